What follows belongs to an exercise in optimizing a design on an open flow for small area and a short achievable clock period; a production flow would make more cautious choices. At most, simulation tests tie the RTL to the original design; equivalence was not proved. The runs stand in the order in which they began. Some may have run side by side, so a run need not build on the results above it, and the first need not be the original design. The series may have gaps, and a smaller design here may also do less where the tests do not look. The RTL of run 14 was laid out without a check of its function. Power is estimated from default activity; no workload was simulated.

[flow/design.v]
module processor_arm #(
    parameter N = 64
) (
    input logic CLOCK_50,
    reset,
    output logic [N-1:0] DM_writeData,
    DM_addr,
    output logic DM_writeEnable,
    output logic DM_readEnable,
    input logic [N-1:0] DM_readData,
    output logic [N-1:0] IM_addr,
    input logic [31:0] IM_readData
);
  logic clk;
  assign clk = CLOCK_50;
  logic [63:2] pc;
  logic [31:21] opD;
  logic [20:0] fldD;
  logic [63:2] pcD;
  logic regWriteE, memReadE, memWriteE, branchE;
  logic fwdAE, fwdBE, useImmE, andE, orrE, subE;
  logic [4:0] rdE;
  logic [63:0] opAE, opBE;
  logic [15:0] immPE;
  logic [4:0] immQE;
  logic immSE, immE0E, immM1E, immM2E, immM3E;
  logic regWriteM, memReadM, memWriteM, takenM;
  logic [4:0] rdM;
  logic [63:0] aluM, wdM;
  logic [30:0][63:0] R;
  logic [30:0] valid;
  logic stall;
  always_ff @(posedge clk or posedge reset)
    if (reset) pc <= '0;
    else if (!stall) pc <= takenM ? aluM[63:2] : pc + 62'd1;
  assign IM_addr = {pc, 2'b00};
  always_ff @(posedge clk or posedge reset)
    if (reset) opD <= '0;
    else if (!stall) opD <= IM_readData[31:21];
  always_ff @(posedge clk)
    if (!stall) begin
      fldD <= IM_readData[20:0];
      pcD  <= pc;
    end
  logic isLDUR, isSTUR, isCBZ, isMOVZ, isADD, isSUB, isAND, isORR, isR, reg2loc;
  assign isLDUR = opD == 11'b11111000010;
  assign isSTUR = opD == 11'b11111000000;
  assign isCBZ = opD[31:24] == 8'b10110100;
  assign isMOVZ = opD[31:23] == 9'b110100101;
  assign isADD = opD == 11'b10001011000;
  assign isSUB = opD == 11'b11001011000;
  assign isAND = opD == 11'b10001010000;
  assign isORR = opD == 11'b10101010000;
  assign isR = isADD | isSUB | isAND | isORR;
  assign reg2loc = isSTUR | isCBZ | isMOVZ;
  logic [4:0] rnD, rmD, rdD;
  assign rnD = fldD[9:5];
  assign rmD = reg2loc ? fldD[4:0] : fldD[20:16];
  assign rdD = fldD[4:0];
  assign stall = memReadE && (rnD == rdE || rmD == rdE);
  logic [63:0] wbM;
  logic weRF;
  assign wbM  = memReadM ? DM_readData : aluM;
  assign weRF = regWriteM && rdM != 5'd31;
  logic noRegA, bypA, bypB;
  logic [31:0] ohA, ohB;
  logic [30:0] selA, selB, invA, invB;
  logic [63:0] rdA, rdB;
  logic [4:0] lowA, lowB;
  assign noRegA = isCBZ | isMOVZ;
  assign bypA = weRF && rdM == rnD && !noRegA;
  assign bypB = weRF && rdM == rmD;
  assign ohA = 32'd1 << rnD;
  assign ohB = 32'd1 << rmD;
  assign selA = ohA[30:0] & valid & {31{!bypA && !noRegA}};
  assign invA = ohA[30:0] & ~valid & {31{!bypA && !noRegA}};
  assign selB = ohB[30:0] & valid & {31{!bypB}};
  assign invB = ohB[30:0] & ~valid & {31{!bypB}};
  always_comb begin
    rdA  = ({64{bypA}} & wbM) | ({64{isCBZ}} & {pcD, 2'b00});
    rdB  = {64{bypB}} & wbM;
    lowA = '0;
    lowB = '0;
    for (int k = 0; k < 31; k++) begin
      rdA  = rdA | ({64{selA[k]}} & R[k]);
      rdB  = rdB | ({64{selB[k]}} & R[k]);
      lowA = lowA | ({5{invA[k]}} & 5'(k));
      lowB = lowB | ({5{invB[k]}} & 5'(k));
    end
    rdA[4:0] = rdA[4:0] | lowA;
    rdB[4:0] = rdB[4:0] | lowB;
  end
  logic [15:0] immP;
  logic [4:0] immQ;
  logic immS;
  always_comb begin
    if (isMOVZ) begin
      immP = fldD[20:5];
      immQ = '0;
      immS = 1'b0;
    end else if (isCBZ) begin
      immP = {fldD[18:5], 2'b00};
      immQ = {opD[23:21], fldD[20:19]};
      immS = opD[23];
    end else begin   
      immP = {{7{fldD[20]}}, fldD[20:12]};
      immQ = {5{fldD[20]}};
      immS = fldD[20];
    end
  end
  always_ff @(posedge clk or posedge reset)
    if (reset) begin
      regWriteE <= 1'b0;
      memReadE  <= 1'b0;
      memWriteE <= 1'b0;
      branchE   <= 1'b0;
    end else begin
      regWriteE <= !stall && (isLDUR || isR || isMOVZ);
      memReadE  <= !stall && isLDUR;
      memWriteE <= !stall && isSTUR;
      branchE   <= !stall && isCBZ;
    end
  always_ff @(posedge clk) begin
    fwdAE   <= regWriteE && rdE != 5'd31 && rdE == rnD && !noRegA;
    fwdBE   <= regWriteE && rdE != 5'd31 && rdE == rmD;
    useImmE <= !isR;
    andE    <= isAND;
    orrE    <= isORR;
    subE    <= isSUB;
    rdE     <= rdD;
    opAE    <= rdA;
    opBE    <= rdB;
    immPE   <= immP;
    immQE   <= immQ;
    immSE   <= immS;
    immE0E  <= !isMOVZ || opD[22:21] == 2'd0;
    immM1E  <= isMOVZ && opD[22:21] == 2'd1;
    immM2E  <= isMOVZ && opD[22:21] == 2'd2;
    immM3E  <= isMOVZ && opD[22:21] == 2'd3;
  end
  logic [63:0] aE, bfE, bE, immE, resE;
  assign immE[15:0]  = immE0E ? immPE : 16'd0;
  assign immE[20:16] = immM1E ? immPE[4:0] : immQE;
  assign immE[31:21] = immM1E ? immPE[15:5] : {11{immSE}};
  assign immE[47:32] = immM2E ? immPE : {16{immSE}};
  assign immE[63:48] = immM3E ? immPE : {16{immSE}};
  assign aE  = fwdAE ? aluM : opAE;
  assign bfE = fwdBE ? aluM : opBE;
  assign bE  = useImmE ? immE : bfE;
  always_comb
    if (andE) resE = aE & bE;
    else if (orrE) resE = aE | bE;
    else resE = aE + (subE ? ~bE : bE) + {63'd0, subE};
  always_ff @(posedge clk or posedge reset)
    if (reset) begin
      regWriteM <= 1'b0;
      memReadM  <= 1'b0;
      memWriteM <= 1'b0;
      takenM    <= 1'b0;
    end else begin
      regWriteM <= regWriteE;
      memReadM  <= memReadE;
      memWriteM <= memWriteE;
      takenM    <= branchE && bfE == 64'd0;
    end
  always_ff @(posedge clk) begin
    rdM  <= rdE;
    aluM <= resE;
    wdM  <= bfE;
  end
  assign DM_addr = aluM;
  assign DM_writeData = wdM;
  assign DM_writeEnable = memWriteM;
  assign DM_readEnable = memReadM;
  for (genvar k = 0; k < 31; k++) begin : g_rf
    always_ff @(posedge clk) if (weRF && rdM == 5'(k)) R[k] <= wbM;
    always_ff @(posedge clk or posedge reset)
      if (reset) valid[k] <= 1'b0;
      else if (weRF && rdM == 5'(k)) valid[k] <= 1'b1;
  end
endmodule
[flow/run.sh]
#!/bin/bash
# synth_recipe.tcl (not shown) runs the flow's synth.tcl, then flattens the netlist and writes it again
# the make line also repeats each setting of config.mk as NAME=value (left out here)
make -C /OpenROAD-flow-scripts/flow DESIGN_CONFIG=/design/flow/config.mk WORK_HOME=/design/flow/orfs CLKGATE_MAP_FILE= SYNTH_SCRIPT=/design/flow/synth_recipe.tcl finish
[flow/config.mk]
export PLATFORM = sky130hd
export DESIGN_NAME = processor_arm
export DESIGN_NICKNAME = processor_arm
export VERILOG_FILES = /design/flow/design.v
export SDC_FILE = /design/flow/constraint.sdc
export NUM_CORES = 8
export LEC_CHECK = 0
export CAP_MARGIN = 30
export CORE_MARGIN = 2
export CORE_UTILIZATION = 35
export PLACE_DENSITY = 0.55
export SLEW_MARGIN = 40
[flow/constraint.sdc]
create_clock -name core_clock -period 8.5 [get_ports {CLOCK_50}]
set_input_delay 1.7000 -clock core_clock [delete_from_list [all_inputs] [get_ports {CLOCK_50}]]
set_output_delay 1.7000 -clock core_clock [all_outputs]
set_load 0.01 [all_outputs]
==> key figures, run 1 <==
STA
  • FMAX: ~0.15 GHz
  • RSZ-0062 raised after global routing: false
  • Worst Max-Slew Pin Slew: between 1 and 1.5 ns
  • Worst setup margin: approximately 1.9 ns
  • Final min period: around 6.6 ns
  • Crit share post-route: 78.0%
  • Final setup viols: 0
  • Fin. Hold Viols: 0
  • Worst Skew: 0.0566 ns
  • Slew HR: about 15%
  • Setup tns final: 0 ns
  • Worst hold margin: 0.354 ns
  • Max Slew Vio Count: 0

Critical path
  • Crit path max-delay cell type: and3_4
  • Crit Reg-Reg Startpoint: opD[29]
  • Reg2Reg Setup Slack: about 1.9 ns
  • CP Launch Type: register
  • CP max FO: 33
  • Critical-path cell list: nor4bb_1 -> nand4_1 -> o22ai_4 -> mux2i_1 -> xor2_1 -> nand4_1 -> buf_4 -> and3_4 -> buf_4 -> buf_4 -> a221oi_1 -> nand4_1 -> or3_1
  • CP peak stage delay: between 0.9 and 1 ns
  • Crit end category: register
  • Req. time, crit path: 9.34 ns
  • R2R cell count: 13
  • WP data arrival: approximately 7.5 ns
  • CP bufs+invs: 3
  • Class of the most critical setup path: reg -> reg
  • RR Endpoint: opBE[56]
  • CP top delay family: simple AND/OR/NAND/NOR gates

Layout
  • Fin nets: approximately 8600
  • Final Util: between 40% and 50%
  • Share of layout cells above drive strength 1: about an eighth
  • Area growth syn-to-layout: 17.6%
  • Post-route cell area: between 100000 and 150000 um2

Flow run
  • Max Cap Viol: 0

Die
  • Boundary Pins: approximately 300
  • Chip height: 560 um
  • FP Rows: between 200 and 250
  • Core area: 308000 um2
  • Initial core utilization: 35.1%
  • Die width: 560 um
  • Die footprint: 314000 um2

Global routing
  • Initial antenna violation count: 95
  • First-pass GRT wire length: around 840 mm
  • Vias in the first global route: about 88000
  • Largest net degree at the start of global routing: about 120
  • Grt total ovfl: 0
  • Total GRT Usage: approximately 40%

Route
  • WL final: ~650 mm
  • Remaining DRCs: 0
  • First DRT Iteration DRCs: around 23000
  • Vias: approximately 98000
  • WL per Instance: 50.5 um
  • Antenna viol nets, final: 0
  • Via density: ~7.6
  • DRT Pass-1 Iters: 15

Power
  • Worst VDD drop: around 0.14 mV
  • Pwr/cell area: 214 nW/um2
  • Lkg Pwr: 42.2 nW

Yosys
  • EDFF count, synth: between 2000 and 2500
  • Warnings, synthesis: 1
  • Number of synthesized register bits: about 2500
  • Post-synth top area share: between 50% and 60%
  • Synth cell types: 94
  • Synth Cell Area: between 100000 and 150000 um2
  • Most used flip-flop cell after synthesis: edfxtp_1
  • Post-synthesis xor/xnor area fraction: under 10%
  • Post-Synth Simple-Gate Area: under 10%
  • Top post-synthesis cells by area: edfxtp_1 57%, a22oi_1 6.4%, dfxtp_1 5.5%
  • Commonest cells post-synth: 2067 x edfxtp_1, 917 x a22oi_1, 454 x a221oi_1, 428 x clkbuf_1, 399 x nand2_1
  • Complex-gate fraction of the synthesized area: about a fifth
  • Adder-Cell Fraction of Synth Area: less than 1%
  • Syn Inst Count: ~8000
  • Top-count cell post-synth: edfxtp_1
  • Seq/Total Area, Yosys: between 60% and 70%
  • Post-synthesis mux area share: 2.08%
  • Yosys top cell by area: edfxtp_1
  • Ys async rst share: under 10%
  • Mean Syn Cell Area: between 10 and 15 um2
  • Largest family of logic cells by synthesized area: compound AO/OA/AOI/OAI gates

Place
  • IO Port Bufs: 289
  • GPL Wtd Cong: 1.06
  • Post-DP HPWL: between 300 and 400 mm
  • Pre-CTS setup slack: between 2 and 2.5 ns
  • Area after DPL: about 120000 um2

Clocking
  • Htree depth: 5
  • Hold buffers post-CTS: 0
  • Worst skew pair latency: 0.94 ns
  • Clk slew on worst S/H paths: 0.07 ns
  • Deepest clock path buffer count: 4
  • Root Driver: clkbuf_16
  • CTS buffer count: 273
  • Post-CTS Setup Bufs: 0
  • Post_cts resized: 0
  • TritonCTS clock tree: yes
  • Clk sinks: roughly 2500

Hold path
  • Worst hold endpoint: memWriteM
  • Min-Delay Path Class: reg -> reg
  • Hold depth: 0
  • Worst Hold Launch: memWriteE

Status
  • Outcome: complete, no violations
[routing by layer]
metal / up-vias / global-route usage (%) / share of wire [%]
li1: 34400 / - / -
met1: 48100 / 47.0 / 33
met2: 11900 / 54.9 / 40
met3: 3281 / 21.1 / 18
met4: 71 / 28.9 / 9.2
met5: - / 0.181 / 0.21
[layout make-up]
cell class	count	area [um2]
diodes	137	343
clock buffers	352	7390
clock inverters	138	1510
fillers	28400	181000
inverters	162	618
multi-input cells	4912	35100
flip-flops and latches	2476	70800
well taps	4120	5150
repair buffers	615	6440
[where the power goes]
part	internal (mW)	total [mW]	switching [mW]
Combinational	0.345	1.22	0.879
Sequential	13.4	13.7	0.306
Clock	6.99	12.3	5.31
Total	20.7	27.2	6.49
[worst max path at each step]
| stage | startpoint | to | cells past startpoint |
|---|---|---|---|
| after detailed placement | opD[31] | opBE[30] | 13 |
| after global routing | opD[29] | opBE[42] | 14 |
| after floorplan | opD[31] | fldD[0] | 12 |
| final | opD[29] | opBE[56] | 13 |
| after global placement | opD[31] | opBE[46] | 13 |
| after CTS | opD[31] | opBE[42] | 14 |
[worst register-to-register path: stages (launching register included)]
cell and delay, ns:
dfrtp_1 0.51, nor4bb_1 0.55, nand4_1 0.34, o22ai_4 0.58
mux2i_1 0.38, xor2_1 0.16, nand4_1 0.63, buf_4 0.72
and3_4 0.95, buf_4 0.74, buf_4 0.53, a221oi_1 0.18
nand4_1 0.18, or3_1 0.12
[per-stage QoR]
step / cells / power (mW)
5_1_grt: 12800 / 27.5
3_3_place_gp: 12200 / 15.0
2_1_floorplan: 8196 / 14.2
4_1_cts: 12800 / 27.0
6_report: 12900 / 27.2
3_5_place_dp: 12300 / 15.0
[cell usage in the layout, fill, tap and decap left out, types with 150 or more instances in the layout]
cell             instances
nand3_1                229
nor2_1                 250
a22o_1                 370
nand2_1                396
clkdlybuf4s50_1        289
nand4_1                321
a221oi_1               454
dfxtp_1                292
buf_4                  229
o21ai_0                284
edfxtp_1              2067
clkbuf_16              282
a222oi_1               150
a22oi_1                917
a21oi_1                280
[kinds of logic after synthesis]
| kind of cell | Yosys count |
|---|---|
| DFF | 2476 |
| and+or+nand+nor | 1649 |
| xor gates and xnor gates | 137 |
| adders and majority gates | 64 |
| AOI/OAI and AO/OA | 2849 |
| other | 1 |
| muxes | 211 |
| buffers and inverters | 808 |
[flip-flops by register name (all words and copies together), names as in the netlist, 21 cells and up]
register  cells
aluM         64
fldD         21
opAE         64
pcD          62
wdM          64
R          1984
valid        31
opBE         64
pc           62
==> run 2, diff against run 1 <==
==> flow/design.v (replaced) <==
module alu (
    input  logic [63:0] fwd,
    input  logic [63:0] opA,
    input  logic [63:0] opX,
    input  logic        fwdA,
    input  logic        selFp,
    input  logic        selFn,
    input  logic        selX,
    input  logic        arith,
    input  logic        andOp,
    input  logic        orrOp,
    input  logic        sub,
    output logic [63:0] result
);
  logic [63:0] a, b;
  logic [64:0] sum;
  assign a = fwdA ? fwd : opA;
  assign b = ({64{selFp}} & fwd) | ({64{selFn}} & ~fwd) | ({64{selX}} & opX);
  assign sum = {a, sub} + {b, sub};
  assign result = ({64{arith}} & sum[64:1]) | ({64{andOp}} & a & b) | ({64{orrOp}} & (a | b));
endmodule
module processor_arm #(
    parameter N = 64
) (
    input logic CLOCK_50,
    reset,
    output logic [N-1:0] DM_writeData,
    DM_addr,
    output logic DM_writeEnable,
    output logic DM_readEnable,
    input logic [N-1:0] DM_readData,
    output logic [N-1:0] IM_addr,
    input logic [31:0] IM_readData
);
  logic clk;
  assign clk = CLOCK_50;
  logic [63:2] pc;
  logic isLDUR, isSTUR, isCBZ, isMOVZ, isADD, isSUB, isAND, isORR;
  logic [23:21] opD;
  logic [20:0] fldD;
  logic [4:0] rmD;
  logic bypRawA, bypRawB;   
  logic [63:2] pcD;
  logic regWriteE, memReadE, memWriteE, branchE;
  logic fwdAE, fwdBE, selBFpE, selBFnE, selBXE, andE, orrE, subE, arithE;
  logic [4:0] rdE;
  logic [63:0] opAE, opBE, opXE;
  logic regWriteM, memReadM, memWriteM, takenM, loadWbM;
  logic [4:0] rdM;
  logic [63:0] aluM, wdM;
  logic [30:0][63:0] R;
  logic [30:0] valid;
  logic stall;
  always_ff @(posedge clk or posedge reset)
    if (reset) pc <= '0;
    else if (!stall) pc <= takenM ? aluM[63:2] : pc + 62'd1;
  assign IM_addr = {pc, 2'b00};
  logic [10:0] opF;
  logic isSTURF, isCBZF, isMOVZF;
  assign opF = IM_readData[31:21];
  assign isSTURF = opF == 11'b11111000000;
  assign isCBZF = opF[10:3] == 8'b10110100;
  assign isMOVZF = opF[10:2] == 9'b110100101;
  always_ff @(posedge clk or posedge reset)
    if (reset) begin
      isLDUR <= 1'b0;
      isSTUR <= 1'b0;
      isCBZ  <= 1'b0;
      isMOVZ <= 1'b0;
      isADD  <= 1'b0;
      isSUB  <= 1'b0;
      isAND  <= 1'b0;
      isORR  <= 1'b0;
    end else if (!stall) begin
      isLDUR <= opF == 11'b11111000010;
      isSTUR <= isSTURF;
      isCBZ  <= isCBZF;
      isMOVZ <= isMOVZF;
      isADD  <= opF == 11'b10001011000;
      isSUB  <= opF == 11'b11001011000;
      isAND  <= opF == 11'b10001010000;
      isORR  <= opF == 11'b10101010000;
    end
  logic [4:0] rnNext, rmNext;
  assign rnNext = stall ? fldD[9:5] : IM_readData[9:5];
  assign rmNext = stall ? rmD :
      (isSTURF || isCBZF || isMOVZF) ? IM_readData[4:0] : IM_readData[20:16];
  always_ff @(posedge clk)
    if (!stall) begin
      opD  <= IM_readData[23:21];
      fldD <= IM_readData[20:0];
      pcD  <= pc;
    end
  always_ff @(posedge clk) rmD <= rmNext;
  always_ff @(posedge clk or posedge reset)
    if (reset) begin
      bypRawA <= 1'b0;
      bypRawB <= 1'b0;
    end else begin
      bypRawA <= regWriteE && rdE != 5'd31 && rdE == rnNext;
      bypRawB <= regWriteE && rdE != 5'd31 && rdE == rmNext;
    end
  logic isR;
  assign isR = isADD | isSUB | isAND | isORR;
  logic [4:0] rnD, rdD;
  assign rnD = fldD[9:5];
  assign rdD = fldD[4:0];
  assign stall = memReadE && (rnD == rdE || rmD == rdE);
  logic [63:0] wbM;
  logic weRF;
  assign wbM  = loadWbM ? DM_readData : aluM;
  assign weRF = regWriteM && rdM != 5'd31;
  logic noRegA, bypA, bypB;
  logic [30:0] selA, selB;
  logic [63:0] rdA, rdB;
  logic [4:0] lowA, lowB;
  assign noRegA = isCBZ | isMOVZ;
  assign bypA = bypRawA && !noRegA;
  assign bypB = bypRawB;
  logic noRegNext;
  logic [30:0] validNext, selANext, selBNext;
  logic [4:0] lowANext, lowBNext;
  assign noRegNext = stall ? noRegA : (isCBZF || isMOVZF);
  for (genvar k = 0; k < 31; k++) begin : g_sel
    assign validNext[k] = valid[k] || (weRF && rdM == 5'(k));
    assign selANext[k]  = rnNext == 5'(k) && validNext[k] && !noRegNext;
    assign selBNext[k]  = rmNext == 5'(k) && validNext[k];
  end
  logic [31:0] validNext32;
  assign validNext32 = {1'b1, validNext};   
  assign lowANext = (!validNext32[rnNext] && !noRegNext) ? rnNext : 5'd0;
  assign lowBNext = !validNext32[rmNext] ? rmNext : 5'd0;
  always_ff @(posedge clk) begin
    selA <= selANext;
    selB <= selBNext;
    lowA <= lowANext;
    lowB <= lowBNext;
  end
  logic [63:0] treeA, treeB;
  always_comb begin
    treeA = {64{isCBZ}} & {pcD, 2'b00};
    treeB = '0;
    for (int k = 0; k < 31; k++) begin
      treeA = treeA | ({64{selA[k]}} & R[k]);
      treeB = treeB | ({64{selB[k]}} & R[k]);
    end
    treeA[4:0] = treeA[4:0] | lowA;
    treeB[4:0] = treeB[4:0] | lowB;
  end
  assign rdA = ({64{bypA && loadWbM}} & DM_readData) | ({64{bypA && !loadWbM}} & aluM) |
               ({64{!bypA}} & treeA);
  assign rdB = ({64{bypB && loadWbM}} & DM_readData) | ({64{bypB && !loadWbM}} & aluM) |
               ({64{!bypB}} & treeB);
  logic [63:0] immD;
  always_comb
    if (isMOVZ) immD = {48'd0, fldD[20:5]} << {opD[22:21], 4'd0};
    else if (isCBZ) immD = {{43{opD[23]}}, opD[23:21], fldD[20:5], 2'b00};
    else immD = {{55{fldD[20]}}, fldD[20:12]};
  always_ff @(posedge clk or posedge reset)
    if (reset) begin
      regWriteE <= 1'b0;
      memReadE  <= 1'b0;
      memWriteE <= 1'b0;
      branchE   <= 1'b0;
    end else begin
      regWriteE <= !stall && (isLDUR || isR || isMOVZ);
      memReadE  <= !stall && isLDUR;
      memWriteE <= !stall && isSTUR;
      branchE   <= !stall && isCBZ;
    end
  always_ff @(posedge clk) begin
    fwdAE   <= regWriteE && rdE != 5'd31 && rdE == rnD && !noRegA;
    fwdBE   <= regWriteE && rdE != 5'd31 && rdE == rmD;
    selBFpE <= (isADD || isAND || isORR) && regWriteE && rdE != 5'd31 && rdE == rmD;
    selBFnE <= isSUB && regWriteE && rdE != 5'd31 && rdE == rmD;
    selBXE  <= !(isR && regWriteE && rdE != 5'd31 && rdE == rmD);
    arithE  <= !(isAND || isORR);
    andE    <= isAND;
    orrE    <= isORR;
    subE    <= isSUB;
    rdE     <= rdD;
    opAE    <= rdA;
    opBE    <= rdB;
    opXE    <= isR ? (isSUB ? ~rdB : rdB) : immD;
  end
  logic [63:0] bfE, resE;
  assign bfE = fwdBE ? aluM : opBE;
  alu ALU (
      .fwd   (aluM),
      .opA   (opAE),
      .opX   (opXE),
      .fwdA  (fwdAE),
      .selFp (selBFpE),
      .selFn (selBFnE),
      .selX  (selBXE),
      .arith (arithE),
      .andOp (andE),
      .orrOp (orrE),
      .sub   (subE),
      .result(resE)
  );
  always_ff @(posedge clk or posedge reset)
    if (reset) begin
      regWriteM <= 1'b0;
      loadWbM   <= 1'b0;
      memReadM  <= 1'b0;
      memWriteM <= 1'b0;
      takenM    <= 1'b0;
    end else begin
      regWriteM <= regWriteE;
      loadWbM   <= memReadE && rdE != 5'd31;   
      memReadM  <= memReadE;
      memWriteM <= memWriteE;
      takenM    <= branchE && bfE == 64'd0;
    end
  always_ff @(posedge clk) begin
    rdM  <= rdE;
    aluM <= resE;
    wdM  <= bfE;
  end
  assign DM_addr = aluM;
  assign DM_writeData = wdM;
  assign DM_writeEnable = memWriteM;
  assign DM_readEnable = memReadM;
  for (genvar k = 0; k < 31; k++) begin : g_rf
    always_ff @(posedge clk) if (weRF && rdM == 5'(k)) R[k] <= wbM;
    always_ff @(posedge clk or posedge reset)
      if (reset) valid[k] <= 1'b0;
      else valid[k] <= validNext[k];
  end
endmodule
==> flow/flow/run.sh (new file) <==
#!/bin/bash
# Layout flow: the standard ORFS flow (standard.sh) with these changes:
#  - synthesis keeps the ALU (alu.sv, no registers) as its own module until the end,
#    maps it with ABC's delay-driven "map" (flow/abc_alu.script), and maps the rest with
#    flow/abc_top.script; the design is flattened afterwards as usual (synth_recipe.tcl),
#    so the registers are the standard synthesis's;
#  - input and output ports are buffered with buf_4;
#  - timing repair aims at a setup margin of 5.3 ns.
# ORFS writes each tool's log under orfs/logs; make's own output goes to flow.log.
set -euo pipefail
here=$(pwd)
rm -rf "$here/scripts_mod"
cp -r "$FLOW_HOME/scripts" "$here/scripts_mod"
python3 "$here/flow/patch_synth.py" "$here/scripts_mod/synth.tcl"
bash standard.sh \
  SCRIPTS_DIR="$here/scripts_mod" \
  SYNTH_HIERARCHICAL=1 \
  FAST_ABC_MODULES=alu \
  FAST_ABC_SCRIPT="$here/flow/abc_alu.script" \
  TOP_ABC_SCRIPT="$here/flow/abc_top.script" \
  BUFFER_PORTS_ARGS="-buffer_cell sky130_fd_sc_hd__buf_4" \
  SETUP_SLACK_MARGIN=5.3 \
  finish > "$here/flow.log" 2>&1
==> flow/flow/abc_alu.script (new file) <==
strash
dch
map -D 1000
buffer -c
topo
stime -c
upsize -c
dnsize -c
==> flow/flow/abc_top.script (new file) <==
strash
dch
map -D 1500
buffer -c
topo
stime -c
upsize -c
dnsize -c
==> flow/flow/patch_synth.py (new file) <==
# Patch ORFS synth.tcl (copy) so that the modules in FAST_ABC_MODULES are mapped with
# FAST_ABC_SCRIPT and the top module with TOP_ABC_SCRIPT, instead of one ABC run for all.
import sys
p = sys.argv[1]
s = open(p).read()
old = """  log_cmd abc {*}$abc_args
} else {"""
new = """  if { [env_var_exists_and_non_empty FAST_ABC_MODULES] } {
    set map_args [lrange $abc_args 2 end]
    foreach m $::env(FAST_ABC_MODULES) {
      log_cmd abc -script $::env(FAST_ABC_SCRIPT) {*}$map_args $m
    }
    log_cmd abc -script $::env(TOP_ABC_SCRIPT) {*}$map_args $::env(DESIGN_NAME)
  } else {
    log_cmd abc {*}$abc_args
  }
} else {"""
assert s.count(old) == 1
open(p, 'w').write(s.replace(old, new))
==> flow/standard.sh (new file) <==
#!/bin/bash
# synth_recipe.tcl (not shown) runs the flow's synth.tcl, then flattens the netlist and writes it again
# the make line also repeats each setting of config.mk as NAME=value (left out here)
make -C /OpenROAD-flow-scripts/flow DESIGN_CONFIG=/design/flow/config.mk WORK_HOME=/design/flow/orfs CLKGATE_MAP_FILE= SYNTH_SCRIPT=/design/flow/synth_recipe.tcl "${@:-finish}"
--- a/flow/config.mk
+++ b/flow/config.mk
@@ -8,5 +8,8 @@
 export CAP_MARGIN = 30
 export CORE_MARGIN = 2
-export CORE_UTILIZATION = 35
+export CORE_UTILIZATION = 45
+export CTS_CLUSTER_DIAMETER = 100
+export CTS_CLUSTER_SIZE = 20
 export PLACE_DENSITY = 0.55
+export SETUP_SLACK_MARGIN = 5
 export SLEW_MARGIN = 40
removed: flow/run.sh
==> run 2 against run 1 <==
Routed wire length grew 4.3%; hold slack lost 0.0068 ns; core utilization grew 11 points; synthesized cell count grew 24%; final cell count grew 9.9%; fmax grew 94%; register-to-register slack gained 3.2 ns; still clean on timing, DRC and antenna.
==> key figures, run 2 <==
Status
  • Outcome: complete, no violations

Power
  • Worst VDD drop: 0.199 mV (+46%)
  • Pwr/cell area: 181 nW/um2 (-15%)
  • Lkg Pwr: 47.2 nW (+12%)
  • Final Power: 24.1 mW (-11%)

Yosys
  • Yosys top cell by area: edfxtp_1
  • Top post-synthesis cells by area: edfxtp_1 54%, a22oi_1 8.5%, dfxtp_1 7.3%
  • Synth Cell Area: 115000 um2 (+5.9%)
  • Mean Syn Cell Area: 11.2 um2 (-15%)
  • Commonest cells post-synth: 2070 x edfxtp_1, 1503 x nand2_1, 1291 x a22oi_1, 755 x inv_1, 616 x nor2_1
  • Syn Inst Count: 10200 (+24%)
  • Warnings, synthesis: 7 (+6)
  • Synth cell types: 80 (-15%)
  • Top-count cell post-synth: edfxtp_1
  • EDFF count, synth: 2070 (+0.15%)
  • Number of synthesized register bits: 2598 (+4.9%)
  • Post-synth top area share: 54.2% (-3.1 points)
  • Most used flip-flop cell after synthesis: edfxtp_1
  • Seq/Total Area, Yosys: 63.9% (-1.5 points)
  • Ys async rst share: 4.31% (-0.21 points)

STA
  • Max Slew Vio Count: 0 (unchanged)
  • Setup tns final: 0 ns (unchanged)
  • FMAX: 0.292 GHz (+94%)
  • Fin. Hold Viols: 0 (unchanged)
  • Worst Skew: 0.0504 ns (-0.00618 ns)
  • Slew HR: 29.4% (+14 points)
  • Final min period: 3.42 ns (-3.20 ns)
  • Worst Max-Slew Pin Slew: 1.06 ns (-0.215 ns)
  • Crit share post-route: 40.3% (-38 points)
  • RSZ-0062 raised after global routing: true
  • Final setup viols: 0 (unchanged)

Global routing
  • Grt total ovfl: 0 (unchanged)
  • First-pass GRT wire length: 876 mm (+3.8%)
  • Initial antenna violation count: 94 (-1.1%)
  • Largest net degree at the start of global routing: 92 (-25%)
  • Vias in the first global route: 94900 (+7.4%)
  • Total GRT Usage: 50.9% (+11 points)

Die
  • Die width: 509 um (-9.2%)
  • Chip height: 509 um (-9.2%)
  • FP Rows: 185 (-9.3%)
  • Initial core utilization: 45.2% (+10 points)
  • Boundary Pins: 292 (unchanged)
  • Core area: 254000 um2 (-18%)
  • Die footprint: 259000 um2 (-18%)

Layout
  • Fin nets: 10800 (+26%)
  • Max reg flops: 1984 (unchanged)
  • Share of layout cells above drive strength 1: 16.8% (+4.7 points)
  • Reg with most FFs: R
  • Commonest non-fill, non-tap cell in the layout: edfxtp_1
  • Final Util: 52.4% (+11 points)
  • Most frequent cells in the layout: 2070 x edfxtp_1, 1460 x nand2_1, 1290 x a22oi_1
  • Fin cells: 14200 (+9.9%)
  • Area growth syn-to-layout: 16.0%

Place
  • Placed cell count: 13500 (+10%)
  • GPL Wtd Cong: 1.04 (-2.2%)
  • IO Port Bufs: 289 (unchanged)
  • Post-DP HPWL: 424 mm (+8.2%)

Clocking
  • CTS buffer count: 157 (-42%)
  • Htree depth: 4 (-1)
  • Worst skew pair latency: 0.94 ns (about the same)
  • Hold buffers post-CTS: 0 (unchanged)
  • Clk slew on worst S/H paths: 0.09 ns (+0.02 ns)
  • Root Driver: clkbuf_16
  • Clk sinks: 2598 (+4.9%)
  • TritonCTS clock tree: yes
  • Deepest clock path buffer count: 3 (-1)

Route
  • WL per Instance: 47.9 um (-5.1%)
  • Via density: 7.40 (-2.2%)
  • WL final: 681 mm (+4.3%)
  • Antenna viol nets, final: 0 (unchanged)
  • First DRT Iteration DRCs: 21100 (-8.1%)
  • Vias: 105000 (+7.5%)
  • Remaining DRCs: 0 (unchanged)
  • DRT Pass-1 Iters: 7 (-8)

Critical path
  • Crit end category: register
  • CP max FO: 29 (-12%)
  • CP Launch Type: register
  • WP data arrival: 4.14 ns (-3.33 ns)
  • Req. time, crit path: 9.22 ns (-0.12 ns)
  • Class of the most critical setup path: reg -> reg

Flow run
  • Max Cap Viol: 0 (unchanged)

Hold path
  • Min-Delay Path Class: reg -> reg
[run 2: modules after synthesis (local to each module, per instance)]
module / flops+latches / area [um2] / cells
processor_arm: 2598 / 105000 / 8458
alu: 0 / 9170 / 1740
[run 2: cell families (layout without fill, tap and decap cells)]
logic type | Yosys count | count (layout) | synth area share [%]
compound gates | 2946 | 2946 | 17.9
xor+xnor | 38 | 38 | 0.290
fa+ha+maj | 129 | 129 | 1.41
mux | 5 | 5 | 0.0447
simple gates | 3085 | 3085 | 11.8
buf+inv | 1396 | 1909 | 4.64
flops | 2598 | 2598 | 63.9
other cells | 1 | 120 | 0.00327
[run 2: final timing paths]
path,start,end,slack (ns),depth (start not counted)
min reg2reg,fldD[1],rdE[1],0.35,0
max in group asynchronous,reset,loadWbM,6.05,4
min in group asynchronous,reset,pc[2],0.73,2
max,isMOVZ,opAE[48],5.08,6
max reg2reg,isMOVZ,opAE[48],5.08,6
min,fldD[1],rdE[1],0.35,0
[run 2: critical path, stage by stage (launching register included)]
cell and delay, ns:
dfrtp_2 0.77, nor2_2 0.22, nand2_4 0.23, buf_4 0.63, buf_6 0.48, nor2_1 0.09, a31oi_1 0.67
[run 2: per-stage QoR]
| stage | worst slack (ns) | hold WS (ns) | instance area, um2 |
|---|---|---|---|
| floorplan | 5.08 | 0.323 | 115000 |
| global placement | 3.58 | 0.330 | 122000 |
| detailed placement | 4.06 | 0.327 | 123000 |
| CTS | 5.17 | 0.350 | 131000 |
| global route | 5.14 | 0.360 | 133000 |
| finish | 5.08 | 0.347 | 133000 |
[run 2: cell type report]
type	count	area, um2
antenna	118	295
clock buffer	257	4370
clock inverter	33	513
fill	22300	121000
inverter	767	2970
multi-input combinational	6205	38600
sequential	2598	73900
tap	3366	4210
timing repair buffer	849	8220
timing repair inverter	3	26.3
[run 2: repair_timing]
item,in CTS,in global routing
setup endpoints to repair,895,277
gates resized for setup,442,339
pin swaps,28,79
cloned,6,11
setup buffers,154,75
[run 2: where the power goes]
group	total, mW	internal (mW)	switching, mW
clock network	8.43	3.65	4.78
registers	14.2	13.9	0.249
logic	1.54	0.412	1.13
total	24.1	18.0	6.15
[run 2: layer usage]
metal	vias up	GRT usage [%]	share of wire [%]
met5	-	0	0.099
met4	52	39.1	9.8
met3	2966	22.8	17
met2	11000	69.8	39
met1	51700	62.3	34
li1	39400	-	-
==> run 3, diff against run 2 <==
--- a/flow/design.v
+++ b/flow/design.v
@@ -40,5 +40,6 @@
   logic [20:0] fldD;
   logic [4:0] rmD;
-  logic bypRawA, bypRawB;   
+  logic cbzA;   
+  logic bypLdA, bypAluA, keepA, bypLdB, bypAluB, keepB;
   logic [63:2] pcD;
   logic regWriteE, memReadE, memWriteE, branchE;
@@ -91,14 +92,7 @@
       fldD <= IM_readData[20:0];
       pcD  <= pc;
+      cbzA <= isCBZF;
     end
   always_ff @(posedge clk) rmD <= rmNext;
-  always_ff @(posedge clk or posedge reset)
-    if (reset) begin
-      bypRawA <= 1'b0;
-      bypRawB <= 1'b0;
-    end else begin
-      bypRawA <= regWriteE && rdE != 5'd31 && rdE == rnNext;
-      bypRawB <= regWriteE && rdE != 5'd31 && rdE == rmNext;
-    end
   logic isR;
   assign isR = isADD | isSUB | isAND | isORR;
@@ -111,11 +105,9 @@
   assign wbM  = loadWbM ? DM_readData : aluM;
   assign weRF = regWriteM && rdM != 5'd31;
-  logic noRegA, bypA, bypB;
+  logic noRegA;
   logic [30:0] selA, selB;
   logic [63:0] rdA, rdB;
   logic [4:0] lowA, lowB;
   assign noRegA = isCBZ | isMOVZ;
-  assign bypA = bypRawA && !noRegA;
-  assign bypB = bypRawB;
   logic noRegNext;
   logic [30:0] validNext, selANext, selBNext;
@@ -131,5 +123,14 @@
   assign lowANext = (!validNext32[rnNext] && !noRegNext) ? rnNext : 5'd0;
   assign lowBNext = !validNext32[rmNext] ? rmNext : 5'd0;
+  logic hitA, hitB;
+  assign hitA = regWriteE && rdE != 5'd31 && rdE == rnNext && !noRegNext;
+  assign hitB = regWriteE && rdE != 5'd31 && rdE == rmNext;
   always_ff @(posedge clk) begin
+    bypLdA  <= hitA && memReadE;
+    bypAluA <= hitA && !memReadE;
+    keepA   <= !hitA;
+    bypLdB  <= hitB && memReadE;
+    bypAluB <= hitB && !memReadE;
+    keepB   <= !hitB;
     selA <= selANext;
     selB <= selBNext;
@@ -139,5 +140,5 @@
   logic [63:0] treeA, treeB;
   always_comb begin
-    treeA = {64{isCBZ}} & {pcD, 2'b00};
+    treeA = {64{cbzA}} & {pcD, 2'b00};
     treeB = '0;
     for (int k = 0; k < 31; k++) begin
@@ -148,8 +149,6 @@
     treeB[4:0] = treeB[4:0] | lowB;
   end
-  assign rdA = ({64{bypA && loadWbM}} & DM_readData) | ({64{bypA && !loadWbM}} & aluM) |
-               ({64{!bypA}} & treeA);
-  assign rdB = ({64{bypB && loadWbM}} & DM_readData) | ({64{bypB && !loadWbM}} & aluM) |
-               ({64{!bypB}} & treeB);
+  assign rdA = ({64{bypLdA}} & DM_readData) | ({64{bypAluA}} & aluM) | ({64{keepA}} & treeA);
+  assign rdB = ({64{bypLdB}} & DM_readData) | ({64{bypAluB}} & aluM) | ({64{keepB}} & treeB);
   logic [63:0] immD;
   always_comb
--- a/flow/config.mk
+++ b/flow/config.mk
@@ -6,5 +6,5 @@
 export NUM_CORES = 8
 export LEC_CHECK = 0
-export CAP_MARGIN = 30
+export CAP_MARGIN = 20
 export CORE_MARGIN = 2
 export CORE_UTILIZATION = 45
@@ -13,3 +13,3 @@
 export PLACE_DENSITY = 0.55
 export SETUP_SLACK_MARGIN = 5
-export SLEW_MARGIN = 40
+export SLEW_MARGIN = 25
==> run 3 against run 2 <==
Routed wire length rose by 5.1%; die area rose by 0.73%; global-route usage rose by 1.1 points; combinational power rose by 11%; hold slack improved by 0.011 ns; critical path depth rose by 5; area after synthesis rose by 0.74%; via count rose by 3.9%; register-to-register slack got worse by 0.07 ns; core utilization rose by 1.2 points; largest power group unchanged.
==> key figures, run 3 <==
Clocking
  • Worst skew pair latency: 0.89 ns (-0.05 ns)
  • Clk sinks: 2603 (+0.19%)
  • Htree depth: 4 (unchanged)
  • Clk slew on worst S/H paths: 0.09 ns (about the same)
  • Root Driver: clkbuf_16
  • CTS buffer count: 156 (-0.64%)
  • TritonCTS clock tree: yes
  • Deepest clock path buffer count: 3 (unchanged)

Yosys
  • Yosys top cell by area: edfxtp_1
  • Seq/Total Area, Yosys: 63.5% (-0.38 points)
  • Synth cell types: 76 (-5.0%)
  • Most used flip-flop cell after synthesis: edfxtp_1
  • Warnings, synthesis: 7 (unchanged)
  • Number of synthesized register bits: 2603 (+0.19%)
  • Commonest cells post-synth: 2071 x edfxtp_1, 1432 x nand2_1, 1351 x a22oi_1, 782 x inv_1, 557 x nor2_1
  • Post-synth top area share: 53.8% (-0.37 points)
  • Top post-synthesis cells by area: edfxtp_1 54%, a22oi_1 8.8%, dfxtp_1 7.3%
  • Syn Inst Count: 10200 (+0.23%)
  • Top-count cell post-synth: edfxtp_1
  • Synth Cell Area: 116000 um2 (+0.74%)
  • Mean Syn Cell Area: 11.3 um2 (+0.51%)
  • Ys async rst share: 4.23% (-0.085 points)
  • EDFF count, synth: 2071 (+0.048%)

Place
  • Pre-CTS setup slack: 4.26 ns (+0.202 ns)
  • GPL Wtd Cong: 1.05 (+1.3%)
  • IO Port Bufs: 289 (unchanged)
  • Post-DP HPWL: 432 mm (+1.8%)

Power
  • P_sw: 6.10 mW (-0.87%)
  • Cell Int Power: 18.0 mW (+0.12%)
  • Comb pwr share: 7.1% (+0.7 points)
  • Flop pwr share: 59.0% (+0.3 points)
  • Sw frac: 25.3% (-0.19 points)
  • Lkg Pwr: 48.7 nW (+3.1%)
  • Worst VDD drop: 0.263 mV (+32%)
  • Clock share of power: 33.9% (-1.0 points)
  • Pwr/cell area: 175 nW/um2 (-3.3%)

STA
  • Worst Skew: 0.0644 ns (+0.0140 ns)
  • Setup tns final: 0 ns (unchanged)
  • FMAX: 0.287 GHz (-1.9%)
  • Crit share post-route: 41.0% (+0.77 points)
  • Fin. Hold Viols: 0 (unchanged)
  • Worst setup margin: 5.01 ns (-0.0658 ns)
  • Worst hold margin: 0.358 ns (+0.0107 ns)
  • Max Slew Vio Count: 0 (unchanged)
  • Final setup viols: 0 (unchanged)
  • Slew HR: 12.6% (-17 points)
  • Worst Max-Slew Pin Slew: 1.31 ns (+0.254 ns)
  • Final min period: 3.49 ns (+0.0658 ns)
  • RSZ-0062 raised after global routing: true

Global routing
  • Initial antenna violation count: 90 (-4.3%)
  • Total GRT Usage: 52.0% (+1.1 points)
  • Grt total ovfl: 0 (unchanged)
  • Largest net degree at the start of global routing: 111 (+21%)
  • Vias in the first global route: 96000 (+1.2%)
  • First-pass GRT wire length: 907 mm (+3.6%)

Die
  • FP Rows: 186 (+0.54%)
  • Die footprint: 261000 um2 (+0.73%)
  • Initial core utilization: 45.1% (-0.075 points)
  • Die width: 511 um (+0.37%)
  • Chip height: 511 um (+0.37%)
  • Core area: 256000 um2 (+0.91%)
  • Boundary Pins: 292 (unchanged)

Layout
  • Commonest non-fill, non-tap cell in the layout: edfxtp_1
  • Reg with most FFs: R
  • Fillers: 22300 (+0.022%)
  • Share of layout cells above drive strength 1: 19.9% (+3.1 points)
  • Area growth syn-to-layout: 18.9%
  • Most frequent cells in the layout: 2071 x edfxtp_1, 1373 x nand2_1, 1344 x a22oi_1
  • Max reg flops: 1984 (unchanged)
  • Final Util: 53.7% (+1.2 points)
  • Fin nets: 11000 (+1.7%)

Hold path
  • Hold depth: 0 (unchanged)
  • Min-Delay Path Class: reg -> reg

Route
  • Via density: 7.62 (+3.0%)
  • Vias: 109000 (+3.9%)
  • First DRT Iteration DRCs: 23100 (+9.5%)
  • Antenna viol nets, final: 0 (unchanged)
  • DRT Pass-1 Iters: 9 (+2)
  • WL per Instance: 50.0 um (+4.2%)
  • WL final: 715 mm (+5.1%)
  • Remaining DRCs: 0 (unchanged)

Critical path
  • R2R cell count: 11 (+5)
  • CP Launch Type: register
  • Reg2Reg Setup Slack: 5.01 ns (-0.07 ns)
  • Req. time, crit path: 9.22 ns (about the same)
  • Crit Reg-Reg Startpoint: selB[0]
  • WP data arrival: 4.20 ns (+0.06 ns)
  • Crit end category: register
  • Crit path from: selB[0]
  • CP max FO: 6 (-79%)
  • RR Endpoint: opXE[19]
  • Class of the most critical setup path: reg -> reg
  • CP Capture Point: opXE[19]

Status
  • Outcome: complete, no violations

Flow run
  • Max Cap Viol: 0 (unchanged)
run 3: changes by cell type after synthesis, sizes merged, moves of 36 or more:
| cell | previous run | this run |
|---|---|---|
| o221ai | 51 | 124 |
| a31oi | 85 | 49 |
| nand2 | 1510 | 1442 |
| o41ai | 2 | 60 |
| nand4 | 353 | 392 |
| nor2 | 618 | 569 |
| nor3 | 128 | 62 |
| a22oi | 1293 | 1351 |
run 3: critical path, cell delays in order, from the launching register on:
cell        delay [ns]
dfxtp_4           0.48
buf_12            0.20
clkinvlp_4        0.12
nor2_1            0.10
a221oi_2          0.26
nand4_1           0.19
a2111oi_4         0.24
nand4_1           0.90
nand2_2           0.37
o221ai_4          0.18
nand3_1           0.12
o211ai_1          0.10
run 3: kinds of logic (layout without fill, tap and decap cells):
family          after synthesis  after routing  share of synthesized area (%)
compound gates             3092           3093                           18.8
simple gates               2924           2925                           11.2
flops                      2603           2603                           63.5
buf+inv                    1430           2046                           4.68
fa+ha+maj                   129            129                           1.40
xor+xnor                     39             39                          0.296
mux                           3              3                         0.0260
other cells                   1             89                        0.00325
run 3: per-module statistics from Yosys (local to each module, per instance):
module	times used	area [um2]	flops+latches
alu	1	9170	0
processor_arm	1	106000	2603
run 3: power groups by stage:
stage	clock [mW]	combinational, mW	sequential (mW)
global placement	0	1.21	14.5
detailed placement	0	1.24	14.5
floorplan	0	0.534	14.4
finish	8.18	1.71	14.2
global route	8.50	1.74	14.2
CTS	8.08	1.44	14.2
run 3: layout make-up:
type | instances | area, um2 | area share [%]
Antenna cell | 87 | 218 | 0.159
Clock buffer | 200 | 4130 | 3.00
Clock inverter | 29 | 438 | 0.319
Inverter | 797 | 3090 | 2.25
Multi-Input combinational cell | 6191 | 41000 | 29.9
Sequential cell | 2603 | 73900 | 53.8
Tap cell | 3384 | 4230 | 3.08
Timing Repair Buffer | 1020 | 10300 | 7.50
run 3: how the worst min path moves through the flow:
stage               startpoint        end
floorplan              fldD[0]     rdE[0]
global placement     memWriteE  memWriteM
detailed placement   memWriteE  memWriteM
CTS                  memWriteE  memWriteM
global route         memWriteE  memWriteM
finish               memWriteE  memWriteM
run 3: what timing repair did:
action / CTS / global route
pin swaps: 79 / 155
hold buffers: 0 / 0
cloned: 16 / 13
setup endpoints to repair: 631 / 421
setup buffers: 195 / 162
resized for setup: 586 / 565
run 3: metrics by stage:
| stage | area, um2 | instances | total power [mW] |
|---|---|---|---|
| floorplan | 116000 | 10200 | 14.9 |
| global placement | 124000 | 13600 | 15.7 |
| detailed placement | 124000 | 13600 | 15.8 |
| CTS | 133000 | 14000 | 23.7 |
| global route | 137000 | 14200 | 24.4 |
| finish | 137000 | 14300 | 24.1 |
run 3: routing by layer:
| metal | track usage [%] | vias up | routed length (um) | part of all wire, % |
|---|---|---|---|---|
| met5 | 0.840 | - | 1340 | 0.19 |
| met4 | 37.4 | 57 | 70100 | 9.8 |
| met3 | 26.5 | 3324 | 125000 | 17 |
| met2 | 71.2 | 12100 | 280000 | 39 |
| met1 | 62.6 | 53700 | 238000 | 33 |
| li1 | - | 40000 | - | - |
==> run 4, diff against run 3 <==
--- a/flow/flow/run.sh
+++ b/flow/flow/run.sh
@@ -6,5 +6,5 @@
 #    so the registers are the standard synthesis's;
 #  - input and output ports are buffered with buf_4;
-#  - timing repair aims at a setup margin of 5.3 ns.
+#  - timing repair aims at a setup margin of 5.45 ns.
 # ORFS writes each tool's log under orfs/logs; make's own output goes to flow.log.
 set -euo pipefail
@@ -20,4 +20,4 @@
   TOP_ABC_SCRIPT="$here/flow/abc_top.script" \
   BUFFER_PORTS_ARGS="-buffer_cell sky130_fd_sc_hd__buf_4" \
-  SETUP_SLACK_MARGIN=5.3 \
+  SETUP_SLACK_MARGIN=5.45 \
   finish > "$here/flow.log" 2>&1
==> run 4 against run 3 <==
Total power is 0.12% higher; area after synthesis stayed put; combinational power is 11% higher; final cell count is 2.0% higher; sequential power hardly changed; sequential cell count stayed put; largest cell class unchanged.
==> key figures, run 4 <==
Layout
  • Max reg flops: 1984 (unchanged)
  • Reg with most FFs: R
  • Reg area: 74000 um2 (+0.18%)
  • Fillers: 21600 (-3.3%)
  • Fin nets: 11300 (+2.5%)
  • Multi-input gate area: 43200 um2 (+5.2%)
  • Final Util: 56.1% (+2.4 points)
  • Commonest non-fill, non-tap cell in the layout: edfxtp_1
  • Area growth syn-to-layout: 24.3%
  • Share of layout cells above drive strength 1: 24.9% (+5.0 points)
  • Most frequent cells in the layout: 2071 x edfxtp_1, 1338 x a22oi_1, 1298 x nand2_1

Power
  • Cell Int Power: 18.0 mW (+0.10%)
  • Worst VDD drop: 0.239 mV (-9.3%)
  • Clock share of power: 33.6% (-0.3 points)
  • Sw frac: 25.3% (about the same)
  • P_sw: 6.11 mW (+0.18%)
  • Comb pwr share: 7.8% (+0.7 points)
  • Lkg Pwr: 51.3 nW (+5.2%)
  • Pwr/cell area: 168 nW/um2 (-4.2%)
  • Flop pwr share: 58.6% (-0.4 points)

Clocking
  • Clk slew on worst S/H paths: 0.09 ns (about the same)
  • Deepest clock path buffer count: 3 (unchanged)
  • Htree depth: 4 (unchanged)
  • CTS buffer count: 152 (-2.6%)
  • Clk sinks: 2603 (unchanged)
  • TritonCTS clock tree: yes
  • Root Driver: clkbuf_16
  • Worst skew pair latency: 0.91 ns (+0.02 ns)
  • Hold buffers post-CTS: 0 (unchanged)

Global routing
  • Largest net degree at the start of global routing: 110 (-0.90%)
  • Grt total ovfl: 0 (unchanged)
  • Vias in the first global route: 97300 (+1.3%)
  • First-pass GRT wire length: 910 mm (+0.32%)
  • Total GRT Usage: 52.2% (+0.16 points)
  • Initial antenna violation count: 92 (+2.2%)

Die
  • Boundary Pins: 292 (unchanged)
  • Core area: 256000 um2 (unchanged)
  • Die footprint: 261000 um2 (unchanged)
  • Die width: 511 um (unchanged)
  • FP Rows: 186 (unchanged)
  • Chip height: 511 um (unchanged)
  • Initial core utilization: 45.1% (unchanged)

Yosys
  • Ys async rst share: 4.23% (unchanged)
  • Post-synth top area share: 53.8% (unchanged)
  • Mean Syn Cell Area: 11.3 um2 (unchanged)
  • Top-count cell post-synth: edfxtp_1
  • Post-synthesis mux area share: 0.0260% (unchanged)
  • Synth cell types: 76 (unchanged)
  • Seq/Total Area, Yosys: 63.5% (unchanged)
  • Largest family of logic cells by synthesized area: compound AO/OA/AOI/OAI gates
  • Post-synthesis xor/xnor area fraction: 0.296% (unchanged)
  • Complex-gate fraction of the synthesized area: 18.8% (unchanged)
  • EDFF count, synth: 2071 (unchanged)
  • Adder-Cell Fraction of Synth Area: 1.40% (unchanged)
  • Syn Inst Count: 10200 (unchanged)
  • Top post-synthesis cells by area: edfxtp_1 54%, a22oi_1 8.8%, dfxtp_1 7.3%
  • Yosys top cell by area: edfxtp_1
  • Most used flip-flop cell after synthesis: edfxtp_1
  • Synth Cell Area: 116000 um2 (unchanged)
  • Warnings, synthesis: 7 (unchanged)
  • Post-Synth Simple-Gate Area: 11.2% (unchanged)
  • Number of synthesized register bits: 2603 (unchanged)
  • Commonest cells post-synth: 2071 x edfxtp_1, 1432 x nand2_1, 1351 x a22oi_1, 782 x inv_1, 557 x nor2_1

Status
  • Outcome: complete, no violations

STA
  • Worst Max-Slew Pin Slew: 1.30 ns (-0.0126 ns)
  • Final min period: 3.33 ns (-0.162 ns)
  • Worst Skew: 0.0451 ns (-0.0193 ns)
  • Crit share post-route: 39.1% (-1.9 points)
  • RSZ-0062 raised after global routing: true
  • FMAX: 0.301 GHz (+4.9%)
  • Fin. Hold Viols: 0 (unchanged)
  • Slew HR: 13.4% (+0.84 points)
  • Worst hold margin: 0.349 ns (-0.00905 ns)
  • Setup tns final: 0 ns (unchanged)
  • Final setup viols: 0 (unchanged)
  • Max Slew Vio Count: 0 (unchanged)

Critical path
  • Req. time, crit path: 6.80 ns (-2.42 ns)
  • CP top delay family: flip-flops
  • WP data arrival: 1.63 ns (-2.57 ns)
  • CP peak stage delay: 0.44 ns (-0.46 ns)
  • Critical-path cell list: buf_12 -> buf_8
  • Crit end category: output pin
  • CP max FO: 2 (-4)
  • Crit path max-delay cell type: dfrtp_2
  • CP bufs+invs: 2 (unchanged)
  • Class of the most critical setup path: reg -> out
  • CP Launch Type: register

Route
  • DRT Pass-1 Iters: 14 (+5)
  • WL met3: 135 mm (+7.8%)
  • Vias: 110000 (+1.2%)
  • First DRT Iteration DRCs: 23400 (+1.3%)
  • M1 WL: 236 mm (-1.0%)
  • Met2 routed WL: 282 mm (+0.41%)
  • Max layer used: met5
  • Via density: 7.57 (-0.78%)
  • Antenna viol nets, final: 0 (unchanged)
  • Remaining DRCs: 0 (unchanged)
  • WL per Instance: 50.2 um (+0.37%)
  • WL final: 732 mm (+2.4%)

Flow run
  • Max Cap Viol: 0 (unchanged)

Hold path
  • Min-Delay Path Class: reg -> reg

Place
  • Post-DP HPWL: 425 mm (-1.6%)
  • GPL Wtd Cong: 1.04 (-1.3%)
  • IO Port Bufs: 289 (unchanged)
-- run 4: cell types whose count changed in the layout (fill, tap and decap cells not counted), sizes merged --
cell / delta
buf: +245
bufbuf: +4
clkinv: +2
nand2: +2
clkbuf: +38
diode: +3
inv: -23
clkinvlp: +14
-- run 4: path summary, 6_finish.rpt --
check                          from          to  slack, ns  cells after the start
setup / recovery              pc[6]  IM_addr[6]       5.17                      2
hold / removal              fldD[0]      rdE[0]       0.35                      0
setup reg to reg           selB[16]    opXE[23]       5.23                     11
hold reg to reg             fldD[0]      rdE[0]       0.35                      0
max in group asynchronous     reset      pc[62]       6.18                      3
min in group asynchronous     reset    memReadM       0.93                      2
-- run 4: timing repair --
| action | 4_1_cts | 5_1_grt |
|---|---|---|
| gates resized for setup | 1189 | 819 |
| setup buffers | 297 | 307 |
| endpoints found under the setup margin | 1244 | 587 |
| cloned | 28 | 32 |
| pin swaps | 131 | 286 |
-- run 4: per-module statistics from Yosys (local to each module, per instance) --
module	cells inside	cell area, um2	copies in the design
processor_arm	8481	106000	1
alu	1740	9170	1
-- run 4: logic make-up (layout without fill, tap and decap cells) --
logic type | after synthesis | after routing
compound gates | 3092 | 3093
xor+xnor | 39 | 39
fa+ha+maj | 129 | 129
buf+inv | 1430 | 2326
flops | 2603 | 2603
mux | 3 | 3
other cells | 1 | 92
simple gates | 2924 | 2927
-- run 4: metal layers --
metal	track usage [%]	up-vias
met5	1.22	-
met4	39.2	75
met3	27.2	3571
met2	71.0	12300
met1	62.1	53900
li1	-	40600
-- run 4: area by class of cell --
type                    instances  area share (%)
well taps                    3384            2.95
multi-input cells            6193            30.1
clock inverters                22           0.222
clock buffers                 211            2.87
inverters                     797            2.19
diodes                         90           0.157
flip-flops and latches       2603            51.6
repair buffers               1296            9.97
-- run 4: worst reg2reg max path, stage by stage, from the launching register on --
cell and delay, ns:
dfxtp_4 0.50, buf_16 0.26, buf_4 0.19, clkbuf_16 0.23, a22oi_1 0.22, nand3_1 0.12, a211oi_2 0.18, nand4_1 0.78
nand2_2 0.44, nand2_1 0.11, nand3_1 0.09, nand2_1 0.07
-- run 4: power by group through the flow --
stage	Clock [mW]	Combinational (mW)	Sequential [mW]
after floorplan	0	0.536	14.4
after global placement	0	1.22	14.5
after detailed placement	0	1.24	14.5
after CTS	7.98	1.55	14.1
after global routing	8.38	1.92	14.1
final	8.10	1.89	14.1
-- run 4: through the flow --
stage                     setup WS (ns)  cell area [um2]  power, mW  instances
after floorplan                    5.09           116000       14.9      10200
after global placement             4.01           124000       15.7      13600
after detailed placement           4.28           124000       15.7      13600
after CTS                          5.07           136000       23.7      14200
after global routing               5.17           143000       24.4      14500
final                              5.17           144000       24.1      14600
==> run 5, diff against run 4 <==
--- a/flow/flow/run.sh
+++ b/flow/flow/run.sh
@@ -6,5 +6,5 @@
 #    so the registers are the standard synthesis's;
 #  - input and output ports are buffered with buf_4;
-#  - timing repair aims at a setup margin of 5.45 ns.
+#  - timing repair aims at a setup margin of 5.3 ns.
 # ORFS writes each tool's log under orfs/logs; make's own output goes to flow.log.
 set -euo pipefail
@@ -20,4 +20,4 @@
   TOP_ABC_SCRIPT="$here/flow/abc_top.script" \
   BUFFER_PORTS_ARGS="-buffer_cell sky130_fd_sc_hd__buf_4" \
-  SETUP_SLACK_MARGIN=5.45 \
+  SETUP_SLACK_MARGIN=5.3 \
   finish > "$here/flow.log" 2>&1
--- a/flow/config.mk
+++ b/flow/config.mk
@@ -6,5 +6,5 @@
 export NUM_CORES = 8
 export LEC_CHECK = 0
-export CAP_MARGIN = 20
+export CAP_MARGIN = 30
 export CORE_MARGIN = 2
 export CORE_UTILIZATION = 45
@@ -13,3 +13,3 @@
 export PLACE_DENSITY = 0.55
 export SETUP_SLACK_MARGIN = 5
-export SLEW_MARGIN = 25
+export SLEW_MARGIN = 40
==> run 5 against run 4 <==
Core utilization down 2.6 points; clock power up 2.5%; hold slack better by 0.0087 ns; sequential share of layout area up 2.4 points; combinational power down 12%; critical path type is now reg -> reg; largest cell class unchanged.
==> key figures, run 5 <==
Die
  • Chip height: 511 um (unchanged)
  • Initial core utilization: 45.1% (unchanged)
  • Die width: 511 um (unchanged)
  • Core area: 256000 um2 (unchanged)
  • Boundary Pins: 292 (unchanged)
  • Die footprint: 261000 um2 (unchanged)
  • FP Rows: 186 (unchanged)

STA
  • Fin. Hold Viols: 0 (unchanged)
  • Final min period: 3.43 ns (+0.107 ns)
  • Worst Max-Slew Pin Slew: 1.06 ns (-0.236 ns)
  • RSZ-0062 raised after global routing: true
  • Worst Skew: 0.0598 ns (+0.0147 ns)
  • Slew HR: 29.2% (+16 points)
  • Max Slew Vio Count: 0 (unchanged)
  • Worst setup margin: 5.07 ns (-0.107 ns)
  • Crit share post-route: 40.4% (+1.3 points)
  • FMAX: 0.291 GHz (-3.1%)
  • Worst hold margin: 0.358 ns (+0.00868 ns)
  • Final setup viols: 0 (unchanged)
  • Setup tns final: 0 ns (unchanged)

Hold path
  • Min-Delay Path Class: reg -> reg
  • Hold depth: 0 (unchanged)
  • Worst hold endpoint: memWriteM
  • Worst Hold Launch: memWriteE

Power
  • Final Power: 24.2 mW (+0.13%)
  • Worst VDD drop: 0.247 mV (+3.3%)
  • Lkg Pwr: 48.5 nW (-5.3%)
  • Pwr/cell area: 177 nW/um2 (+5.0%)

Yosys
  • Mean Syn Cell Area: 11.3 um2 (unchanged)
  • Commonest cells post-synth: 2071 x edfxtp_1, 1432 x nand2_1, 1351 x a22oi_1, 782 x inv_1, 557 x nor2_1
  • Warnings, synthesis: 7 (unchanged)
  • Top-count cell post-synth: edfxtp_1
  • Synth cell types: 76 (unchanged)
  • Post-synth top area share: 53.8% (unchanged)
  • Number of synthesized register bits: 2603 (unchanged)
  • Yosys top cell by area: edfxtp_1
  • EDFF count, synth: 2071 (unchanged)
  • Synth Cell Area: 116000 um2 (unchanged)
  • Most used flip-flop cell after synthesis: edfxtp_1
  • Ys async rst share: 4.23% (unchanged)
  • Seq/Total Area, Yosys: 63.5% (unchanged)
  • Syn Inst Count: 10200 (unchanged)
  • Top post-synthesis cells by area: edfxtp_1 54%, a22oi_1 8.8%, dfxtp_1 7.3%

Critical path
  • R2R cell count: 10 (-1)
  • RR Endpoint: opXE[38]
  • Class of the most critical setup path: reg -> reg
  • Crit end category: register
  • WP data arrival: 4.14 ns (+2.51 ns)
  • CP Launch Type: register
  • CP max FO: 24 (+22)
  • Req. time, crit path: 9.20 ns (+2.40 ns)
  • Reg2Reg Setup Slack: 5.07 ns (-0.16 ns)
  • Crit Reg-Reg Startpoint: selB[19]

Clocking
  • TritonCTS clock tree: yes
  • Hold buffers post-CTS: 0 (unchanged)
  • Root Driver: clkbuf_16
  • Clk sinks: 2603 (unchanged)
  • Htree depth: 4 (unchanged)
  • CTS buffer count: 156 (+2.6%)
  • Worst skew pair latency: 0.89 ns (-0.02 ns)
  • Clk slew on worst S/H paths: 0.09 ns (about the same)
  • Deepest clock path buffer count: 3 (unchanged)

Global routing
  • Vias in the first global route: 96800 (-0.58%)
  • Initial antenna violation count: 100 (+8.7%)
  • Total GRT Usage: 52.1% (about the same)
  • Grt total ovfl: 0 (unchanged)
  • Largest net degree at the start of global routing: 111 (+0.91%)
  • First-pass GRT wire length: 909 mm (about the same)

Layout
  • Area growth syn-to-layout: 18.5%
  • Commonest non-fill, non-tap cell in the layout: edfxtp_1
  • Reg with most FFs: R
  • Fin nets: 11000 (-2.7%)
  • Most frequent cells in the layout: 2071 x edfxtp_1, 1375 x nand2_1, 1347 x a22oi_1
  • Share of layout cells above drive strength 1: 19.4% (-5.5 points)
  • Final Util: 53.5% (-2.6 points)
  • Max reg flops: 1984 (unchanged)

Place
  • IO Port Bufs: 289 (unchanged)
  • Pre-CTS setup slack: 4.26 ns (-0.0177 ns)
  • GPL Wtd Cong: 1.05 (+1.3%)
  • Post-DP HPWL: 433 mm (+1.9%)

Flow run
  • Max Cap Viol: 0 (unchanged)

Route
  • Via density: 7.59 (+0.31%)
  • WL per Instance: 50.0 um (-0.41%)
  • Antenna viol nets, final: 0 (unchanged)
  • First DRT Iteration DRCs: 23900 (+2.0%)
  • DRT Pass-1 Iters: 8 (-6)
  • Vias: 108000 (-2.0%)
  • Remaining DRCs: 0 (unchanged)
  • WL final: 712 mm (-2.7%)

Status
  • Outcome: complete, no violations
-- run 5: cell types whose count changed in the layout (fill, tap and decap cells not counted), sizes merged --
cell,previous run,this run
clkinvlp,35,21
nand2,1445,1443
bufinv,0,2
bufbuf,16,12
clkinv,17,20
diode,90,71
buf,1242,963
inv,767,787
clkbuf,249,204
-- run 5: Yosys stat by module (local to each module, per instance) --
| module | cells | flip-flops and latches |
|---|---|---|
| processor_arm | 8481 | 2603 |
| alu | 1740 | 0 |
-- run 5: how the worst max path moves through the flow --
stage                          startpoint    endpoint  slack, ns  depth (start not counted)
final                            selB[19]    opXE[38]       5.07                         10
after detailed placement  IM_readData[30]     lowB[1]       4.26                         14
after global placement               cbzA    opAE[40]       3.79                         13
after floorplan           IM_readData[24]     lowB[0]       5.09                         13
after global routing              selB[0]    opXE[54]       5.10                         13
after CTS                           pc[7]  IM_addr[7]       5.18                          1
-- run 5: worst max-delay path, stage by stage (launching register included) --
cell       delay (ns)
dfxtp_4          0.37
buf_16           0.19
inv_4            0.15
buf_12           0.19
o2111ai_1        0.21
a2111oi_2        0.28
nand4_1          0.76
nand2_2          0.48
o221ai_2         0.19
nand3_1          0.11
o211ai_1         0.13
-- run 5: where the power goes --
part           leakage [nW]  internal [mW]  switching (mW)  total [mW]
combinational          22.5          0.494            1.17        1.67
sequential             23.8           14.0           0.241        14.2
clock                  2.24           3.59            4.71        8.30
total                  48.5           18.0            6.12        24.2
-- run 5: layout make-up --
cell class | count | area, um2
clock inverter | 33 | 514
multi-input combinational | 6191 | 40800
fill | 22300 | 119000
timing repair buffer | 985 | 9990
tap | 3384 | 4230
clock buffer | 194 | 4140
sequential | 2603 | 73900
inverter | 797 | 3080
antenna | 71 | 178
-- run 5: stage by stage --
| step | instance area, um2 | std cells |
|---|---|---|
| after global placement | 124000 | 13600 |
| final | 137000 | 14300 |
| after detailed placement | 125000 | 13600 |
| after CTS | 134000 | 14100 |
| after floorplan | 116000 | 10200 |
| after global routing | 137000 | 14200 |
-- run 5: per-layer routing --
layer / track usage (%) / share of wire (%) / vias up
met4: 38.6 / 9.8 / 95
met1: 62.3 / 33 / 53100
met2: 70.7 / 39 / 11800
met5: 1.04 / 0.16 / -
li1: - / - / 39900
met3: 27.4 / 18 / 3282
-- run 5: what timing repair did --
action | 4_1_cts | 5_1_grt
gates resized for setup | 594 | 441
setup endpoints to repair | 468 | 251
setup buffers | 205 | 92
cloned | 18 | 9
pin swaps | 72 | 124
-- run 5: logic make-up after synthesis --
family	count (synthesis)	synth area share, %
fa+ha+maj	129	1.40
buf+inv	1430	4.68
flops	2603	63.5
simple gates	2924	11.2
xor+xnor	39	0.296
mux	3	0.0260
compound gates	3092	18.8
other cells	1	0.00325
==> run 6, diff against run 5 <==
--- a/flow/flow/run.sh
+++ b/flow/flow/run.sh
@@ -6,5 +6,5 @@
 #    so the registers are the standard synthesis's;
 #  - input and output ports are buffered with buf_4;
-#  - timing repair aims at a setup margin of 5.3 ns.
+#  - timing repair aims at a setup margin of 5.15 ns.
 # ORFS writes each tool's log under orfs/logs; make's own output goes to flow.log.
 set -euo pipefail
@@ -20,4 +20,4 @@
   TOP_ABC_SCRIPT="$here/flow/abc_top.script" \
   BUFFER_PORTS_ARGS="-buffer_cell sky130_fd_sc_hd__buf_4" \
-  SETUP_SLACK_MARGIN=5.3 \
+  SETUP_SLACK_MARGIN=5.15 \
   finish > "$here/flow.log" 2>&1
==> run 6 against run 5 <==
Clock power shrank 2%; die area unchanged; combinational power decreased by 13%; sequential power about the same; fmax decreased by 5.8%; clock skew down 0.014 ns; non-clock buffer count down 173; largest cell class unchanged; first-iteration DRC count down 11%.
==> key figures, run 6 <==
Flow run
  • Max Cap Viol: 0 (unchanged)

Power
  • Flop pwr share: 59.8% (+1.0 points)
  • Clock share of power: 34.1% (-0.2 points)
  • Worst VDD drop: 0.244 mV (-1.1%)
  • Lkg Pwr: 47.0 nW (-3.1%)
  • Sw frac: 25.0% (-0.37 points)
  • Comb pwr share: 6.1% (-0.8 points)
  • Cell Int Power: 17.9 mW (-1.0%)
  • P_sw: 5.94 mW (-2.9%)
  • Pwr/cell area: 179 nW/um2 (+1.2%)

Layout
  • Reg with most FFs: R
  • Max reg flops: 1984 (unchanged)
  • Fillers: 22300 (+0.35%)
  • Most frequent cells in the layout: 2071 x edfxtp_1, 1393 x nand2_1, 1349 x a22oi_1
  • Post-route cell area: 133000 um2 (-2.7%)
  • Area growth syn-to-layout: 15.3%
  • Commonest non-fill, non-tap cell in the layout: edfxtp_1
  • Share of layout cells above drive strength 1: 16.3% (-3.1 points)
  • Fin nets: 10800 (-1.6%)

Yosys
  • EDFF count, synth: 2071 (unchanged)
  • Syn Inst Count: 10200 (unchanged)
  • Warnings, synthesis: 7 (unchanged)
  • Commonest cells post-synth: 2071 x edfxtp_1, 1432 x nand2_1, 1351 x a22oi_1, 782 x inv_1, 557 x nor2_1
  • Number of synthesized register bits: 2603 (unchanged)
  • Mean Syn Cell Area: 11.3 um2 (unchanged)
  • Most used flip-flop cell after synthesis: edfxtp_1
  • Post-synth top area share: 53.8% (unchanged)
  • Synth Cell Area: 116000 um2 (unchanged)
  • Ys async rst share: 4.23% (unchanged)
  • Top-count cell post-synth: edfxtp_1
  • Seq/Total Area, Yosys: 63.5% (unchanged)
  • Synth cell types: 76 (unchanged)
  • Yosys top cell by area: edfxtp_1
  • Top post-synthesis cells by area: edfxtp_1 54%, a22oi_1 8.8%, dfxtp_1 7.3%

Die
  • Boundary Pins: 292 (unchanged)
  • Core area: 256000 um2 (unchanged)
  • Die width: 511 um (unchanged)
  • Initial core utilization: 45.1% (unchanged)
  • Die footprint: 261000 um2 (unchanged)
  • FP Rows: 186 (unchanged)
  • Chip height: 511 um (unchanged)

Route
  • Antenna viol nets, final: 0 (unchanged)
  • Remaining DRCs: 0 (unchanged)
  • First DRT Iteration DRCs: 21300 (-11%)
  • Via density: 7.54 (-0.69%)
  • WL final: 683 mm (-4.1%)
  • WL per Instance: 48.5 um (-2.9%)
  • DRT Pass-1 Iters: 14 (+6)
  • Vias: 106000 (-1.9%)

Place
  • GPL Wtd Cong: 1.05 (about the same)
  • IO Port Bufs: 289 (unchanged)
  • Area after DPL: 125000 um2 (about the same)
  • Post-DP HPWL: 428 mm (-1.2%)

Critical path
  • Class of the most critical setup path: reg -> reg
  • Req. time, crit path: 9.25 ns (+0.05 ns)
  • Reg2Reg Setup Slack: 4.86 ns (-0.21 ns)
  • WP data arrival: 4.39 ns (+0.25 ns)
  • CP Launch Type: register
  • Crit end category: register
  • CP max FO: 29 (+21%)
  • Crit path from: selA[15]
  • Crit Reg-Reg Startpoint: selA[15]
  • Crit path max-delay cell type: buf_4
  • Critical-path cell list: buf_4 -> buf_4 -> a22oi_1 -> nand4_1 -> nor4_1 -> nand4_1 -> nand2_1 -> o221ai_1
  • CP peak stage delay: 0.83 ns (+0.07 ns)

STA
  • Slew HR: 28.6% (-0.54 points)
  • Final min period: 3.64 ns (+0.211 ns)
  • FMAX: 0.274 GHz (-5.8%)
  • Final setup viols: 0 (unchanged)
  • Setup tns final: 0 ns (unchanged)
  • Worst Max-Slew Pin Slew: 1.07 ns (+0.00810 ns)
  • Crit share post-route: 42.9% (+2.5 points)
  • Max Slew Vio Count: 0 (unchanged)
  • RSZ-0062 raised after global routing: true
  • Worst Skew: 0.0458 ns (-0.0139 ns)
  • Fin. Hold Viols: 0 (unchanged)

Global routing
  • Largest net degree at the start of global routing: 107 (-3.6%)
  • Grt total ovfl: 0 (unchanged)
  • Initial antenna violation count: 102 (+2.0%)
  • First-pass GRT wire length: 880 mm (-3.2%)
  • Vias in the first global route: 95200 (-1.6%)
  • Total GRT Usage: 50.2% (-2.0 points)

Clocking
  • Worst skew pair latency: 0.90 ns (about the same)
  • Htree depth: 4 (unchanged)
  • TritonCTS clock tree: yes
  • Deepest clock path buffer count: 3 (unchanged)
  • CTS buffer count: 153 (-1.9%)
  • Clk slew on worst S/H paths: 0.09 ns (about the same)
  • Clk sinks: 2603 (unchanged)
  • Root Driver: clkbuf_16

Status
  • Outcome: complete, no violations

Hold path
  • Min-Delay Path Class: reg -> reg
  • Worst Hold Launch: fldD[2]
## run 6: layer usage
layer | routed length (um) | track usage (%) | up-vias | part of all wire (%)
met5 | 658 | 0 | - | 0.096
met4 | 63300 | 34.6 | 53 | 9.3
met3 | 121000 | 25.5 | 3122 | 18
met2 | 268000 | 68.9 | 11500 | 39
met1 | 230000 | 60.9 | 52000 | 34
li1 | - | - | 39500 | -
## run 6: timing repair
action,CTS,global route
hold buffers,0,0
resized for setup,278,323
endpoints found under the setup margin,304,151
buffers inserted,60,76
cloned,6,6
endpoints found under the hold margin,0,0
pin swaps,32,69
## run 6: worst paths after layout
path | to | cells after the start
min in group asynchronous | regWriteM | 2
min | rdE[2] | 0
min reg2reg | rdE[2] | 0
max reg2reg | opAE[13] | 8
max | opAE[13] | 8
max in group asynchronous | pc[45] | 3
## run 6: modules after synthesis, one instance, submodules excluded
module         cells inside  area (um2)
processor_arm          8481      106000
alu                    1740        9170
## run 6: kinds of logic after synthesis
group,count (synthesis),synth area share (%)
compound gates,3092,18.8
simple gates,2924,11.2
flops,2603,63.5
buf+inv,1430,4.68
fa+ha+maj,129,1.40
xor+xnor,39,0.296
mux,3,0.0260
other cells,1,0.00325
## run 6: area by class of cell
type                            count  area, um2  area share (%)
Antenna cell                       83        208           0.156
Clock buffer                      193       4080            3.07
Clock inverter                     25        378           0.284
Inverter                          797       3070            2.31
Multi-Input combinational cell   6193      39700            29.8
Sequential cell                  2603      73800            55.4
Tap cell                         3384       4230            3.18
Timing Repair Buffer              812       7750            5.82
## run 6: power by group through the flow
| stage | sequential, mW | clock, mW | combinational (mW) |
|---|---|---|---|
| final | 14.2 | 8.12 | 1.45 |
| after global routing | 14.2 | 8.42 | 1.48 |
| after CTS | 14.2 | 8.03 | 1.32 |
| after detailed placement | 14.5 | 0 | 1.26 |
| after global placement | 14.5 | 0 | 1.22 |
| after floorplan | 14.4 | 0 | 0.533 |
## run 6: per-stage QoR
stage | cells | worst slack, ns | power (mW) | hold slack [ns] | utilization, %
floorplan | 10200 | 5.08 | 14.9 | 0.323 | -
global placement | 13600 | 4.04 | 15.7 | 0.324 | 48.3
global route | 14000 | 4.98 | 24.1 | 0.353 | 52.0
CTS | 13900 | 4.98 | 23.5 | 0.347 | 51.0
finish | 14100 | 4.86 | 23.8 | 0.349 | 52.0
detailed placement | 13600 | 4.02 | 15.7 | 0.327 | 48.6
## run 6: worst max-delay path, delay by kind of cell, from the launching register on
kind / cells / cell delay (ns)
buffers and inverters: 2 / 1.56
DFF: 1 / 0.64
AOI/OAI and AO/OA: 2 / 0.52
and+or+nand+nor: 4 / 0.67
==> run 7, diff against run 6 <==
--- a/flow/flow/run.sh
+++ b/flow/flow/run.sh
@@ -6,5 +6,5 @@
 #    so the registers are the standard synthesis's;
 #  - input and output ports are buffered with buf_4;
-#  - timing repair aims at a setup margin of 5.15 ns.
+#  - timing repair aims at a setup margin of 5.3 ns.
 # ORFS writes each tool's log under orfs/logs; make's own output goes to flow.log.
 set -euo pipefail
@@ -20,4 +20,4 @@
   TOP_ABC_SCRIPT="$here/flow/abc_top.script" \
   BUFFER_PORTS_ARGS="-buffer_cell sky130_fd_sc_hd__buf_4" \
-  SETUP_SLACK_MARGIN=5.15 \
+  SETUP_SLACK_MARGIN=5.3 \
   finish > "$here/flow.log" 2>&1
==> flow/flow/abc_top.script (replaced) <==
&get -n
&st
&dch
&nf
&put
buffer -c
topo
stime -c
upsize -c
dnsize -c
==> run 7 against run 6 <==
Still clean on timing, DRC and antenna; non-clock buffer count rose by 83; final area fell by 1.3%; register-to-register slack improved by 0.05 ns; final cell count fell by 8.5%; synthesized cell count fell by 12%; setup slack improved by 0.053 ns; clock skew rose by 0.0028 ns; area after synthesis fell by 2.3%; largest cell class unchanged; largest power group unchanged; highest routed layer unchanged.
==> key figures, run 7 <==
Die
  • FP Rows: 183 (-1.6%)
  • Boundary Pins: 292 (unchanged)
  • Die footprint: 255000 um2 (-2.3%)
  • Core area: 249000 um2 (-2.8%)
  • Chip height: 505 um (-1.2%)
  • Die width: 505 um (-1.2%)
  • Initial core utilization: 45.3% (+0.20 points)

STA
  • Slew HR: 27.8% (-0.83 points)
  • Worst Max-Slew Pin Slew: 1.08 ns (+0.00521 ns)
  • Worst hold margin: 0.347 ns (-0.00229 ns)
  • Final min period: 3.59 ns (-0.0527 ns)
  • Max Slew Vio Count: 0 (unchanged)
  • Setup tns final: 0 ns (unchanged)
  • RSZ-0062 raised after global routing: true
  • Final setup viols: 0 (unchanged)
  • Worst Skew: 0.0487 ns (+0.00283 ns)
  • Fin. Hold Viols: 0 (unchanged)
  • FMAX: 0.278 GHz (+1.5%)
  • Crit share post-route: 42.2% (-0.62 points)

Yosys
  • Post-synth top area share: 55.1% (+1.3 points)
  • Yosys top cell by area: edfxtp_1
  • Ys async rst share: 4.23% (unchanged)
  • Top post-synthesis cells by area: edfxtp_1 55%, dfxtp_1 7.5%, a222oi_1 7.0%
  • Top-count cell post-synth: edfxtp_1
  • Seq/Total Area, Yosys: 65.1% (+1.5 points)
  • Synth cell types: 88 (+16%)
  • Synth Cell Area: 113000 um2 (-2.3%)
  • Syn Inst Count: 8983 (-12%)
  • Commonest cells post-synth: 2071 x edfxtp_1, 980 x nand2_1, 787 x a222oi_1, 626 x a22oi_1, 469 x nor2_1
  • Most used flip-flop cell after synthesis: edfxtp_1
  • Mean Syn Cell Area: 12.6 um2 (+11%)
  • Number of synthesized register bits: 2603 (unchanged)
  • Warnings, synthesis: 7 (unchanged)
  • EDFF count, synth: 2071 (unchanged)

Critical path
  • Class of the most critical setup path: reg -> reg
  • WP data arrival: 4.28 ns (-0.11 ns)
  • CP Launch Type: register
  • Req. time, crit path: 9.19 ns (-0.06 ns)
  • CP max FO: 22 (-24%)
  • Crit end category: register

Layout
  • Share of layout cells above drive strength 1: 20.6% (+4.3 points)
  • Fin nets: 9624 (-11%)
  • Most frequent cells in the layout: 2071 x edfxtp_1, 923 x nand2_1, 787 x a222oi_1
  • Area growth syn-to-layout: 16.6%
  • Commonest non-fill, non-tap cell in the layout: edfxtp_1
  • Fin cells: 12900 (-8.5%)
  • Reg with most FFs: R
  • Max reg flops: 1984 (unchanged)

Power
  • Pwr/cell area: 182 nW/um2 (+1.8%)
  • Worst VDD drop: 0.198 mV (-19%)
  • Final Power: 23.9 mW (+0.52%)
  • Lkg Pwr: 45.8 nW (-2.7%)

Route
  • Antenna viol nets, final: 0 (unchanged)
  • Remaining DRCs: 0 (unchanged)
  • WL per Instance: 49.1 um (+1.3%)
  • DRT Pass-1 Iters: 17 (+3)
  • WL final: 633 mm (-7.4%)
  • Vias: 98900 (-6.8%)
  • Via density: 7.68 (+1.9%)
  • First DRT Iteration DRCs: 22400 (+5.1%)

Place
  • GPL Wtd Cong: 0.989 (-5.9%)
  • Post-DP HPWL: 381 mm (-11%)
  • IO Port Bufs: 289 (unchanged)
  • Placed cell count: 12200 (-10%)

Clocking
  • Clk sinks: 2603 (unchanged)
  • Htree depth: 4 (unchanged)
  • Clk slew on worst S/H paths: 0.10 ns (about the same)
  • Deepest clock path buffer count: 3 (unchanged)
  • Root Driver: clkbuf_16
  • Worst skew pair latency: 0.90 ns (about the same)
  • TritonCTS clock tree: yes
  • CTS buffer count: 151 (-1.3%)

Global routing
  • Total GRT Usage: 47.2% (-3.0 points)
  • Vias in the first global route: 89900 (-5.5%)
  • Grt total ovfl: 0 (unchanged)
  • Largest net degree at the start of global routing: 90 (-16%)
  • Initial antenna violation count: 82 (-20%)
  • First-pass GRT wire length: 812 mm (-7.7%)

Flow run
  • Max Cap Viol: 0 (unchanged)

Status
  • Outcome: complete, no violations

Hold path
  • Min-Delay Path Class: reg -> reg
==> run 7: path summary, 6_finish.rpt <==
path                       startpoint      end  slack (ns)  cells after the start
max reg2reg                  selA[28]  opAE[2]        4.91                      6
min in group asynchronous       reset   pc[31]        0.74                      2
min                           fldD[4]   rdE[4]        0.35                      0
max                          selA[28]  opAE[2]        4.91                      6
max in group asynchronous       reset    pc[6]        6.75                      3
min reg2reg                   fldD[4]   rdE[4]        0.35                      0
==> run 7: per-layer routing <==
metal | wire length [um] | vias to the layer above | track usage, %
li1 | - | 36900 | -
met4 | 64400 | 58 | 38.3
met3 | 102000 | 2672 | 19.4
met1 | 209000 | 49100 | 56.6
met5 | 773 | - | 0.507
met2 | 256000 | 10100 | 66.2
==> run 7: worst max-delay path, stage by stage (launching register included) <==
cell	delay [ns]
dfxtp_4	0.69
buf_4	0.56
buf_4	0.65
a222oi_1	0.24
nand4_1	0.16
nor3_1	0.08
o21ai_0	0.79
==> run 7: area by class of cell <==
cell class,count,area (um2)
fillers,21300,117000
flip-flops and latches,2603,74000
multi-input cells,5387,38600
repair buffers,895,8670
well taps,3330,4170
clock buffers,230,4160
inverters,354,1420
clock inverters,20,333
diodes,63,158
repair inverters,5,46.3
==> run 7: cell families after synthesis <==
group                      Yosys count  synth area share (%)
DFF                               2603                  65.1
xor gates and xnor gates           111                 0.862
and+or+nand+nor                   2395                  9.67
AOI/OAI and AO/OA                 2533                  17.6
buffers and inverters             1000                  3.37
other                                1               0.00332
muxes                              211                  2.04
adders and majority gates          129                  1.44
==> run 7: repair_timing <==
action	in CTS	in global routing
gates cloned	12	13
setup endpoints to repair	420	149
buffers inserted	236	81
pin swaps	49	77
hold buffers	0	0
resized for setup	585	446
==> run 7: through the flow <==
stage | util (%) | cell area, um2 | worst slack, ns
after floorplan | - | 113000 | 4.74
after global placement | 48.1 | 120000 | 3.47
after detailed placement | 48.2 | 120000 | 3.54
after CTS | 51.7 | 129000 | 5.18
after global routing | 52.8 | 131000 | 5.02
final | 52.8 | 132000 | 4.91
==> run 7: power breakdown <==
part / total, mW / switching, mW / internal (mW)
clock network: 8.01 / 4.51 / 3.50
registers: 14.2 / 0.239 / 13.9
logic: 1.74 / 1.20 / 0.533
==> run 7: modules after synthesis (local to each module, per instance) <==
module | cell area (um2) | cells inside | copies in the design
processor_arm | 104000 | 7243 | 1
alu | 9170 | 1740 | 1
==> run 8, diff against run 7 <==
--- a/flow/design.v
+++ b/flow/design.v
@@ -40,6 +40,5 @@
   logic [20:0] fldD;
   logic [4:0] rmD;
-  logic cbzA;   
-  logic bypLdA, bypAluA, keepA, bypLdB, bypAluB, keepB;
+  logic bypRawA, bypRawB;   
   logic [63:2] pcD;
   logic regWriteE, memReadE, memWriteE, branchE;
@@ -92,7 +91,14 @@
       fldD <= IM_readData[20:0];
       pcD  <= pc;
-      cbzA <= isCBZF;
     end
   always_ff @(posedge clk) rmD <= rmNext;
+  always_ff @(posedge clk or posedge reset)
+    if (reset) begin
+      bypRawA <= 1'b0;
+      bypRawB <= 1'b0;
+    end else begin
+      bypRawA <= regWriteE && rdE != 5'd31 && rdE == rnNext;
+      bypRawB <= regWriteE && rdE != 5'd31 && rdE == rmNext;
+    end
   logic isR;
   assign isR = isADD | isSUB | isAND | isORR;
@@ -105,9 +111,11 @@
   assign wbM  = loadWbM ? DM_readData : aluM;
   assign weRF = regWriteM && rdM != 5'd31;
-  logic noRegA;
+  logic noRegA, bypA, bypB;
   logic [30:0] selA, selB;
   logic [63:0] rdA, rdB;
   logic [4:0] lowA, lowB;
   assign noRegA = isCBZ | isMOVZ;
+  assign bypA = bypRawA && !noRegA;
+  assign bypB = bypRawB;
   logic noRegNext;
   logic [30:0] validNext, selANext, selBNext;
@@ -123,14 +131,5 @@
   assign lowANext = (!validNext32[rnNext] && !noRegNext) ? rnNext : 5'd0;
   assign lowBNext = !validNext32[rmNext] ? rmNext : 5'd0;
-  logic hitA, hitB;
-  assign hitA = regWriteE && rdE != 5'd31 && rdE == rnNext && !noRegNext;
-  assign hitB = regWriteE && rdE != 5'd31 && rdE == rmNext;
   always_ff @(posedge clk) begin
-    bypLdA  <= hitA && memReadE;
-    bypAluA <= hitA && !memReadE;
-    keepA   <= !hitA;
-    bypLdB  <= hitB && memReadE;
-    bypAluB <= hitB && !memReadE;
-    keepB   <= !hitB;
     selA <= selANext;
     selB <= selBNext;
@@ -140,5 +139,5 @@
   logic [63:0] treeA, treeB;
   always_comb begin
-    treeA = {64{cbzA}} & {pcD, 2'b00};
+    treeA = {64{isCBZ}} & {pcD, 2'b00};
     treeB = '0;
     for (int k = 0; k < 31; k++) begin
@@ -149,6 +148,8 @@
     treeB[4:0] = treeB[4:0] | lowB;
   end
-  assign rdA = ({64{bypLdA}} & DM_readData) | ({64{bypAluA}} & aluM) | ({64{keepA}} & treeA);
-  assign rdB = ({64{bypLdB}} & DM_readData) | ({64{bypAluB}} & aluM) | ({64{keepB}} & treeB);
+  assign rdA = ({64{bypA && loadWbM}} & DM_readData) | ({64{bypA && !loadWbM}} & aluM) |
+               ({64{!bypA}} & treeA);
+  assign rdB = ({64{bypB && loadWbM}} & DM_readData) | ({64{bypB && !loadWbM}} & aluM) |
+               ({64{!bypB}} & treeB);
   logic [63:0] immD;
   always_comb
==> run 8 against run 7 <==
Still clean on timing, DRC and antenna; sequential share of layout area is 0.66 points higher; synthesized cell count is 1.8% lower; global-route usage is 2.6 points lower; non-clock buffer count is 11 lower; first-iteration DRC count is 13% lower; area after synthesis is 1.1% lower; register-to-register slack better by 0.11 ns; die area is 1.1% lower; core utilization is 0.067 points lower; largest power group unchanged; highest routed layer unchanged.
==> key figures, run 8 <==
Route
  • DRT Pass-1 Iters: 17 (unchanged)
  • Vias: 93700 (-5.3%)
  • Via density: 7.42 (-3.4%)
  • Remaining DRCs: 0 (unchanged)
  • WL per Instance: 46.1 um (-6.1%)
  • Antenna viol nets, final: 0 (unchanged)
  • WL final: 583 mm (-8.0%)
  • First DRT Iteration DRCs: 19600 (-13%)

Global routing
  • Total GRT Usage: 44.5% (-2.6 points)
  • Grt total ovfl: 0 (unchanged)
  • Largest net degree at the start of global routing: 92 (+2.2%)
  • Vias in the first global route: 86700 (-3.6%)
  • First-pass GRT wire length: 758 mm (-6.6%)
  • Initial antenna violation count: 49 (-40%)

Layout
  • Fin nets: 9453 (-1.8%)
  • Final Util: 52.8% (-0.067 points)
  • Post-route cell area: 130000 um2 (-1.2%)
  • Commonest non-fill, non-tap cell in the layout: edfxtp_1
  • Most frequent cells in the layout: 2070 x edfxtp_1, 781 x a222oi_1, 762 x nand2_1
  • Share of layout cells above drive strength 1: 21.0% (+0.34 points)
  • Fin cells: 12600 (-2.0%)
  • Reg with most FFs: R
  • Area growth syn-to-layout: 16.5%
  • Max reg flops: 1984 (unchanged)

Power
  • Pwr/cell area: 182 nW/um2 (about the same)
  • Final Power: 23.6 mW (-1.2%)
  • Worst VDD drop: 0.227 mV (+15%)
  • Lkg Pwr: 44.9 nW (-2.0%)

Clocking
  • Clk sinks: 2598 (-0.19%)
  • Htree depth: 4 (unchanged)
  • Root Driver: clkbuf_16
  • Clk slew on worst S/H paths: 0.09 ns (about the same)
  • Hold buffers post-CTS: 0 (unchanged)
  • CTS buffer count: 152 (+0.66%)
  • Deepest clock path buffer count: 3 (unchanged)
  • Worst skew pair latency: 0.88 ns (-0.02 ns)
  • TritonCTS clock tree: yes

Yosys
  • Most used flip-flop cell after synthesis: edfxtp_1
  • Post-synth top area share: 55.7% (+0.60 points)
  • Top-count cell post-synth: edfxtp_1
  • Yosys top cell by area: edfxtp_1
  • Commonest cells post-synth: 2070 x edfxtp_1, 814 x nand2_1, 781 x a222oi_1, 543 x a22oi_1, 441 x clkbuf_1
  • Warnings, synthesis: 7 (unchanged)
  • Complex-gate fraction of the synthesized area: 17.2% (-0.33 points)
  • Seq/Total Area, Yosys: 65.7% (+0.65 points)
  • EDFF count, synth: 2070 (-0.048%)
  • Syn Inst Count: 8818 (-1.8%)
  • Post-synthesis mux area share: 2.05% (+0.013 points)
  • Adder-Cell Fraction of Synth Area: 1.45% (+0.016 points)
  • Mean Syn Cell Area: 12.7 um2 (+0.73%)
  • Largest family of logic cells by synthesized area: compound AO/OA/AOI/OAI gates
  • Number of synthesized register bits: 2598 (-0.19%)
  • Top post-synthesis cells by area: edfxtp_1 56%, dfxtp_1 7.5%, a222oi_1 7.0%
  • Post-synthesis xor/xnor area fraction: 0.707% (-0.16 points)
  • Post-Synth Simple-Gate Area: 9.24% (-0.44 points)
  • Synth cell types: 87 (-1.1%)
  • Ys async rst share: 4.31% (+0.085 points)
  • Synth Cell Area: 112000 um2 (-1.1%)

Die
  • Core area: 246000 um2 (-1.1%)
  • Chip height: 502 um (-0.56%)
  • Initial core utilization: 45.3% (about the same)
  • Boundary Pins: 292 (unchanged)
  • FP Rows: 182 (-0.55%)
  • Die width: 502 um (-0.56%)
  • Die footprint: 252000 um2 (-1.1%)

Place
  • Post-DP HPWL: 364 mm (-4.5%)
  • Placed cell count: 12100 (-1.4%)
  • Pre-CTS setup slack: 3.71 ns (+0.168 ns)
  • Area after DPL: 119000 um2 (-0.59%)
  • GPL Wtd Cong: 1.05 (+6.2%)
  • IO Port Bufs: 289 (unchanged)

Critical path
  • Reg2Reg Setup Slack: 5.02 ns (+0.11 ns)
  • WP data arrival: 4.15 ns (-0.13 ns)
  • Crit end category: register
  • Class of the most critical setup path: reg -> reg
  • Req. time, crit path: 9.17 ns (-0.02 ns)
  • CP peak stage delay: 0.68 ns (-0.11 ns)
  • Crit path max-delay cell type: buf_4
  • Most common cell on crit path: buf_4
  • CP max FO: 24 (+9.1%)
  • CP Launch Type: register
  • Critical-path cell list: buf_4 -> buf_4 -> a222oi_1 -> nand4_1 -> nor3_2 -> a21oi_1

Hold path
  • Min-Delay Path Class: reg -> reg

Status
  • Outcome: complete, no violations

STA
  • Worst hold margin: 0.340 ns (-0.00621 ns)
  • FMAX: 0.287 GHz (+3.2%)
  • RSZ-0062 raised after global routing: true
  • Fin. Hold Viols: 0 (unchanged)
  • Worst setup margin: 5.02 ns (+0.111 ns)
  • Crit share post-route: 40.9% (-1.3 points)
  • Setup tns final: 0 ns (unchanged)
  • Final setup viols: 0 (unchanged)
  • Final min period: 3.48 ns (-0.111 ns)
  • Worst Skew: 0.0450 ns (-0.00367 ns)
  • Max Slew Vio Count: 0 (unchanged)
  • Worst Max-Slew Pin Slew: 1.04 ns (-0.0344 ns)
  • Slew HR: 30.3% (+2.5 points)

Flow run
  • Max Cap Viol: 0 (unchanged)
[run 8: changes by cell type after synthesis, sizes merged, moves of 44 or more]
cell,delta
a31oi,+48
nor4,+44
a21oi,+148
a22oi,-83
nand2,-166
inv,+67
mux2,-63
o21ai,-75
mux2i,+71
[run 8: routing by layer]
layer  share of wire (%)  vias to the layer above  GRT usage [%]
li1                    -                    36200              -
met1                  34                    46800           53.7
met2                  42                     8534           64.0
met3                  16                     2095           19.8
met4                 8.5                       38           29.8
met5               0.040                        -              0
[run 8: final cells by class]
cell class | count | area (um2)
clock buffers | 209 | 4170
repair inverters | 5 | 36.3
inverters | 422 | 1660
diodes | 25 | 62.6
clock inverters | 16 | 213
repair buffers | 884 | 8150
multi-input cells | 5163 | 37600
flip-flops and latches | 2598 | 73900
well taps | 3312 | 4140
fillers | 21100 | 116000
[run 8: per-module statistics from Yosys (local to each module, per instance)]
module	times used	flip-flops and latches	cell area (um2)	cells
processor_arm	1	2598	102000	7078
alu	1	0	9170	1740
[run 8: final timing paths]
kind	depth (start not counted)	startpoint	endpoint
min reg2reg	0	fldD[1]	rdE[1]
max reg2reg	6	selA[21]	opAE[13]
min	0	fldD[1]	rdE[1]
max	6	selA[21]	opAE[13]
min in group asynchronous	2	reset	valid[29]
max in group asynchronous	3	reset	pc[46]
[run 8: logic make-up (layout without fill, tap and decap cells)]
| kind of cell | Yosys count | in the layout |
|---|---|---|
| XOR/XNOR | 90 | 90 |
| buffers and inverters | 1062 | 1536 |
| AND/OR/NAND/NOR | 2213 | 2215 |
| flip-flops | 2598 | 2598 |
| AO/OA/AOI/OAI | 2506 | 2507 |
| other | 1 | 27 |
| adder cells (fa/ha/maj) | 129 | 129 |
| multiplexers | 219 | 220 |
[run 8: repair_timing]
item	CTS	global route
endpoints found under the setup margin	1370	466
buffers inserted	204	86
gates resized for setup	528	367
cloned	12	9
pin swaps	49	51
[run 8: worst max-delay path: cells and delay by family (launching register included)]
family	cells	cell delay (ns)
AO/OA/AOI/OAI	2	0.84
buffers and inverters	2	1.28
flip-flops	1	0.67
AND/OR/NAND/NOR	2	0.36
[run 8: report_power, final]
part           internal [mW]  switching (mW)
combinational          0.479            1.13
clock                   3.46            4.41
sequential              13.9           0.236
==> run 9, diff against run 8 <==
--- a/flow/design.v
+++ b/flow/design.v
@@ -3,8 +3,8 @@
     input  logic [63:0] opA,
     input  logic [63:0] opX,
-    input  logic        fwdA,
-    input  logic        selFp,
-    input  logic        selFn,
-    input  logic        selX,
+    input  logic [1:0]  fwdA,
+    input  logic [1:0]  selFp,
+    input  logic [1:0]  selFn,
+    input  logic [1:0]  selX,
     input  logic        arith,
     input  logic        andOp,
@@ -15,6 +15,11 @@
   logic [63:0] a, b;
   logic [64:0] sum;
-  assign a = fwdA ? fwd : opA;
-  assign b = ({64{selFp}} & fwd) | ({64{selFn}} & ~fwd) | ({64{selX}} & opX);
+  logic [63:0] fwdAw, selFpw, selFnw, selXw;
+  assign fwdAw  = {{32{fwdA[1]}}, {32{fwdA[0]}}};
+  assign selFpw = {{32{selFp[1]}}, {32{selFp[0]}}};
+  assign selFnw = {{32{selFn[1]}}, {32{selFn[0]}}};
+  assign selXw  = {{32{selX[1]}}, {32{selX[0]}}};
+  assign a = (fwdAw & fwd) | (~fwdAw & opA);
+  assign b = (selFpw & fwd) | (selFnw & ~fwd) | (selXw & opX);
   assign sum = {a, sub} + {b, sub};
   assign result = ({64{arith}} & sum[64:1]) | ({64{andOp}} & a & b) | ({64{orrOp}} & (a | b));
@@ -40,12 +45,14 @@
   logic [20:0] fldD;
   logic [4:0] rmD;
-  logic bypRawA, bypRawB;   
+  logic cbzA;   
+  logic [1:0] bypLdA, bypAluA, keepA, bypLdB, bypAluB, keepB;
   logic [63:2] pcD;
   logic regWriteE, memReadE, memWriteE, branchE;
-  logic fwdAE, fwdBE, selBFpE, selBFnE, selBXE, andE, orrE, subE, arithE;
+  logic fwdBE, andE, orrE, subE, arithE;
+  logic [1:0] fwdAE, selBFpE, selBFnE, selBXE;
   logic [4:0] rdE;
   logic [63:0] opAE, opBE, opXE;
-  logic regWriteM, memReadM, memWriteM, takenM, loadWbM;
-  logic [4:0] rdM;
+  logic memReadM, memWriteM, takenM, loadWbM;
+  logic [30:0] weM;   
   logic [63:0] aluM, wdM;
   logic [30:0][63:0] R;
@@ -91,14 +98,7 @@
       fldD <= IM_readData[20:0];
       pcD  <= pc;
+      cbzA <= isCBZF;
     end
   always_ff @(posedge clk) rmD <= rmNext;
-  always_ff @(posedge clk or posedge reset)
-    if (reset) begin
-      bypRawA <= 1'b0;
-      bypRawB <= 1'b0;
-    end else begin
-      bypRawA <= regWriteE && rdE != 5'd31 && rdE == rnNext;
-      bypRawB <= regWriteE && rdE != 5'd31 && rdE == rmNext;
-    end
   logic isR;
   assign isR = isADD | isSUB | isAND | isORR;
@@ -108,14 +108,10 @@
   assign stall = memReadE && (rnD == rdE || rmD == rdE);
   logic [63:0] wbM;
-  logic weRF;
   assign wbM  = loadWbM ? DM_readData : aluM;
-  assign weRF = regWriteM && rdM != 5'd31;
-  logic noRegA, bypA, bypB;
-  logic [30:0] selA, selB;
+  logic noRegA;
+  logic [30:0] selA, selB, selAHi, selBHi;
   logic [63:0] rdA, rdB;
   logic [4:0] lowA, lowB;
   assign noRegA = isCBZ | isMOVZ;
-  assign bypA = bypRawA && !noRegA;
-  assign bypB = bypRawB;
   logic noRegNext;
   logic [30:0] validNext, selANext, selBNext;
@@ -123,5 +119,5 @@
   assign noRegNext = stall ? noRegA : (isCBZF || isMOVZF);
   for (genvar k = 0; k < 31; k++) begin : g_sel
-    assign validNext[k] = valid[k] || (weRF && rdM == 5'(k));
+    assign validNext[k] = valid[k] || weM[k];
     assign selANext[k]  = rnNext == 5'(k) && validNext[k] && !noRegNext;
     assign selBNext[k]  = rmNext == 5'(k) && validNext[k];
@@ -131,7 +127,24 @@
   assign lowANext = (!validNext32[rnNext] && !noRegNext) ? rnNext : 5'd0;
   assign lowBNext = !validNext32[rmNext] ? rmNext : 5'd0;
+  logic hitA, hitB, hitAHi, hitBHi;
+  logic [31:0] ohRdE, ohRnNext, ohRmNext;
+  assign ohRdE    = 32'd1 << rdE;
+  assign ohRnNext = 32'd1 << rnNext;
+  assign ohRmNext = 32'd1 << rmNext;
+  assign hitA   = regWriteE && rdE != 5'd31 && rdE == rnNext && !noRegNext;
+  assign hitB   = regWriteE && rdE != 5'd31 && rdE == rmNext;
+  assign hitAHi = regWriteE && |(ohRdE[30:0] & ohRnNext[30:0]) && !noRegNext;
+  assign hitBHi = regWriteE && |(ohRdE[30:0] & ohRmNext[30:0]);
   always_ff @(posedge clk) begin
-    selA <= selANext;
-    selB <= selBNext;
+    bypLdA  <= {hitAHi && memReadE, hitA && memReadE};
+    bypAluA <= {hitAHi && !memReadE, hitA && !memReadE};
+    keepA   <= {!hitAHi, !hitA};
+    bypLdB  <= {hitBHi && memReadE, hitB && memReadE};
+    bypAluB <= {hitBHi && !memReadE, hitB && !memReadE};
+    keepB   <= {!hitBHi, !hitB};
+    selA    <= selANext;
+    selB    <= selBNext;
+    selAHi  <= ohRnNext[30:0] & validNext & {31{!noRegNext}};
+    selBHi  <= ohRmNext[30:0] & validNext;
     lowA <= lowANext;
     lowB <= lowBNext;
@@ -139,17 +152,22 @@
   logic [63:0] treeA, treeB;
   always_comb begin
-    treeA = {64{isCBZ}} & {pcD, 2'b00};
+    treeA = {64{cbzA}} & {pcD, 2'b00};
     treeB = '0;
     for (int k = 0; k < 31; k++) begin
-      treeA = treeA | ({64{selA[k]}} & R[k]);
-      treeB = treeB | ({64{selB[k]}} & R[k]);
+      treeA = treeA | ({{32{selAHi[k]}}, {32{selA[k]}}} & R[k]);
+      treeB = treeB | ({{32{selBHi[k]}}, {32{selB[k]}}} & R[k]);
     end
     treeA[4:0] = treeA[4:0] | lowA;
     treeB[4:0] = treeB[4:0] | lowB;
   end
-  assign rdA = ({64{bypA && loadWbM}} & DM_readData) | ({64{bypA && !loadWbM}} & aluM) |
-               ({64{!bypA}} & treeA);
-  assign rdB = ({64{bypB && loadWbM}} & DM_readData) | ({64{bypB && !loadWbM}} & aluM) |
-               ({64{!bypB}} & treeB);
+  logic [63:0] bypLdAw, bypAluAw, keepAw, bypLdBw, bypAluBw, keepBw;
+  assign bypLdAw  = {{32{bypLdA[1]}}, {32{bypLdA[0]}}};
+  assign bypAluAw = {{32{bypAluA[1]}}, {32{bypAluA[0]}}};
+  assign keepAw   = {{32{keepA[1]}}, {32{keepA[0]}}};
+  assign bypLdBw  = {{32{bypLdB[1]}}, {32{bypLdB[0]}}};
+  assign bypAluBw = {{32{bypAluB[1]}}, {32{bypAluB[0]}}};
+  assign keepBw   = {{32{keepB[1]}}, {32{keepB[0]}}};
+  assign rdA = (bypLdAw & DM_readData) | (bypAluAw & aluM) | (keepAw & treeA);
+  assign rdB = (bypLdBw & DM_readData) | (bypAluBw & aluM) | (keepBw & treeB);
   logic [63:0] immD;
   always_comb
@@ -157,4 +175,12 @@
     else if (isCBZ) immD = {{43{opD[23]}}, opD[23:21], fldD[20:5], 2'b00};
     else immD = {{55{fldD[20]}}, fldD[20:12]};
+  logic fwdA, fwdB, fwdAHi, fwdBHi;
+  logic [31:0] ohRnD, ohRmD;
+  assign ohRnD  = 32'd1 << rnD;
+  assign ohRmD  = 32'd1 << rmD;
+  assign fwdA   = regWriteE && rdE != 5'd31 && rdE == rnD && !noRegA;
+  assign fwdB   = regWriteE && rdE != 5'd31 && rdE == rmD;
+  assign fwdAHi = regWriteE && |(ohRdE[30:0] & ohRnD[30:0]) && !noRegA;
+  assign fwdBHi = regWriteE && |(ohRdE[30:0] & ohRmD[30:0]);
   always_ff @(posedge clk or posedge reset)
     if (reset) begin
@@ -170,9 +196,9 @@
     end
   always_ff @(posedge clk) begin
-    fwdAE   <= regWriteE && rdE != 5'd31 && rdE == rnD && !noRegA;
-    fwdBE   <= regWriteE && rdE != 5'd31 && rdE == rmD;
-    selBFpE <= (isADD || isAND || isORR) && regWriteE && rdE != 5'd31 && rdE == rmD;
-    selBFnE <= isSUB && regWriteE && rdE != 5'd31 && rdE == rmD;
-    selBXE  <= !(isR && regWriteE && rdE != 5'd31 && rdE == rmD);
+    fwdAE   <= {fwdAHi, fwdA};
+    fwdBE   <= fwdB;
+    selBFpE <= {(isADD || isAND || isORR) && fwdBHi, (isADD || isAND || isORR) && fwdB};
+    selBFnE <= {isSUB && fwdBHi, isSUB && fwdB};
+    selBXE  <= {!(isR && fwdBHi), !(isR && fwdB)};
     arithE  <= !(isAND || isORR);
     andE    <= isAND;
@@ -202,5 +228,4 @@
   always_ff @(posedge clk or posedge reset)
     if (reset) begin
-      regWriteM <= 1'b0;
       loadWbM   <= 1'b0;
       memReadM  <= 1'b0;
@@ -208,5 +233,4 @@
       takenM    <= 1'b0;
     end else begin
-      regWriteM <= regWriteE;
       loadWbM   <= memReadE && rdE != 5'd31;   
       memReadM  <= memReadE;
@@ -215,5 +239,5 @@
     end
   always_ff @(posedge clk) begin
-    rdM  <= rdE;
+    weM  <= ohRdE[30:0] & {31{regWriteE}};
     aluM <= resE;
     wdM  <= bfE;
@@ -224,5 +248,5 @@
   assign DM_readEnable = memReadM;
   for (genvar k = 0; k < 31; k++) begin : g_rf
-    always_ff @(posedge clk) if (weRF && rdM == 5'(k)) R[k] <= wbM;
+    always_ff @(posedge clk) if (weM[k]) R[k] <= wbM;
     always_ff @(posedge clk or posedge reset)
       if (reset) valid[k] <= 1'b0;
==> run 9 against run 8 <==
Via count barely moved; first-iteration DRC count rose by 4.9%; final area rose by 1.7%; synthesized cell count rose by 3.6%; non-clock buffer count fell by 1; global-route usage fell by 3.5 points; final cell count rose by 3.5%; clock skew rose by 0.0078 ns; fmax fell by 4.3%; sequential share of layout area rose by 0.50 points.
==> key figures, run 9 <==
Layout
  • Fin cells: 13100 (+3.5%)
  • Share of layout cells above drive strength 1: 19.0% (-1.9 points)
  • Area growth syn-to-layout: 14.6%
  • Reg with most FFs: R
  • Final Util: 51.9% (-0.86 points)
  • Most frequent cells in the layout: 2071 x edfxtp_1, 924 x nand2_1, 803 x a222oi_1
  • Max reg flops: 1984 (unchanged)
  • Commonest non-fill, non-tap cell in the layout: edfxtp_1
  • Fin nets: 9818 (+3.9%)
  • Fillers: 21900 (+3.9%)

Yosys
  • Warnings, synthesis: 7 (unchanged)
  • Most used flip-flop cell after synthesis: edfxtp_1
  • Top-count cell post-synth: edfxtp_1
  • Number of synthesized register bits: 2700 (+3.9%)
  • Yosys top cell by area: edfxtp_1
  • Complex-gate fraction of the synthesized area: 17.6% (+0.33 points)
  • Synth Cell Area: 115000 um2 (+3.3%)
  • Post-Synth Simple-Gate Area: 9.80% (+0.57 points)
  • Post-synthesis mux area share: 1.80% (-0.25 points)
  • Post-synth top area share: 54.0% (-1.8 points)
  • Top post-synthesis cells by area: edfxtp_1 54%, dfxtp_1 9.0%, a222oi_1 7.0%
  • Mean Syn Cell Area: 12.6 um2 (-0.30%)
  • Post-synthesis xor/xnor area fraction: 0.844% (+0.14 points)
  • EDFF count, synth: 2071 (+0.048%)
  • Syn Inst Count: 9137 (+3.6%)
  • Largest family of logic cells by synthesized area: compound AO/OA/AOI/OAI gates
  • Commonest cells post-synth: 2071 x edfxtp_1, 957 x nand2_1, 803 x a222oi_1, 680 x a22oi_1, 521 x clkbuf_1
  • Synth cell types: 104 (+20%)
  • Adder-Cell Fraction of Synth Area: 1.41% (-0.047 points)
  • Seq/Total Area, Yosys: 65.4% (-0.33 points)
  • Ys async rst share: 4.04% (-0.27 points)

Critical path
  • Critical-path cell list: buf_4 -> nand3b_1 -> or4_4 -> nand3_4 -> mux2_4 -> mux2i_4 -> buf_12 -> buf_12 -> mux4_2 -> a2bb2oi_4 -> nand4_4 -> buf_4 -> inv_2
  • Req. time, crit path: 9.32 ns (+0.15 ns)
  • CP max FO: 6 (-75%)
  • CP peak stage delay: 0.54 ns (-0.14 ns)
  • CP top delay family: simple AND/OR/NAND/NOR gates
  • CP bufs+invs: 5 (+3)
  • WP data arrival: 4.46 ns (+0.31 ns)
  • Class of the most critical setup path: in -> reg
  • CP Launch Type: primary input
  • Crit end category: register
  • Crit path max-delay cell type: or4_4

STA
  • Slew HR: 24.6% (-5.8 points)
  • Final setup viols: 0 (unchanged)
  • FMAX: 0.275 GHz (-4.3%)
  • Max Slew Vio Count: 0 (unchanged)
  • Worst Skew: 0.0527 ns (+0.00775 ns)
  • Fin. Hold Viols: 0 (unchanged)
  • Crit share post-route: 42.8% (+1.8 points)
  • RSZ-0062 raised after global routing: true
  • Setup tns final: 0 ns (unchanged)
  • Final min period: 3.64 ns (+0.156 ns)
  • Worst Max-Slew Pin Slew: 1.12 ns (+0.0784 ns)

Route
  • First DRT Iteration DRCs: 20600 (+4.9%)
  • Remaining DRCs: 0 (unchanged)
  • Antenna viol nets, final: 0 (unchanged)
  • Vias: 93800 (+0.048%)
  • WL per Instance: 42.5 um (-7.9%)
  • Via density: 7.17 (-3.3%)
  • DRT Pass-1 Iters: 14 (-3)
  • WL final: 555 mm (-4.8%)

Die
  • Initial core utilization: 45.3% (about the same)
  • FP Rows: 185 (+1.6%)
  • Chip height: 510 um (+1.6%)
  • Core area: 254000 um2 (+3.3%)
  • Die width: 510 um (+1.6%)
  • Boundary Pins: 292 (unchanged)
  • Die footprint: 260000 um2 (+3.3%)

Clocking
  • TritonCTS clock tree: yes
  • CTS buffer count: 156 (+2.6%)
  • Hold buffers post-CTS: 0 (unchanged)
  • Root Driver: clkbuf_16
  • Clk sinks: 2700 (+3.9%)
  • Deepest clock path buffer count: 3 (unchanged)
  • Clk slew on worst S/H paths: 0.09 ns (about the same)
  • Htree depth: 4 (unchanged)
  • Worst skew pair latency: 0.90 ns (+0.02 ns)

Power
  • Pwr/cell area: 184 nW/um2 (+1.2%)
  • Lkg Pwr: 46.0 nW (+2.4%)
  • Worst VDD drop: 0.218 mV (-4.2%)

Hold path
  • Min-Delay Path Class: reg -> reg

Place
  • Post-DP HPWL: 351 mm (-3.5%)
  • IO Port Bufs: 289 (unchanged)
  • GPL Wtd Cong: 0.995 (-5.3%)
  • Placed cell count: 12500 (+3.5%)

Global routing
  • Vias in the first global route: 85200 (-1.7%)
  • Total GRT Usage: 41.0% (-3.5 points)
  • Largest net degree at the start of global routing: 89 (-3.3%)
  • Initial antenna violation count: 69 (+41%)
  • First-pass GRT wire length: 734 mm (-3.2%)
  • Grt total ovfl: 0 (unchanged)

Flow run
  • Max Cap Viol: 0 (unchanged)

Status
  • Outcome: complete, no violations
==> run 9: changes by cell type after synthesis, moves of 56 or more <==
cell	before	now
nand2_1	814	957
a22oi_1	543	680
mux2i_1	144	18
clkbuf_1	441	521
inv_1	417	361
buf_1	169	46
mux2_2	75	135
a21oi_1	429	267
nor2_1	428	493
o21ai_0	264	480
dfxtp_1	416	520
==> run 9: cell type report <==
class | instances | area, um2 | share of cell area (%)
multi-input cells | 5481 | 38400 | 29.1
repair buffers | 883 | 7610 | 5.76
clock inverters | 21 | 285 | 0.216
clock buffers | 230 | 4230 | 3.21
diodes | 22 | 55.1 | 0.0417
flip-flops and latches | 2700 | 75800 | 57.4
well taps | 3366 | 4210 | 3.19
inverters | 367 | 1430 | 1.09
repair inverters | 2 | 27.5 | 0.0208
==> run 9: power breakdown <==
group / total (mW) / leakage [nW] / internal (mW) / switching [mW]
logic: 1.62 / 19.2 / 0.474 / 1.14
registers: 14.6 / 24.6 / 14.4 / 0.172
clock network: 8.11 / 2.17 / 3.51 / 4.60
total: 24.3 / 46.0 / 18.4 / 5.91
==> run 9: timing repair <==
| action | in CTS | in global routing |
|---|---|---|
| gates resized for setup | 482 | 346 |
| setup buffers | 214 | 86 |
| endpoints found under the setup margin | 485 | 258 |
| pin swaps | 42 | 68 |
| gates cloned | 5 | 7 |
==> run 9: routing by layer <==
metal	share of wire [%]	wire length (um)	GRT usage [%]
met5	0.034	186	0
met4	4.9	27300	17.0
met3	17	92700	18.1
met2	41	229000	57.5
met1	37	206000	55.2
==> run 9: worst register-to-register path, stage by stage (launching register included) <==
cell     delay, ns
dfxtp_4       0.56
mux2_2        0.49
nor4_2        0.49
nand4_1       0.79
nor4_4        0.61
nor4b_1       0.29
==> run 9: Yosys stat by module (local to each module, per instance) <==
module         times used  cells inside  cell area [um2]  flip-flops and latches
alu                     1          1754             9320                       0
processor_arm           1          7383           106000                    2700
==> run 9: path summary, 6_finish.rpt <==
| check | start | to | slack (ns) | cells past startpoint |
|---|---|---|---|---|
| setup / recovery | IM_readData[29] | lowB[4] | 4.86 | 13 |
| hold / removal | memWriteE | memWriteM | 0.36 | 0 |
| setup reg to reg | fwdBE | takenM | 5.16 | 5 |
| hold reg to reg | memWriteE | memWriteM | 0.36 | 0 |
| max in group asynchronous | reset | pc[14] | 6.33 | 3 |
| min in group asynchronous | reset | valid[14] | 0.95 | 2 |
==> run 9: logic make-up after synthesis <==
logic type / count (synthesis)
AO/OA/AOI/OAI: 2641
buffers and inverters: 959
XOR/XNOR: 111
other: 1
flip-flops: 2700
AND/OR/NAND/NOR: 2425
adder cells (fa/ha/maj): 129
multiplexers: 171
==> run 9: through the flow <==
stage	instance area [um2]	total power, mW	setup slack (ns)	hold WS (ns)
after global placement	122000	16.1	3.52	0.336
after global routing	132000	24.8	4.83	0.368
after detailed placement	122000	16.1	3.43	0.340
final	132000	24.3	4.86	0.355
after CTS	130000	24.1	4.97	0.358
after floorplan	115000	15.4	4.49	0.323
==> run 10, diff against run 9 <==
==> flow/design.v: back to that of run 2 <==
--- a/flow/config.mk
+++ b/flow/config.mk
@@ -8,8 +8,8 @@
 export CAP_MARGIN = 30
 export CORE_MARGIN = 2
-export CORE_UTILIZATION = 45
+export CORE_UTILIZATION = 52
 export CTS_CLUSTER_DIAMETER = 100
 export CTS_CLUSTER_SIZE = 20
-export PLACE_DENSITY = 0.55
+export PLACE_DENSITY = 0.62
 export SETUP_SLACK_MARGIN = 5
 export SLEW_MARGIN = 40
==> run 10 against run 9 <==
First-iteration DRC count is 6.4% higher; via count up 1.7%; fmax rose by 5.7%; total power is 2.6% lower; sequential power shrank 3%; critical endpoint is now opAE[1]; combinational power increased by 3%.
==> key figures, run 10 <==
Die
  • Die width: 467 um (-8.4%)
  • FP Rows: 170 (-8.1%)
  • Initial core utilization: 52.1% (+6.8 points)
  • Boundary Pins: 292 (unchanged)
  • Chip height: 467 um (-8.4%)
  • Die footprint: 218000 um2 (-16%)
  • Core area: 214000 um2 (-16%)

STA
  • Setup tns final: 0 ns (unchanged)
  • Final setup viols: 0 (unchanged)
  • Max Slew Vio Count: 0 (unchanged)
  • Worst setup margin: 5.06 ns (+0.196 ns)
  • Final min period: 3.44 ns (-0.196 ns)
  • FMAX: 0.291 GHz (+5.7%)
  • RSZ-0062 raised after global routing: true
  • Slew HR: 30.6% (+6.0 points)
  • Worst hold margin: 0.345 ns (-0.0105 ns)
  • Crit share post-route: 40.5% (-2.3 points)
  • Worst Skew: 0.0760 ns (+0.0232 ns)
  • Worst Max-Slew Pin Slew: 1.04 ns (-0.0783 ns)
  • Fin. Hold Viols: 0 (unchanged)

Yosys
  • Most used flip-flop cell after synthesis: edfxtp_1
  • Warnings, synthesis: 7 (unchanged)
  • Mean Syn Cell Area: 12.7 um2 (+0.30%)
  • Syn Inst Count: 8818 (-3.5%)
  • Post-synth top area share: 55.7% (+1.8 points)
  • Synth Cell Area: 112000 um2 (-3.2%)
  • Top-count cell post-synth: edfxtp_1
  • Ys async rst share: 4.31% (+0.27 points)
  • Yosys top cell by area: edfxtp_1
  • Commonest cells post-synth: 2070 x edfxtp_1, 814 x nand2_1, 781 x a222oi_1, 543 x a22oi_1, 441 x clkbuf_1
  • Seq/Total Area, Yosys: 65.7% (+0.33 points)
  • Synth cell types: 87 (-16%)
  • EDFF count, synth: 2070 (-0.048%)
  • Top post-synthesis cells by area: edfxtp_1 56%, dfxtp_1 7.5%, a222oi_1 7.0%
  • Number of synthesized register bits: 2598 (-3.8%)

Place
  • Placed cell count: 11600 (-7.2%)
  • Post-DP HPWL: 363 mm (+3.2%)
  • Pre-CTS setup slack: 3.78 ns (+0.357 ns)
  • IO Port Bufs: 289 (unchanged)
  • GPL Wtd Cong: 1.07 (+7.8%)
  • Area after DPL: 119000 um2 (-2.7%)

Critical path
  • Crit path max-delay cell type: buf_4
  • CP peak stage delay: 0.70 ns (+0.16 ns)
  • Reg2Reg Setup Slack: 5.06 ns (-0.10 ns)
  • CP Launch Type: register
  • Crit end category: register
  • Req. time, crit path: 9.20 ns (-0.12 ns)
  • Most common cell on crit path: buf_4
  • Class of the most critical setup path: reg -> reg
  • CP max FO: 31 (+25)
  • Critical-path cell list: nor2_1 -> and2_4 -> buf_4 -> nor4_1 -> buf_4 -> a21oi_1
  • WP data arrival: 4.14 ns (-0.32 ns)

Clocking
  • Clk sinks: 2598 (-3.8%)
  • Deepest clock path buffer count: 3 (unchanged)
  • Htree depth: 4 (unchanged)
  • Worst skew pair latency: 0.91 ns (about the same)
  • Root Driver: clkbuf_16
  • Clk slew on worst S/H paths: 0.09 ns (about the same)
  • CTS buffer count: 151 (-3.2%)
  • TritonCTS clock tree: yes
  • Hold buffers post-CTS: 0 (unchanged)

Layout
  • Commonest non-fill, non-tap cell in the layout: edfxtp_1
  • Max reg flops: 1984 (unchanged)
  • Share of layout cells above drive strength 1: 22.1% (+3.1 points)
  • Reg with most FFs: R
  • Most frequent cells in the layout: 2070 x edfxtp_1, 781 x a222oi_1, 750 x nand2_1
  • Fin nets: 9464 (-3.6%)
  • Area growth syn-to-layout: 16.9%
  • Final Util: 60.9% (+9.0 points)
  • Post-route cell area: 130000 um2 (-1.3%)
  • Fin cells: 12200 (-6.6%)

Global routing
  • Grt total ovfl: 0 (unchanged)
  • Total GRT Usage: 50.9% (+9.8 points)
  • Initial antenna violation count: 62 (-10%)
  • First-pass GRT wire length: 751 mm (+2.3%)
  • Largest net degree at the start of global routing: 105 (+18%)
  • Vias in the first global route: 88000 (+3.3%)

Route
  • Antenna viol nets, final: 0 (unchanged)
  • WL final: 573 mm (+3.3%)
  • Via density: 7.81 (+8.9%)
  • WL per Instance: 47.0 um (+11%)
  • Vias: 95400 (+1.7%)
  • DRT Pass-1 Iters: 14 (unchanged)
  • First DRT Iteration DRCs: 21900 (+6.4%)
  • Remaining DRCs: 0 (unchanged)

Power
  • Final Power: 23.7 mW (-2.6%)
  • Worst VDD drop: 0.243 mV (+11%)
  • Pwr/cell area: 182 nW/um2 (-1.4%)
  • Lkg Pwr: 45.3 nW (-1.5%)

Hold path
  • Min-Delay Path Class: reg -> reg

Flow run
  • Max Cap Viol: 0 (unchanged)

Status
  • Outcome: complete, no violations
-- run 10: cell count changes in the layout (fill, tap and decap cells not counted), moves of 38 or more --
cell	previous run	this run
o21ai_0	384	202
nand2_1	924	750
a22oi_1	680	543
dfxtp_1	407	278
a21oi_1	213	333
nor2_1	414	312
mux2i_1	18	101
mux2_2	133	70
nor2_4	22	84
a31oi_1	31	69
-- run 10: layout make-up --
class	instances	area [um2]
Timing Repair inverter	11	72.6
Antenna cell	38	95.1
Sequential cell	2598	73900
Timing Repair Buffer	891	8160
Tap cell	2838	3550
Clock inverter	19	305
Multi-Input combinational cell	5162	38500
Inverter	422	1680
Clock buffer	226	4140
Fill cell	16800	83600
-- run 10: path summary, 6_finish.rpt --
| kind | from | end | cells after the start |
|---|---|---|---|
| hold / removal | fldD[2] | rdE[2] | 0 |
| max in group asynchronous | reset | pc[46] | 4 |
| hold reg to reg | fldD[2] | rdE[2] | 0 |
| setup / recovery | isCBZ | opAE[1] | 6 |
| min in group asynchronous | reset | valid[25] | 2 |
| setup reg to reg | isCBZ | opAE[1] | 6 |
-- run 10: cell families after synthesis --
family          synth area share (%)
flops                           65.7
compound gates                  17.2
simple gates                    9.24
buf+inv                         3.62
mux                             2.05
fa+ha+maj                       1.45
xor+xnor                       0.707
other cells                  0.00336
-- run 10: timing repair --
item                        CTS  global route
pin swaps                    56            98
setup endpoints to repair  1785           967
gates cloned                  6            12
hold endpoints to repair      0             0
setup buffers               204           113
resized for setup           615           468
-- run 10: worst max-delay path: cells and delay by family (launching register included) --
kind                   cells  cell delay (ns)
flip-flops                 1             0.63
AND/OR/NAND/NOR            3             0.93
AO/OA/AOI/OAI              1             0.60
buffers and inverters      2             0.95
-- run 10: layer usage --
| metal | share of wire (%) | wire length (um) | global-route usage (%) | up-vias |
|---|---|---|---|---|
| li1 | - | - | - | 36300 |
| met1 | 32 | 182000 | 58.5 | 46500 |
| met2 | 41 | 236000 | 72.0 | 9799 |
| met3 | 17 | 98600 | 25.5 | 2721 |
| met4 | 9.8 | 56000 | 39.5 | 48 |
| met5 | 0.15 | 851 | 0.769 | - |
-- run 10: where the power goes --
| part | switching, mW | internal [mW] |
|---|---|---|
| combinational | 1.16 | 0.503 |
| sequential | 0.229 | 13.9 |
| clock | 4.43 | 3.44 |
| total | 5.82 | 17.9 |
-- run 10: Yosys stat by module, one instance, submodules excluded --
module,cells inside,area [um2],flip-flops and latches,copies in the design
alu,1740,9170,0,1
processor_arm,7078,102000,2598,1
==> run 11, diff against run 10 <==
--- a/flow/flow/run.sh
+++ b/flow/flow/run.sh
@@ -6,5 +6,5 @@
 #    so the registers are the standard synthesis's;
 #  - input and output ports are buffered with buf_4;
-#  - timing repair aims at a setup margin of 5.3 ns.
+#  - timing repair aims at a setup margin of 5.15 ns.
 # ORFS writes each tool's log under orfs/logs; make's own output goes to flow.log.
 set -euo pipefail
@@ -20,4 +20,4 @@
   TOP_ABC_SCRIPT="$here/flow/abc_top.script" \
   BUFFER_PORTS_ARGS="-buffer_cell sky130_fd_sc_hd__buf_4" \
-  SETUP_SLACK_MARGIN=5.3 \
+  SETUP_SLACK_MARGIN=5.15 \
   finish > "$here/flow.log" 2>&1
--- a/flow/config.mk
+++ b/flow/config.mk
@@ -8,8 +8,8 @@
 export CAP_MARGIN = 30
 export CORE_MARGIN = 2
-export CORE_UTILIZATION = 52
+export CORE_UTILIZATION = 45
 export CTS_CLUSTER_DIAMETER = 100
 export CTS_CLUSTER_SIZE = 20
-export PLACE_DENSITY = 0.62
+export PLACE_DENSITY = 0.55
 export SETUP_SLACK_MARGIN = 5
 export SLEW_MARGIN = 40
==> run 11 against run 10 <==
Still clean on timing, DRC and antenna; via count is 3.5% lower; largest power group unchanged; die area is 15% higher; global-route usage is 6.4 points lower.
==> key figures, run 11 <==
Layout
  • Commonest non-fill, non-tap cell in the layout: edfxtp_1
  • Reg with most FFs: R
  • Fin nets: 9287 (-1.9%)
  • Post-route cell area: 127000 um2 (-2.4%)
  • Share of layout cells above drive strength 1: 18.1% (-4.0 points)
  • Fin cells: 12500 (+2.3%)
  • Multi-input gate area: 36700 um2 (-4.7%)
  • Max reg flops: 1984 (unchanged)
  • Reg area: 73800 um2 (-0.12%)
  • Most frequent cells in the layout: 2070 x edfxtp_1, 791 x nand2_1, 781 x a222oi_1
  • Area growth syn-to-layout: 14.1%
  • Fillers: 21100 (+25%)

Yosys
  • Top-count cell post-synth: edfxtp_1
  • Top post-synthesis cells by area: edfxtp_1 56%, dfxtp_1 7.5%, a222oi_1 7.0%
  • Number of synthesized register bits: 2598 (unchanged)
  • Ys async rst share: 4.31% (unchanged)
  • Synth Cell Area: 112000 um2 (unchanged)
  • Mean Syn Cell Area: 12.7 um2 (unchanged)
  • EDFF count, synth: 2070 (unchanged)
  • Synth cell types: 87 (unchanged)
  • Adder-Cell Fraction of Synth Area: 1.45% (unchanged)
  • Complex-gate fraction of the synthesized area: 17.2% (unchanged)
  • Most used flip-flop cell after synthesis: edfxtp_1
  • Commonest cells post-synth: 2070 x edfxtp_1, 814 x nand2_1, 781 x a222oi_1, 543 x a22oi_1, 441 x clkbuf_1
  • Post-synthesis mux area share: 2.05% (unchanged)
  • Warnings, synthesis: 7 (unchanged)
  • Post-Synth Simple-Gate Area: 9.24% (unchanged)
  • Syn Inst Count: 8818 (unchanged)
  • Largest family of logic cells by synthesized area: compound AO/OA/AOI/OAI gates
  • Post-synth top area share: 55.7% (unchanged)
  • Yosys top cell by area: edfxtp_1
  • Seq/Total Area, Yosys: 65.7% (unchanged)
  • Post-synthesis xor/xnor area fraction: 0.707% (unchanged)

Route
  • Remaining DRCs: 0 (unchanged)
  • Vias: 92100 (-3.5%)
  • Antenna viol nets, final: 0 (unchanged)
  • WL final: 575 mm (+0.33%)
  • WL per Instance: 46.1 um (-1.9%)
  • DRT Pass-1 Iters: 14 (unchanged)
  • Via density: 7.37 (-5.7%)
  • First DRT Iteration DRCs: 19200 (-12%)

STA
  • Max Slew Vio Count: 0 (unchanged)
  • Worst setup margin: 4.99 ns (-0.0716 ns)
  • Worst Max-Slew Pin Slew: 1.03 ns (-0.00685 ns)
  • Crit share post-route: 41.3% (+0.84 points)
  • Fin. Hold Viols: 0 (unchanged)
  • Final setup viols: 0 (unchanged)
  • RSZ-0062 raised after global routing: true
  • Setup tns final: 0 ns (unchanged)
  • Final min period: 3.51 ns (+0.0716 ns)
  • Slew HR: 30.5% (-0.074 points)
  • Worst Skew: 0.0485 ns (-0.0274 ns)
  • FMAX: 0.285 GHz (-2.0%)

Die
  • FP Rows: 182 (+7.1%)
  • Initial core utilization: 45.3% (-6.8 points)
  • Chip height: 502 um (+7.4%)
  • Boundary Pins: 292 (unchanged)
  • Core area: 246000 um2 (+15%)
  • Die width: 502 um (+7.4%)
  • Die footprint: 252000 um2 (+15%)

Flow run
  • Max Cap Viol: 0 (unchanged)

Power
  • Lkg Pwr: 43.8 nW (-3.2%)
  • P_sw: 5.87 mW (+0.93%)
  • Pwr/cell area: 186 nW/um2 (+2.7%)
  • Comb pwr share: 6.0% (-1.0 points)
  • Flop pwr share: 60.0% (+0.2 points)
  • Cell Int Power: 17.9 mW (about the same)
  • Worst VDD drop: 0.204 mV (-16%)
  • Clock share of power: 34.0% (+0.8 points)
  • Sw frac: 24.7% (+0.17 points)

Place
  • Pre-CTS setup slack: 3.77 ns (-0.0197 ns)
  • Area after DPL: 119000 um2 (+0.58%)
  • Placed cell count: 12100 (+4.3%)
  • GPL Wtd Cong: 1.02 (-4.8%)
  • Post-DP HPWL: 373 mm (+2.7%)
  • IO Port Bufs: 289 (unchanged)

Global routing
  • Initial antenna violation count: 61 (-1.6%)
  • Largest net degree at the start of global routing: 94 (-10%)
  • Grt total ovfl: 0 (unchanged)
  • Total GRT Usage: 44.5% (-6.4 points)
  • Vias in the first global route: 86600 (-1.6%)
  • First-pass GRT wire length: 759 mm (+1.1%)

Critical path
  • CP Launch Type: register
  • Crit end category: register
  • CP peak stage delay: 0.67 ns (-0.03 ns)
  • Most common cell on crit path: buf_4
  • WP data arrival: 4.27 ns (+0.13 ns)
  • Crit path max-delay cell type: dfxtp_4
  • Critical-path cell list: buf_4 -> buf_4 -> a222oi_1 -> nand3_1 -> nor4_2 -> a21oi_2 -> mux2i_2 -> o21ai_0
  • CP bufs+invs: 2 (unchanged)
  • Req. time, crit path: 9.25 ns (+0.05 ns)
  • Class of the most critical setup path: reg -> reg
  • CP max FO: 21 (-32%)
  • CP top delay family: buffers and inverters

Clocking
  • Worst skew pair latency: 0.91 ns (about the same)
  • Htree depth: 4 (unchanged)
  • Hold buffers post-CTS: 0 (unchanged)
  • Root Driver: clkbuf_16
  • Deepest clock path buffer count: 3 (unchanged)
  • Clk slew on worst S/H paths: 0.09 ns (about the same)
  • TritonCTS clock tree: yes
  • Clk sinks: 2598 (unchanged)
  • CTS buffer count: 154 (+2.0%)

Hold path
  • Min-Delay Path Class: reg -> reg

Status
  • Outcome: complete, no violations
## run 11: cell count changes in the layout (fill, tap and decap cells not counted), sizes merged
cell | before | now
buf | 888 | 713
inv | 401 | 415
clkbuf | 228 | 216
clkinvlp | 28 | 18
diode | 38 | 33
clkinv | 22 | 19
bufinv | 1 | 2
## run 11: area by class of cell
type | instances | share of cell area, %
sequential | 2598 | 58.0
timing repair inverter | 5 | 0.0295
timing repair buffer | 717 | 4.92
inverter | 422 | 1.29
clock inverter | 27 | 0.323
antenna | 33 | 0.0649
clock buffer | 213 | 3.28
tap | 3312 | 3.26
multi-input combinational | 5162 | 28.8
## run 11: per-layer routing
layer	GRT usage (%)	wire, um	vias up
met2	64.6	243000	7929
li1	-	-	35900
met4	29.0	45600	32
met3	19.7	87800	1977
met1	53.3	198000	46200
met5	0.733	457	-
## run 11: metrics by stage
step / hold slack, ns / utilization (%) / total power [mW]
detailed placement: 0.327 / 48.5 / 15.7
CTS: 0.346 / 51.0 / 23.5
global placement: 0.327 / 48.2 / 15.6
global route: 0.354 / 51.7 / 24.2
floorplan: 0.323 / - / 14.9
finish: 0.346 / 51.7 / 23.7
## run 11: power groups by stage
| stage | Combinational [mW] | Clock (mW) | Sequential (mW) |
|---|---|---|---|
| 2_1_floorplan | 0.539 | 0 | 14.3 |
| 3_3_place_gp | 1.12 | 0 | 14.5 |
| 3_5_place_dp | 1.15 | 0 | 14.5 |
| 4_1_cts | 1.25 | 8.06 | 14.2 |
| 5_1_grt | 1.46 | 8.48 | 14.2 |
| 6_report | 1.42 | 8.08 | 14.2 |
## run 11: final timing paths
| kind | start | end | slack, ns | cells after the start |
|---|---|---|---|---|
| worst max-delay path | selB[21] | opXE[34] | 4.99 | 8 |
| worst min-delay path | fldD[4] | rdE[4] | 0.35 | 0 |
| worst max register to register | selB[21] | opXE[34] | 4.99 | 8 |
| worst min register to register | fldD[4] | rdE[4] | 0.35 | 0 |
| max in group asynchronous | reset | pc[41] | 6.42 | 4 |
| min in group asynchronous | reset | valid[17] | 0.84 | 2 |
## run 11: kinds of logic after synthesis
logic type	count (synthesis)
AO/OA/AOI/OAI	2506
buffers and inverters	1062
adder cells (fa/ha/maj)	129
other	1
multiplexers	219
flip-flops	2598
AND/OR/NAND/NOR	2213
XOR/XNOR	90
## run 11: repair_timing
item / in CTS / in global routing
buffers inserted: 84 / 37
pin swaps: 24 / 43
endpoints found under the setup margin: 709 / 371
cloned: 7 / 8
gates resized for setup: 309 / 248
## run 11: modules after synthesis, one instance, submodules excluded
module	area [um2]	cells inside	copies in the design	flops+latches
alu	9170	1740	1	0
processor_arm	102000	7078	1	2598
==> run 12, diff against run 11 <==
--- a/flow/flow/run.sh
+++ b/flow/flow/run.sh
@@ -5,6 +5,6 @@
 #    flow/abc_top.script; the design is flattened afterwards as usual (synth_recipe.tcl),
 #    so the registers are the standard synthesis's;
-#  - input and output ports are buffered with buf_4;
-#  - timing repair aims at a setup margin of 5.15 ns.
+#  - input and output ports are buffered with buf_2;
+#  - timing repair aims at a setup margin of 5.3 ns.
 # ORFS writes each tool's log under orfs/logs; make's own output goes to flow.log.
 set -euo pipefail
@@ -19,5 +19,5 @@
   FAST_ABC_SCRIPT="$here/flow/abc_alu.script" \
   TOP_ABC_SCRIPT="$here/flow/abc_top.script" \
-  BUFFER_PORTS_ARGS="-buffer_cell sky130_fd_sc_hd__buf_4" \
-  SETUP_SLACK_MARGIN=5.15 \
+  BUFFER_PORTS_ARGS="-buffer_cell sky130_fd_sc_hd__buf_2" \
+  SETUP_SLACK_MARGIN=5.3 \
   finish > "$here/flow.log" 2>&1
--- a/flow/config.mk
+++ b/flow/config.mk
@@ -10,5 +10,5 @@
 export CORE_UTILIZATION = 45
 export CTS_CLUSTER_DIAMETER = 100
-export CTS_CLUSTER_SIZE = 20
+export CTS_CLUSTER_SIZE = 25
 export PLACE_DENSITY = 0.55
 export SETUP_SLACK_MARGIN = 5
==> run 12 against run 11 <==
Core utilization grew 0.74 points; combinational power is 13% higher; global-route usage up 0.91 points; first-iteration DRC count increased by 7.8%; sequential share of layout area fell by 0.73 points; still clean on timing, DRC and antenna; final area up 1.4%; final cell count rose by 1.4%; critical endpoint is now opAE[13]; register-to-register slack better by 0.06 ns; hold slack improved by 0.0062 ns; synthesized cell count is the same; sequential power about the same; setup slack better by 0.062 ns; largest cell class unchanged.
==> key figures, run 12 <==
Status
  • Outcome: complete, no violations

Hold path
  • Hold depth: 0 (unchanged)
  • Worst Hold Launch: fldD[1]
  • Worst hold endpoint: rdE[1]
  • Min-Delay Path Class: reg -> reg

Route
  • Vias: 94800 (+3.0%)
  • DRT Pass-1 Iters: 14 (unchanged)
  • WL per Instance: 46.7 um (+1.4%)
  • Antenna viol nets, final: 0 (unchanged)
  • First DRT Iteration DRCs: 20700 (+7.8%)
  • Via density: 7.49 (+1.6%)
  • WL final: 592 mm (+2.9%)
  • Remaining DRCs: 0 (unchanged)

Critical path
  • Reg2Reg Setup Slack: 5.05 ns (+0.06 ns)
  • RR Endpoint: opAE[13]
  • Req. time, crit path: 9.16 ns (-0.09 ns)
  • Crit end category: register
  • CP max FO: 25 (+19%)
  • WP data arrival: 4.11 ns (-0.16 ns)
  • Crit Reg-Reg Startpoint: selA[14]
  • R2R cell count: 8 (unchanged)
  • Class of the most critical setup path: reg -> reg
  • CP Launch Type: register

STA
  • Worst hold margin: 0.352 ns (+0.00622 ns)
  • Worst Max-Slew Pin Slew: 1.01 ns (-0.0243 ns)
  • RSZ-0062 raised after global routing: true
  • Setup tns final: 0 ns (unchanged)
  • Final min period: 3.45 ns (-0.0620 ns)
  • Worst setup margin: 5.05 ns (+0.0620 ns)
  • Crit share post-route: 40.6% (-0.73 points)
  • Max Slew Vio Count: 0 (unchanged)
  • Fin. Hold Viols: 0 (unchanged)
  • Slew HR: 32.7% (+2.1 points)
  • Worst Skew: 0.0406 ns (-0.00795 ns)
  • Final setup viols: 0 (unchanged)
  • FMAX: 0.290 GHz (+1.8%)

Yosys
  • Most used flip-flop cell after synthesis: edfxtp_1
  • Synth cell types: 87 (unchanged)
  • Number of synthesized register bits: 2598 (unchanged)
  • Top-count cell post-synth: edfxtp_1
  • Commonest cells post-synth: 2070 x edfxtp_1, 814 x nand2_1, 781 x a222oi_1, 543 x a22oi_1, 441 x clkbuf_1
  • Yosys top cell by area: edfxtp_1
  • Seq/Total Area, Yosys: 65.7% (unchanged)
  • Top post-synthesis cells by area: edfxtp_1 56%, dfxtp_1 7.5%, a222oi_1 7.0%
  • Syn Inst Count: 8818 (unchanged)
  • Ys async rst share: 4.31% (unchanged)
  • Synth Cell Area: 112000 um2 (unchanged)
  • Mean Syn Cell Area: 12.7 um2 (unchanged)
  • Warnings, synthesis: 7 (unchanged)
  • Post-synth top area share: 55.7% (unchanged)
  • EDFF count, synth: 2070 (unchanged)

Layout
  • Commonest non-fill, non-tap cell in the layout: edfxtp_1
  • Reg with most FFs: R
  • Share of layout cells above drive strength 1: 21.4% (+3.3 points)
  • Area growth syn-to-layout: 15.7%
  • Most frequent cells in the layout: 2070 x edfxtp_1, 781 x a222oi_1, 757 x nand2_1
  • Fin nets: 9458 (+1.8%)
  • Max reg flops: 1984 (unchanged)
  • Fillers: 21000 (-0.48%)
  • Fin cells: 12700 (+1.4%)

Clocking
  • Clk sinks: 2598 (unchanged)
  • TritonCTS clock tree: yes
  • Hold buffers post-CTS: 0 (unchanged)
  • Deepest clock path buffer count: 3 (unchanged)
  • Clk slew on worst S/H paths: 0.11 ns (+0.02 ns)
  • Root Driver: clkbuf_16
  • Worst skew pair latency: 0.86 ns (-0.05 ns)
  • Htree depth: 3 (-1)
  • CTS buffer count: 120 (-22%)

Die
  • Die footprint: 252000 um2 (unchanged)
  • Die width: 502 um (unchanged)
  • Initial core utilization: 45.3% (unchanged)
  • FP Rows: 182 (unchanged)
  • Boundary Pins: 292 (unchanged)
  • Chip height: 502 um (unchanged)
  • Core area: 246000 um2 (unchanged)

Global routing
  • First-pass GRT wire length: 772 mm (+1.7%)
  • Vias in the first global route: 87400 (+0.95%)
  • Initial antenna violation count: 50 (-18%)
  • Grt total ovfl: 0 (unchanged)
  • Total GRT Usage: 45.4% (+0.91 points)
  • Largest net degree at the start of global routing: 90 (-4.3%)

Flow run
  • Max Cap Viol: 0 (unchanged)

Power
  • Pwr/cell area: 177 nW/um2 (-5.2%)
  • Final Power: 22.8 mW (-3.8%)
  • Worst VDD drop: 0.215 mV (+5.2%)
  • Lkg Pwr: 44.7 nW (+1.9%)

Place
  • Pre-CTS setup slack: 3.71 ns (-0.0507 ns)
  • GPL Wtd Cong: 1.06 (+3.7%)
  • Placed cell count: 12100 (-0.025%)
  • Post-DP HPWL: 365 mm (-2.1%)
  • IO Port Bufs: 289 (unchanged)
[run 12: cell counts after synthesis]
No cell type changed its count.
[run 12: per-module statistics from Yosys, one instance, submodules excluded]
module / flops+latches / cell area [um2] / cells inside / copies in the design
alu: 0 / 9170 / 1740 / 1
processor_arm: 2598 / 102000 / 7078 / 1
[run 12: metal layers]
metal / GRT usage, % / vias to the layer above / wire length (um)
li1: - / 36300 / -
met1: 54.6 / 47400 / 200000
met2: 63.8 / 8923 / 242000
met3: 21.6 / 2152 / 98700
met4: 31.3 / 32 / 50700
met5: 0.810 / - / 575
[run 12: logic make-up (layout without fill, tap and decap cells)]
| logic type | after synthesis | after routing | share of synthesized area [%] |
|---|---|---|---|
| muxes | 219 | 220 | 2.05 |
| and+or+nand+nor | 2213 | 2217 | 9.24 |
| AOI/OAI and AO/OA | 2506 | 2506 | 17.2 |
| DFF | 2598 | 2598 | 65.7 |
| other | 1 | 42 | 0.00336 |
| xor gates and xnor gates | 90 | 90 | 0.707 |
| buffers and inverters | 1062 | 1551 | 3.62 |
| adders and majority gates | 129 | 129 | 1.45 |
[run 12: area by class of cell]
type	instances	area, um2	area share (%)
tap	3312	4140	3.21
antenna	40	100	0.0776
timing repair buffer	917	7780	6.03
sequential	2598	73900	57.3
timing repair inverter	8	50.0	0.0388
clock inverter	23	279	0.216
clock buffer	181	3300	2.56
inverter	422	1650	1.28
multi-input combinational	5164	37900	29.3
[run 12: timing repair]
action / CTS / global route
pin swaps: 43 / 99
buffers inserted: 197 / 124
endpoints found under the setup margin: 1510 / 320
cloned: 15 / 8
resized for setup: 558 / 406
[run 12: how the worst max path moves through the flow]
stage,startpoint,end,slack (ns)
finish,selA[14],opAE[13],5.05
CTS,selBFnE,aluM[59],5.13
detailed placement,IM_readData[27],lowB[0],3.71
global placement,IM_readData[27],lowB[1],3.75
floorplan,IM_readData[25],lowB[3],4.56
global route,IM_readData[27],lowB[2],5.06
[run 12: power breakdown]
group          internal, mW  leakage [nW]  switching (mW)
combinational         0.460          19.2            1.14
clock                  2.76          1.72            4.30
sequential             13.9          23.8           0.232
[run 12: metrics by stage]
| step | util, % | cell area [um2] |
|---|---|---|
| 2_1_floorplan | - | 112000 |
| 6_report | 52.4 | 129000 |
| 5_1_grt | 52.4 | 129000 |
| 3_3_place_gp | 47.9 | 118000 |
| 4_1_cts | 51.2 | 126000 |
| 3_5_place_dp | 48.2 | 119000 |
[run 12: critical path, stage by stage, from the launching register on]
cell and delay, ns:
dfxtp_4 0.70, buf_4 0.67, buf_4 0.63, a22oi_1 0.14, nand4_1 0.14, nor2_1 0.07, nand3_1 0.07, nor3_1 0.10
a21oi_1 0.64
==> run 13, diff against run 12 <==
--- a/flow/flow/run.sh
+++ b/flow/flow/run.sh
@@ -5,5 +5,5 @@
 #    flow/abc_top.script; the design is flattened afterwards as usual (synth_recipe.tcl),
 #    so the registers are the standard synthesis's;
-#  - input and output ports are buffered with buf_2;
+#  - input and output ports are buffered with buf_4;
 #  - timing repair aims at a setup margin of 5.3 ns.
 # ORFS writes each tool's log under orfs/logs; make's own output goes to flow.log.
@@ -19,5 +19,5 @@
   FAST_ABC_SCRIPT="$here/flow/abc_alu.script" \
   TOP_ABC_SCRIPT="$here/flow/abc_top.script" \
-  BUFFER_PORTS_ARGS="-buffer_cell sky130_fd_sc_hd__buf_2" \
+  BUFFER_PORTS_ARGS="-buffer_cell sky130_fd_sc_hd__buf_4" \
   SETUP_SLACK_MARGIN=5.3 \
   finish > "$here/flow.log" 2>&1
==> flow/flow/abc_alu.script (replaced) <==
strash
dch
map -D 1500
buffer -c
topo
stime -c
upsize -c
dnsize -c
--- a/flow/config.mk
+++ b/flow/config.mk
@@ -10,5 +10,5 @@
 export CORE_UTILIZATION = 45
 export CTS_CLUSTER_DIAMETER = 100
-export CTS_CLUSTER_SIZE = 25
+export CTS_CLUSTER_SIZE = 20
 export PLACE_DENSITY = 0.55
 export SETUP_SLACK_MARGIN = 5
==> run 13 against run 12 <==
Total power increased by 3.7%; fmax shrank 0.23%; clock-buffer cell count up 23; first-iteration DRC count fell by 0.48%; sequential power about the same; area after synthesis shrank 0.52%.
==> key figures, run 13 <==
Critical path
  • CP max FO: 25 (unchanged)
  • Most common cell on crit path: buf_4
  • WP data arrival: 4.10 ns (about the same)
  • Crit end category: register
  • Crit path max-delay cell type: a21oi_1
  • Class of the most critical setup path: reg -> reg
  • Req. time, crit path: 9.14 ns (-0.02 ns)
  • Crit path from: selA[13]
  • WP depth: 6 (-2)
  • CP top delay family: buffers and inverters
  • CP peak stage delay: 0.81 ns (+0.11 ns)
  • CP Launch Type: register
  • Crit Reg-Reg Startpoint: selA[13]
  • CP bufs+invs: 2 (unchanged)
  • R2R cell count: 6 (-2)
  • Critical-path cell list: buf_4 -> buf_4 -> a22oi_1 -> nand4_1 -> nor3_1 -> a21oi_1

Route
  • DRT Pass-1 Iters: 13 (-1)
  • Antenna viol nets, final: 0 (unchanged)
  • First DRT Iteration DRCs: 20600 (-0.48%)
  • Vias: 92800 (-2.2%)
  • Remaining DRCs: 0 (unchanged)
  • Via density: 7.45 (-0.53%)
  • WL per Instance: 45.8 um (-1.9%)
  • WL final: 571 mm (-3.5%)

Yosys
  • Post-synth top area share: 56.0% (+0.29 points)
  • Syn Inst Count: 8682 (-1.5%)
  • Mean Syn Cell Area: 12.8 um2 (+1.0%)
  • Most used flip-flop cell after synthesis: edfxtp_1
  • Yosys top cell by area: edfxtp_1
  • Commonest cells post-synth: 2070 x edfxtp_1, 781 x a222oi_1, 729 x nand2_1, 543 x a22oi_1, 475 x a21oi_1
  • Warnings, synthesis: 7 (unchanged)
  • Synth Cell Area: 111000 um2 (-0.52%)
  • Ys async rst share: 4.31% (unchanged)
  • Seq/Total Area, Yosys: 66.0% (+0.35 points)
  • EDFF count, synth: 2070 (unchanged)
  • Top post-synthesis cells by area: edfxtp_1 56%, dfxtp_1 7.5%, a222oi_1 7.0%
  • Number of synthesized register bits: 2598 (unchanged)
  • Synth cell types: 92 (+5.7%)
  • Top-count cell post-synth: edfxtp_1

STA
  • Slew HR: 31.8% (-0.86 points)
  • RSZ-0062 raised after global routing: true
  • Worst Skew: 0.0411 ns (+0.000539 ns)
  • Max Slew Vio Count: 0 (unchanged)
  • Final setup viols: 0 (unchanged)
  • Worst setup margin: 5.04 ns (-0.00782 ns)
  • Worst Max-Slew Pin Slew: 1.02 ns (+0.0129 ns)
  • Setup tns final: 0 ns (unchanged)
  • Crit share post-route: 40.7% (+0.092 points)
  • FMAX: 0.289 GHz (-0.23%)
  • Final min period: 3.46 ns (+0.00782 ns)
  • Fin. Hold Viols: 0 (unchanged)

Layout
  • Reg area: 73900 um2 (about the same)
  • Fin nets: 9367 (-0.96%)
  • Max reg flops: 1984 (unchanged)
  • Most frequent cells in the layout: 2070 x edfxtp_1, 781 x a222oi_1, 754 x buf_4
  • Fin cells: 12500 (-1.7%)
  • Area growth syn-to-layout: 17.3%
  • Fillers: 20800 (-0.69%)
  • Multi-input gate area: 37700 um2 (-0.53%)
  • Commonest non-fill, non-tap cell in the layout: edfxtp_1
  • Share of layout cells above drive strength 1: 22.5% (+1.1 points)
  • Reg with most FFs: R

Clocking
  • Root Driver: clkbuf_16
  • Clk sinks: 2598 (unchanged)
  • TritonCTS clock tree: yes
  • Hold buffers post-CTS: 0 (unchanged)
  • Htree depth: 4 (+1)
  • Deepest clock path buffer count: 3 (unchanged)
  • Worst skew pair latency: 0.87 ns (about the same)
  • Clk slew on worst S/H paths: 0.09 ns (-0.02 ns)
  • CTS buffer count: 152 (+27%)

Global routing
  • Grt total ovfl: 0 (unchanged)
  • Largest net degree at the start of global routing: 87 (-3.3%)
  • Total GRT Usage: 43.5% (-1.9 points)
  • Initial antenna violation count: 53 (+6.0%)
  • First-pass GRT wire length: 744 mm (-3.7%)
  • Vias in the first global route: 86100 (-1.4%)

Hold path
  • Hold depth: 0 (unchanged)
  • Min-Delay Path Class: reg -> reg
  • Worst Hold Launch: fldD[4]

Die
  • Die footprint: 251000 um2 (-0.52%)
  • Chip height: 501 um (-0.26%)
  • FP Rows: 182 (unchanged)
  • Boundary Pins: 292 (unchanged)
  • Core area: 245000 um2 (-0.28%)
  • Initial core utilization: 45.2% (-0.11 points)
  • Die width: 501 um (-0.26%)

Power
  • Lkg Pwr: 44.8 nW (+0.29%)
  • Worst VDD drop: 0.197 mV (-8.2%)
  • Pwr/cell area: 182 nW/um2 (+2.8%)

Status
  • Outcome: complete, no violations

Place
  • Pre-CTS setup slack: 3.82 ns (+0.102 ns)
  • IO Port Bufs: 289 (unchanged)
  • GPL Wtd Cong: 1.05 (-0.52%)
  • Placed cell count: 11800 (-2.0%)
  • Post-DP HPWL: 359 mm (-1.6%)

Flow run
  • Max Cap Viol: 0 (unchanged)
==> run 13: cell types whose count changed after synthesis, moves of 16 or more <==
cell	previous run	this run
a21oi_1	429	475
inv_1	417	401
nand2_1	814	729
nor2_1	428	391
o21ai_0	264	290
o21ai_1	38	22
==> run 13: layer usage <==
layer | vias to the layer above | GRT usage [%] | part of all wire (%)
met5 | - | 0 | 0.073
met4 | 48 | 25.3 | 7.3
met3 | 1908 | 18.4 | 16
met2 | 8433 | 63.4 | 42
met1 | 46400 | 53.9 | 35
li1 | 35900 | - | -
==> run 13: path summary, 6_finish.rpt <==
kind	end	slack (ns)
min reg2reg	rdE[4]	0.35
min in group asynchronous	valid[27]	0.80
max in group asynchronous	pc[38]	6.54
min	rdE[4]	0.35
max	opAE[28]	5.04
max reg2reg	opAE[28]	5.04
==> run 13: area by class of cell <==
cell class / instances / area share [%]
multi-input combinational: 5038 / 28.9
clock buffer: 204 / 3.15
tap: 3220 / 3.10
timing repair inverter: 14 / 0.0788
antenna: 25 / 0.0481
sequential: 2598 / 56.8
timing repair buffer: 927 / 6.44
clock inverter: 19 / 0.220
inverter: 409 / 1.25
==> run 13: Yosys stat by module (local to each module, per instance) <==
| module | cells inside | flip-flops and latches | area [um2] |
|---|---|---|---|
| processor_arm | 7078 | 2598 | 102000 |
| alu | 1604 | 0 | 8580 |
==> run 13: cell families (layout without fill, tap and decap cells) <==
group	count (synthesis)	count (layout)	share of synthesized area (%)
buffers and inverters	1052	1573	3.61
xor gates and xnor gates	97	97	0.766
AOI/OAI and AO/OA	2525	2526	17.3
muxes	219	221	2.06
DFF	2598	2598	66.0
other	1	27	0.00338
adders and majority gates	129	129	1.46
and+or+nand+nor	2061	2063	8.71
==> run 13: metrics by stage <==
step | power [mW] | instance area (um2) | util, % | hold slack, ns
after floorplan | 14.9 | 111000 | - | 0.323
after global placement | 15.6 | 118000 | 48.0 | 0.331
after detailed placement | 15.6 | 118000 | 48.3 | 0.329
after CTS | 23.4 | 127000 | 51.8 | 0.349
after global routing | 24.1 | 130000 | 53.0 | 0.357
final | 23.7 | 130000 | 53.0 | 0.347
==> run 13: repair_timing <==
| action | 4_1_cts | 5_1_grt |
|---|---|---|
| resized for setup | 614 | 444 |
| gates cloned | 17 | 12 |
| setup endpoints to repair | 1357 | 543 |
| pin swaps | 69 | 115 |
| buffers inserted | 233 | 105 |
==> run 13: power by group <==
| group | internal [mW] | switching (mW) | total (mW) |
|---|---|---|---|
| logic | 0.495 | 1.11 | 1.61 |
| registers | 13.9 | 0.236 | 14.2 |
| clock network | 3.48 | 4.41 | 7.89 |
==> run 14, diff against run 13 <==
--- a/flow/design.v
+++ b/flow/design.v
@@ -16,5 +16,5 @@
   logic [64:0] sum;
   assign a = fwdA ? fwd : opA;
-  assign b = ({64{selFp}} & fwd) | ({64{selFn}} & ~fwd) | ({64{selX}} & opX);
+  assign b = ({64{selFp}} & fwd) | ({64{selFn}} & ~fwd) | ({64{selX}} & (opX ^ {64{sub}}));
   assign sum = {a, sub} + {b, sub};
   assign result = ({64{arith}} & sum[64:1]) | ({64{andOp}} & a & b) | ({64{orrOp}} & (a | b));
@@ -125,10 +125,15 @@
     assign validNext[k] = valid[k] || (weRF && rdM == 5'(k));
     assign selANext[k]  = rnNext == 5'(k) && validNext[k] && !noRegNext;
-    assign selBNext[k]  = rmNext == 5'(k) && validNext[k];
+    assign selBNext[k]  = validNext[k] && (stall ? rmD == 5'(k) :
+        (isSTURF || isCBZF || isMOVZF) ? IM_readData[4:0] == 5'(k) : IM_readData[20:16] == 5'(k));
   end
   logic [31:0] validNext32;
   assign validNext32 = {1'b1, validNext};   
   assign lowANext = (!validNext32[rnNext] && !noRegNext) ? rnNext : 5'd0;
-  assign lowBNext = !validNext32[rmNext] ? rmNext : 5'd0;
+  logic [4:0] lowB4, lowB20, lowBHold;
+  assign lowB4    = !validNext32[IM_readData[4:0]] ? IM_readData[4:0] : 5'd0;
+  assign lowB20   = !validNext32[IM_readData[20:16]] ? IM_readData[20:16] : 5'd0;
+  assign lowBHold = !validNext32[rmD] ? rmD : 5'd0;
+  assign lowBNext = stall ? lowBHold : (isSTURF || isCBZF || isMOVZF) ? lowB4 : lowB20;
   always_ff @(posedge clk) begin
     selA <= selANext;
@@ -156,5 +161,6 @@
     if (isMOVZ) immD = {48'd0, fldD[20:5]} << {opD[22:21], 4'd0};
     else if (isCBZ) immD = {{43{opD[23]}}, opD[23:21], fldD[20:5], 2'b00};
-    else immD = {{55{fldD[20]}}, fldD[20:12]};
+    else if (isLDUR || isSTUR) immD = {{55{fldD[20]}}, fldD[20:12]};
+    else immD = '0;
   always_ff @(posedge clk or posedge reset)
     if (reset) begin
@@ -182,5 +188,5 @@
     opAE    <= rdA;
     opBE    <= rdB;
-    opXE    <= isR ? (isSUB ? ~rdB : rdB) : immD;
+    opXE    <= ({64{isR}} & rdB) | immD;   
   end
   logic [63:0] bfE, resE;
==> flow/flow/abc_alu.script (replaced) <==
strash
dch
map -D 1000
buffer -c
topo
stime -c
upsize -c
dnsize -c
==> run 14 against run 13 <==
Clock-buffer cell count up 35; first-iteration DRC count increased by 21%; highest routed layer unchanged; area after synthesis grew 1.7%; via count increased by 8.6%; register-to-register slack improved by 0.03 ns; non-clock buffer count up 5; critical endpoint is now opXE[12]; synthesized cell count is 5.3% higher.
==> key figures, run 14 <==
Status
  • Outcome: complete, no violations

Clocking
  • Hold buffers post-CTS: 0 (unchanged)
  • Clk slew on worst S/H paths: 0.10 ns (about the same)
  • Htree depth: 4 (unchanged)
  • CTS buffer count: 151 (-0.66%)
  • Clk sinks: 2598 (unchanged)
  • Root Driver: clkbuf_16
  • TritonCTS clock tree: yes
  • Deepest clock path buffer count: 3 (unchanged)
  • Worst skew pair latency: 0.90 ns (+0.03 ns)

Critical path
  • CP peak stage delay: 0.89 ns (+0.08 ns)
  • Crit end category: register
  • Critical-path cell list: buf_4 -> a22o_1 -> a221oi_1 -> nand3_1 -> nor2_1 -> nand3_1 -> nor3_4 -> a21oi_1 -> a21oi_1 -> nand2_1
  • Crit Reg-Reg Startpoint: selB[5]
  • WP depth: 10 (+4)
  • Crit path max-delay cell type: dfxtp_4
  • Crit path from: selB[5]
  • R2R cell count: 10 (+4)
  • Class of the most critical setup path: reg -> reg
  • CP Launch Type: register
  • WP data arrival: 4.23 ns (+0.13 ns)
  • CP bufs+invs: 1 (-1)
  • CP max FO: 26 (+4.0%)
  • CP top delay family: compound AO/OA/AOI/OAI gates
  • Req. time, crit path: 9.30 ns (+0.16 ns)

Yosys
  • Ys async rst share: 4.31% (unchanged)
  • Post-synthesis xor/xnor area fraction: 0.675% (-0.091 points)
  • Complex-gate fraction of the synthesized area: 16.8% (-0.57 points)
  • Post-Synth Simple-Gate Area: 10.6% (+1.9 points)
  • Post-synth top area share: 55.1% (-0.95 points)
  • Mean Syn Cell Area: 12.3 um2 (-3.4%)
  • Number of synthesized register bits: 2598 (unchanged)
  • Largest family of logic cells by synthesized area: compound AO/OA/AOI/OAI gates
  • Synth cell types: 93 (+1.1%)
  • Adder-Cell Fraction of Synth Area: 1.44% (-0.025 points)
  • EDFF count, synth: 2070 (unchanged)
  • Post-synthesis mux area share: 1.80% (-0.26 points)
  • Most used flip-flop cell after synthesis: edfxtp_1
  • Warnings, synthesis: 7 (unchanged)
  • Top-count cell post-synth: edfxtp_1
  • Top post-synthesis cells by area: edfxtp_1 55%, dfxtp_1 7.4%, a222oi_1 6.9%
  • Seq/Total Area, Yosys: 64.9% (-1.1 points)
  • Syn Inst Count: 9141 (+5.3%)
  • Commonest cells post-synth: 2070 x edfxtp_1, 882 x nand2_1, 782 x a222oi_1, 595 x nor2_1, 563 x a22oi_1
  • Yosys top cell by area: edfxtp_1
  • Synth Cell Area: 113000 um2 (+1.7%)

Layout
  • Fin cells: 13100 (+5.0%)
  • Fillers: 21100 (+1.2%)
  • Area growth syn-to-layout: 17.7%
  • Reg with most FFs: R
  • Max reg flops: 1984 (unchanged)
  • Final Util: 53.3% (+0.32 points)
  • Share of layout cells above drive strength 1: 21.2% (-1.3 points)
  • Fin nets: 9806 (+4.7%)
  • Most frequent cells in the layout: 2070 x edfxtp_1, 840 x nand2_1, 782 x a222oi_1
  • Commonest non-fill, non-tap cell in the layout: edfxtp_1

Route
  • Via density: 7.70 (+3.4%)
  • First DRT Iteration DRCs: 24900 (+21%)
  • Antenna viol nets, final: 0 (unchanged)
  • DRT Pass-1 Iters: 14 (+1)
  • WL final: 639 mm (+12%)
  • WL per Instance: 48.9 um (+6.6%)
  • Remaining DRCs: 0 (unchanged)
  • Vias: 101000 (+8.6%)

STA
  • Slew HR: 31.7% (-0.075 points)
  • FMAX: 0.291 GHz (+0.77%)
  • Worst Max-Slew Pin Slew: 1.02 ns (+0.00112 ns)
  • Crit share post-route: 40.4% (-0.31 points)
  • RSZ-0062 raised after global routing: true
  • Setup tns final: 0 ns (unchanged)
  • Fin. Hold Viols: 0 (unchanged)
  • Final min period: 3.43 ns (-0.0265 ns)
  • Worst Skew: 0.0553 ns (+0.0142 ns)
  • Worst setup margin: 5.07 ns (+0.0265 ns)
  • Final setup viols: 0 (unchanged)
  • Worst hold margin: 0.349 ns (+0.00189 ns)
  • Max Slew Vio Count: 0 (unchanged)

Hold path
  • Worst Hold Launch: fldD[1]
  • Hold depth: 0 (unchanged)
  • Min-Delay Path Class: reg -> reg

Global routing
  • Total GRT Usage: 47.8% (+4.3 points)
  • GRT met2 Usage: 65.4% (+2.0 points)
  • Initial antenna violation count: 91 (+72%)
  • Met1 Usage GRT: 56.2% (+2.4 points)
  • GR Util met3: 24.6% (+6.2 points)
  • Vias in the first global route: 91200 (+5.8%)
  • First-pass GRT wire length: 824 mm (+11%)
  • Largest net degree at the start of global routing: 86 (-1.1%)
  • Grt total ovfl: 0 (unchanged)
  • Busiest metal layer after global routing: met2

Place
  • Post-DP HPWL: 387 mm (+7.8%)
  • Pre-CTS setup slack: 4.01 ns (+0.196 ns)
  • Placed cell count: 12400 (+4.8%)
  • IO Port Bufs: 289 (unchanged)
  • GPL Wtd Cong: 1.10 (+4.8%)

Power
  • Cell Int Power: 19.8 mW (+10%)
  • P_sw: 8.39 mW (+46%)
  • Pwr/cell area: 212 nW/um2 (+17%)
  • Sw frac: 29.8% (+5.5 points)
  • Clock share of power: 28.2% (-5.1 points)
  • Comb pwr share: 17.1% (+10 points)
  • Worst VDD drop: 0.163 mV (-17%)
  • Lkg Pwr: 46.9 nW (+4.7%)
  • Flop pwr share: 54.6% (-5.2 points)

Die
  • Boundary Pins: 292 (unchanged)
  • Die width: 505 um (+0.85%)
  • Initial core utilization: 45.3% (+0.11 points)
  • Die footprint: 255000 um2 (+1.7%)
  • Chip height: 505 um (+0.85%)
  • FP Rows: 183 (+0.55%)
  • Core area: 249000 um2 (+1.5%)

Flow run
  • Max Cap Viol: 0 (unchanged)
[run 14: cell count changes after synthesis, moves of 20 or more]
| cell | previous run | this run |
|---|---|---|
| inv_1 | 401 | 461 |
| o22ai_1 | 21 | 0 |
| nand2_1 | 729 | 882 |
| a31oi_1 | 63 | 83 |
| mux2i_1 | 144 | 84 |
| o21ai_0 | 290 | 212 |
| nor2_1 | 391 | 595 |
| nand3_1 | 281 | 396 |
| a22oi_1 | 543 | 563 |
| a21oi_1 | 475 | 398 |
[run 14: power by group through the flow]
stage | clock network (mW) | logic [mW] | registers (mW)
3_3_place_gp | 0 | 3.30 | 15.8
4_1_cts | 7.88 | 4.05 | 15.3
3_5_place_dp | 0 | 3.39 | 15.8
2_1_floorplan | 0 | 1.66 | 15.4
6_report | 7.95 | 4.82 | 15.4
5_1_grt | 8.30 | 4.89 | 15.4
[run 14: routing by layer]
metal	part of all wire (%)	vias up
met5	0.19	-
met4	10	74
met3	18	2958
met2	40	10800
met1	32	49500
li1	-	37300
[run 14: timing repair]
action | CTS | global route
cloned | 17 | 17
buffers inserted | 217 | 105
endpoints found under the setup margin | 1253 | 644
resized for setup | 602 | 466
pin swaps | 29 | 120
endpoints found under the hold margin | 0 | 0
[run 14: per-module statistics from Yosys, one instance, submodules excluded]
module | copies in the design | cells inside | flip-flops and latches | cell area [um2]
alu | 1 | 1942 | 0 | 9950
processor_arm | 1 | 7199 | 2598 | 103000
[run 14: path summary, 6_finish.rpt]
path | to | slack [ns]
max | opXE[12] | 5.07
min | rdE[1] | 0.35
max reg2reg | opXE[12] | 5.07
min reg2reg | rdE[1] | 0.35
max in group asynchronous | pc[51] | 6.22
min in group asynchronous | valid[16] | 0.94
[run 14: kinds of logic (layout without fill, tap and decap cells)]
group / Yosys count / count (layout)
other: 1 / 62
AOI/OAI and AO/OA: 2433 / 2435
adders and majority gates: 129 / 129
xor gates and xnor gates: 87 / 87
buffers and inverters: 1122 / 1662
muxes: 174 / 174
DFF: 2598 / 2598
and+or+nand+nor: 2597 / 2597
[run 14: cell type report]
| class | count | area [um2] | share of cell area [%] |
|---|---|---|---|
| inverter | 466 | 1820 | 1.37 |
| timing repair inverter | 6 | 40.0 | 0.0301 |
| antenna | 60 | 150 | 0.113 |
| multi-input combinational | 5424 | 39000 | 29.4 |
| clock buffer | 239 | 4190 | 3.16 |
| sequential | 2598 | 73900 | 55.6 |
| tap | 3330 | 4170 | 3.14 |
| timing repair buffer | 932 | 9320 | 7.01 |
| clock inverter | 19 | 256 | 0.193 |
[run 14: through the flow]
stage	instance area, um2	total power, mW
6_report	133000	28.1
5_1_grt	133000	28.5
4_1_cts	129000	27.3
3_5_place_dp	121000	19.2
3_3_place_gp	120000	19.1
2_1_floorplan	113000	17.0
==> run 15, diff against run 14 <==
--- a/flow/design.v
+++ b/flow/design.v
@@ -16,5 +16,5 @@
   logic [64:0] sum;
   assign a = fwdA ? fwd : opA;
-  assign b = ({64{selFp}} & fwd) | ({64{selFn}} & ~fwd) | ({64{selX}} & (opX ^ {64{sub}}));
+  assign b = ({64{selFp}} & fwd) | ({64{selFn}} & ~fwd) | ({64{selX}} & opX);
   assign sum = {a, sub} + {b, sub};
   assign result = ({64{arith}} & sum[64:1]) | ({64{andOp}} & a & b) | ({64{orrOp}} & (a | b));
@@ -125,15 +125,10 @@
     assign validNext[k] = valid[k] || (weRF && rdM == 5'(k));
     assign selANext[k]  = rnNext == 5'(k) && validNext[k] && !noRegNext;
-    assign selBNext[k]  = validNext[k] && (stall ? rmD == 5'(k) :
-        (isSTURF || isCBZF || isMOVZF) ? IM_readData[4:0] == 5'(k) : IM_readData[20:16] == 5'(k));
+    assign selBNext[k]  = rmNext == 5'(k) && validNext[k];
   end
   logic [31:0] validNext32;
   assign validNext32 = {1'b1, validNext};   
   assign lowANext = (!validNext32[rnNext] && !noRegNext) ? rnNext : 5'd0;
-  logic [4:0] lowB4, lowB20, lowBHold;
-  assign lowB4    = !validNext32[IM_readData[4:0]] ? IM_readData[4:0] : 5'd0;
-  assign lowB20   = !validNext32[IM_readData[20:16]] ? IM_readData[20:16] : 5'd0;
-  assign lowBHold = !validNext32[rmD] ? rmD : 5'd0;
-  assign lowBNext = stall ? lowBHold : (isSTURF || isCBZF || isMOVZF) ? lowB4 : lowB20;
+  assign lowBNext = !validNext32[rmNext] ? rmNext : 5'd0;
   always_ff @(posedge clk) begin
     selA <= selANext;
@@ -161,6 +156,5 @@
     if (isMOVZ) immD = {48'd0, fldD[20:5]} << {opD[22:21], 4'd0};
     else if (isCBZ) immD = {{43{opD[23]}}, opD[23:21], fldD[20:5], 2'b00};
-    else if (isLDUR || isSTUR) immD = {{55{fldD[20]}}, fldD[20:12]};
-    else immD = '0;
+    else immD = {{55{fldD[20]}}, fldD[20:12]};
   always_ff @(posedge clk or posedge reset)
     if (reset) begin
@@ -188,5 +182,5 @@
     opAE    <= rdA;
     opBE    <= rdB;
-    opXE    <= ({64{isR}} & rdB) | immD;   
+    opXE    <= isR ? (isSUB ? ~rdB : rdB) : immD;
   end
   logic [63:0] bfE, resE;
--- a/flow/config.mk
+++ b/flow/config.mk
@@ -6,5 +6,5 @@
 export NUM_CORES = 8
 export LEC_CHECK = 0
-export CAP_MARGIN = 30
+export CAP_MARGIN = 20
 export CORE_MARGIN = 2
 export CORE_UTILIZATION = 45
@@ -13,3 +13,3 @@
 export PLACE_DENSITY = 0.55
 export SETUP_SLACK_MARGIN = 5
-export SLEW_MARGIN = 40
+export SLEW_MARGIN = 20
==> run 15 against run 14 <==
Still clean on timing, DRC and antenna; non-clock buffer count fell by 42; total power is 16% lower; sequential power shrank 8%; routed wire length is 8.4% lower; setup slack improved by 0.021 ns; critical path depth decreased by 7; global-route usage down 2.9 points; final area shrank 2.1%; final cell count decreased by 3.2%; sequential cell count unchanged; hold slack improved by 0.00097 ns; combinational power is 66% lower; critical path type unchanged; largest cell class unchanged; largest power group unchanged.
==> key figures, run 15 <==
Status
  • Outcome: complete, no violations

Clocking
  • Clk slew on worst S/H paths: 0.09 ns (about the same)
  • CTS buffer count: 152 (+0.66%)
  • Deepest clock path buffer count: 3 (unchanged)
  • Htree depth: 4 (unchanged)
  • Worst skew pair latency: 0.91 ns (about the same)
  • Root Driver: clkbuf_16
  • TritonCTS clock tree: yes
  • Clk sinks: 2598 (unchanged)

Power
  • Comb pwr share: 6.9% (-10 points)
  • Clock share of power: 33.3% (+5.1 points)
  • Sw frac: 24.5% (-5.3 points)
  • Pwr/cell area: 182 nW/um2 (-14%)
  • Flop pwr share: 59.8% (+5.2 points)
  • P_sw: 5.81 mW (-31%)
  • Worst VDD drop: 0.170 mV (+4.5%)
  • Lkg Pwr: 45.0 nW (-4.0%)
  • Cell Int Power: 17.9 mW (-9.6%)

Yosys
  • Commonest cells post-synth: 2070 x edfxtp_1, 814 x nand2_1, 781 x a222oi_1, 543 x a22oi_1, 441 x clkbuf_1
  • Yosys top cell by area: edfxtp_1
  • EDFF count, synth: 2070 (unchanged)
  • Synth cell types: 87 (-6.5%)
  • Post-synth top area share: 55.7% (+0.66 points)
  • Mean Syn Cell Area: 12.7 um2 (+2.4%)
  • Seq/Total Area, Yosys: 65.7% (+0.77 points)
  • Most used flip-flop cell after synthesis: edfxtp_1
  • Number of synthesized register bits: 2598 (unchanged)
  • Syn Inst Count: 8818 (-3.5%)
  • Warnings, synthesis: 7 (unchanged)
  • Ys async rst share: 4.31% (unchanged)
  • Synth Cell Area: 112000 um2 (-1.2%)
  • Top post-synthesis cells by area: edfxtp_1 56%, dfxtp_1 7.5%, a222oi_1 7.0%
  • Top-count cell post-synth: edfxtp_1

Critical path
  • CP bufs+invs: 2 (+1)
  • Req. time, crit path: 8.93 ns (-0.37 ns)
  • Crit path max-delay cell type: mux2i_1
  • CP peak stage delay: 0.82 ns (-0.07 ns)
  • CP Launch Type: register
  • Crit end category: register
  • Class of the most critical setup path: reg -> reg
  • Critical-path cell list: buf_6 -> mux2i_1 -> inv_1
  • CP top delay family: buffers and inverters
  • CP max FO: 33 (+27%)
  • WP data arrival: 3.84 ns (-0.39 ns)

Place
  • Area after DPL: 119000 um2 (-1.6%)
  • GPL Wtd Cong: 1.05 (-4.8%)
  • Post-DP HPWL: 363 mm (-6.3%)
  • IO Port Bufs: 289 (unchanged)

STA
  • Slew HR: 15.0% (-17 points)
  • Worst Skew: 0.0602 ns (+0.00486 ns)
  • Worst hold margin: 0.350 ns (+0.000972 ns)
  • FMAX: 0.293 GHz (+0.61%)
  • Final setup viols: 0 (unchanged)
  • RSZ-0062 raised after global routing: true
  • Max Slew Vio Count: 0 (unchanged)
  • Crit share post-route: 40.1% (-0.25 points)
  • Setup tns final: 0 ns (unchanged)
  • Worst Max-Slew Pin Slew: 1.26 ns (+0.241 ns)
  • Fin. Hold Viols: 0 (unchanged)
  • Final min period: 3.41 ns (-0.0210 ns)

Global routing
  • GR Util met3: 21.4% (-3.3 points)
  • Met1 Usage GRT: 53.3% (-3.0 points)
  • Largest net degree at the start of global routing: 92 (+7.0%)
  • GRT met2 Usage: 65.0% (-0.46 points)
  • Grt total ovfl: 0 (unchanged)
  • Total GRT Usage: 44.9% (-2.9 points)
  • Busiest metal layer after global routing: met2
  • Vias in the first global route: 86700 (-4.9%)
  • Initial antenna violation count: 58 (-36%)
  • First-pass GRT wire length: 764 mm (-7.2%)

Layout
  • Commonest non-fill, non-tap cell in the layout: edfxtp_1
  • Most frequent cells in the layout: 2070 x edfxtp_1, 781 x a222oi_1, 762 x nand2_1
  • Area growth syn-to-layout: 16.6%
  • Fin nets: 9472 (-3.4%)
  • Max reg flops: 1984 (unchanged)
  • Fillers: 21000 (-0.51%)
  • Reg with most FFs: R
  • Post-route cell area: 130000 um2 (-2.1%)
  • Share of layout cells above drive strength 1: 20.7% (-0.51 points)

Flow run
  • Max Cap Viol: 0 (unchanged)

Die
  • Chip height: 502 um (-0.59%)
  • Core area: 246000 um2 (-1.2%)
  • Die width: 502 um (-0.59%)
  • FP Rows: 182 (-0.55%)
  • Die footprint: 252000 um2 (-1.2%)
  • Boundary Pins: 292 (unchanged)
  • Initial core utilization: 45.3% (about the same)

Route
  • Vias: 94000 (-6.7%)
  • DRT Pass-1 Iters: 14 (unchanged)
  • First DRT Iteration DRCs: 20200 (-19%)
  • Antenna viol nets, final: 0 (unchanged)
  • Via density: 7.42 (-3.6%)
  • WL final: 585 mm (-8.4%)
  • WL per Instance: 46.2 um (-5.4%)
  • Remaining DRCs: 0 (unchanged)

Hold path
  • Min-Delay Path Class: reg -> reg
[run 15: changes by cell type in the layout (fill, tap and decap cells not counted), moves of 22 or more]
| cell | delta |
|---|---|
| a21oi_1 | +39 |
| a31oi_1 | +24 |
| buf_12 | -29 |
| buf_4 | +29 |
| clkbuf_1 | -31 |
| dfxtp_2 | -22 |
| diode_2 | -31 |
| inv_2 | -36 |
| mux2i_1 | +61 |
| nand2_1 | -78 |
| nand3_1 | -106 |
| nor2_1 | -171 |
| o21ai_0 | +50 |
[run 15: layout make-up]
cell class / instances / area [um2] / share of cell area [%]
Sequential cell: 2598 / 73900 / 56.8
Multi-Input combinational cell: 5166 / 37700 / 29.0
Timing Repair Buffer: 890 / 8060 / 6.19
Tap cell: 3312 / 4140 / 3.19
Clock buffer: 210 / 4130 / 3.17
Inverter: 422 / 1680 / 1.29
Clock inverter: 19 / 248 / 0.190
Timing Repair inverter: 15 / 104 / 0.0798
Antenna cell: 29 / 72.6 / 0.0558
[run 15: cells by family after synthesis]
family	share of synthesized area [%]
AO/OA/AOI/OAI	17.2
XOR/XNOR	0.707
adder cells (fa/ha/maj)	1.45
buffers and inverters	3.62
flip-flops	65.7
multiplexers	2.05
other	0.00336
AND/OR/NAND/NOR	9.24
[run 15: final timing paths]
kind	slack, ns	start	cells after the start	end
hold / removal	0.35	fldD[1]	0	rdE[1]
min in group asynchronous	0.96	reset	2	valid[29]
hold reg to reg	0.35	fldD[1]	0	rdE[1]
max in group asynchronous	6.21	reset	3	pc[54]
setup / recovery	5.09	loadWbM	3	R[1363]
setup reg to reg	5.09	loadWbM	3	R[1363]
[run 15: metrics by stage]
step	utilization, %	setup WS (ns)	total power, mW	std cells
global route	52.8	5.07	24.1	12600
finish	52.8	5.09	23.7	12700
CTS	51.6	4.97	23.4	12500
floorplan	-	4.56	14.9	8819
global placement	48.2	3.66	15.6	12100
detailed placement	48.2	3.77	15.6	12100
[run 15: timing repair]
action,CTS,global route
setup endpoints to repair,1374,959
cloned,14,17
hold endpoints to repair,0,0
pin swaps,47,80
hold buffers,0,0
buffers inserted,197,114
resized for setup,576,458
[run 15: metal layers]
| metal | up-vias | share of wire, % | wire, um |
|---|---|---|---|
| met1 | 47000 | 34 | 197000 |
| met3 | 2026 | 16 | 94600 |
| met5 | - | 0.037 | 215 |
| met2 | 8633 | 42 | 247000 |
| met4 | 32 | 7.9 | 46000 |
| li1 | 36300 | - | - |
[run 15: modules after synthesis (local to each module, per instance)]
module,flip-flops and latches,cells,area [um2],copies in the design
alu,0,1740,9170,1
processor_arm,2598,7078,102000,1
[run 15: worst reg2reg max path, stage by stage (launching register included)]
cell     delay [ns]
dfrtp_4        0.79
buf_6          0.63
mux2i_1        0.84
inv_1          0.69
[run 15: power by group through the flow]
stage          sequential, mW  combinational, mW  clock, mW
6_report                 14.2               1.63       7.89
4_1_cts                  14.1               1.39       7.87
3_3_place_gp             14.5               1.13          0
2_1_floorplan            14.3              0.543          0
3_5_place_dp             14.5               1.15          0
5_1_grt                  14.2               1.67       8.29
==> run 16, diff against run 15 <==
--- a/flow/config.mk
+++ b/flow/config.mk
@@ -6,5 +6,5 @@
 export NUM_CORES = 8
 export LEC_CHECK = 0
-export CAP_MARGIN = 20
+export CAP_MARGIN = 30
 export CORE_MARGIN = 2
 export CORE_UTILIZATION = 45
@@ -13,3 +13,4 @@
 export PLACE_DENSITY = 0.55
 export SETUP_SLACK_MARGIN = 5
-export SLEW_MARGIN = 20
+export SLEW_MARGIN = 40
+export TNS_END_PERCENT = 20
==> run 16 against run 15 <==
Hold slack barely moved; synthesized cell count did not move; die area unchanged; routed wire length increased by 0.14%; clock skew shrank 0.025 ns; total power down 0.66%.
==> key figures, run 16 <==
Critical path
  • Crit end category: register
  • Critical-path cell list: buf_6 -> nor2_4 -> and2_4 -> buf_12 -> bufbuf_16 -> nor4_4 -> a21oi_1
  • CP peak stage delay: 0.93 ns (+0.11 ns)
  • CP max FO: 36 (+9.1%)
  • Req. time, crit path: 9.24 ns (+0.31 ns)
  • WP data arrival: 4.33 ns (+0.49 ns)
  • CP top delay family: simple AND/OR/NAND/NOR gates
  • Crit path max-delay cell type: nor4_4
  • CP Launch Type: register
  • Class of the most critical setup path: reg -> reg
  • CP bufs+invs: 3 (+1)

Yosys
  • Top-count cell post-synth: edfxtp_1
  • Most used flip-flop cell after synthesis: edfxtp_1
  • Syn Inst Count: 8818 (unchanged)
  • Warnings, synthesis: 7 (unchanged)
  • Post-synth top area share: 55.7% (unchanged)
  • Number of synthesized register bits: 2598 (unchanged)
  • Commonest cells post-synth: 2070 x edfxtp_1, 814 x nand2_1, 781 x a222oi_1, 543 x a22oi_1, 441 x clkbuf_1
  • Ys async rst share: 4.31% (unchanged)
  • Seq/Total Area, Yosys: 65.7% (unchanged)
  • Yosys top cell by area: edfxtp_1
  • EDFF count, synth: 2070 (unchanged)
  • Top post-synthesis cells by area: edfxtp_1 56%, dfxtp_1 7.5%, a222oi_1 7.0%
  • Mean Syn Cell Area: 12.7 um2 (unchanged)
  • Synth Cell Area: 112000 um2 (unchanged)
  • Synth cell types: 87 (unchanged)

Flow run
  • Max Cap Viol: 0 (unchanged)

Layout
  • Fin cells: 12500 (-1.1%)
  • Share of layout cells above drive strength 1: 17.6% (-3.1 points)
  • Commonest non-fill, non-tap cell in the layout: edfxtp_1
  • Area growth syn-to-layout: 14.3%
  • Fillers: 20900 (-0.41%)
  • Multi-input gate area: 36700 um2 (-2.6%)
  • Fin nets: 9324 (-1.6%)
  • Max reg flops: 1984 (unchanged)
  • Most frequent cells in the layout: 2070 x edfxtp_1, 781 x a222oi_1, 780 x nand2_1
  • Reg area: 73700 um2 (-0.28%)
  • Reg with most FFs: R

Place
  • IO Port Bufs: 289 (unchanged)
  • Post-DP HPWL: 369 mm (+1.7%)
  • GPL Wtd Cong: 1.08 (+2.9%)
  • Placed cell count: 12100 (+0.12%)

Status
  • Outcome: complete, no violations

Route
  • Max layer used: met5
  • Vias: 93300 (-0.80%)
  • Remaining DRCs: 0 (unchanged)
  • WL final: 586 mm (+0.14%)
  • M1 WL: 198 mm (+0.34%)
  • Via density: 7.45 (+0.29%)
  • Antenna viol nets, final: 0 (unchanged)
  • Met2 routed WL: 242 mm (-2.1%)
  • WL met3: 96.6 mm (+2.1%)
  • WL per Instance: 46.8 um (+1.2%)
  • DRT Pass-1 Iters: 14 (unchanged)
  • First DRT Iteration DRCs: 20600 (+2.0%)

STA
  • Worst Max-Slew Pin Slew: 0.984 ns (-0.281 ns)
  • Max Slew Vio Count: 0 (unchanged)
  • Slew HR: 32.5% (+18 points)
  • Fin. Hold Viols: 0 (unchanged)
  • Setup tns final: 0 ns (unchanged)
  • FMAX: 0.279 GHz (-5.0%)
  • RSZ-0062 raised after global routing: true
  • Crit share post-route: 42.2% (+2.1 points)
  • Worst Skew: 0.0353 ns (-0.0248 ns)
  • Final setup viols: 0 (unchanged)
  • Final min period: 3.59 ns (+0.180 ns)

Power
  • Pwr/cell area: 185 nW/um2 (+1.3%)
  • Worst VDD drop: 0.210 mV (+23%)
  • Lkg Pwr: 44.0 nW (-2.2%)

Global routing
  • First-pass GRT wire length: 767 mm (+0.33%)
  • Grt total ovfl: 0 (unchanged)
  • Total GRT Usage: 45.0% (+0.10 points)
  • Largest net degree at the start of global routing: 98 (+6.5%)
  • Initial antenna violation count: 57 (-1.7%)
  • Vias in the first global route: 86400 (-0.33%)

Die
  • Die width: 502 um (unchanged)
  • Initial core utilization: 45.3% (unchanged)
  • FP Rows: 182 (unchanged)
  • Chip height: 502 um (unchanged)
  • Die footprint: 252000 um2 (unchanged)
  • Core area: 246000 um2 (unchanged)
  • Boundary Pins: 292 (unchanged)

Clocking
  • Worst skew pair latency: 0.89 ns (-0.02 ns)
  • Clk sinks: 2598 (unchanged)
  • Deepest clock path buffer count: 3 (unchanged)
  • Root Driver: clkbuf_16
  • CTS buffer count: 153 (+0.66%)
  • TritonCTS clock tree: yes
  • Clk slew on worst S/H paths: 0.09 ns (about the same)
  • Htree depth: 4 (unchanged)

Hold path
  • Min-Delay Path Class: reg -> reg
==> run 16: cell counts after synthesis <==
Identical to the previous run, type by type.
==> run 16: cell families after synthesis <==
| group | share of synthesized area (%) |
|---|---|
| compound gates | 17.2 |
| xor+xnor | 0.707 |
| fa+ha+maj | 1.45 |
| buf+inv | 3.62 |
| flops | 65.7 |
| mux | 2.05 |
| other cells | 0.00336 |
| simple gates | 9.24 |
==> run 16: metrics by stage <==
step	cell area, um2	power, mW	hold slack, ns	util [%]	setup WS, ns
after global routing	127000	24.0	0.368	51.8	4.99
after floorplan	112000	14.9	0.323	-	4.56
after global placement	119000	15.6	0.327	48.2	3.79
after CTS	126000	23.4	0.351	51.4	4.95
after detailed placement	119000	15.7	0.331	48.5	3.78
final	127000	23.5	0.350	51.8	4.91
==> run 16: worst paths after layout <==
kind	startpoint	to	slack (ns)	cells past startpoint
max in group asynchronous	reset	pc[38]	6.59	3
worst min register to register	fldD[2]	rdE[2]	0.35	0
worst max-delay path	isCBZ	opAE[46]	4.91	7
worst min-delay path	fldD[2]	rdE[2]	0.35	0
min in group asynchronous	reset	valid[25]	0.77	2
worst max register to register	isCBZ	opAE[46]	4.91	7
==> run 16: per-layer routing <==
layer  vias up  GRT usage [%]
li1      36000              -
met1     46300           54.7
met2      8848           64.3
met3      2123           20.2
met4        38           30.1
met5         -              0
==> run 16: worst register-to-register path: stages (launching register included) <==
cell and delay (ns):
dfrtp_4 0.72, buf_6 0.57, nor2_4 0.29, and2_4 0.26, buf_12 0.15, bufbuf_16 0.38, nor4_4 0.98, a21oi_1 0.12
==> run 16: power breakdown <==
group / leakage [nW] / internal (mW) / switching (mW)
Sequential: 23.8 / 13.9 / 0.278
Clock: 2.15 / 3.45 / 4.48
Combinational: 18.1 / 0.375 / 1.03
Total: 44.0 / 17.7 / 5.79
==> run 16: repair_timing <==
| action | 4_1_cts | 5_1_grt |
|---|---|---|
| gates resized for setup | 372 | 112 |
| hold buffers | 0 | 0 |
| gates cloned | 10 | 7 |
| buffers inserted | 124 | 34 |
| setup endpoints to repair | 1121 | 766 |
| pin swaps | 52 | 21 |
==> run 16: layout make-up <==
class / instances / area share [%]
diodes: 36 / 0.0707
clock inverters: 27 / 0.270
repair inverters: 6 / 0.0304
multi-input cells: 5165 / 28.8
clock buffers: 207 / 3.21
inverters: 422 / 1.28
repair buffers: 751 / 5.27
flip-flops and latches: 2598 / 57.8
well taps: 3312 / 3.25
==> run 16: Yosys stat by module, one instance, submodules excluded <==
module | flip-flops and latches | copies in the design | area (um2)
alu | 0 | 1 | 9170
processor_arm | 2598 | 1 | 102000
==> run 17, diff against run 16 <==
==> flow/flow/abc_top.script (replaced) <==
&get -n
&st
&dch
&nf
&put
--- a/flow/config.mk
+++ b/flow/config.mk
@@ -14,3 +14,2 @@
 export SETUP_SLACK_MARGIN = 5
 export SLEW_MARGIN = 40
-export TNS_END_PERCENT = 20
==> run 17 against run 16 <==
Still clean; first-iteration DRC count rose by 11%; non-clock buffer count rose by 112; area after synthesis fell by 2.1%; fmax rose by 3.1%; global-route usage rose by 3.4 points; highest routed layer unchanged.
==> key figures, run 17 <==
Status
  • Outcome: complete, no violations

Yosys
  • Top post-synthesis cells by area: edfxtp_1 57%, dfxtp_1 7.6%, a222oi_1 7.2%
  • Warnings, synthesis: 7 (unchanged)
  • Synth cell types: 80 (-8.0%)
  • EDFF count, synth: 2070 (unchanged)
  • Synth Cell Area: 109000 um2 (-2.1%)
  • Most used flip-flop cell after synthesis: edfxtp_1
  • Seq/Total Area, Yosys: 67.1% (+1.4 points)
  • Mean Syn Cell Area: 13.3 um2 (+4.9%)
  • Post-synth top area share: 56.9% (+1.2 points)
  • Number of synthesized register bits: 2598 (unchanged)
  • Ys async rst share: 4.31% (unchanged)
  • Yosys top cell by area: edfxtp_1
  • Commonest cells post-synth: 2070 x edfxtp_1, 814 x nand2_1, 781 x a222oi_1, 543 x a22oi_1, 429 x a21oi_1
  • Syn Inst Count: 8234 (-6.6%)
  • Top-count cell post-synth: edfxtp_1

Global routing
  • Largest net degree at the start of global routing: 85 (-13%)
  • Vias in the first global route: 90600 (+4.8%)
  • Grt total ovfl: 0 (unchanged)
  • Initial antenna violation count: 73 (+28%)
  • Total GRT Usage: 48.4% (+3.4 points)
  • First-pass GRT wire length: 803 mm (+4.8%)

Power
  • Pwr/cell area: 185 nW/um2 (about the same)
  • Lkg Pwr: 44.4 nW (+0.89%)
  • Worst VDD drop: 0.174 mV (-17%)

Route
  • Antenna viol nets, final: 0 (unchanged)
  • DRT Pass-1 Iters: 17 (+3)
  • WL final: 618 mm (+5.5%)
  • First DRT Iteration DRCs: 23000 (+11%)
  • Remaining DRCs: 0 (unchanged)
  • Via density: 7.81 (+4.9%)
  • WL per Instance: 49.2 um (+5.2%)
  • Vias: 98100 (+5.2%)

Layout
  • Area growth syn-to-layout: 17.9%
  • Max reg flops: 1984 (unchanged)
  • Commonest non-fill, non-tap cell in the layout: edfxtp_1
  • Share of layout cells above drive strength 1: 18.0% (+0.35 points)
  • Reg with most FFs: R
  • Fin nets: 9431 (+1.1%)
  • Fillers: 20400 (-2.4%)
  • Most frequent cells in the layout: 2070 x edfxtp_1, 783 x nand2_1, 781 x a222oi_1

Clocking
  • Clk slew on worst S/H paths: 0.09 ns (about the same)
  • Worst skew pair latency: 0.90 ns (about the same)
  • Root Driver: clkbuf_16
  • Deepest clock path buffer count: 3 (unchanged)
  • Hold buffers post-CTS: 0 (unchanged)
  • CTS buffer count: 153 (unchanged)
  • TritonCTS clock tree: yes
  • Clk sinks: 2598 (unchanged)
  • Htree depth: 4 (unchanged)

STA
  • Final min period: 3.48 ns (-0.107 ns)
  • Worst setup margin: 5.02 ns (+0.107 ns)
  • Slew HR: 29.0% (-3.6 points)
  • Final setup viols: 0 (unchanged)
  • Fin. Hold Viols: 0 (unchanged)
  • Setup tns final: 0 ns (unchanged)
  • Worst Skew: 0.0477 ns (+0.0124 ns)
  • Crit share post-route: 41.0% (-1.3 points)
  • RSZ-0062 raised after global routing: true
  • FMAX: 0.287 GHz (+3.1%)
  • Max Slew Vio Count: 0 (unchanged)
  • Worst Max-Slew Pin Slew: 1.07 ns (+0.0817 ns)

Critical path
  • Req. time, crit path: 9.24 ns (about the same)
  • R2R cell count: 9 (+2)
  • Class of the most critical setup path: reg -> reg
  • Crit end category: register
  • Critical-path cell list: buf_4 -> a222oi_1 -> nand3_1 -> a21oi_1 -> nand4_1 -> nor3_1 -> a21oi_1 -> mux2i_1 -> o21ai_0
  • Crit Reg-Reg Startpoint: selB[24]
  • Crit path max-delay cell type: dfxtp_4
  • CP Launch Type: register
  • RR Endpoint: opXE[13]
  • Reg2Reg Setup Slack: 5.02 ns (+0.11 ns)
  • CP max FO: 23 (-36%)
  • CP peak stage delay: 0.80 ns (-0.13 ns)
  • Most common cell on crit path: a21oi_1
  • WP data arrival: 4.22 ns (-0.11 ns)

Die
  • Chip height: 497 um (-1.0%)
  • Die footprint: 247000 um2 (-2.1%)
  • Initial core utilization: 45.3% (about the same)
  • Die width: 497 um (-1.0%)
  • Boundary Pins: 292 (unchanged)
  • Core area: 241000 um2 (-2.1%)
  • FP Rows: 180 (-1.1%)

Flow run
  • Max Cap Viol: 0 (unchanged)

Hold path
  • Hold depth: 0 (unchanged)
  • Worst Hold Launch: fldD[1]
  • Worst hold endpoint: rdE[1]
  • Min-Delay Path Class: reg -> reg

Place
  • GPL Wtd Cong: 1.05 (-2.9%)
  • IO Port Bufs: 289 (unchanged)
  • Pre-CTS setup slack: 3.92 ns (+0.136 ns)
  • Post-DP HPWL: 370 mm (+0.31%)
==> run 17: cell count changes in the layout (fill, tap and decap cells not counted), sizes merged, moves of 7 or more <==
cell / previous run / this run
diode: 36 / 43
clkinv: 30 / 116
inv: 413 / 325
clkbuf: 210 / 264
buf: 746 / 862
clkinvlp: 12 / 4
==> run 17: worst max path at each step <==
stage | start | endpoint | cells past startpoint
2_1_floorplan | IM_readData[25] | lowB[0] | 11
3_3_place_gp | pc[4] | pc[59] | 10
3_5_place_dp | IM_readData[27] | lowB[0] | 12
4_1_cts | pc[63] | IM_addr[63] | 1
5_1_grt | IM_readData[27] | lowB[3] | 11
6_report | selB[24] | opXE[13] | 9
==> run 17: power by group <==
| part | internal (mW) | switching (mW) |
|---|---|---|
| Sequential | 13.9 | 0.214 |
| Combinational | 0.482 | 1.08 |
| Clock | 3.55 | 4.54 |
==> run 17: modules after synthesis (local to each module, per instance) <==
module         flip-flops and latches  area, um2  copies in the design  cells inside
processor_arm                    2598     100000                     1          6494
alu                                 0       9170                     1          1740
==> run 17: logic make-up (layout without fill, tap and decap cells) <==
family / after synthesis / in the layout / share of synthesized area, %
xor+xnor: 90 / 90 / 0.722
other cells: 1 / 45 / 0.00343
simple gates: 2213 / 2215 / 9.35
mux: 219 / 221 / 2.09
fa+ha+maj: 129 / 129 / 1.48
compound gates: 2506 / 2506 / 17.6
buf+inv: 478 / 1572 / 1.66
flops: 2598 / 2598 / 67.1
==> run 17: per-stage QoR <==
| stage | cells | util, % | hold WS, ns | instance area [um2] | power, mW |
|---|---|---|---|---|---|
| final | 12600 | 53.5 | 0.349 | 129000 | 23.8 |
| after floorplan | 8235 | - | 0.323 | 110000 | 14.8 |
| after global placement | 11900 | 49.0 | 0.331 | 118000 | 15.5 |
| after detailed placement | 11900 | 49.2 | 0.339 | 119000 | 15.5 |
| after global routing | 12500 | 53.4 | 0.357 | 129000 | 24.2 |
| after CTS | 12400 | 52.6 | 0.352 | 127000 | 23.5 |
==> run 17: worst max-delay path: cells and delay by family (launching register included) <==
kind	cells	cell delay, ns
muxes	1	0.39
buffers and inverters	1	0.64
and+or+nand+nor	3	0.32
AOI/OAI and AO/OA	4	1.09
DFF	1	0.80
==> run 17: area by class of cell <==
type                    instances  area (um2)  area share (%)
well taps                    3185        3990            3.09
repair buffers                863        8070            6.27
clock inverters                21         270           0.210
flip-flops and latches       2598       73900            57.4
diodes                         43         108          0.0835
repair inverters                3        30.0          0.0233
clock buffers                 263        4310            3.34
inverters                     422        1670            1.29
multi-input cells            5163       36500            28.3
==> run 17: layer usage <==
metal | vias up | GRT usage, % | part of all wire (%)
met5 | - | 1.08 | 0.14
li1 | 36300 | - | -
met3 | 2903 | 21.5 | 17
met1 | 48300 | 58.6 | 33
met2 | 10600 | 67.4 | 40
met4 | 63 | 36.9 | 9.7
==> run 17: what timing repair did <==
action                                  CTS  global route
pin swaps                                35            57
gates resized for setup                 516           272
cloned                                    7             2
endpoints found under the setup margin  937           535
buffers inserted                        242            74
==> run 18, diff against run 17 <==
--- a/flow/flow/run.sh
+++ b/flow/flow/run.sh
@@ -6,5 +6,5 @@
 #    so the registers are the standard synthesis's;
 #  - input and output ports are buffered with buf_4;
-#  - timing repair aims at a setup margin of 5.3 ns.
+#  - timing repair aims at a setup margin of 5.45 ns.
 # ORFS writes each tool's log under orfs/logs; make's own output goes to flow.log.
 set -euo pipefail
@@ -20,4 +20,4 @@
   TOP_ABC_SCRIPT="$here/flow/abc_top.script" \
   BUFFER_PORTS_ARGS="-buffer_cell sky130_fd_sc_hd__buf_4" \
-  SETUP_SLACK_MARGIN=5.3 \
+  SETUP_SLACK_MARGIN=5.45 \
   finish > "$here/flow.log" 2>&1
==> flow/flow/abc_top.script (replaced) <==
&get -n
&st
&dch
&nf
&put
buffer -c
topo
stime -c
upsize -c
dnsize -c
==> run 18 against run 17 <==
Final cell count rose by 2.7%; first-iteration DRC count decreased by 6.9%; synthesized cell count increased by 7.1%; register-to-register slack gained 0.15 ns; largest cell class unchanged; largest power group unchanged; highest routed layer unchanged.
==> key figures, run 18 <==
Status
  • Outcome: complete, no violations

STA
  • Max Slew Vio Count: 0 (unchanged)
  • Worst setup margin: 5.09 ns (+0.0759 ns)
  • FMAX: 0.294 GHz (+2.2%)
  • Final setup viols: 0 (unchanged)
  • Worst Skew: 0.0626 ns (+0.0148 ns)
  • Worst hold margin: 0.337 ns (-0.0122 ns)
  • RSZ-0062 raised after global routing: true
  • Crit share post-route: 40.1% (-0.89 points)
  • Slew HR: 23.5% (-5.5 points)
  • Worst Max-Slew Pin Slew: 1.13 ns (+0.0598 ns)
  • Setup tns final: 0 ns (unchanged)
  • Final min period: 3.41 ns (-0.0759 ns)
  • Fin. Hold Viols: 0 (unchanged)

Critical path
  • CP Launch Type: register
  • Critical-path cell list: buf_6
  • Class of the most critical setup path: reg -> out
  • Req. time, crit path: 6.80 ns (-2.44 ns)
  • CP max FO: 2 (-91%)
  • CP bufs+invs: 1 (unchanged)
  • Crit path max-delay cell type: dfrtp_4
  • WP depth: 1 (-8)
  • Crit end category: output pin
  • CP top delay family: flip-flops
  • WP data arrival: 1.71 ns (-2.51 ns)
  • CP peak stage delay: 0.61 ns (-0.19 ns)
  • R2R cell count: 6 (-3)

Route
  • WL final: 631 mm (+2.0%)
  • Antenna viol nets, final: 0 (unchanged)
  • Remaining DRCs: 0 (unchanged)
  • Via density: 7.58 (-2.9%)
  • DRT Pass-1 Iters: 13 (-4)
  • WL per Instance: 48.9 um (-0.65%)
  • Vias: 97800 (-0.30%)
  • First DRT Iteration DRCs: 21400 (-6.9%)

Yosys
  • Post-synth top area share: 55.7% (-1.2 points)
  • Synth cell types: 87 (+8.8%)
  • Ys async rst share: 4.31% (unchanged)
  • Number of synthesized register bits: 2598 (unchanged)
  • Top-count cell post-synth: edfxtp_1
  • Seq/Total Area, Yosys: 65.7% (-1.4 points)
  • Most used flip-flop cell after synthesis: edfxtp_1
  • EDFF count, synth: 2070 (unchanged)
  • Synth Cell Area: 112000 um2 (+2.1%)
  • Warnings, synthesis: 7 (unchanged)
  • Commonest cells post-synth: 2070 x edfxtp_1, 814 x nand2_1, 781 x a222oi_1, 543 x a22oi_1, 441 x clkbuf_1
  • Yosys top cell by area: edfxtp_1
  • Mean Syn Cell Area: 12.7 um2 (-4.6%)
  • Top post-synthesis cells by area: edfxtp_1 56%, dfxtp_1 7.5%, a222oi_1 7.0%
  • Syn Inst Count: 8818 (+7.1%)

Place
  • Pre-CTS setup slack: 3.79 ns (-0.130 ns)
  • Post-DP HPWL: 375 mm (+1.4%)
  • GPL Wtd Cong: 1.05 (-0.32%)
  • IO Port Bufs: 289 (unchanged)

Clocking
  • Worst skew pair latency: 0.90 ns (about the same)
  • Deepest clock path buffer count: 3 (unchanged)
  • CTS buffer count: 152 (-0.65%)
  • Root Driver: clkbuf_16
  • Hold buffers post-CTS: 0 (unchanged)
  • TritonCTS clock tree: yes
  • Clk sinks: 2598 (unchanged)
  • Htree depth: 4 (unchanged)
  • Clk slew on worst S/H paths: 0.09 ns (about the same)

Layout
  • Area growth syn-to-layout: 21.6%
  • Fin nets: 9694 (+2.8%)
  • Final Util: 55.1% (+1.7 points)
  • Share of layout cells above drive strength 1: 26.6% (+8.7 points)
  • Most frequent cells in the layout: 2070 x edfxtp_1, 781 x a222oi_1, 705 x buf_4
  • Max reg flops: 1984 (unchanged)
  • Reg with most FFs: R
  • Commonest non-fill, non-tap cell in the layout: edfxtp_1

Die
  • Boundary Pins: 292 (unchanged)
  • Core area: 246000 um2 (+2.2%)
  • Initial core utilization: 45.3% (about the same)
  • FP Rows: 182 (+1.1%)
  • Die width: 502 um (+1.1%)
  • Die footprint: 252000 um2 (+2.1%)
  • Chip height: 502 um (+1.1%)

Global routing
  • Largest net degree at the start of global routing: 87 (+2.4%)
  • First-pass GRT wire length: 807 mm (+0.50%)
  • Initial antenna violation count: 66 (-9.6%)
  • Vias in the first global route: 89400 (-1.2%)
  • Total GRT Usage: 48.0% (-0.43 points)
  • Grt total ovfl: 0 (unchanged)

Flow run
  • Max Cap Viol: 0 (unchanged)

Hold path
  • Hold depth: 0 (unchanged)
  • Min-Delay Path Class: reg -> reg

Power
  • Pwr/cell area: 177 nW/um2 (-4.2%)
  • Lkg Pwr: 47.0 nW (+5.9%)
  • Final Power: 24.0 mW (+0.85%)
  • Worst VDD drop: 0.228 mV (+31%)
[run 18: routing by layer]
metal  part of all wire [%]  vias to the layer above  GRT usage, %
li1                       -                    36800             -
met1                     32                    48700          55.2
met2                     41                     9612          67.2
met3                     17                     2733          24.1
met4                     10                       44          38.4
met5                  0.071                        -         0.772
[run 18: area by class of cell]
type | instances | area (um2)
repair inverters | 26 | 173
well taps | 3312 | 4140
repair buffers | 1103 | 11000
clock buffers | 211 | 4200
fillers | 20300 | 110000
clock inverters | 19 | 245
multi-input cells | 5164 | 40100
flip-flops and latches | 2598 | 73900
inverters | 422 | 1720
diodes | 47 | 118
[run 18: cell families (layout without fill, tap and decap cells)]
| family | count (synthesis) | count (layout) | share of synthesized area (%) |
|---|---|---|---|
| xor gates and xnor gates | 90 | 90 | 0.707 |
| and+or+nand+nor | 2213 | 2216 | 9.24 |
| other | 1 | 49 | 0.00336 |
| DFF | 2598 | 2598 | 65.7 |
| AOI/OAI and AO/OA | 2506 | 2506 | 17.2 |
| buffers and inverters | 1062 | 1781 | 3.62 |
| muxes | 219 | 221 | 2.05 |
| adders and majority gates | 129 | 129 | 1.45 |
[run 18: final timing paths]
kind	startpoint	endpoint	slack, ns
hold / removal	fldD[4]	rdE[4]	0.34
setup reg to reg	selA[21]	opAE[57]	5.17
setup / recovery	pc[21]	IM_addr[21]	5.09
max in group asynchronous	reset	pc[46]	6.29
hold reg to reg	fldD[4]	rdE[4]	0.34
min in group asynchronous	reset	valid[25]	0.96
[run 18: report_power, final]
group | switching [mW] | internal (mW)
Clock | 4.45 | 3.52
Sequential | 0.237 | 13.9
Combinational | 1.27 | 0.597
Total | 5.96 | 18.0
[run 18: what timing repair did]
| action | CTS | global route |
|---|---|---|
| gates resized for setup | 939 | 764 |
| gates cloned | 35 | 12 |
| buffers inserted | 295 | 204 |
| pin swaps | 66 | 252 |
| endpoints found under the setup margin | 2124 | 950 |
[run 18: stage by stage]
step,area (um2),cells
after floorplan,112000,8819
after global placement,119000,12100
after detailed placement,120000,12100
after CTS,130000,12600
after global routing,136000,12900
final,136000,12900
[run 18: Yosys stat by module (local to each module, per instance)]
module	cells	cell area, um2	flip-flops and latches	copies in the design
processor_arm	7078	102000	2598	1
alu	1740	9170	0	1
==> run 19, diff against run 18 <==
--- a/flow/flow/run.sh
+++ b/flow/flow/run.sh
@@ -6,5 +6,5 @@
 #    so the registers are the standard synthesis's;
 #  - input and output ports are buffered with buf_4;
-#  - timing repair aims at a setup margin of 5.45 ns.
+#  - timing repair aims at a setup margin of 5.6 ns.
 # ORFS writes each tool's log under orfs/logs; make's own output goes to flow.log.
 set -euo pipefail
@@ -20,4 +20,4 @@
   TOP_ABC_SCRIPT="$here/flow/abc_top.script" \
   BUFFER_PORTS_ARGS="-buffer_cell sky130_fd_sc_hd__buf_4" \
-  SETUP_SLACK_MARGIN=5.45 \
+  SETUP_SLACK_MARGIN=5.6 \
   finish > "$here/flow.log" 2>&1
==> run 19 against run 18 <==
Register-to-register slack got worse by 0.05 ns; clock-buffer cell count fell by 4; still clean on timing, DRC and antenna; sequential share of layout area fell by 1.4 points; core utilization rose by 1.5 points; sequential power barely moved; die area did not move; routed wire length rose by 2.3%; largest power group unchanged; fmax fell by 1.5%; critical path type unchanged; final cell count rose by 1.3%; sequential cell count did not move; global-route usage rose by 0.93 points; total power rose by 0.54%; highest routed layer unchanged.
==> key figures, run 19 <==
Clocking
  • TritonCTS clock tree: yes
  • Clk slew on worst S/H paths: 0.09 ns (about the same)
  • Worst skew pair latency: 0.90 ns (about the same)
  • Htree depth: 4 (unchanged)
  • Hold buffers post-CTS: 0 (unchanged)
  • CTS buffer count: 152 (unchanged)
  • Clk sinks: 2598 (unchanged)
  • Deepest clock path buffer count: 3 (unchanged)
  • Root Driver: clkbuf_16

Die
  • Die width: 502 um (unchanged)
  • Die footprint: 252000 um2 (unchanged)
  • Chip height: 502 um (unchanged)
  • Initial core utilization: 45.3% (unchanged)
  • Core area: 246000 um2 (unchanged)
  • FP Rows: 182 (unchanged)
  • Boundary Pins: 292 (unchanged)

STA
  • Slew HR: 31.3% (+7.8 points)
  • RSZ-0062 raised after global routing: true
  • Max Slew Vio Count: 0 (unchanged)
  • FMAX: 0.289 GHz (-1.5%)
  • Fin. Hold Viols: 0 (unchanged)
  • Final min period: 3.46 ns (+0.0535 ns)
  • Setup tns final: 0 ns (unchanged)
  • Worst Max-Slew Pin Slew: 1.03 ns (-0.0950 ns)
  • Worst Skew: 0.0479 ns (-0.0146 ns)
  • Final setup viols: 0 (unchanged)
  • Crit share post-route: 40.7% (+0.63 points)

Yosys
  • Top post-synthesis cells by area: edfxtp_1 56%, dfxtp_1 7.5%, a222oi_1 7.0%
  • Post-synthesis xor/xnor area fraction: 0.707% (unchanged)
  • Commonest cells post-synth: 2070 x edfxtp_1, 814 x nand2_1, 781 x a222oi_1, 543 x a22oi_1, 441 x clkbuf_1
  • Post-Synth Simple-Gate Area: 9.24% (unchanged)
  • Ys async rst share: 4.31% (unchanged)
  • Warnings, synthesis: 7 (unchanged)
  • Post-synth top area share: 55.7% (unchanged)
  • Synth cell types: 87 (unchanged)
  • Complex-gate fraction of the synthesized area: 17.2% (unchanged)
  • Post-synthesis mux area share: 2.05% (unchanged)
  • Seq/Total Area, Yosys: 65.7% (unchanged)
  • Yosys top cell by area: edfxtp_1
  • Number of synthesized register bits: 2598 (unchanged)
  • Syn Inst Count: 8818 (unchanged)
  • Largest family of logic cells by synthesized area: compound AO/OA/AOI/OAI gates
  • Adder-Cell Fraction of Synth Area: 1.45% (unchanged)
  • EDFF count, synth: 2070 (unchanged)
  • Mean Syn Cell Area: 12.7 um2 (unchanged)
  • Synth Cell Area: 112000 um2 (unchanged)
  • Most used flip-flop cell after synthesis: edfxtp_1
  • Top-count cell post-synth: edfxtp_1

Critical path
  • CP Launch Type: register
  • CP peak stage delay: 0.66 ns (+0.05 ns)
  • CP bufs+invs: 1 (unchanged)
  • Critical-path cell list: buf_6
  • CP max FO: 2 (unchanged)
  • Crit path max-delay cell type: dfrtp_4
  • Req. time, crit path: 6.80 ns (about the same)
  • Class of the most critical setup path: reg -> out
  • CP top delay family: flip-flops
  • Crit end category: output pin
  • WP data arrival: 1.76 ns (+0.05 ns)

Power
  • Cell Int Power: 18.0 mW (about the same)
  • Sw frac: 25.2% (+0.39 points)
  • P_sw: 6.09 mW (+2.1%)
  • Pwr/cell area: 173 nW/um2 (-2.1%)
  • Lkg Pwr: 48.7 nW (+3.6%)
  • Flop pwr share: 58.7% (-0.3 points)
  • Clock share of power: 33.0% (-0.2 points)
  • Comb pwr share: 8.3% (+0.5 points)
  • Worst VDD drop: 0.204 mV (-11%)

Global routing
  • Vias in the first global route: 91100 (+1.9%)
  • Initial antenna violation count: 72 (+9.1%)
  • GR Util met3: 25.9% (+1.9 points)
  • Met1 Usage GRT: 57.1% (+1.9 points)
  • First-pass GRT wire length: 824 mm (+2.1%)
  • Grt total ovfl: 0 (unchanged)
  • Busiest metal layer after global routing: met2
  • GRT met2 Usage: 66.9% (-0.27 points)
  • Total GRT Usage: 48.9% (+0.93 points)
  • Largest net degree at the start of global routing: 92 (+5.7%)

Route
  • Vias: 99300 (+1.5%)
  • Antenna viol nets, final: 0 (unchanged)
  • WL per Instance: 49.4 um (+1.0%)
  • Remaining DRCs: 0 (unchanged)
  • WL final: 646 mm (+2.3%)
  • Via density: 7.59 (+0.14%)
  • First DRT Iteration DRCs: 21900 (+2.2%)
  • DRT Pass-1 Iters: 14 (+1)

Place
  • Post-DP HPWL: 371 mm (-1.2%)
  • IO Port Bufs: 289 (unchanged)
  • GPL Wtd Cong: 1.01 (-3.5%)
  • Area after DPL: 120000 um2 (about the same)

Layout
  • Reg with most FFs: R
  • Max reg flops: 1984 (unchanged)
  • Fillers: 20000 (-1.6%)
  • Share of layout cells above drive strength 1: 29.4% (+2.8 points)
  • Area growth syn-to-layout: 24.9%
  • Post-route cell area: 139000 um2 (+2.7%)
  • Most frequent cells in the layout: 2070 x edfxtp_1, 781 x a222oi_1, 708 x buf_4
  • Fin nets: 9879 (+1.9%)
  • Commonest non-fill, non-tap cell in the layout: edfxtp_1

Hold path
  • Min-Delay Path Class: reg -> reg

Status
  • Outcome: complete, no violations

Flow run
  • Max Cap Viol: 0 (unchanged)
==> run 19: cell counts after synthesis <==
No cell type changed its count.
==> run 19: metrics by stage <==
| step | instances | utilization, % | worst slack [ns] | hold WS [ns] | total power, mW |
|---|---|---|---|---|---|
| floorplan | 8819 | - | 4.61 | 0.323 | 14.9 |
| global placement | 12100 | 48.2 | 3.67 | 0.328 | 15.6 |
| detailed placement | 12100 | 48.6 | 3.65 | 0.330 | 15.7 |
| CTS | 12800 | 54.5 | 5.15 | 0.350 | 23.7 |
| global route | 13000 | 56.6 | 5.04 | 0.356 | 24.5 |
| finish | 13100 | 56.6 | 5.04 | 0.353 | 24.1 |
==> run 19: Yosys stat by module (local to each module, per instance) <==
| module | cells | flops+latches | times used |
|---|---|---|---|
| alu | 1740 | 0 | 1 |
| processor_arm | 7078 | 2598 | 1 |
==> run 19: path summary, 6_finish.rpt <==
kind                         start           to  slack, ns  cells after the start
setup / recovery            pc[26]  IM_addr[26]       5.04                      1
hold / removal             fldD[0]       rdE[0]       0.35                      0
setup reg to reg            pc[13]       pc[58]       5.12                     12
hold reg to reg            fldD[0]       rdE[0]       0.35                      0
max in group asynchronous    reset       pc[30]       6.55                      3
min in group asynchronous    reset    valid[17]       0.78                      2
==> run 19: what timing repair did <==
action | 4_1_cts | 5_1_grt
endpoints found under the setup margin | 2711 | 1630
buffers inserted | 450 | 223
pin swaps | 189 | 293
resized for setup | 1524 | 643
gates cloned | 37 | 22
==> run 19: kinds of logic (layout without fill, tap and decap cells) <==
kind of cell	after synthesis	in the layout
flops	2598	2598
compound gates	2506	2506
simple gates	2213	2216
buf+inv	1062	1965
mux	219	220
fa+ha+maj	129	129
xor+xnor	90	90
other cells	1	38
==> run 19: cell type report <==
class                           count  area, um2  share of cell area [%]
Tap cell                         3312       4140                    2.97
Multi-Input combinational cell   5163      41000                    29.4
Clock inverter                     21        279                   0.200
Inverter                          422       1750                    1.25
Timing Repair Buffer             1286      13800                    9.92
Sequential cell                  2598      74000                    53.1
Clock buffer                      207       4100                    2.94
Antenna cell                       36       90.1                  0.0646
Timing Repair inverter             29        200                   0.144
==> run 19: per-layer routing <==
| metal | up-vias | share of wire, % | wire length, um |
|---|---|---|---|
| met5 | - | 0.14 | 877 |
| met4 | 50 | 10 | 64300 |
| met3 | 2769 | 18 | 117000 |
| met2 | 10100 | 40 | 256000 |
| met1 | 49200 | 32 | 207000 |
| li1 | 37100 | - | - |
==> run 19: power groups by stage <==
| stage | Sequential (mW) | Combinational (mW) | Clock, mW |
|---|---|---|---|
| floorplan | 14.3 | 0.548 | 0 |
| global placement | 14.5 | 1.12 | 0 |
| detailed placement | 14.5 | 1.15 | 0 |
| CTS | 14.1 | 1.66 | 7.88 |
| global route | 14.2 | 2.03 | 8.29 |
| finish | 14.2 | 2.00 | 7.96 |

what the ideal ports hide:
The results above use ideal ports. As a check the final layouts listed here were re-extracted and re-timed, cells and wires unchanged. Step 1 (the two cells are an assumption about what drives the block):
set clk [get_ports {CLOCK_50}]
set_driving_cell -lib_cell sky130_fd_sc_hd__clkbuf_16 $clk
set_driving_cell -lib_cell sky130_fd_sc_hd__buf_2 [delete_from_list [all_inputs] $clk]
Step 2 moves the port delays by t, midway between the first and last clock arrival at a register: inputs arrive t later, outputs are due t later. That takes back most of the time a late clock gives input paths. Three values: ideal, step 1, step 2; two values: the first two.
run | t (ns) | setup slack, ns | worst register clock-pin slew, ns
run 1 | 1.007 | 1.873 / 1.873 / 1.873 | 0.07 / 0.07
run 2 | 1.018 | 5.078 / 5.074 / 4.370 | 0.10 / 0.10
run 3 | 0.957 | 5.012 / 5.012 / 4.369 | 0.10 / 0.10
run 4 | 1.003 | 5.174 / 5.061 / 4.397 | 0.10 / 0.10
run 5 | 0.969 | 5.067 / 5.041 / 4.354 | 0.10 / 0.10
run 6 | 0.976 | 4.856 / 4.856 / 4.404 | 0.10 / 0.10
run 7 | 0.968 | 4.909 / 4.909 / 4.204 | 0.10 / 0.10
run 8 | 0.962 | 5.020 / 5.010 / 4.272 | 0.10 / 0.10
run 9 | 0.962 | 4.865 / 4.932 / 3.970 | 0.10 / 0.10
run 10 | 0.959 | 5.060 / 5.036 / 4.313 | 0.10 / 0.10
run 11 | 0.974 | 4.989 / 4.989 / 4.146 | 0.10 / 0.10
run 12 | 0.939 | 5.051 / 5.051 / 4.235 | 0.12 / 0.12
run 13 | 0.959 | 5.043 / 5.043 / 4.234 | 0.11 / 0.11
run 14 | 0.968 | 5.069 / 5.021 / 4.424 | 0.10 / 0.10
run 15 | 0.980 | 5.090 / 5.067 / 4.191 | 0.10 / 0.10
run 16 | 0.972 | 4.911 / 4.866 / 4.142 | 0.10 / 0.10
run 17 | 0.973 | 5.018 / 5.018 / 4.130 | 0.10 / 0.10
run 18 | 0.971 | 5.094 / 4.996 / 4.236 | 0.10 / 0.10
run 19 | 0.966 | 5.040 / 4.946 / 4.215 | 0.10 / 0.10
After both steps setup and hold are still met in every run listed. The setup slack of run 15, which loses most, moves by -0.023 ns with the drivers and by -0.899 ns with both steps.
